What follows belongs to an exercise in optimizing a design on an open flow for a short achievable clock period, few clock cycles per item and low power; a production flow would make more cautious choices.
Where RTL was checked, it was by simulation tests only, not by an equivalence proof against the original.
Order is by start time. A run may have started before the one above it ended, and the first run may already hold edits.
The series may have gaps, and a smaller design here may also do less where the tests do not look.
Only the layout flow was run in runs 3 to 12, 18, 20, 21 and 23; the RTL was not checked for function there.
No activity file was given, so power comes from the tool's default toggle rates.

$ cat flow/config.mk
export PLATFORM = sky130hd
export DESIGN_NAME = PID_controller
export DESIGN_NICKNAME = PID_controller
export VERILOG_FILES = /design/flow/design.v
export SDC_FILE = /design/flow/constraint.sdc
export NUM_CORES = 4
export LEC_CHECK = 0
export CAP_MARGIN = 20
export CORE_MARGIN = 2
export CORE_UTILIZATION = 40
export SLEW_MARGIN = 20
$ cat flow/constraint.sdc
create_clock -name core_clock -period 7.5 [get_ports {clk}]
set_input_delay 1.5000 -clock core_clock [delete_from_list [all_inputs] [get_ports {clk}]]
set_output_delay 1.5000 -clock core_clock [all_outputs]
set_load 0.01 [all_outputs]
$ cat flow/design.v
`timescale 1ns / 1ps
module PID_controller #(
    parameter W = 16,
    parameter signed MAX_VAL = 32767, 
    parameter signed MIN_VAL = -32768
)(
    input logic clk,
    input logic reset_n,
    input  logic signed [W-1:0] s_axi_tdata,
    input  logic s_axi_tvalid,
    output logic s_axi_tready,
    input  logic signed [W-1:0] Kp, Ki, Kd,
    input  logic signed [W-1:0] setpoint,
    output logic [W-1:0] m_axi_tdata,
    output logic m_axi_tvalid,
    input  logic m_axi_tready
);
    logic signed [W:0] err_s1, prev_err_s1, diff_s1;
    logic valid_s1;
    logic signed [(2*W)+1:0] p_term_s2, i_term_s2, d_term_s2;
    logic valid_s2;
    logic signed [(2*W)+1:0] acc_s3; 
    logic valid_s3;
    assign s_axi_tready = m_axi_tready;
    always_ff @(posedge clk or negedge reset_n) begin
        if (!reset_n) begin
            err_s1      <= 0;
            prev_err_s1 <= 0;
            diff_s1     <= 0;
            valid_s1    <= 0;
        end else if (s_axi_tready) begin
            valid_s1 <= s_axi_tvalid;
            if (s_axi_tvalid) begin
                prev_err_s1 <= err_s1;
                err_s1 <= setpoint - $signed(s_axi_tdata);
                diff_s1 <= prev_err_s1 - err_s1;
            end
        end
    end
    always_ff @(posedge clk or negedge reset_n) begin
        if (!reset_n) begin
            p_term_s2 <= 0;
            i_term_s2 <= 0;
            d_term_s2 <= 0;
            valid_s2  <= 0;
        end else if (s_axi_tready) begin
            valid_s2  <= valid_s1;
            p_term_s2 <= err_s1 * Kp;
            i_term_s2 <= err_s1 * Ki;
            d_term_s2 <= diff_s1 * Kd;
        end
    end
    logic signed [(2*W)+1:0] full_sum;
    logic saturated;
    assign full_sum  = p_term_s2 + acc_s3 + d_term_s2;
    assign saturated = (full_sum >= MAX_VAL) || (full_sum <= MIN_VAL);
    always_ff @(posedge clk or negedge reset_n) begin
        if (!reset_n) begin
            acc_s3 <= 0;
            m_axi_tdata <= 0;
            valid_s3 <= 0;
        end else if (s_axi_tready) begin
            valid_s3 <= valid_s2;
            if (valid_s2) begin
                if (!saturated) begin
                    acc_s3 <= acc_s3 + i_term_s2;
                end
                if (full_sum > MAX_VAL)
                    m_axi_tdata <= MAX_VAL[W-1:0];
                else if (full_sum < MIN_VAL)
                    m_axi_tdata <= MIN_VAL[W-1:0];
                else
                    m_axi_tdata <= full_sum[W-1:0];
            end
        end
    end
    assign m_axi_tvalid = valid_s3;
endmodule
$ cat flow/run.sh
#!/bin/bash
# synth_recipe.tcl (not shown) runs the flow's synth.tcl, then flattens the netlist and writes it again
# the make line also repeats each setting of config.mk as NAME=value (left out here)
make -C /OpenROAD-flow-scripts/flow DESIGN_CONFIG=/design/flow/config.mk WORK_HOME=/design/flow/orfs CLKGATE_MAP_FILE= SYNTH_SCRIPT=/design/flow/synth_recipe.tcl finish
==> results of run 1 <==
==> worst max path at each step <==
stage,end
3_3_place_gp,d_term_s2[29]
4_1_cts,d_term_s2[32]
5_1_grt,d_term_s2[31]
6_report,p_term_s2[29]
3_5_place_dp,d_term_s2[29]
2_1_floorplan,d_term_s2[29]
==> worst min-delay path: stages, from the launching register on <==
cell     delay (ns)
dfrtp_1        0.34
nand2_1        0.05
o21ai_0        0.06
==> cell type report <==
type	instances	area, um2
Clock buffer	34	752.0
Timing Repair Buffer	537	4643
Inverter	1003	3765
Multi-Input combinational cell	3369	35020
Clock inverter	13	162.7
Fill cell	10393	57890
Sequential cell	203	5080
Tap cell	1476	1847
==> cell usage in the layout, fill, tap and decap left out, types with 15 or more instances in the layout <==
cell,n
ha_1,343
a211oi_1,16
mux2_4,28
buf_4,399
o211ai_1,18
o21ai_0,118
nor2_1,174
fa_1,850
clkdlybuf4s50_1,78
xnor2_1,136
dfrtp_1,203
a21oi_1,145
nand2b_1,29
nand3_1,30
nand2_1,528
o21a_1,18
and2_1,388
o31ai_1,15
fa_2,15
nor2b_1,19
inv_1,999
mux2_2,83
a21boi_0,19
a31oi_1,21
nand4_1,20
xor2_1,39
nor3_1,26
a21o_1,75
and3_1,20
buf_12,23
clkbuf_16,28
o21bai_1,20
==> registers in the layout (all words and copies together) (netlist names) <==
register,count
acc_s3,34
d_term_s2,33
diff_s1,17
err_s1,17
i_term_s2,33
m_axi_tdata,16
p_term_s2,33
prev_err_s1,17
valid_s1,1
valid_s2,1
valid_s3,1
==> stage by stage <==
| step | cell area, um2 | setup TNS, ns | hold WS [ns] | cells | util |
|---|---|---|---|---|---|
| global route | 51270 | -0.01593 | 0.5092 | 6635 | 0.4697 |
| global placement | 49730 | -19.21 | 0.4656 | 6570 | 0.4556 |
| floorplan | 44190 | -0.004984 | 0.4538 | 4747 | - |
| CTS | 50690 | 0 | 0.4875 | 6615 | 0.4644 |
| finish | 51270 | 0 | 0.4826 | 6635 | 0.4697 |
| detailed placement | 49730 | -20.36 | 0.4748 | 6570 | 0.4556 |
==> kinds of logic after synthesis <==
logic type               count (synthesis)  synth area share
multiplexers                           116           0.03181
AO/OA/AOI/OAI                          565           0.08166
AND/OR/NAND/NOR                       1297            0.1440
XOR/XNOR                               176           0.03490
adder cells (fa/ha/maj)               1215            0.4911
buffers and inverters                 1175            0.1015
flip-flops                             203            0.1150
==> layer usage <==
layer,wire (um),share of wire
met5,14,0.00012
met4,2473,0.022
met3,4175,0.037
met2,55070,0.49
met1,50980,0.45
==> repair_timing <==
action	in CTS	in global routing
pin swaps	16	72
resized for setup	26	96
setup endpoints to repair	16	29
hold buffers	0	0
cloned	0	1
buffers inserted	0	20
==> flow_metrics.tcl, run 1 <==
set metrics [dict create \
    clock_latency_ns 0.57 \
    gp_congestion 0.8846 \
    dieArea_um2 113100 \
    syn-cell-area_um2 44170 \
    layout_min_cycle_time_ns 7.329 \
    viasPerCell 4.940 \
    slew_violations 0 \
    path_common_cell "fa_1" \
    groute.layer.met1.usage 0.2926 \
    timing.max_cap.violations 0 \
    dp_hpwl_um 95710 \
    worstMarginPinSlew_ns 0.9386 \
    ys_warn_count 1 \
    antenna_found_initial 1 \
    core_um2 109200 \
    endpoint_kind "flop" \
    fmax_ghz 0.1364 \
    layout_setup_ws_ns 0.1707 \
    max_stage_delay_ns 0.58 \
    r2r-start "err_s1[12]" \
    cp_slowest_cell "fa_1" \
    synth_top_area_cell "fa_1" \
    drive_gt1_frac 0.1322 \
    grt_remaining_overflow 0 \
    ys_seq_elements 203 \
    yosys-top-cells-count "inv_1, fa_1, nand2_1, and2_1, ha_1" \
    critical_path_class "input port to flop" \
    firstDrtPassIters 5 \
    crit_required_ns 7.94 \
    grtUsageMet3 0.01684 \
    cts_tree "done" \
    r2r_slack_ns 0.68 \
    die_w_um 336.3 \
    die_h_um 336.3 \
    critPathLaunchType "input port" \
    ys_types 75 \
    critPathArrivalTime_ns 7.77 \
    wl_per_cell_um 16.99 \
    async_flop_share 1.000 \
    clock_sinks 203 \
    synth_top_area_share 0.3920 \
    grt-busiest-layer "met2" \
    grt_max_degree 113 \
    setup_viol 0 \
    clock-skew-final_ns 0.01942 \
    num_rows 121 \
    use_met2 0.3644 \
    cts_root_buffer "clkbuf_16" \
    reg2regPathDepth 24 \
    cp.buffers_inverters 8 \
    grt_pass1_wl_um 190700 \
    finalNetCount 6439 \
    postRouteAntennaNets 0 \
    cts-htree-levels 1 \
    ctsLongestPathBuffers 3 \
    outcome "no timing/DRC/antenna violations" \
    crit_cells 25 \
    drc 0 \
    syn_area_per_cell_um2 9.306 \
    hold_viol_final 0 \
    min_period_over_period 0.9772 \
    hold_start "prev_err_s1[15]" \
    pre_cts_ws_ns -0.8471 \
    worstPathMaxFanout 6 \
    netlist_top_cells_area "fa_1, dfrtp_1, ha_1, inv_1, and2_1" \
    critPathTopFamily "adder cells" \
    dr.first_iter.drc_count 1665 \
    grtUsageTotal 0.2115 \
    syn_to_final_growth_pct 16.07 \
    ys_seq_area_frac 0.1150 \
    wl_um 112700 \
    slew_headroom 0.3743 \
    antenna_cells 0 \
    r2r_end "i_term_s2[30]" \
    cts.reportedPaths.clkPinSlew_ns 0.06 \
    holdPathEnd "prev_err_s1[15]" \
    postSynthCellCount 4747 \
    pin_count 102 \
    synth_edf_count 0 \
    hp-class "flop to flop" \
    startpoint "Kp[1]" \
    portBuffers 101 \
    grt_pass1_vias 35478 \
    synth_most_common_cell "inv_1" \
    num_vias 32779 \
    cts_made_buffers 26 \
    initial_utilization 0.4047 \
    holdPathStages 2 \
    synth_flop_cell "dfrtp_1" \
]
Testbench counts, summed over its fixed seeds: cycles 2,424, items 2,400.
Power of run 1 is left out: the tool's default activity adds up to more than one toggle a clock period on the data nets, which glitch-free logic cannot reach.
--- run 2: outline of the changes from run 1 ---
flow/design.v: 78 -> 1690 lines; modules unchanged: 0
  PID_controller: edited, 77 -> 1689 lines, shown in part
==> module PID_controller, changes in run 2, first 58 of 1740 lines <==
@@ -1,5 +1,5 @@
 module PID_controller #(
     parameter W = 16,
-    parameter signed MAX_VAL = 32767, 
+    parameter signed MAX_VAL = 32767,
     parameter signed MIN_VAL = -32768
 )(
@@ -15,63 +15,1675 @@
     input  logic m_axi_tready
 );
-    logic signed [W:0] err_s1, prev_err_s1, diff_s1;
-    logic valid_s1;
-    logic signed [(2*W)+1:0] p_term_s2, i_term_s2, d_term_s2;
-    logic valid_s2;
-    logic signed [(2*W)+1:0] acc_s3; 
-    logic valid_s3;
-    assign s_axi_tready = m_axi_tready;
-    always_ff @(posedge clk or negedge reset_n) begin
-        if (!reset_n) begin
-            err_s1      <= 0;
-            prev_err_s1 <= 0;
-            diff_s1     <= 0;
-            valid_s1    <= 0;
-        end else if (s_axi_tready) begin
-            valid_s1 <= s_axi_tvalid;
-            if (s_axi_tvalid) begin
-                prev_err_s1 <= err_s1;
-                err_s1 <= setpoint - $signed(s_axi_tdata);
-                diff_s1 <= prev_err_s1 - err_s1;
-            end
-        end
+  logic vA, vB, vo, vs;
+  logic [15:0] skid;
+  wire adv = ~vs;
+  wire take = s_axi_tvalid & adv;
+  assign s_axi_tready = adv;
+  logic [16:0] e1, e0, df;
+  logic [15:0] kp_r, ki_r, kd_r;
+  wire [16:0] e_new = {setpoint[15], setpoint} - {s_axi_tdata[15], s_axi_tdata};
+  always_ff @(posedge clk or negedge reset_n) begin
+    if (!reset_n) begin
+      e1 <= '0;
+      e0 <= '0;
+      vA <= 1'b0;
+    end else begin
+      if (adv) vA <= take;
+      if (take) begin
+        e1 <= e_new;
+        e0 <= e1;
+      end
     end
-    always_ff @(posedge clk or negedge reset_n) begin
-        if (!reset_n) begin
-            p_term_s2 <= 0;
-            i_term_s2 <= 0;
-            d_term_s2 <= 0;
-            valid_s2  <= 0;
-        end else if (s_axi_tready) begin
==> run 2 against run 1 <==
- first-iteration DRC count grew 140%
- non-clock buffer count shrank 327
- register-to-register slack gained 1.2 ns
- critical path depth shrank 10
- synthesized area shrank 2.1%
- flip-flop and latch count grew 158
- critical path type is now flop to flop
- critical endpoint is now acc[33]
- hold slack gained 0.0020 ns
- maximum frequency grew 29%
- cell area shrank 9.2%
- worst setup slack gained 1.7 ns
==> flow_metrics.tcl, run 2 <==
set metrics [dict create \
    grtUsageTotal 0.2417 \
    pre_cts_ws_ns 1.847 \
    endpoint_kind "flop" \
    rsz0062_at_grt "no" \
    cts_setup_buffers 0 \
    setup_viol 0 \
    ys_types 75 \
    postRouteAntennaNets 0 \
    slew_violations 0 \
    drc 0 \
    clock_sinks 361 \
    dieArea_um2 110800 \
    gp_congestion 0.9047 \
    die_w_um 332.9 \
    regArea_um2 10060 \
    wl_um 136000 \
    cts-htree-levels 2 \
    clock_latency_ns 0.63 \
    portBuffers 101 \
    cp.buffers_inverters 2 \
    antenna_found_initial 1 \
    critPathArrivalTime_ns 6.20 \
    path_cells "fa_1 -> fa_1 -> inv_1 -> fa_1 -> inv_1 -> ha_1 -> fa_1 -> nand4b_1 -> nor4_1 -> nor4_1 -> o2111a_1 -> nand2_2 -> o21ai_0 -> a311oi_1 -> xnor2_1" \
    num_vias 37144 \
    critPathTopFamily "adder cells" \
    cts_tree "done" \
    num_rows 120 \
    ys_warn_count 1 \
    worstMarginPinSlew_ns 1.128 \
    cts_root_buffer "clkbuf_16" \
    final_common_cell "inv_1" \
    layout_min_cycle_time_ns 5.663 \
    viasPerCell 5.787 \
    final_cell_mix "inv_1, o21ai_0, a21oi_1" \
    antenna_cells 0 \
    syn-cell-area_um2 43260 \
    min_period_over_period 0.7551 \
    ys_seq_area_frac 0.2316 \
    whs_ns 0.4846 \
    synth_edf_count 241 \
    slew_headroom 0.2450 \
    netlist_top_cells_area "fa_1, edfxtp_1, ha_1, o21ai_0, a21oi_1" \
    post_cts_resize_count 0 \
    drive_gt1_frac 0.05622 \
    layout_setup_ws_ns 1.837 \
    cts_made_buffers 47 \
    ys_seq_elements 361 \
    top_register "acc" \
    worstPathMaxFanout 42 \
    dr.first_iter.drc_count 3931 \
    dp_hpwl_um 98600 \
    postSynthCellCount 5218 \
    cts_hold_buffers 0 \
    grt_remaining_overflow 0 \
    grt_pass1_wl_um 209300 \
    timing.max_cap.violations 0 \
    fmax_ghz 0.1766 \
    max_stage_delay_ns 0.67 \
    grt_max_degree 81 \
    firstDrtPassIters 6 \
    grt_pass1_vias 34275 \
    crit_required_ns 8.04 \
    critPathLaunchType "flop" \
    synth_most_common_cell "inv_1" \
    ctsLongestPathBuffers 3 \
    hp-class "flop to flop" \
    finalNetCount 5692 \
    largest_reg_flops 34 \
    hold_viol_final 0 \
    fillers 10558 \
    path_common_cell "fa_1" \
    syn_to_final_growth_pct 7.607 \
    clock-skew-final_ns 0.02966 \
    wl_per_cell_um 21.19 \
    initial_utilization 0.4035 \
    pin_count 102 \
    synth_flop_cell "edfxtp_1" \
    synth_top_area_share 0.1911 \
    outcome "no timing/DRC/antenna violations" \
    critical_path_class "flop to flop" \
    async_flop_share 0.1994 \
    die_h_um 332.9 \
    setup_tns_ns 0 \
    core_um2 107200 \
    cts.reportedPaths.clkPinSlew_ns 0.06 \
    multi_input_area_um2 29250 \
    synth_top_area_cell "fa_1" \
    yosys-top-cells-count "inv_1, o21ai_0, a21oi_1, nor2_1, nand2_1" \
    syn_area_per_cell_um2 8.290 \
    cp_slowest_cell "nand2_2" \
]
[run 2: cell count changes after synthesis, sizes merged, moves of 249 or more]
cell / before / now
fa: 865 / 413
clkbuf: 154 / 403
a21oi: 158 / 471
nor2: 174 / 460
o21ai: 128 / 508
and2: 390 / 30
inv: 1003 / 544
[run 2: metrics by stage]
step,cells,utilization,instance area [um2]
3_5_place_dp,6331,0.4197,45000
4_1_cts,6419,0.4342,46540
6_report,6419,0.4342,46550
2_1_floorplan,5218,-,43260
3_3_place_gp,6331,0.4197,45000
5_1_grt,6419,0.4342,46550
[run 2: path summary, 6_finish.rpt]
check,slack [ns],depth (start not counted),endpoint,startpoint
max in group asynchronous,5.61,2,e1[13],reset_n
worst max register to register,1.84,15,acc[33],acc[12]
worst min register to register,0.48,2,e0[13],e0[13]
worst max-delay path,1.84,15,acc[33],acc[12]
worst min-delay path,0.48,2,e0[13],e0[13]
min in group asynchronous,0.74,1,vA,reset_n
[run 2: area by class of cell]
type                    count  area share
clock buffers              59     0.02715
clock inverters            29    0.006075
inverters                 561     0.04540
multi-input cells        3796      0.6283
flip-flops and latches    361      0.2161
well taps                1403     0.03771
repair buffers            210     0.03925
[run 2: cell families after synthesis]
| logic type | Yosys count | share of synthesized area |
|---|---|---|
| flops | 361 | 0.2316 |
| compound gates | 1653 | 0.2325 |
| xor+xnor | 179 | 0.03624 |
| fa+ha+maj | 767 | 0.2857 |
| buf+inv | 1061 | 0.09253 |
| simple gates | 1158 | 0.1115 |
| mux | 39 | 0.009979 |
[run 2: worst min-delay path, cell delays in order, from the launching register on]
cell	delay [ns]
dfrtp_1	0.34
nand2_1	0.05
o21ai_0	0.06
[run 2: layer usage]
layer	part of all wire	vias to the layer above	track usage
li1	-	17469	-
met1	0.44	18002	0.3477
met2	0.45	1494	0.3818
met3	0.080	179	0.03638
met4	0.022	0	0.05728
met5	0	-	0
Testbench counts for the RTL of run 2, summed over its fixed seeds: cycles 2,424, items 2,400.
Power of run 2 is left out for the same reason.
--- run 3: outline of the changes from run 2 ---
flow/design.v: 1690 -> 1512 lines; modules unchanged: 0
  PID_controller: edited, 1689 -> 1503 lines, shown in part
  pid_fa: new, 4 lines
  pid_ha: new, 4 lines
==> module PID_controller, changes in run 3, first 48 of 3036 lines <==
@@ -15,5 +15,5 @@
     input  logic m_axi_tready
 );
-  logic vA, vB, vo, vs;
+  logic vA, vB, vC, vo, vs;
   logic [15:0] skid;
   wire adv = ~vs;
@@ -21,5 +21,16 @@
   assign s_axi_tready = adv;
   logic [16:0] e1, e0, df;
-  logic [15:0] kp_r, ki_r, kd_r;
+  logic [7:0] kp_neg, kp_one, kp_two, ki_neg, ki_one, ki_two, kd_neg, kd_one, kd_two;
+  function automatic [23:0] booth_enc(input logic [15:0] k);
+    logic [16:0] kk;
+    logic [7:0] ng, on, tw;
+    kk = {k, 1'b0};
+    for (int j = 0; j < 8; j++) begin
+      ng[j] = kk[2*j+2];
+      on[j] = kk[2*j+1] ^ kk[2*j];
+      tw[j] = (kk[2*j+2] & ~kk[2*j+1] & ~kk[2*j]) | (~kk[2*j+2] & kk[2*j+1] & kk[2*j]);
+    end
+    booth_enc = {ng, on, tw};
+  endfunction
   wire [16:0] e_new = {setpoint[15], setpoint} - {s_axi_tdata[15], s_axi_tdata};
   always_ff @(posedge clk or negedge reset_n) begin
@@ -38,1324 +49,1252 @@
   always_ff @(posedge clk) begin
     if (take) df <= e0 - e1;
-    kp_r <= Kp;
-    ki_r <= Ki;
-    kd_r <= Kd;
+    {kp_neg, kp_one, kp_two} <= booth_enc(Kp);
+    {ki_neg, ki_one, ki_two} <= booth_enc(Ki);
+    {kd_neg, kd_one, kd_two} <= booth_enc(Kd);
   end
   logic [33:0] pS_d, pC_d, iS_d, iC_d, dS_d, dC_d;
   logic [33:0] pS, pC, iS, iC, dS, dC;
-  wire pneg1 = kp_r[1];
-  wire pone2 = kp_r[0];
-  wire ptwo3 = kp_r[1] & ~kp_r[0];
-  wire ppp4 = (pone2 & e1[0]) ^ pneg1;
-  wire ppp5 = ((pone2 & e1[1]) | (ptwo3 & e1[0])) ^ pneg1;
-  wire ppp6 = ((pone2 & e1[2]) | (ptwo3 & e1[1])) ^ pneg1;
-  wire ppp7 = ((pone2 & e1[3]) | (ptwo3 & e1[2])) ^ pneg1;
-  wire ppp8 = ((pone2 & e1[4]) | (ptwo3 & e1[3])) ^ pneg1;
-  wire ppp9 = ((pone2 & e1[5]) | (ptwo3 & e1[4])) ^ pneg1;
-  wire ppp10 = ((pone2 & e1[6]) | (ptwo3 & e1[5])) ^ pneg1;
-  wire ppp11 = ((pone2 & e1[7]) | (ptwo3 & e1[6])) ^ pneg1;
==> module pid_fa as of run 3 <==
module pid_fa (input logic a, b, c, output logic s, co);
  assign s = a ^ b ^ c;
  assign co = (a & b) | (a & c) | (b & c);
endmodule
==> module pid_ha as of run 3 <==
module pid_ha (input logic a, b, output logic s, co);
  assign s = a ^ b;
  assign co = a & b;
endmodule
--- a/flow/config.mk
+++ b/flow/config.mk
@@ -10,2 +10,4 @@
 export CORE_UTILIZATION = 40
 export SLEW_MARGIN = 20
+export SYNTH_HIERARCHICAL = 1
+export SYNTH_MINIMUM_KEEP_SIZE = 0
==> run 3 against run 2 <==
- still clean
- critical path depth decreased by 2
- non-clock buffer count down 63
- synthesized area shrank 10%
- register-to-register slack better by 1.5 ns
- clock skew decreased by 0.0055 ns
- first-iteration DRC count shrank 46%
- clock-buffer cell count grew 9
- die area is 10% lower
- worst setup slack better by 1.5 ns
- via count down 29%
- cell count decreased by 26%
==> flow_metrics.tcl, run 3 <==
set metrics [dict create \
    outcome "no timing/DRC/antenna violations" \
    critPathArrivalTime_ns 4.59 \
    async_flop_share 0.1597 \
    cp_slowest_cell "fa_1" \
    worstMarginPinSlew_ns 0.9480 \
    synth_flop_cell "edfxtp_1" \
    cts_hold_buffers 0 \
    cts_made_buffers 53 \
    max_stage_delay_ns 0.57 \
    num_rows 114 \
    syn_area_per_cell_um2 11.17 \
    ys_seq_area_frac 0.3256 \
    worstPathMaxFanout 4 \
    layout_min_cycle_time_ns 4.203 \
    rsz0062_at_grt "no" \
    grt_remaining_overflow 0 \
    antenna_found_initial 3 \
    dr.first_iter.drc_count 2112 \
    ys_seq_elements 457 \
    clock_sinks 457 \
    wl_per_cell_um 20.85 \
    hold_viol_final 0 \
    post_cts_resize_count 0 \
    critical_path_class "flop to flop" \
    cts_tree "done" \
    synth_top_area_cell "edfxtp_1" \
    clock-skew-final_ns 0.02414 \
    final_common_cell "xnor2_1" \
    drc 0 \
    whs_ns 0.4837 \
    netlist_top_cells_area "edfxtp_1, fa_1, xnor2_1, ha_1, a22oi_1" \
    yosys-top-cells-count "xnor2_1, fa_1, a22oi_1, edfxtp_1, ha_1" \
    clock_latency_ns 0.64 \
    setup_viol 0 \
    postSynthCellCount 3475 \
    multi_input_area_um2 24530 \
    core_um2 96420 \
    syn_to_final_growth_pct 10.30 \
    timing.max_cap.violations 0 \
    portBuffers 101 \
    num_vias 26272 \
    cts_root_buffer "clkbuf_16" \
    initial_utilization 0.4025 \
    viasPerCell 5.526 \
    setup_tns_ns 0 \
    grt_max_degree 65 \
    ctsLongestPathBuffers 3 \
    grtUsageTotal 0.2001 \
    cts-htree-levels 2 \
    die_h_um 315.5 \
    path_cells "fa_1 -> fa_1 -> ha_1 -> a21oi_1 -> nand2_1 -> o211ai_1 -> a31oi_1 -> o22a_1 -> a41o_1 -> a21oi_1 -> o21ai_0 -> a221o_1 -> xor2_1" \
    die_w_um 315.5 \
    pin_count 102 \
    crit_required_ns 7.89 \
    min_period_over_period 0.5603 \
    slew_violations 0 \
    critPathLaunchType "flop" \
    fmax_ghz 0.2379 \
    final_cell_mix "xnor2_1, fa_1, a22oi_1" \
    hp-class "flop to flop" \
    firstDrtPassIters 7 \
    syn-cell-area_um2 38810 \
    postRouteAntennaNets 0 \
    synth_edf_count 312 \
    synth_most_common_cell "xnor2_1" \
    ys_types 76 \
    wl_um 99110 \
    drive_gt1_frac 0.05608 \
    ys_warn_count 7 \
    regArea_um2 12650 \
    dieArea_um2 99530 \
    endpoint_kind "flop" \
    slew_headroom 0.3671 \
    cts.reportedPaths.clkPinSlew_ns 0.06 \
    synth_top_area_share 0.2414 \
    cts_setup_buffers 0 \
    fillers 9113 \
    gp_congestion 0.9329 \
    dp_hpwl_um 71470 \
    finalNetCount 4171 \
    grt_pass1_vias 26724 \
    grt_pass1_wl_um 154900 \
    largestRegisters "accq (34), ib (34), pd (34)" \
]
[run 3: cell families (layout without fill, tap and decap cells)]
group                      after synthesis  after routing  synth area share
buffers and inverters                  464            441           0.04494
DFF                                    457            457            0.3256
muxes                                   22             22          0.006319
AOI/OAI and AO/OA                      860            860            0.1506
and+or+nand+nor                        431            431           0.05474
xor gates and xnor gates               586            586            0.1324
adders and majority gates              654            654            0.2853
other                                    1             27        0.00009662
[run 3: cell type report]
cell class              count  share of cell area
inverters                 195             0.01730
repair buffers            147             0.03162
multi-input cells        2579              0.5730
flip-flops and latches    457              0.2954
diodes                      1          0.00005846
well taps                1276             0.03729
clock buffers              68             0.03645
clock inverters            31            0.008885
[run 3: worst paths after layout]
path | start | endpoint | slack, ns | depth (start not counted)
min in group asynchronous | reset_n | e0[15] | 0.73 | 1
hold / removal | vA | vA | 0.48 | 2
max in group asynchronous | reset_n | accq[28] | 5.57 | 2
hold reg to reg | vA | vA | 0.48 | 2
setup / recovery | pS[4] | pd[31] | 3.30 | 13
setup reg to reg | pS[4] | pd[31] | 3.30 | 13
[run 3: per-layer routing]
layer	part of all wire	GRT usage	wire length [um]	up-vias
met1	0.44	0.2762	44080	13133
met2	0.46	0.3209	45900	916
met3	0.069	0.03824	6847	135
li1	-	-	-	12088
met5	0	0	0	-
met4	0.023	0.05784	2284	0
[run 3: critical path, delay by kind of cell, from the launching register on]
| kind | cells | cell delay [ns] |
|---|---|---|
| adders and majority gates | 3 | 1.33 |
| AOI/OAI and AO/OA | 8 | 2.00 |
| DFF | 1 | 0.40 |
| and+or+nand+nor | 1 | 0.10 |
| xor gates and xnor gates | 1 | 0.15 |
[run 3: stage by stage]
step	std cells	utilization	instance area [um2]	setup WS, ns
after floorplan	3500	-	38910	1.687
after global placement	4654	0.4238	40860	2.807
after detailed placement	4654	0.4238	40870	2.813
after CTS	4753	0.4439	42810	3.336
after global routing	4754	0.4440	42810	3.058
final	4754	0.4440	42810	3.297
[run 3: Yosys stat by module, one instance, submodules excluded]
module          cells inside  flip-flops and latches  times used
pid_fa                     1                       0         372
pid_ha                     1                       0          72
PID_controller          3031                     457           1
Power of run 3 is left out for the same reason.
==> inputs of run 4 (changes only) <==
--- a/flow/config.mk
+++ b/flow/config.mk
@@ -6,7 +6,9 @@
 export NUM_CORES = 4
 export LEC_CHECK = 0
+export ABC_CLOCK_PERIOD_IN_PS = 3000
 export CAP_MARGIN = 20
 export CORE_MARGIN = 2
 export CORE_UTILIZATION = 40
+export SETUP_SLACK_MARGIN = 4.5
 export SLEW_MARGIN = 20
 export SYNTH_HIERARCHICAL = 1
==> run 4 against run 3 <==
- hold slack better by 0.0049 ns
- critical path depth is 1 higher
- clock skew grew 0.0030 ns
- global-route usage is 2.7 points higher
- utilization rose by 7.7 points
- worst setup slack improved by 0.43 ns
- non-clock buffer count up 338
- die area is the same
- flip-flop and latch count is the same
- critical endpoint is now pd[30]
==> flow_metrics.tcl, run 4 <==
set metrics [dict create \
    outcome "no timing/DRC/antenna violations" \
    layoutNonFillerInstCount 5100 \
    fmax_ghz 0.2654 \
    setup_tns_ns 0 \
    synth_flop_cell "edfxtp_1" \
    num_vias 28433 \
    firstDrtPassIters 6 \
    initial_utilization 0.4025 \
    final_cell_mix "xnor2_1, edfxtp_1, a22oi_1" \
    hold_start "vA" \
    die_w_um 315.5 \
    min_period_over_period 0.5024 \
    ys_warn_count 7 \
    synth_top_area_share 0.2414 \
    timing.max_cap.violations 0 \
    grt_max_degree 76 \
    crit_required_ns 7.90 \
    slew_headroom 0.3312 \
    critical_path_class "flop to flop" \
    r2r_end "pd[30]" \
    drc 0 \
    netlist_top_cells_area "edfxtp_1, fa_1, xnor2_1, ha_1, a22oi_1" \
    ys_types 76 \
    slew_violations 0 \
    grt_pass1_vias 28970 \
    ctsLongestPathBuffers 3 \
    async_flop_share 0.1597 \
    max_stage_delay_ns 0.59 \
    dp_cells 4669 \
    dieArea_um2 99530 \
    regArea_um2 12780 \
    cts_made_buffers 55 \
    pin_count 102 \
    holdPathStages 2 \
    largestRegisters "accq (34), ib (34), pd (34)" \
    clock-skew-final_ns 0.02711 \
    reg2regPathDepth 14 \
    final_common_cell "xnor2_1" \
    portBuffers 101 \
    ys_seq_elements 457 \
    synth_edf_count 312 \
    clock_latency_ns 0.65 \
    path_cells "fa_2 -> fa_1 -> ha_4 -> and3_4 -> a31oi_1 -> o21ai_1 -> a221o_1 -> a32o_2 -> o211ai_2 -> buf_4 -> a21oi_2 -> o21a_1 -> nor2_2 -> xnor2_1" \
    gp_congestion 0.9106 \
    syn_area_per_cell_um2 11.17 \
    endpoint_kind "flop" \
    wl_per_cell_um 22.46 \
    postSynthCellCount 3475 \
    syn_to_final_growth_pct 29.35 \
    synth_top_area_cell "edfxtp_1" \
    hold_viol_final 0 \
    core_um2 96420 \
    antenna_found_initial 2 \
    rsz0062_at_grt "yes" \
    hp-class "flop to flop" \
    finalNetCount 4515 \
    postRouteAntennaNets 0 \
    dr.first_iter.drc_count 2553 \
    ys_seq_area_frac 0.3256 \
    drive_gt1_frac 0.3210 \
    num_rows 114 \
    cts-htree-levels 2 \
    yosys-top-cells-count "xnor2_1, fa_1, a22oi_1, edfxtp_1, ha_1" \
    grtUsageTotal 0.2269 \
    multi_input_area_um2 27840 \
    cts_tree "done" \
    viasPerCell 5.575 \
    clock_sinks 457 \
    r2r-start "pS[13]" \
    cp_slowest_cell "fa_2" \
    cts.reportedPaths.clkPinSlew_ns 0.06 \
    worstMarginPinSlew_ns 1.003 \
    wl_um 114500 \
    grt_pass1_wl_um 173700 \
    critPathArrivalTime_ns 4.16 \
    fillers 8282 \
    critPathLaunchType "flop" \
    die_h_um 315.5 \
    worstPathMaxFanout 5 \
    setup_viol 0 \
    synth_most_common_cell "xnor2_1" \
    r2r_slack_ns 3.73 \
    syn-cell-area_um2 38810 \
    layout_min_cycle_time_ns 3.768 \
    cts_root_buffer "clkbuf_16" \
    holdPathEnd "vA" \
    grt_remaining_overflow 0 \
    cts_hold_buffers 0 \
    dp_hpwl_um 71810 \
]
run 4: stage by stage:
| step | util | setup slack [ns] | area, um2 | hold slack (ns) |
|---|---|---|---|---|
| floorplan | - | 3.628 | 40600 | 0.4064 |
| global placement | 0.4328 | 2.814 | 41740 | 0.4613 |
| detailed placement | 0.4329 | 2.764 | 41740 | 0.4667 |
| CTS | 0.5011 | 3.769 | 48320 | 0.4938 |
| global route | 0.5206 | 3.553 | 50200 | 0.5157 |
| finish | 0.5206 | 3.732 | 50200 | 0.4886 |
run 4: layout make-up:
cell class,instances,area share
tap,1276,0.03180
clock buffer,69,0.02991
timing repair buffer,485,0.1067
multi-input combinational,2580,0.5547
sequential,457,0.2545
clock inverter,34,0.006480
antenna,1,0.00004985
timing repair inverter,3,0.0005234
inverter,195,0.01535
run 4: critical path, delay by kind of cell (launching register included):
kind | cells | cell delay, ns
DFF | 1 | 0.40
xor gates and xnor gates | 1 | 0.07
buffers and inverters | 1 | 0.16
AOI/OAI and AO/OA | 7 | 1.30
adders and majority gates | 3 | 1.32
and+or+nand+nor | 2 | 0.29
run 4: cells by family after synthesis:
kind of cell             Yosys count  synth area share
XOR/XNOR                         586            0.1324
other                              1        0.00009662
multiplexers                      22          0.006319
buffers and inverters            464           0.04494
adder cells (fa/ha/maj)          654            0.2853
AND/OR/NAND/NOR                  431           0.05474
flip-flops                       457            0.3256
AO/OA/AOI/OAI                    860            0.1506
run 4: how the worst max path moves through the flow:
stage                start     end  slack [ns]  cells past startpoint
2_1_floorplan  setpoint[0]  e1[14]        3.63                     13
3_3_place_gp   setpoint[0]  e1[14]        2.81                     14
3_5_place_dp   setpoint[0]  e1[14]        2.76                     14
4_1_cts             pC[17]  pd[32]        3.77                     12
5_1_grt             pS[15]  pd[30]        3.55                     14
6_report            pS[13]  pd[30]        3.73                     14
run 4: routing by layer:
layer / share of wire / routed length (um) / GRT usage
met1: 0.42 / 47610 / 0.3042
met2: 0.47 / 53700 / 0.3678
met3: 0.077 / 8771 / 0.04139
met4: 0.038 / 4390 / 0.08337
met5: 0.00047 / 54 / 0
run 4: Yosys stat by module (local to each module, per instance):
module / copies in the design / flops+latches / cells inside / area, um2
PID_controller: 1 / 457 / 3031 / 30460
pid_ha: 72 / 0 / 1 / 12.51
pid_fa: 372 / 0 / 1 / 20.02
run 4: what timing repair did:
action / 4_1_cts / 5_1_grt
endpoints found under the hold margin: 0 / 0
endpoints found under the setup margin: 306 / 224
resized for setup: 627 / 294
cloned: 25 / 3
buffers inserted: 226 / 73
pin swaps: 315 / 257
Power of run 4 is left out for the same reason.
==> inputs of run 5 (changes only) <==
--- a/flow/config.mk
+++ b/flow/config.mk
@@ -10,4 +10,5 @@
 export CORE_MARGIN = 2
 export CORE_UTILIZATION = 40
+export CTS_BUF_LIST = sky130_fd_sc_hd__clkbuf_4 sky130_fd_sc_hd__clkbuf_8
 export SETUP_SLACK_MARGIN = 4.5
 export SLEW_MARGIN = 20
==> run 5 against run 4 <==
- maximum frequency decreased by 2.0%
- hold slack improved by 0.00055 ns
- largest cell class unchanged
- non-clock buffer count increased by 18
- routed wire length increased by 0.94%
- flip-flop and latch count unchanged
==> flow_metrics.tcl, run 5 <==
set metrics [dict create \
    ys_types 76 \
    slew_headroom 0.3431 \
    clock_latency_ns 0.73 \
    cts_hold_buffers 0 \
    dr.first_iter.drc_count 2550 \
    use_met2 0.3695 \
    slew_violations 0 \
    synth_xor_xnor_area_share 0.1324 \
    clock_sinks 457 \
    grt_pass1_vias 29184 \
    hold_start "e0[10]" \
    timing.max_cap.violations 0 \
    groute.layer.met1.usage 0.3022 \
    setup_viol 0 \
    holdPathStages 2 \
    layout_min_cycle_time_ns 3.846 \
    grt_max_degree 76 \
    gp_congestion 0.9106 \
    portBuffers 101 \
    cts.reportedPaths.clkPinSlew_ns 0.06 \
    grtUsageTotal 0.2292 \
    path_common_cell "a21oi_2" \
    setup_tns_ns 0 \
    synth_top_family_by_area "adder cells" \
    worstPathMaxFanout 4 \
    synth_compound_gate_area_share 0.1506 \
    critPathArrivalTime_ns 4.30 \
    yosys-top-cells-count "xnor2_1, fa_1, a22oi_1, edfxtp_1, ha_1" \
    whs_ns 0.4891 \
    hp-class "flop to flop" \
    critPathTopFamily "compound AO/OA/AOI/OAI gates" \
    final_util 0.5256 \
    critical_path_class "flop to flop" \
    postPlaceCellArea_um2 41740 \
    dp_hpwl_um 71810 \
    rsz0062_at_grt "yes" \
    cts-htree-levels 3 \
    die_w_um 315.5 \
    synth_top_area_share 0.2414 \
    worstMarginPinSlew_ns 0.9854 \
    ctsLongestPathBuffers 3 \
    syn_to_final_growth_pct 30.57 \
    max_stage_delay_ns 0.60 \
    netlist_top_cells_area "edfxtp_1, fa_1, xnor2_1, ha_1, a22oi_1" \
    ys_warn_count 7 \
    drc 0 \
    reg2regPathDepth 13 \
    grt-busiest-layer "met2" \
    syn_area_per_cell_um2 11.17 \
    async_flop_share 0.1597 \
    postSynthCellCount 3475 \
    startpoint "pS[13]" \
    drive_gt1_frac 0.3410 \
    critPathLaunchType "flop" \
    endpoint_kind "flop" \
    ys_seq_area_frac 0.3256 \
    num_rows 114 \
    crit_required_ns 7.96 \
    synth_fa_ha_area_frac 0.2853 \
    ys_seq_elements 457 \
    cts_made_buffers 84 \
    r2r-start "pS[13]" \
    pin_count 102 \
    wl_um 115600 \
    viasPerCell 5.557 \
    outcome "no timing/DRC/antenna violations" \
    crit_cells 13 \
    initial_utilization 0.4025 \
    synth_most_common_cell "xnor2_1" \
    synth_mux_area_frac 0.006319 \
    grt_remaining_overflow 0 \
    path_cells "fa_2 -> fa_1 -> ha_4 -> and3_4 -> a31oi_1 -> o21ai_1 -> a221o_1 -> a32o_2 -> o211ai_2 -> a21oi_2 -> a211o_1 -> a21oi_2 -> xnor2_1" \
    final_common_cell "xnor2_1" \
    synth_top_area_cell "edfxtp_1" \
    postRouteAntennaNets 0 \
    cp_slowest_cell "fa_2" \
    antenna_found_initial 4 \
    synth_edf_count 312 \
    cts_tree "done" \
    design_area_um2 50670 \
    yosys.area_share.simple 0.05474 \
    num_vias 28729 \
    die_h_um 315.5 \
    firstDrtPassIters 6 \
    core_um2 96420 \
    min_period_over_period 0.5128 \
    cp.buffers_inverters 0 \
    clock-skew-final_ns 0.04389 \
    fmax_ghz 0.2600 \
    synth_flop_cell "edfxtp_1" \
    grt_pass1_wl_um 175100 \
    dieArea_um2 99530 \
    wl_per_cell_um 22.36 \
    cts_root_buffer "clkbuf_8" \
    final_cell_mix "xnor2_1, edfxtp_1, buf_4" \
    syn-cell-area_um2 38810 \
    finalNetCount 4562 \
    hold_viol_final 0 \
    grtUsageMet3 0.05018 \
    largestRegisters "accq (34), ib (34), pd (34)" \
]
## run 5: cell counts after synthesis
No cell type changed its count.
## run 5: final timing paths
kind | to | slack (ns)
max | pd[32] | 3.65
min | e0[10] | 0.49
max reg2reg | pd[32] | 3.65
min reg2reg | e0[10] | 0.49
max in group asynchronous | vs | 5.49
min in group asynchronous | e0[8] | 0.67
## run 5: timing repair
item | CTS | global route
pin swaps | 362 | 307
resized for setup | 610 | 351
setup buffers | 225 | 91
endpoints found under the hold margin | 0 | 0
gates cloned | 26 | 3
endpoints found under the setup margin | 304 | 283
## run 5: per-layer routing
layer	vias to the layer above	share of wire
met5	-	0
li1	12933	-
met1	14345	0.41
met2	1151	0.47
met4	0	0.039
met3	300	0.080
## run 5: worst register-to-register path, delay by kind of cell, from the launching register on
kind | cells | cell delay [ns]
fa+ha+maj | 3 | 1.32
flops | 1 | 0.41
simple gates | 1 | 0.19
xor+xnor | 1 | 0.09
compound gates | 8 | 1.58
## run 5: Yosys stat by module (local to each module, per instance)
module | flip-flops and latches | area, um2
pid_ha | 0 | 12.51
pid_fa | 0 | 20.02
PID_controller | 457 | 30460
## run 5: cell families after synthesis
group	after synthesis
flip-flops	457
adder cells (fa/ha/maj)	654
multiplexers	22
other	1
AND/OR/NAND/NOR	431
XOR/XNOR	586
AO/OA/AOI/OAI	860
buffers and inverters	464
## run 5: metrics by stage
step | cells | setup WS, ns
after floorplan | 3500 | 3.628
after global placement | 4669 | 2.814
after detailed placement | 4669 | 2.764
after CTS | 5073 | 3.693
after global routing | 5170 | 3.489
final | 5170 | 3.654
## run 5: final cells by class
class / instances / area (um2)
antenna: 3 / 7.507
clock buffer: 107 / 1366
clock inverter: 46 / 481.7
fill: 8291 / 45750
inverter: 195 / 780.7
multi-input combinational: 2580 / 28000
sequential: 457 / 12780
tap: 1276 / 1597
timing repair buffer: 503 / 5635
timing repair inverter: 3 / 28.78
Power of run 5 is left out for the same reason.
==> run 6: too many edits to list; what changed since run 5 <==
flow/design.v: 1512 -> 1573 lines; modules unchanged: 2
  PID_controller: edited, 1503 -> 1564 lines, shown in part
==> module PID_controller, changes in run 6, first 44 of 2339 lines <==
@@ -15,5 +15,5 @@
     input  logic m_axi_tready
 );
-  logic vA, vB, vC, vo, vs;
+  logic vA, vB, vo, vs;
   logic [15:0] skid;
   wire adv = ~vs;
@@ -22,4 +22,5 @@
   logic [16:0] e1, e0, df;
   logic [7:0] kp_neg, kp_one, kp_two, ki_neg, ki_one, ki_two, kd_neg, kd_one, kd_two;
+  wire [16:0] e_new = {setpoint[15], setpoint} - {s_axi_tdata[15], s_axi_tdata};
   function automatic [23:0] booth_enc(input logic [15:0] k);
     logic [16:0] kk;
@@ -33,5 +34,4 @@
     booth_enc = {ng, on, tw};
   endfunction
-  wire [16:0] e_new = {setpoint[15], setpoint} - {s_axi_tdata[15], s_axi_tdata};
   always_ff @(posedge clk or negedge reset_n) begin
     if (!reset_n) begin
@@ -53,6 +53,6 @@
     {kd_neg, kd_one, kd_two} <= booth_enc(Kd);
   end
-  logic [33:0] pS_d, pC_d, iS_d, iC_d, dS_d, dC_d;
-  logic [33:0] pS, pC, iS, iC, dS, dC;
+  logic [33:0] pdS_d, pdC_d, iS_d, iC_d;
+  logic [33:0] pdS, pdC, iS, iC;
   wire ppp1 = (kp_one[0] & e1[0]) ^ kp_neg[0];
   wire ppp2 = ((kp_one[0] & e1[1]) | (kp_two[0] & e1[0])) ^ kp_neg[0];
@@ -215,1091 +215,1156 @@
   wire ppp159 = ((kp_one[7] & e1[16]) | (kp_two[7] & e1[16])) ^ kp_neg[7];
   wire pppn160 = ~ppp159;
-  wire hs161, hc162;
-  pid_ha u_hs161 (.a(ppp11), .b(ppp29), .s(hs161), .co(hc162));
-  wire hs163, hc164;
-  pid_ha u_hs163 (.a(ppp12), .b(ppp30), .s(hs163), .co(hc164));
-  wire fs165, fc166;
-  pid_fa u_fs165 (.a(ppp13), .b(ppp31), .c(ppp49), .s(fs165), .co(fc166));
-  wire hs167, hc168;
-  pid_ha u_hs167 (.a(ppp67), .b(ppp85), .s(hs167), .co(hc168));
-  wire fs169, fc170;
-  pid_fa u_fs169 (.a(ppp14), .b(ppp32), .c(ppp50), .s(fs169), .co(fc170));
-  wire hs171, hc172;
-  pid_ha u_hs171 (.a(ppp68), .b(ppp86), .s(hs171), .co(hc172));
-  wire fs173, fc174;
--- a/flow/config.mk
+++ b/flow/config.mk
@@ -6,10 +6,7 @@
 export NUM_CORES = 4
 export LEC_CHECK = 0
-export ABC_CLOCK_PERIOD_IN_PS = 3000
 export CAP_MARGIN = 20
 export CORE_MARGIN = 2
 export CORE_UTILIZATION = 40
-export CTS_BUF_LIST = sky130_fd_sc_hd__clkbuf_4 sky130_fd_sc_hd__clkbuf_8
-export SETUP_SLACK_MARGIN = 4.5
 export SLEW_MARGIN = 20
 export SYNTH_HIERARCHICAL = 1
==> run 6 against run 5 <==
- still clean on timing, DRC and antenna
- register-to-register slack worse by 1.1 ns
- critical path depth is 4 lower
- flip-flop and latch count decreased by 131
- die area fell by 15%
- utilization down 8.5 points
- cell count shrank 23%
- non-clock buffer count shrank 349
- clock skew decreased by 0.019 ns
- sequential share of layout area fell by 1.0 points
- cell area decreased by 29%
- critical path type unchanged
- critical endpoint is now pdC[14]
==> flow_metrics.tcl, run 6 <==
set metrics [dict create \
    outcome "no timing/DRC/antenna violations" \
    drive_gt1_frac 0.05988 \
    r2r-start "e1[8]" \
    regArea_um2 8716 \
    die_h_um 290.7 \
    firstDrtPassIters 7 \
    min_period_over_period 0.6615 \
    ys_seq_elements 326 \
    wl_per_cell_um 25.01 \
    holdPathStages 2 \
    multi_input_area_um2 22740 \
    critPathLaunchType "flop" \
    netlist_top_cells_area "fa_1, edfxtp_1, xnor2_1, a22oi_1, ha_1" \
    final_common_cell "xnor2_1" \
    worstPathMaxFanout 19 \
    final_cell_mix "xnor2_1, fa_1, a22oi_1" \
    pre_cts_ws_ns 2.390 \
    setup_viol 0 \
    hp-class "flop to flop" \
    cts_setup_buffers 0 \
    viasPerCell 5.885 \
    cts.reportedPaths.clkPinSlew_ns 0.06 \
    syn-cell-area_um2 32880 \
    endpoint_kind "flop" \
    r2r_end "pdC[14]" \
    antenna_cells 0 \
    rsz0062_at_grt "no" \
    timing.max_cap.violations 0 \
    grt_pass1_wl_um 153000 \
    critPathArrivalTime_ns 5.28 \
    largestRegisters "acc (34), pdC (34), pdS (34)" \
    grtUsageMet3 0.06325 \
    synth_top_area_share 0.2679 \
    r2r_slack_ns 2.54 \
    postSynthCellCount 2927 \
    grt_max_degree 82 \
    slew_violations 0 \
    dp_hpwl_um 70560 \
    yosys-top-cells-count "xnor2_1, fa_1, a22oi_1, clkbuf_1, edfxtp_1" \
    clock_sinks 326 \
    synth_edf_count 182 \
    cts_tree "done" \
    ys_types 76 \
    post_cts_resize_count 0 \
    holdPathEnd "vA" \
    clock_latency_ns 0.59 \
    design_area_um2 36010 \
    synth_most_common_cell "xnor2_1" \
    die_w_um 290.7 \
    worstMarginPinSlew_ns 1.193 \
    core_um2 81720 \
    drc 0 \
    cts_hold_buffers 0 \
    hold_viol_final 0 \
    reg2regPathDepth 9 \
    antenna_found_initial 2 \
    crit_required_ns 7.81 \
    num_vias 23399 \
    num_rows 105 \
    async_flop_share 0.2209 \
    use_met2 0.3617 \
    grt-busiest-layer "met2" \
    wl_um 99450 \
    postRouteAntennaNets 0 \
    dieArea_um2 84500 \
    pin_count 102 \
    ctsLongestPathBuffers 3 \
    cts_made_buffers 41 \
    layout_setup_ws_ns 2.539 \
    portBuffers 101 \
    critical_path_class "flop to flop" \
    postPlaceCellArea_um2 34680 \
    grt_pass1_vias 25036 \
    ys_seq_area_frac 0.2649 \
    cts_root_buffer "clkbuf_16" \
    fillers 7595 \
    whs_ns 0.4762 \
    finalNetCount 3566 \
    synth_top_area_cell "fa_1" \
    gp_congestion 0.8856 \
    grtUsageTotal 0.2352 \
    hold_start "vA" \
    synth_flop_cell "edfxtp_1" \
    dr.first_iter.drc_count 2543 \
    ys_warn_count 7 \
    clock-skew-final_ns 0.02473 \
    slew_headroom 0.2033 \
    grt_remaining_overflow 0 \
    initial_utilization 0.4023 \
    layout_min_cycle_time_ns 4.961 \
    syn_area_per_cell_um2 11.23 \
    syn_to_final_growth_pct 9.538 \
    groute.layer.met1.usage 0.3132 \
    cts-htree-levels 2 \
    setup_tns_ns 0 \
    fmax_ghz 0.2016 \
]
==> run 6: changes by cell type after synthesis, sizes merged, moves of 13 or more <==
cell / before / now
clkbuf: 232 / 219
a21oi: 121 / 48
ha: 269 / 169
mux2: 20 / 34
nand2: 143 / 110
o21ai: 153 / 112
edfxtp: 312 / 182
fa: 385 / 440
xor2: 79 / 58
a21o: 69 / 29
a31oi: 21 / 8
nor2: 90 / 50
xnor2: 507 / 488
inv: 194 / 131
==> run 6: per-layer routing <==
metal,vias to the layer above,wire length [um]
met4,4,4460
met1,11724,41150
met2,1342,43770
li1,10046,-
met3,283,10060
met5,-,18
==> run 6: how the worst max path moves through the flow <==
stage | slack [ns] | endpoint | start | depth (start not counted)
2_1_floorplan | 2.23 | skid[0] | vs | 3
3_3_place_gp | 2.53 | m_axi_tdata[14] | acc[4] | 11
3_5_place_dp | 2.39 | m_axi_tdata[9] | acc[4] | 11
4_1_cts | 2.34 | m_axi_tdata[9] | acc[4] | 11
5_1_grt | 2.39 | m_axi_tdata[9] | acc[4] | 11
6_report | 2.54 | pdC[14] | e1[8] | 9
==> run 6: through the flow <==
step / utilization / cells
2_1_floorplan: - / 2943
3_3_place_gp: 0.4244 / 3900
3_5_place_dp: 0.4244 / 3900
4_1_cts: 0.4404 / 3976
5_1_grt: 0.4407 / 3976
6_report: 0.4407 / 3976
==> run 6: cells by family (layout without fill, tap and decap cells) <==
family                     Yosys count  in the layout  share of synthesized area
AOI/OAI and AO/OA                  685            685                     0.1473
adders and majority gates          609            609                     0.3323
buffers and inverters              398            361                    0.04617
and+or+nand+nor                    327            327                    0.05085
DFF                                326            326                     0.2649
other                                1             17                  0.0001141
muxes                               35             35                    0.01298
xor gates and xnor gates           546            546                     0.1455
==> run 6: cell type report <==
type | instances | area share
clock buffers | 61 | 0.03172
clock inverters | 15 | 0.004586
inverters | 131 | 0.01379
multi-input cells | 2219 | 0.6314
flip-flops and latches | 326 | 0.2420
well taps | 1070 | 0.03718
repair buffers | 154 | 0.03926
==> run 6: critical path, stage by stage (launching register included) <==
cell     delay (ns)
dfrtp_1        0.90
buf_4          0.41
a22oi_1        0.16
xnor2_1        0.28
fa_1           0.49
fa_1           0.48
fa_1           0.53
fa_1           0.47
fa_1           0.56
fa_1           0.41
==> run 6: Yosys stat by module, one instance, submodules excluded <==
module          flip-flops and latches  times used
PID_controller                     326           1
pid_ha                               0          53
pid_fa                               0         427
Power of run 6 is left out for the same reason.
--- run 7: outline of the changes from run 6 ---
flow/design.v: 1573 -> 1583 lines; modules unchanged: 2
  PID_controller: edited, 1564 -> 1574 lines, shown in part
==> module PID_controller as of run 7, first 57 of 1574 lines <==
module PID_controller #(
    parameter W = 16,
    parameter signed MAX_VAL = 32767,
    parameter signed MIN_VAL = -32768
)(
    input logic clk,
    input logic reset_n,
    input  logic signed [W-1:0] s_axi_tdata,
    input  logic s_axi_tvalid,
    output logic s_axi_tready,
    input  logic signed [W-1:0] Kp, Ki, Kd,
    input  logic signed [W-1:0] setpoint,
    output logic [W-1:0] m_axi_tdata,
    output logic m_axi_tvalid,
    input  logic m_axi_tready
);
  logic vA, vB, vC, vo, vs;
  logic [15:0] skid;
  wire adv = ~vs;
  wire take = s_axi_tvalid & adv;
  assign s_axi_tready = adv;
  logic [16:0] e1, e0, df;
  logic [7:0] kp_neg, kp_one, kp_two, ki_neg, ki_one, ki_two, kd_neg, kd_one, kd_two;
  wire [16:0] e_new = {setpoint[15], setpoint} - {s_axi_tdata[15], s_axi_tdata};
  function automatic [23:0] booth_enc(input logic [15:0] k);
    logic [16:0] kk;
    logic [7:0] ng, on, tw;
    kk = {k, 1'b0};
    for (int j = 0; j < 8; j++) begin
      ng[j] = kk[2*j+2];
      on[j] = kk[2*j+1] ^ kk[2*j];
      tw[j] = (kk[2*j+2] & ~kk[2*j+1] & ~kk[2*j]) | (~kk[2*j+2] & kk[2*j+1] & kk[2*j]);
    end
    booth_enc = {ng, on, tw};
  endfunction
  always_ff @(posedge clk or negedge reset_n) begin
    if (!reset_n) begin
      e1 <= '0;
      e0 <= '0;
      vA <= 1'b0;
    end else begin
      if (adv) vA <= take;
      if (take) begin
        e1 <= e_new;
        e0 <= e1;
      end
    end
  end
  always_ff @(posedge clk) begin
    if (take) df <= e0 - e1;
    {kp_neg, kp_one, kp_two} <= booth_enc(Kp);
    {ki_neg, ki_one, ki_two} <= booth_enc(Ki);
    {kd_neg, kd_one, kd_two} <= booth_enc(Kd);
  end
  logic [33:0] pS_d, pC_d, iS_d, iC_d, dS_d, dC_d;
  logic [33:0] pS, pC, iS, iC, dS, dC;
  wire ppp1 = (kp_one[0] & e1[0]) ^ kp_neg[0];
==> run 7 against run 6 <==
- routed wire length shrank 1.0%
- critical path depth rose by 2
- cell count increased by 16%
- worst setup slack gained 0.18 ns
- non-clock buffer count shrank 10
- still clean on timing, DRC and antenna
- first-iteration DRC count shrank 8.0%
- register-to-register slack improved by 0.18 ns
- largest cell class unchanged
- cell area is 20% higher
- die area increased by 19%
==> flow_metrics.tcl, run 7 <==
set metrics [dict create \
    num_vias 25518 \
    die_h_um 316.8 \
    viasPerCell 5.513 \
    syn_area_per_cell_um2 11.70 \
    fmax_ghz 0.2091 \
    initial_utilization 0.4041 \
    ys_seq_area_frac 0.3490 \
    yosys.area_share.simple 0.05451 \
    grt_remaining_overflow 0 \
    grt_pass1_vias 25652 \
    synth_top_area_share 0.2655 \
    cts_made_buffers 59 \
    post_cts_resize_count 0 \
    critPathLaunchType "flop" \
    cts_setup_buffers 0 \
    portBuffers 101 \
    wl_um 98420 \
    drive_gt1_frac 0.05040 \
    dp_hpwl_um 72250 \
    synth_xor_xnor_area_share 0.1267 \
    worstPathMaxFanout 12 \
    max_stage_delay_ns 0.86 \
    dieArea_um2 100400 \
    async_flop_share 0.1487 \
    ys_seq_elements 491 \
    cp_slowest_cell "a21oi_2" \
    path_cells "fa_1 -> ha_1 -> a211oi_1 -> nor3_1 -> o211ai_2 -> a31oi_1 -> xor2_1 -> or4_1 -> a41o_1 -> a21oi_2 -> mux2_2" \
    netlist_top_cells_area "edfxtp_1, fa_1, xnor2_1, a22oi_1, ha_1" \
    critical_path_class "flop to flop" \
    antenna_found_initial 2 \
    slew_violations 0 \
    cts_root_buffer "clkbuf_16" \
    core_um2 96850 \
    whs_ns 0.4484 \
    firstDrtPassIters 6 \
    dr.first_iter.drc_count 2339 \
    slew_headroom 0.2645 \
    reg2regPathDepth 11 \
    cts-htree-levels 2 \
    cts_tree "done" \
    critPathArrivalTime_ns 5.31 \
    holdPathStages 0 \
    die_w_um 316.8 \
    pin_count 102 \
    worstMarginPinSlew_ns 1.103 \
    final_util 0.4458 \
    endpoint_kind "flop" \
    min_period_over_period 0.6377 \
    postRouteAntennaNets 0 \
    postSynthCellCount 3345 \
    wl_per_cell_um 21.26 \
    yosys-top-cells-count "xnor2_1, fa_1, a22oi_1, edfxtp_1, clkbuf_1" \
    synth_fa_ha_area_frac 0.2848 \
    grt_max_degree 131 \
    rsz0062_at_grt "no" \
    syn-cell-area_um2 39130 \
    hold_viol_final 0 \
    clock-skew-final_ns 0.02903 \
    final_cell_mix "xnor2_1, fa_1, a22oi_1" \
    drc 0 \
    synth_edf_count 346 \
    synth_top_area_cell "edfxtp_1" \
    num_rows 114 \
    dp_cells 4516 \
    grtUsageTotal 0.1995 \
    synth_flop_cell "edfxtp_1" \
    ctsLongestPathBuffers 3 \
    setup_viol 0 \
    fillers 8869 \
    clock_latency_ns 0.66 \
    synth_mux_area_frac 0.003677 \
    synth_most_common_cell "xnor2_1" \
    clock_sinks 491 \
    ys_types 76 \
    timing.max_cap.violations 0 \
    cts.reportedPaths.clkPinSlew_ns 0.06 \
    antenna_cells 0 \
    ys_warn_count 7 \
    cts_hold_buffers 0 \
    synth_top_family_by_area "adder cells" \
    syn_to_final_growth_pct 10.33 \
    hp-class "flop to flop" \
    grt_pass1_wl_um 154100 \
    outcome "no timing/DRC/antenna violations" \
    crit_required_ns 8.03 \
    layoutNonFillerInstCount 4629 \
    final_common_cell "xnor2_1" \
    gp_congestion 0.9105 \
    layout_min_cycle_time_ns 4.783 \
    setup_tns_ns 0 \
    synth_compound_gate_area_share 0.1400 \
    finalNetCount 4026 \
]
-- run 7: layout make-up --
class / count / area [um2] / area share
clock buffer: 80 / 1680 / 0.03892
timing repair buffer: 144 / 1376 / 0.03188
sequential: 491 / 13660 / 0.3165
inverter: 146 / 551.8 / 0.01278
tap: 1276 / 1597 / 0.03698
multi-input combinational: 2460 / 23980 / 0.5555
clock inverter: 32 / 322.8 / 0.007477
-- run 7: cells by family (layout without fill, tap and decap cells) --
kind of cell	after synthesis	count (layout)
compound gates	797	797
fa+ha+maj	640	640
xor+xnor	566	566
flops	491	491
buf+inv	419	402
simple gates	418	418
mux	13	13
other cells	1	26
-- run 7: path summary, 6_finish.rpt --
kind / startpoint / to / slack (ns)
max: acc[1] / acc[1] / 2.72
min: dC[0] / pdy[0] / 0.45
max reg2reg: acc[1] / acc[1] / 2.72
min reg2reg: dC[0] / pdy[0] / 0.45
max in group asynchronous: reset_n / e1[7] / 5.53
min in group asynchronous: reset_n / acc[12] / 0.73
-- run 7: per-stage QoR --
stage	setup slack, ns	instance area [um2]
finish	2.717	43180
global route	2.418	43180
CTS	2.638	43140
detailed placement	2.634	41130
global placement	2.729	41130
floorplan	1.265	39230
-- run 7: Yosys stat by module, one instance, submodules excluded --
module | copies in the design | cell area [um2]
pid_ha | 73 | 12.51
PID_controller | 1 | 30110
pid_fa | 405 | 20.02
-- run 7: critical path: cells and delay by family (launching register included) --
kind / cells / cell delay (ns)
flops: 1 / 0.44
xor+xnor: 1 / 0.23
fa+ha+maj: 2 / 0.87
compound gates: 5 / 1.59
simple gates: 2 / 1.11
mux: 1 / 0.42
-- run 7: per-layer routing --
layer,track usage,share of wire,up-vias
li1,-,-,11689
met1,0.2832,0.44,12700
met5,0,0.00012,-
met4,0.06657,0.035,2
met3,0.03417,0.072,165
met2,0.3100,0.45,962
Power of run 7 is not shown: the default activity estimate is doubtful for this run.
==> inputs of run 8 (changes only) <==
--- a/flow/design.v
+++ b/flow/design.v
@@ -16,9 +16,9 @@
     input  logic m_axi_tready
 );
-  logic vA, vB, vC, vo, vs;
+  logic vA, vB, vC, vo, vs, rdy;
   logic [15:0] skid;
   wire adv = ~vs;
   wire take = s_axi_tvalid & adv;
-  assign s_axi_tready = adv;
+  assign s_axi_tready = rdy;       
   logic [16:0] e1, e0, df;
   logic [7:0] kp_neg, kp_one, kp_two, ki_neg, ki_one, ki_two, kd_neg, kd_one, kd_two;
@@ -1549,16 +1549,16 @@
   end
   wire pop = vo & m_axi_tready;
+  wire vs_next = vs ? ~pop : (fire & vo & ~pop);
   always_ff @(posedge clk or negedge reset_n) begin
     if (!reset_n) begin
       vo <= 1'b0;
       vs <= 1'b0;
+      rdy <= 1'b1;
     end else begin
-      if (vs) begin
-        if (pop) vs <= 1'b0;
-      end else if (fire) begin
-        if (!pop && vo) vs <= 1'b1;
-        vo <= 1'b1;
-      end else if (pop) begin
-        vo <= 1'b0;
+      vs <= vs_next;
+      rdy <= ~vs_next;
+      if (!vs) begin
+        if (fire) vo <= 1'b1;
+        else if (pop) vo <= 1'b0;
       end
     end
--- a/flow/config.mk
+++ b/flow/config.mk
@@ -9,4 +9,5 @@
 export CORE_MARGIN = 2
 export CORE_UTILIZATION = 40
+export SETUP_SLACK_MARGIN = 3.6
 export SLEW_MARGIN = 20
 export SYNTH_HIERARCHICAL = 1
==> run 8 against run 7 <==
- still clean
- register-to-register slack improved by 0.62 ns
- clock skew decreased by 0.0065 ns
- synthesized area decreased by 0.14%
- flip-flop and latch count increased by 1
- routed wire length decreased by 1.1%
- die area decreased by 0.14%
- first-iteration DRC count decreased by 10%
- worst setup slack improved by 0.62 ns
- critical path depth increased by 3
==> flow_metrics.tcl, run 8 <==
set metrics [dict create \
    ys_seq_area_frac 0.3502 \
    gp_congestion 0.8178 \
    groute.layer.met1.usage 0.2792 \
    cts-htree-levels 2 \
    synth_most_common_cell "xnor2_1" \
    reg2regPathDepth 14 \
    antenna_cells 0 \
    clock_latency_ns 0.63 \
    hold_viol_final 0 \
    use_met2 0.3184 \
    cts.reportedPaths.clkPinSlew_ns 0.06 \
    cts_root_buffer "clkbuf_16" \
    ys_warn_count 7 \
    async_flop_share 0.1504 \
    syn_to_final_growth_pct 13.19 \
    critPathLaunchType "flop" \
    postSynthCellCount 3301 \
    hp-class "flop to flop" \
    crit_required_ns 8.00 \
    pin_count 102 \
    worstPathMaxFanout 6 \
    synth_edf_count 346 \
    synth_top_area_cell "edfxtp_1" \
    grt_pass1_vias 26264 \
    ys_seq_elements 492 \
    drc 0 \
    dp_cells 4479 \
    netlist_top_cells_area "edfxtp_1, fa_1, xnor2_1, a22oi_1, ha_1" \
    clock-skew-final_ns 0.02250 \
    min_period_over_period 0.5548 \
    ys_types 79 \
    viasPerCell 5.452 \
    synth_flop_cell "edfxtp_1" \
    postRouteAntennaNets 0 \
    cts_tree "done" \
    worstMarginPinSlew_ns 1.166 \
    setup_viol 0 \
    num_vias 25257 \
    wl_um 97380 \
    die_w_um 316.6 \
    timing.max_cap.violations 0 \
    rsz0062_at_grt "yes" \
    core_um2 96710 \
    holdPathStages 0 \
    portBuffers 101 \
    layoutNonFillerInstCount 4633 \
    yosys-top-cells-count "xnor2_1, fa_1, a22oi_1, edfxtp_1, clkbuf_1" \
    dr.first_iter.drc_count 2104 \
    endpoint_kind "flop" \
    dieArea_um2 100200 \
    grt-busiest-layer "met2" \
    firstDrtPassIters 8 \
    final_cell_mix "xnor2_1, fa_1, a22oi_1" \
    ctsLongestPathBuffers 3 \
    critical_path_class "flop to flop" \
    critPathArrivalTime_ns 4.66 \
    grt_remaining_overflow 0 \
    num_rows 114 \
    setup_tns_ns 0 \
    outcome "no timing/DRC/antenna violations" \
    fmax_ghz 0.2403 \
    layout_min_cycle_time_ns 4.161 \
    wl_per_cell_um 21.02 \
    grt_max_degree 155 \
    die_h_um 316.6 \
    initial_utilization 0.4041 \
    fillers 8867 \
    grtUsageTotal 0.1969 \
    final_common_cell "xnor2_1" \
    slew_headroom 0.2217 \
    cts_hold_buffers 0 \
    clock_sinks 492 \
    drive_gt1_frac 0.09711 \
    syn_area_per_cell_um2 11.84 \
    dp_hpwl_um 68480 \
    grtUsageMet3 0.02910 \
    cts_made_buffers 58 \
    finalNetCount 4031 \
    synth_top_area_share 0.2659 \
    antenna_found_initial 1 \
    grt_pass1_wl_um 153400 \
    slew_violations 0 \
    syn-cell-area_um2 39080 \
]
==> run 8: worst max-delay path, stage by stage, from the launching register on <==
cell	delay, ns
edfxtp_1	0.39
fa_1	0.59
ha_4	0.24
a2111oi_4	0.37
o21ai_2	0.15
o2111a_2	0.32
o211ai_2	0.14
nand3b_1	0.10
buf_6	0.14
or4_4	0.54
a221oi_4	0.28
buf_12	0.17
buf_12	0.12
clkbuf_16	0.16
mux2_4	0.30
==> run 8: metrics by stage <==
step                      cell area (um2)    util  hold WS (ns)  worst slack, ns
after detailed placement            41110  0.4251        0.4045            2.754
after global routing                44230  0.4574        0.4398            3.236
after floorplan                     39190       -        0.4003            3.610
after global placement              41110  0.4251        0.4043            2.723
after CTS                           43720  0.4521        0.4186            3.415
final                               44230  0.4574        0.4186            3.339
==> run 8: layer usage <==
metal | vias up | share of wire
met5 | - | 0
met4 | 0 | 0.021
met3 | 145 | 0.060
met2 | 820 | 0.47
met1 | 12674 | 0.45
li1 | 11618 | -
==> run 8: logic make-up (layout without fill, tap and decap cells) <==
group,Yosys count,count (layout),synth area share
xor+xnor,574,574,0.1286
simple gates,384,385,0.04850
compound gates,749,749,0.1325
flops,492,492,0.3502
other cells,1,26,0.00009596
fa+ha+maj,640,640,0.2852
buf+inv,411,441,0.04040
mux,50,50,0.01450
==> run 8: worst paths after layout <==
| kind | end | slack, ns | from |
|---|---|---|---|
| worst max-delay path | acc[5] | 3.34 | pdy[4] |
| worst min-delay path | pdy[0] | 0.42 | dC[0] |
| worst max register to register | acc[5] | 3.34 | pdy[4] |
| worst min register to register | pdy[0] | 0.42 | dC[0] |
| max in group asynchronous | acc[1] | 5.56 | reset_n |
| min in group asynchronous | vA | 0.87 | reset_n |
==> run 8: cell type report <==
cell class                      count  area (um2)  share of cell area
Multi-Input combinational cell   2424       24510              0.5541
Sequential cell                   492       13720              0.3101
Timing Repair Buffer              184        1872             0.04232
Clock buffer                       74        1598             0.03612
Tap cell                         1276        1597             0.03609
Inverter                          147       559.3             0.01264
Clock inverter                     36       381.6            0.008627
==> run 8: modules after synthesis, one instance, submodules excluded <==
module,flip-flops and latches,cells
PID_controller,492,2823
pid_fa,0,1
pid_ha,0,1
==> run 8: what timing repair did <==
action | in CTS | in global routing
gates cloned | 5 | 2
gates resized for setup | 60 | 95
pin swaps | 13 | 32
endpoints found under the setup margin | 78 | 94
buffers inserted | 23 | 14
Power of run 8 is not shown: the default activity estimate is doubtful for this run.
==> inputs of run 9 (changes only) <==
--- a/flow/config.mk
+++ b/flow/config.mk
@@ -6,4 +6,5 @@
 export NUM_CORES = 4
 export LEC_CHECK = 0
+export ABC_CLOCK_PERIOD_IN_PS = 4000
 export CAP_MARGIN = 20
 export CORE_MARGIN = 2
==> run 9 against run 8 <==
- still clean
- flip-flop and latch count unchanged
- routed wire length did not move
- cell area unchanged
- cell count stayed put
- first-iteration DRC count is the same
- clock skew unchanged
- critical path depth did not move
- maximum frequency unchanged
- utilization is the same
- critical endpoint unchanged
- largest cell class unchanged
==> flow_metrics.tcl, run 9 <==
set metrics [dict create \
    outcome "no timing/DRC/antenna violations" \
    cts_root_buffer "clkbuf_16" \
    setup_viol 0 \
    postRouteAntennaNets 0 \
    syn_to_final_growth_pct 13.19 \
    cts-htree-levels 2 \
    wl_um 97380 \
    ys_seq_area_frac 0.3502 \
    worstMarginPinSlew_ns 1.166 \
    cp_slowest_cell "fa_1" \
    synth_edf_count 346 \
    crit_required_ns 8.00 \
    dp_hpwl_um 68480 \
    drc 0 \
    path_cells "fa_1 -> ha_4 -> a2111oi_4 -> o21ai_2 -> o2111a_2 -> o211ai_2 -> nand3b_1 -> buf_6 -> or4_4 -> a221oi_4 -> buf_12 -> buf_12 -> clkbuf_16 -> mux2_4" \
    setup_tns_ns 0 \
    syn_area_per_cell_um2 11.84 \
    final_cell_mix "xnor2_1, fa_1, a22oi_1" \
    worstPathMaxFanout 6 \
    whs_ns 0.4186 \
    synth_most_common_cell "xnor2_1" \
    drive_gt1_frac 0.09711 \
    pin_count 102 \
    clock_sinks 492 \
    critical_path_class "flop to flop" \
    grt_pass1_vias 26264 \
    clock-skew-final_ns 0.02250 \
    timing.max_cap.violations 0 \
    grt_remaining_overflow 0 \
    num_vias 25257 \
    rsz0062_at_grt "yes" \
    cts_tree "done" \
    fmax_ghz 0.2403 \
    synth_top_area_share 0.2659 \
    core_um2 96710 \
    yosys-top-cells-count "xnor2_1, fa_1, a22oi_1, edfxtp_1, clkbuf_1" \
    r2r_end "acc[5]" \
    hold_viol_final 0 \
    synth_flop_cell "edfxtp_1" \
    worstSetupEndpoint "acc[5]" \
    max_stage_delay_ns 0.59 \
    ctsLongestPathBuffers 3 \
    critPathArrivalTime_ns 4.66 \
    async_flop_share 0.1504 \
    startpoint "pdy[4]" \
    clock_latency_ns 0.63 \
    initial_utilization 0.4041 \
    ys_warn_count 7 \
    postPlaceCellArea_um2 41110 \
    portBuffers 101 \
    min_period_over_period 0.5548 \
    slew_headroom 0.2217 \
    r2r-start "pdy[4]" \
    slew_violations 0 \
    wl_per_cell_um 21.02 \
    design_area_um2 44230 \
    hp-class "flop to flop" \
    cts_made_buffers 58 \
    syn-cell-area_um2 39080 \
    cts.reportedPaths.clkPinSlew_ns 0.06 \
    critPathLaunchType "flop" \
    r2r_slack_ns 3.34 \
    antenna_cells 0 \
    cts_hold_buffers 0 \
    ys_seq_elements 492 \
    synth_top_area_cell "edfxtp_1" \
    dieArea_um2 100200 \
    die_h_um 316.6 \
    pre_cts_ws_ns 2.754 \
    die_w_um 316.6 \
    layout_min_cycle_time_ns 4.161 \
    path_common_cell "buf_12" \
    dr.first_iter.drc_count 2104 \
    ys_types 79 \
    layout_setup_ws_ns 3.339 \
    netlist_top_cells_area "edfxtp_1, fa_1, xnor2_1, a22oi_1, ha_1" \
    finalNetCount 4031 \
    final_common_cell "xnor2_1" \
    reg2regPathDepth 14 \
    firstDrtPassIters 8 \
    endpoint_kind "flop" \
    grt_max_degree 155 \
    antenna_found_initial 1 \
    gp_congestion 0.8178 \
    grt_pass1_wl_um 153400 \
    postSynthCellCount 3301 \
    num_rows 114 \
    viasPerCell 5.452 \
    grtUsageTotal 0.1969 \
]
[run 9: what timing repair did]
action	in CTS	in global routing
endpoints found under the setup margin	78	94
buffers inserted	23	14
pin swaps	13	32
cloned	5	2
gates resized for setup	60	95
endpoints found under the hold margin	0	0
[run 9: layout make-up]
class                           instances  area [um2]
Fill cell                            8867       52470
Timing Repair Buffer                  184        1872
Tap cell                             1276        1597
Clock inverter                         36       381.6
Sequential cell                       492       13720
Inverter                              147       559.3
Multi-Input combinational cell       2424       24510
Clock buffer                           74        1598
[run 9: modules after synthesis (local to each module, per instance)]
| module | cells | area [um2] | flops+latches |
|---|---|---|---|
| pid_ha | 1 | 12.51 | 0 |
| PID_controller | 2823 | 30060 | 492 |
| pid_fa | 1 | 20.02 | 0 |
[run 9: per-layer routing]
| metal | part of all wire | up-vias | global-route usage |
|---|---|---|---|
| li1 | - | 11618 | - |
| met1 | 0.45 | 12674 | 0.2792 |
| met2 | 0.47 | 820 | 0.3184 |
| met3 | 0.060 | 145 | 0.02910 |
| met4 | 0.021 | 0 | 0.04760 |
| met5 | 0 | - | 0 |
[run 9: logic make-up after synthesis]
| group | Yosys count | share of synthesized area |
|---|---|---|
| buffers and inverters | 411 | 0.04040 |
| adders and majority gates | 640 | 0.2852 |
| muxes | 50 | 0.01450 |
| DFF | 492 | 0.3502 |
| other | 1 | 0.00009596 |
| AOI/OAI and AO/OA | 749 | 0.1325 |
| xor gates and xnor gates | 574 | 0.1286 |
| and+or+nand+nor | 384 | 0.04850 |
[run 9: worst min path at each step]
stage | startpoint | to | slack (ns) | cells after the start
after CTS | dC[0] | pdy[0] | 0.42 | 0
after global placement | dC[0] | pdy[0] | 0.40 | 0
after global routing | dC[0] | pdy[0] | 0.44 | 0
final | dC[0] | pdy[0] | 0.42 | 0
after floorplan | dC[0] | pdy[0] | 0.40 | 0
after detailed placement | dC[0] | pdy[0] | 0.40 | 0
[run 9: critical path, delay by kind of cell (launching register included)]
kind | cells | cell delay (ns)
adder cells (fa/ha/maj) | 2 | 0.83
flip-flops | 1 | 0.39
buffers and inverters | 4 | 0.59
AND/OR/NAND/NOR | 2 | 0.64
AO/OA/AOI/OAI | 5 | 1.26
multiplexers | 1 | 0.30
[run 9: metrics by stage]
stage,utilization,std cells
2_1_floorplan,-,3326
3_3_place_gp,0.4251,4479
3_5_place_dp,0.4251,4479
4_1_cts,0.4521,4617
5_1_grt,0.4574,4633
6_report,0.4574,4633
Power of run 9 is not shown: the default activity estimate is doubtful for this run.
==> inputs of run 10 (changes only) <==
--- a/flow/design.v
+++ b/flow/design.v
@@ -1528,14 +1528,19 @@
   wire [16:0] lo_sum = {1'b0, ux[15:0]} + {1'b0, uy[15:0]};
   wire [15:0] s_lo = lo_sum[15:0];                                    
-  wire c15 = lo_sum[15] ^ ux[15] ^ uy[15];                            
-  wire [33:15] hx = ux[33:15] ^ uy[33:15];
-  wire [33:15] ho = ux[33:15] | uy[33:15];
-  wire [33:15] ha = ux[33:15] & uy[33:15];
-  wire s_hi_zero = (&(hx[33:16] ~^ ho[32:15])) & (hx[15] ~^ c15);
-  wire s_hi_ones = (&(hx[33:16] ^ ha[32:15])) & (hx[15] ^ c15);
-  wire s_lo_zero = ~|lo_sum[14:0];
-  wire s_lo_ones = &lo_sum[14:0];
-  wire not_sat = (s_hi_zero & ~s_lo_ones) | (s_hi_ones & ~s_lo_zero);
-  wire in_range = s_hi_zero | s_hi_ones;
+  wire [15:0] lo15 = {1'b0, ux[14:0]} + {1'b0, uy[14:0]};
+  wire c15 = lo15[15];                                                
+  wire [33:0] hx = ux ^ uy;
+  wire [33:0] ho = ux | uy;
+  wire [33:0] ha = ux & uy;
+  wire hi_zero_r = &(hx[33:16] ~^ ho[32:15]);        
+  wire hi_ones_r = &(hx[33:16] ^ ha[32:15]);         
+  wire z0 = hi_zero_r & ~hx[15], z1 = hi_zero_r & hx[15];             
+  wire o0 = hi_ones_r & hx[15],  o1 = hi_ones_r & ~hx[15];            
+  wire s_lo_zero = ~hx[0] & (&(hx[14:1] ~^ ho[13:0]));                
+  wire s_lo_ones = hx[0] & (&(hx[14:1] ^ ha[13:0]));                  
+  wire ns0 = (z0 & ~s_lo_ones) | (o0 & ~s_lo_zero);
+  wire ns1 = (z1 & ~s_lo_ones) | (o1 & ~s_lo_zero);
+  wire not_sat = c15 ? ns1 : ns0;
+  wire in_range = c15 ? (z1 | o1) : (z0 | o0);
   wire [18:0] hi_sum = {1'b0, ux[32:15]} + {1'b0, uy[32:15]};
   wire c33 = hi_sum[18] | ((&hx[32:15]) & c15);
--- a/flow/config.mk
+++ b/flow/config.mk
@@ -6,9 +6,8 @@
 export NUM_CORES = 4
 export LEC_CHECK = 0
-export ABC_CLOCK_PERIOD_IN_PS = 4000
 export CAP_MARGIN = 20
 export CORE_MARGIN = 2
 export CORE_UTILIZATION = 40
-export SETUP_SLACK_MARGIN = 3.6
+export SETUP_SLACK_MARGIN = 3.7
 export SLEW_MARGIN = 20
 export SYNTH_HIERARCHICAL = 1
==> run 10 against run 9 <==
- global-route usage grew 0.074 points
- still clean on timing, DRC and antenna
- clock skew is 0.012 ns higher
- critical path depth grew 1
- cell area hardly changed
- die area grew 1.2%
- non-clock buffer count shrank 12
==> flow_metrics.tcl, run 10 <==
set metrics [dict create \
    p_leak_nw 16.36 \
    final_common_cell "xnor2_1" \
    design_area_um2 44190 \
    syn_area_per_cell_um2 11.76 \
    ys_warn_count 7 \
    dp_cells 4548 \
    cts.reportedPaths.clkPinSlew_ns 0.06 \
    die_h_um 318.5 \
    dieArea_um2 101500 \
    wl_per_cell_um 21.39 \
    crit_cells 15 \
    synth_flop_cell "edfxtp_1" \
    yosys-top-cells-count "xnor2_1, fa_1, a22oi_1, edfxtp_1, ha_1" \
    viasPerCell 5.439 \
    firstDrtPassIters 6 \
    synth_top_area_share 0.2626 \
    cellPowerDensity_nw_per_um2 201.1 \
    worstMarginPinSlew_ns 0.9606 \
    pre_cts_ws_ns 2.839 \
    holdPathStages 0 \
    postPlaceCellArea_um2 41580 \
    dp_hpwl_um 72070 \
    critPathLaunchType "flop" \
    ys_types 79 \
    max_stage_delay_ns 0.64 \
    timing.max_cap.violations 0 \
    critPathArrivalTime_ns 4.23 \
    pin_count 102 \
    cp_slowest_cell "fa_2" \
    ys_seq_area_frac 0.3458 \
    finalNetCount 4105 \
    final_cell_mix "xnor2_1, fa_1, a22oi_1" \
    grtUsageTotal 0.1976 \
    min_period_over_period 0.5141 \
    die_w_um 318.5 \
    ys_seq_elements 492 \
    synth_top_area_cell "edfxtp_1" \
    grt_pass1_wl_um 156400 \
    setup_tns_ns 0 \
    dr.first_iter.drc_count 2219 \
    syn-cell-area_um2 39570 \
    worstPathMaxFanout 6 \
    num_vias 25483 \
    antenna_found_initial 3 \
    critical_path_class "flop to flop" \
    ctsLongestPathBuffers 3 \
    cts_hold_buffers 0 \
    layoutNonFillerInstCount 4685 \
    whs_ns 0.4213 \
    wl_um 100200 \
    reg2regPathDepth 15 \
    async_flop_share 0.1504 \
    clock-skew-final_ns 0.03411 \
    hp-class "flop to flop" \
    synth_edf_count 346 \
    ir_worst_vdd_mv 0.1704 \
    syn_to_final_growth_pct 11.67 \
    clock_latency_ns 0.65 \
    crit_required_ns 7.87 \
    cp.buffers_inverters 3 \
    hold_viol_final 0 \
    fmax_ghz 0.2594 \
    outcome "no timing/DRC/antenna violations" \
    cts_made_buffers 56 \
    grt_remaining_overflow 0 \
    synth_most_common_cell "xnor2_1" \
    slew_headroom 0.3596 \
    layout_min_cycle_time_ns 3.855 \
    initial_utilization 0.4027 \
    drc 0 \
    drive_gt1_frac 0.08802 \
    gp_congestion 0.8806 \
    postSynthCellCount 3364 \
    netlist_top_cells_area "edfxtp_1, fa_1, xnor2_1, ha_1, a22oi_1" \
    slew_violations 0 \
    grt_pass1_vias 25947 \
    cts_tree "done" \
    setup_viol 0 \
    cts_root_buffer "clkbuf_16" \
    critPathTopFamily "simple AND/OR/NAND/NOR gates" \
    path_cells "fa_2 -> inv_2 -> ha_4 -> xor2_2 -> nand2_1 -> or3b_1 -> or4_4 -> a211oi_4 -> o21bai_4 -> a221oi_4 -> nand2_4 -> buf_12 -> buf_12 -> nand2_4 -> mux2_4" \
    cts-htree-levels 2 \
    grt_max_degree 114 \
    endpoint_kind "flop" \
    layout_setup_ws_ns 3.645 \
    rsz0062_at_grt "yes" \
    portBuffers 101 \
    postRouteAntennaNets 0 \
    num_rows 115 \
    clock_sinks 492 \
    core_um2 98280 \
]
## run 10: final cells by class
class | count | area, um2
fillers | 9052 | 54080
multi-input cells | 2454 | 24680
flip-flops and latches | 492 | 13750
well taps | 1287 | 1610
repair buffers | 172 | 1605
clock buffers | 68 | 1468
inverters | 178 | 679.4
clock inverters | 33 | 392.9
diodes | 1 | 2.502
## run 10: cell families after synthesis
family / count (synthesis) / synth area share
compound gates: 752 / 0.1304
xor+xnor: 590 / 0.1311
mux: 25 / 0.007841
other cells: 1 / 0.00009476
simple gates: 393 / 0.04951
buf+inv: 444 / 0.04259
fa+ha+maj: 667 / 0.2927
flops: 492 / 0.3458
## run 10: power by group
part	switching (mW)	internal [mW]	leakage, nW	total (mW)
logic	1.40	1.29	10.8	2.69
clock network	1.14	1.69	0.912	2.83
registers	0.159	3.22	4.63	3.37
## run 10: worst paths after layout
| path | end | slack, ns | start |
|---|---|---|---|
| min reg2reg | pdy[0] | 0.42 | dC[0] |
| max reg2reg | m_axi_tdata[11] | 3.64 | pdx[16] |
| min | pdy[0] | 0.42 | dC[0] |
| min in group asynchronous | e1[8] | 0.85 | reset_n |
| max in group asynchronous | acc[5] | 5.57 | reset_n |
| max | m_axi_tdata[11] | 3.64 | pdx[16] |
## run 10: stage by stage
stage | power [mW] | utilization
after floorplan | 5.116 | -
after global routing | 9.415 | 0.4496
final | 8.889 | 0.4497
after global placement | 6.082 | 0.4230
after detailed placement | 6.128 | 0.4231
after CTS | 8.990 | 0.4439
## run 10: per-module statistics from Yosys, one instance, submodules excluded
module | copies in the design | cells | cell area (um2) | flops+latches
pid_ha | 73 | 1 | 12.51 | 0
pid_fa | 405 | 1 | 20.02 | 0
PID_controller | 1 | 2886 | 30550 | 492
## run 10: routing by layer
| metal | wire [um] | GRT usage | vias up |
|---|---|---|---|
| met3 | 6380 | 0.03084 | 164 |
| met2 | 45600 | 0.3094 | 869 |
| met1 | 44680 | 0.2791 | 12764 |
| met5 | 27 | 0 | - |
| met4 | 3503 | 0.06888 | 4 |
| li1 | - | - | 11682 |
## run 10: worst reg2reg max path: cells and delay by family, from the launching register on
family / cells / cell delay (ns)
simple gates: 5 / 1.12
flops: 1 / 0.40
xor+xnor: 1 / 0.15
fa+ha+maj: 2 / 0.92
mux: 1 / 0.25
compound gates: 3 / 0.49
buf+inv: 3 / 0.28
## run 10: repair_timing
action | in CTS | in global routing
endpoints found under the setup margin | 106 | 106
gates cloned | 1 | 0
pin swaps | 14 | 37
setup buffers | 8 | 26
gates resized for setup | 33 | 89
--- run 11: outline of the changes from run 10 ---
flow/design.v: 1588 -> 1659 lines; modules unchanged: 2
  PID_controller: edited, 1579 -> 1650 lines, shown in part
==> module PID_controller as of run 11, first 58 of 1650 lines <==
module PID_controller #(
    parameter W = 16,
    parameter signed MAX_VAL = 32767,
    parameter signed MIN_VAL = -32768
)(
    input logic clk,
    input logic reset_n,
    input  logic signed [W-1:0] s_axi_tdata,
    input  logic s_axi_tvalid,
    output logic s_axi_tready,
    input  logic signed [W-1:0] Kp, Ki, Kd,
    input  logic signed [W-1:0] setpoint,
    output logic [W-1:0] m_axi_tdata,
    output logic m_axi_tvalid,
    input  logic m_axi_tready
);
  logic vA, vB, vC, vo, vs, rdy;
  logic [15:0] skid;
  wire adv = ~vs;
  wire take = s_axi_tvalid & adv;
  assign s_axi_tready = rdy;       
  logic [16:0] e1, e0, df;
  logic [7:0] kp_neg, kp_one, kp_two, ki_neg, ki_one, ki_two, kd_neg, kd_one, kd_two;
  wire [16:0] e_new = {setpoint[15], setpoint} - {s_axi_tdata[15], s_axi_tdata};
  function automatic [23:0] booth_enc(input logic [15:0] k);
    logic [16:0] kk;
    logic [7:0] ng, on, tw;
    kk = {k, 1'b0};
    for (int j = 0; j < 8; j++) begin
      ng[j] = kk[2*j+2];
      on[j] = kk[2*j+1] ^ kk[2*j];
      tw[j] = (kk[2*j+2] & ~kk[2*j+1] & ~kk[2*j]) | (~kk[2*j+2] & kk[2*j+1] & kk[2*j]);
    end
    booth_enc = {ng, on, tw};
  endfunction
  always_ff @(posedge clk or negedge reset_n) begin
    if (!reset_n) begin
      e1 <= '0;
      e0 <= '0;
      vA <= 1'b0;
    end else begin
      if (adv) vA <= take;
      if (take) begin
        e1 <= e_new;
        e0 <= e1;
      end
    end
  end
  always_ff @(posedge clk) begin
    if (take) df <= e0 - e1;
    {kp_neg, kp_one, kp_two} <= booth_enc(Kp);
    {ki_neg, ki_one, ki_two} <= booth_enc(Ki);
    {kd_neg, kd_one, kd_two} <= booth_enc(Kd);
  end
  logic [33:0] pS_d, pC_d, dS_d, dC_d;
  logic [33:0] pS, pC, dS, dC;
  logic [16:0] e1b;
  wire ppp1 = (kp_one[0] & e1[0]) ^ kp_neg[0];
==> run 11 against run 10 <==
- cell area decreased by 3.3%
- synthesized cell count decreased by 4.8%
- worst setup slack got worse by 0.046 ns
- routed wire length decreased by 2.9%
- clock skew decreased by 0.016 ns
- non-clock buffer count decreased by 23
- flip-flop and latch count decreased by 17
- clock power increased by 6%
- clock-buffer cell count decreased by 3
- die area decreased by 3.5%
==> flow_metrics.tcl, run 11 <==
set metrics [dict create \
    clock_sinks 475 \
    worstPathMaxFanout 8 \
    pre_cts_ws_ns 2.629 \
    largestRegisters "acc (34), pdx (34), pdy (34)" \
    ys_warn_count 7 \
    antenna_found_initial 2 \
    final_cell_mix "xnor2_1, fa_1, a22oi_1" \
    die_w_um 312.9 \
    critPathArrivalTime_ns 4.42 \
    critical_path_class "flop to flop" \
    clock_latency_ns 0.64 \
    num_rows 113 \
    rsz0062_at_grt "yes" \
    setup_viol 0 \
    syn-cell-area_um2 38180 \
    hold_viol_final 0 \
    setup_tns_ns 0 \
    num_vias 24610 \
    slew_violations 0 \
    path_cells "fa_1 -> ha_2 -> inv_2 -> fa_1 -> or4b_4 -> nor4b_4 -> nand4_1 -> nor3_4 -> buf_6 -> nand3_4 -> mux2_8 -> mux2_4" \
    grtUsageTotal 0.2003 \
    yosys-top-cells-count "xnor2_1, fa_1, a22oi_1, edfxtp_1, clkbuf_1" \
    slew_headroom 0.4090 \
    syn_to_final_growth_pct 11.98 \
    postSynthCellCount 3201 \
    min_period_over_period 0.5201 \
    hp-class "flop to flop" \
    grt_remaining_overflow 0 \
    cts_made_buffers 55 \
    cts_tree "done" \
    synth_top_area_cell "edfxtp_1" \
    viasPerCell 5.486 \
    core_um2 94730 \
    initial_utilization 0.4030 \
    cts-htree-levels 2 \
    dp_hpwl_um 69610 \
    cts.reportedPaths.clkPinSlew_ns 0.06 \
    timing.max_cap.violations 0 \
    portBuffers 101 \
    firstDrtPassIters 5 \
    cp_slowest_cell "fa_1" \
    dp_cells 4353 \
    synth_edf_count 329 \
    fmax_ghz 0.2563 \
    layoutNonFillerInstCount 4486 \
    pin_count 102 \
    path_common_cell "fa_1" \
    gp_congestion 0.8489 \
    critPathLaunchType "flop" \
    synth_flop_cell "edfxtp_1" \
    die_h_um 312.9 \
    syn_area_per_cell_um2 11.93 \
    drive_gt1_frac 0.08010 \
    synth_top_area_share 0.2588 \
    grt_pass1_wl_um 152500 \
    finalNetCount 3926 \
    drc 0 \
    wl_um 97270 \
    netlist_top_cells_area "edfxtp_1, fa_1, xnor2_1, a22oi_1, ha_1" \
    antenna_cells 0 \
    grt_pass1_vias 25317 \
    dr.first_iter.drc_count 2206 \
    ir_worst_vdd_mv 0.1710 \
    cts_hold_buffers 0 \
    ys_types 68 \
    r2r_slack_ns 3.60 \
    worstMarginPinSlew_ns 0.8865 \
    cellPowerDensity_nw_per_um2 228.0 \
    layout_setup_ws_ns 3.599 \
    synth_most_common_cell "xnor2_1" \
    max_stage_delay_ns 0.57 \
    cts_root_buffer "clkbuf_16" \
    design_area_um2 42750 \
    crit_required_ns 8.02 \
    ys_seq_elements 475 \
    final_common_cell "xnor2_1" \
    p_leak_nw 15.79 \
    dieArea_um2 97930 \
    wl_per_cell_um 21.68 \
    ys_seq_area_frac 0.3451 \
    postPlaceCellArea_um2 40080 \
    outcome "no timing/DRC/antenna violations" \
    layout_min_cycle_time_ns 3.901 \
    ctsLongestPathBuffers 3 \
    clock-skew-final_ns 0.01818 \
    async_flop_share 0.1558 \
    endpoint_kind "flop" \
    grt_max_degree 108 \
    postRouteAntennaNets 0 \
]
[run 11: changes by cell type after synthesis, moves of 15 or more]
cell	change
a21o_1	-24
nor2_1	+17
inv_1	-15
o21ai_0	+17
a21oi_1	-21
fa_1	+31
edfxtp_1	-17
nand2_1	-25
xnor2_1	-17
ha_1	-30
buf_1	+15
[run 11: power breakdown]
group	switching, mW	internal [mW]
logic	1.82	1.59
registers	0.153	3.18
clock network	1.13	1.87
total	3.11	6.64
[run 11: layout make-up]
type	count	area (um2)
timing repair inverter	1	7.507
fill	8741	51980
timing repair buffer	149	1428
clock buffer	65	1455
sequential	475	13230
clock inverter	39	578.1
multi-input combinational	2328	23840
inverter	164	635.6
tap	1265	1583
[run 11: metrics by stage]
step           hold slack, ns  utilization  power (mW)
2_1_floorplan          0.4003            -       5.452
5_1_grt                0.4602       0.4513       10.36
4_1_cts                0.4465       0.4482       9.869
3_5_place_dp           0.4321       0.4231       6.837
6_report               0.4394       0.4513       9.746
3_3_place_gp           0.4203       0.4231       6.776
[run 11: logic make-up (layout without fill, tap and decap cells)]
logic type,after synthesis,in the layout,synth area share
other cells,1,27,0.00009823
xor+xnor,562,562,0.1289
compound gates,696,696,0.1240
flops,475,475,0.3451
simple gates,352,356,0.04536
mux,12,19,0.003474
fa+ha+maj,668,668,0.3098
buf+inv,435,418,0.04323
[run 11: what timing repair did]
action	4_1_cts	5_1_grt
setup buffers	8	8
resized for setup	66	73
gates cloned	9	4
endpoints found under the hold margin	0	0
pin swaps	25	19
endpoints found under the setup margin	77	141
[run 11: critical path, delay by kind of cell, from the launching register on]
kind | cells | cell delay (ns)
multiplexers | 2 | 0.73
AND/OR/NAND/NOR | 5 | 1.26
adder cells (fa/ha/maj) | 3 | 1.20
buffers and inverters | 2 | 0.19
flip-flops | 1 | 0.40
[run 11: worst paths after layout]
kind / endpoint / cells after the start / start
max: acc[24] / 12 / acc[17]
min: pdy[0] / 0 / dC[0]
max reg2reg: acc[24] / 12 / acc[17]
min reg2reg: pdy[0] / 0 / dC[0]
max in group asynchronous: acc[5] / 2 / reset_n
min in group asynchronous: e0[12] / 1 / reset_n
[run 11: layer usage]
metal | vias to the layer above | part of all wire | GRT usage
li1 | 11030 | - | -
met1 | 12583 | 0.44 | 0.2799
met2 | 846 | 0.48 | 0.3309
met3 | 151 | 0.056 | 0.02124
met4 | 0 | 0.028 | 0.05872
met5 | - | 0 | 0
[run 11: per-module statistics from Yosys, one instance, submodules excluded]
module          cell area (um2)  flip-flops and latches
pid_ha                    12.51                       0
PID_controller            28500                     475
pid_fa                    20.02                       0
==> inputs of run 12 (changes only) <==
--- a/flow/design.v
+++ b/flow/design.v
@@ -1625,5 +1625,5 @@
   end
   wire pop = vo & m_axi_tready;
-  wire vs_next = vs ? ~pop : (fire & vo & ~pop);
+  wire vs_next = vo & ~pop & (vs | fire);
   always_ff @(posedge clk or negedge reset_n) begin
     if (!reset_n) begin
==> run 12 against run 11 <==
- still clean on timing, DRC and antenna
- cell count fell by 1.4%
- synthesized area barely moved
- worst setup slack got worse by 0.022 ns
- clock-buffer cell count rose by 11
- via count fell by 2.7%
- critical path depth rose by 5
- flip-flop and latch count did not move
- global-route usage fell by 0.57 points
- sequential share of layout area rose by 0.14 points
- register-to-register slack got worse by 0.02 ns
- largest cell class unchanged
- highest routed layer unchanged
==> flow_metrics.tcl, run 12 <==
set metrics [dict create \
    die_h_um 312.8 \
    rsz0062_at_grt "yes" \
    multi_input_area_um2 23730 \
    critPathLaunchType "flop" \
    synth_top_area_cell "edfxtp_1" \
    dp_hpwl_um 67790 \
    cts_hold_buffers 0 \
    crit_required_ns 8.00 \
    yosys-top-cells-count "xnor2_1, fa_1, a22oi_1, edfxtp_1, clkbuf_1" \
    ctsLongestPathBuffers 3 \
    fillers 8698 \
    postSynthCellCount 3125 \
    clock-skew-final_ns 0.02316 \
    num_vias 23951 \
    syn-cell-area_um2 38140 \
    critical_path_class "flop to flop" \
    syn_area_per_cell_um2 12.21 \
    gp_congestion 0.9155 \
    ys_seq_area_frac 0.3454 \
    clock_sinks 475 \
    grt_pass1_vias 24819 \
    synth_edf_count 329 \
    cts-htree-levels 2 \
    timing.max_cap.violations 0 \
    holdPathStages 0 \
    r2r-start "pdx[1]" \
    setup_tns_ns 0 \
    ys_seq_elements 475 \
    worstMarginPinSlew_ns 1.099 \
    critPathArrivalTime_ns 4.43 \
    regArea_um2 13230 \
    num_rows 113 \
    core_um2 94730 \
    cts.reportedPaths.clkPinSlew_ns 0.06 \
    ys_types 73 \
    setup_viol 0 \
    endpoint_kind "flop" \
    cts_tree "done" \
    hold_viol_final 0 \
    synth_top_area_share 0.2590 \
    holdPathEnd "pdy[0]" \
    drc 0 \
    postRouteAntennaNets 0 \
    ys_warn_count 7 \
    r2r_end "acc[31]" \
    synth_most_common_cell "xnor2_1" \
    outcome "no timing/DRC/antenna violations" \
    synth_flop_cell "edfxtp_1" \
    finalNetCount 3862 \
    netlist_top_cells_area "edfxtp_1, fa_1, xnor2_1, a22oi_1, ha_1" \
    portBuffers 101 \
    viasPerCell 5.418 \
    hp-class "flop to flop" \
    firstDrtPassIters 6 \
    min_period_over_period 0.5231 \
    layout_min_cycle_time_ns 3.923 \
    die_w_um 312.8 \
    pin_count 102 \
    hold_start "dC[0]" \
    final_common_cell "xnor2_1" \
    cts_made_buffers 56 \
    drive_gt1_frac 0.09316 \
    slew_violations 0 \
    grtUsageTotal 0.1947 \
    fmax_ghz 0.2549 \
    wl_um 94350 \
    reg2regPathDepth 17 \
    slew_headroom 0.2628 \
    wl_per_cell_um 21.34 \
    grt_max_degree 190 \
    grt_pass1_wl_um 148100 \
    grt_remaining_overflow 0 \
    dr.first_iter.drc_count 2001 \
    final_cell_mix "xnor2_1, fa_1, a22oi_1" \
    cts_root_buffer "clkbuf_16" \
    clock_latency_ns 0.63 \
    antenna_cells 0 \
    r2r_slack_ns 3.58 \
    syn_to_final_growth_pct 11.59 \
    async_flop_share 0.1558 \
    dieArea_um2 97850 \
    initial_utilization 0.4027 \
    antenna_found_initial 0 \
    worstPathMaxFanout 8 \
    largestRegisters "acc (34), pdx (34), pdy (34)" \
]
[run 12: cell types whose count changed after synthesis, moves of 10 or more]
cell | previous run | this run
mux2_2 | 9 | 51
o21ai_0 | 158 | 119
nand2_1 | 140 | 104
a21oi_1 | 54 | 40
clkbuf_1 | 223 | 212
a221o_1 | 11 | 1
[run 12: layout make-up]
| cell class | instances | area share |
|---|---|---|
| repair buffers | 161 | 0.03721 |
| clock buffers | 76 | 0.03610 |
| inverters | 166 | 0.01482 |
| multi-input cells | 2250 | 0.5575 |
| well taps | 1265 | 0.03719 |
| flip-flops and latches | 475 | 0.3108 |
| clock inverters | 28 | 0.006320 |
[run 12: worst max-delay path by stage]
stage | from | endpoint | slack (ns)
after global routing | acc[30] | acc[19] | 3.45
after global placement | s_axi_tdata[1] | e1[15] | 2.96
after detailed placement | setpoint[0] | e1[14] | 2.94
after CTS | acc[7] | acc[33] | 3.67
after floorplan | vs | m_axi_tdata[0] | 3.76
final | pdx[1] | acc[31] | 3.58
[run 12: per-module statistics from Yosys (local to each module, per instance)]
module,cells inside,copies in the design,cell area [um2],flops+latches
PID_controller,2613,1,28460,475
pid_ha,1,76,12.51,0
pid_fa,1,436,20.02,0
[run 12: through the flow]
step | hold slack (ns) | worst slack [ns] | util | instances | area [um2]
global placement | 0.4090 | 2.956 | 0.4231 | 4283 | 40080
CTS | 0.4262 | 3.671 | 0.4457 | 4411 | 42220
detailed placement | 0.4119 | 2.941 | 0.4231 | 4283 | 40080
global route | 0.4319 | 3.451 | 0.4493 | 4421 | 42560
floorplan | 0.4003 | 3.756 | - | 3151 | 38250
finish | 0.4227 | 3.577 | 0.4493 | 4421 | 42560
[run 12: per-layer routing]
| layer | up-vias | wire (um) | part of all wire | global-route usage |
|---|---|---|---|---|
| met2 | 753 | 45480 | 0.48 | 0.3208 |
| met4 | 0 | 2549 | 0.027 | 0.05698 |
| met1 | 12280 | 41110 | 0.44 | 0.2715 |
| met3 | 140 | 5205 | 0.055 | 0.02236 |
| met5 | - | 0 | 0 | 0 |
| li1 | 10778 | - | - | - |
[run 12: worst max-delay path: stages (launching register included)]
cell and delay, ns:
edfxtp_1 0.39, fa_1 0.61, ha_2 0.19, inv_2 0.04, fa_2 0.38, a21oi_2 0.18
o211ai_2 0.12, a21oi_2 0.25, o31ai_2 0.12, a221oi_4 0.31, buf_4 0.18, a211oi_2 0.05
a31oi_4 0.19, buf_6 0.13, nor2_4 0.03, buf_12 0.16, clkbuf_16 0.17, mux2_4 0.30
[run 12: kinds of logic (layout without fill, tap and decap cells)]
kind of cell               count (synthesis)  after routing  share of synthesized area
other                                      1             27                 0.00009831
AOI/OAI and AO/OA                        644            644                     0.1186
buffers and inverters                    427            431                    0.04235
muxes                                     56             56                    0.01663
xor gates and xnor gates                 559            559                     0.1284
DFF                                      475            475                     0.3454
adders and majority gates                668            668                     0.3100
and+or+nand+nor                          295            296                    0.03854
[run 12: timing repair]
action / 4_1_cts / 5_1_grt
setup buffers: 22 / 8
pin swaps: 11 / 18
gates cloned: 2 / 2
gates resized for setup: 36 / 74
setup endpoints to repair: 89 / 115
Power of run 12 is not shown: default switching activity piles up to over one toggle a cycle in this logic, so the estimate is an artifact.
## Run 13: large edit since run 12, in outline
flow/design.v: 1659 -> 1588 lines; modules unchanged: 2
  PID_controller: edited, 1650 -> 1579 lines, shown in part
==> module PID_controller as of run 13, first 57 of 1579 lines <==
module PID_controller #(
    parameter W = 16,
    parameter signed MAX_VAL = 32767,
    parameter signed MIN_VAL = -32768
)(
    input logic clk,
    input logic reset_n,
    input  logic signed [W-1:0] s_axi_tdata,
    input  logic s_axi_tvalid,
    output logic s_axi_tready,
    input  logic signed [W-1:0] Kp, Ki, Kd,
    input  logic signed [W-1:0] setpoint,
    output logic [W-1:0] m_axi_tdata,
    output logic m_axi_tvalid,
    input  logic m_axi_tready
);
  logic vA, vB, vC, vo, vs, rdy;
  logic [15:0] skid;
  wire adv = ~vs;
  wire take = s_axi_tvalid & adv;
  assign s_axi_tready = rdy;       
  logic [16:0] e1, e0, df;
  logic [7:0] kp_neg, kp_one, kp_two, ki_neg, ki_one, ki_two, kd_neg, kd_one, kd_two;
  wire [16:0] e_new = {setpoint[15], setpoint} - {s_axi_tdata[15], s_axi_tdata};
  function automatic [23:0] booth_enc(input logic [15:0] k);
    logic [16:0] kk;
    logic [7:0] ng, on, tw;
    kk = {k, 1'b0};
    for (int j = 0; j < 8; j++) begin
      ng[j] = kk[2*j+2];
      on[j] = kk[2*j+1] ^ kk[2*j];
      tw[j] = (kk[2*j+2] & ~kk[2*j+1] & ~kk[2*j]) | (~kk[2*j+2] & kk[2*j+1] & kk[2*j]);
    end
    booth_enc = {ng, on, tw};
  endfunction
  always_ff @(posedge clk or negedge reset_n) begin
    if (!reset_n) begin
      e1 <= '0;
      e0 <= '0;
      vA <= 1'b0;
    end else begin
      if (adv) vA <= take;
      if (take) begin
        e1 <= e_new;
        e0 <= e1;
      end
    end
  end
  always_ff @(posedge clk) begin
    if (take) df <= e0 - e1;
    {kp_neg, kp_one, kp_two} <= booth_enc(Kp);
    {ki_neg, ki_one, ki_two} <= booth_enc(Ki);
    {kd_neg, kd_one, kd_two} <= booth_enc(Kd);
  end
  logic [33:0] pS_d, pC_d, iS_d, iC_d, dS_d, dC_d;
  logic [33:0] pS, pC, iS, iC, dS, dC;
  wire ppp1 = (kp_one[0] & e1[0]) ^ kp_neg[0];
==> run 13 against run 12 <==
- still clean
- sequential share of layout area shrank 0.094 points
- utilization is 0.19 points higher
- flip-flop and latch count is 17 higher
- register-to-register slack better by 0.14 ns
- clock skew increased by 0.013 ns
- via count up 7.5%
- clock-buffer cell count fell by 7
- worst setup slack better by 0.11 ns
- highest routed layer is now met5
==> flow_metrics.tcl, run 13 <==
set metrics [dict create \
    critPathLaunchType "input port" \
    ys_types 75 \
    timing.max_cap.violations 0 \
    grt_pass1_vias 26045 \
    pin_count 102 \
    ys_seq_elements 492 \
    multi_input_area_um2 24640 \
    grtUsageTotal 0.1975 \
    postRouteAntennaNets 0 \
    num_vias 25742 \
    cts_hold_buffers 0 \
    worstMarginPinSlew_ns 1.066 \
    rsz0062_at_grt "yes" \
    gp_congestion 0.8951 \
    design_area_um2 44290 \
    synth_top_area_share 0.2629 \
    clock-skew-final_ns 0.03580 \
    fmax_ghz 0.2622 \
    crit_required_ns 8.02 \
    cp.buffers_inverters 2 \
    synth_fa_ha_area_frac 0.2931 \
    grt_pass1_wl_um 156500 \
    cts_tree "done" \
    synth_top_area_cell "edfxtp_1" \
    final_util 0.4513 \
    wl_per_cell_um 21.32 \
    min_period_over_period 0.5085 \
    synth_xor_xnor_area_share 0.1310 \
    finalNetCount 4127 \
    cp_slowest_cell "clkdlybuf4s50_1" \
    synth_top_family_by_area "adder cells" \
    clock_sinks 492 \
    regArea_um2 13720 \
    cts.reportedPaths.clkPinSlew_ns 0.06 \
    setup_tns_ns 0 \
    ys_seq_area_frac 0.3463 \
    setup_viol 0 \
    hp-class "flop to flop" \
    clock_latency_ns 0.67 \
    initial_utilization 0.4027 \
    layout_min_cycle_time_ns 3.813 \
    grt_max_degree 124 \
    die_h_um 318.3 \
    endpoint_kind "flop" \
    slew_headroom 0.2882 \
    worstPathMaxFanout 2 \
    r2r-start "acc[7]" \
    antenna_found_initial 6 \
    dp_hpwl_um 72790 \
    yosys-top-cells-count "xnor2_1, fa_1, a22oi_1, edfxtp_1, ha_1" \
    cts_made_buffers 57 \
    synth_edf_count 346 \
    syn_area_per_cell_um2 11.70 \
    startpoint "setpoint[0]" \
    critical_path_class "input port to flop" \
    hold_start "dC[0]" \
    grt_remaining_overflow 0 \
    drive_gt1_frac 0.08528 \
    postPlaceCellArea_um2 41590 \
    postSynthCellCount 3378 \
    outcome "no timing/DRC/antenna violations" \
    r2r_slack_ns 3.72 \
    ctsLongestPathBuffers 3 \
    synth_flop_cell "edfxtp_1" \
    final_cell_mix "xnor2_1, fa_1, a22oi_1" \
    die_w_um 318.3 \
    dieArea_um2 101300 \
    core_um2 98130 \
    firstDrtPassIters 6 \
    syn-cell-area_um2 39510 \
    cts_root_buffer "clkbuf_16" \
    cts-htree-levels 2 \
    dr.first_iter.drc_count 2396 \
    wl_um 100500 \
    final_common_cell "xnor2_1" \
    synth_mux_area_frac 0.004718 \
    path_cells "clkdlybuf4s50_1 -> inv_1 -> ha_1 -> fa_1 -> nor2b_2 -> o21ai_1 -> a21boi_1 -> o21ai_1 -> a211o_1 -> o311a_1 -> a21oi_2 -> a21oi_1 -> xnor2_1 -> o21ai_1" \
    critPathArrivalTime_ns 4.33 \
    num_rows 115 \
    synth_most_common_cell "xnor2_1" \
    viasPerCell 5.463 \
    portBuffers 101 \
    async_flop_share 0.1504 \
    hold_viol_final 0 \
    netlist_top_cells_area "edfxtp_1, fa_1, xnor2_1, ha_1, a22oi_1" \
    path_common_cell "o21ai_1" \
    critPathTopFamily "compound AO/OA/AOI/OAI gates" \
    ys_warn_count 7 \
    syn_to_final_growth_pct 12.07 \
    synth_compound_gate_area_share 0.1312 \
    yosys.area_share.simple 0.05228 \
    slew_violations 0 \
    max_stage_delay_ns 0.46 \
    drc 0 \
    fillers 9028 \
]
[run 13: changes by cell type after synthesis, moves of 23 or more]
cell / previous run / this run
ha_1: 206 / 236
nand2_1: 104 / 164
clkbuf_1: 212 / 235
fa_1: 462 / 431
mux2_2: 51 / 14
o21ai_0: 119 / 150
a21oi_1: 40 / 68
[run 13: repair_timing]
action                                  in CTS  in global routing
setup buffers                               13                 21
hold endpoints to repair                     0                  0
endpoints found under the setup margin     111                110
cloned                                       1                  1
resized for setup                           17                 88
pin swaps                                   12                 17
[run 13: worst reg2reg max path, cell delays in order, from the launching register on]
cell and delay, ns:
dfrtp_1 0.43, fa_1 0.58, ha_2 0.17, inv_2 0.03, fa_2 0.33, nand3b_1 0.17, a21boi_2 0.19, a311oi_4 0.08
nor4_2 0.30, o211ai_1 0.12, a211o_1 0.31, a31o_4 0.29, nand3_4 0.16, o21ai_2 0.09, mux2_2 0.26
[run 13: routing by layer]
metal,up-vias,part of all wire,GRT usage
li1,11765,-,-
met1,12911,0.45,0.2830
met2,911,0.46,0.3124
met3,149,0.063,0.02697
met4,6,0.024,0.05814
met5,-,0.00040,0
[run 13: final timing paths]
| check | endpoint | depth (start not counted) |
|---|---|---|
| worst max-delay path | e1[14] | 14 |
| worst min-delay path | pdy[0] | 0 |
| worst max register to register | m_axi_tdata[4] | 14 |
| worst min register to register | pdy[0] | 0 |
| max in group asynchronous | acc[1] | 2 |
| min in group asynchronous | e1[16] | 1 |
[run 13: per-stage QoR]
step / cells / hold slack, ns / setup WS, ns
6_report: 4712 / 0.4146 / 3.687
5_1_grt: 4711 / 0.4340 / 3.556
4_1_cts: 4689 / 0.4139 / 3.701
3_5_place_dp: 4568 / 0.4045 / 2.493
3_3_place_gp: 4566 / 0.4127 / 2.655
2_1_floorplan: 3403 / 0.4003 / 3.707
[run 13: area by class of cell]
class	instances	area share
Sequential cell	492	0.3099
Clock inverter	38	0.009832
Multi-Input combinational cell	2477	0.5564
Tap cell	1287	0.03636
Clock buffer	69	0.03532
Antenna cell	1	0.00005651
Inverter	171	0.01466
Timing Repair Buffer	177	0.03752
[run 13: Yosys stat by module, one instance, submodules excluded]
module | times used | area (um2)
pid_fa | 405 | 20.02
pid_ha | 73 | 12.51
PID_controller | 1 | 30490
[run 13: logic make-up after synthesis]
logic type / after synthesis
other: 1
AO/OA/AOI/OAI: 757
adder cells (fa/ha/maj): 667
XOR/XNOR: 591
AND/OR/NAND/NOR: 419
buffers and inverters: 435
multiplexers: 16
flip-flops: 492
Testbench counts for the RTL of run 13, summed over its fixed seeds: cycles 2,432, items 2,400.
Power of run 13 is not shown: the default activity estimate is doubtful for this run.
==> inputs of run 14 (changes only) <==
--- a/flow/config.mk
+++ b/flow/config.mk
@@ -9,4 +9,6 @@
 export CORE_MARGIN = 2
 export CORE_UTILIZATION = 40
+export CTS_CLUSTER_DIAMETER = 80
+export CTS_CLUSTER_SIZE = 30
 export SETUP_SLACK_MARGIN = 3.7
 export SLEW_MARGIN = 20
==> run 14 against run 13 <==
- worst setup slack improved by 0.032 ns
- clock skew rose by 0.0032 ns
- cell area is 0.98% lower
- via count decreased by 0.19%
- hold slack improved by 0.0099 ns
- critical endpoint is now e1[15]
- first-iteration DRC count up 1.2%
- clock-buffer cell count down 29
- maximum frequency grew 0.86%
==> flow_metrics.tcl, run 14 <==
set metrics [dict create \
    cts-htree-levels 2 \
    async_flop_share 0.1504 \
    r2r-start "acc[25]" \
    postRouteAntennaNets 0 \
    outcome "no timing/DRC/antenna violations" \
    die_h_um 318.3 \
    layout_min_cycle_time_ns 3.781 \
    regArea_um2 13720 \
    setup_viol 0 \
    fillers 9043 \
    initial_utilization 0.4027 \
    final_cell_mix "xnor2_1, fa_1, a22oi_1" \
    path_cells "clkdlybuf4s50_1 -> inv_1 -> ha_4 -> o21a_1 -> o21ai_2 -> a31oi_2 -> o41ai_2 -> o21ai_2 -> or4_4 -> a31oi_4 -> xor2_1 -> o21ai_1" \
    slew_headroom 0.2829 \
    yosys-top-cells-count "xnor2_1, fa_1, a22oi_1, edfxtp_1, ha_1" \
    crit_required_ns 7.96 \
    firstDrtPassIters 8 \
    clock_sinks 492 \
    drc 0 \
    finalNetCount 4118 \
    fmax_ghz 0.2645 \
    dr.first_iter.drc_count 2425 \
    num_rows 115 \
    critPathLaunchType "input port" \
    grt_remaining_overflow 0 \
    cts_tree "done" \
    ys_types 75 \
    critPathArrivalTime_ns 4.24 \
    slew_violations 0 \
    ys_seq_elements 492 \
    netlist_top_cells_area "edfxtp_1, fa_1, xnor2_1, ha_1, a22oi_1" \
    worstPathMaxFanout 3 \
    ctsLongestPathBuffers 3 \
    max_stage_delay_ns 0.56 \
    worstMarginPinSlew_ns 1.074 \
    holdPathStages 0 \
    synth_top_area_cell "edfxtp_1" \
    critical_path_class "input port to flop" \
    ys_warn_count 7 \
    wl_um 100200 \
    portBuffers 101 \
    reg2regPathDepth 13 \
    holdPathEnd "pdy[0]" \
    critPathTopFamily "compound AO/OA/AOI/OAI gates" \
    hp-class "flop to flop" \
    cts_root_buffer "clkbuf_16" \
    synth_edf_count 346 \
    hold_start "dC[0]" \
    postSynthCellCount 3378 \
    wl_per_cell_um 21.40 \
    rsz0062_at_grt "yes" \
    grt_pass1_wl_um 156000 \
    final_common_cell "xnor2_1" \
    ys_seq_area_frac 0.3463 \
    cp_slowest_cell "or4_4" \
    grt_pass1_vias 25897 \
    grtUsageTotal 0.1963 \
    cp.buffers_inverters 2 \
    dieArea_um2 101300 \
    hold_viol_final 0 \
    synth_top_area_share 0.2629 \
    pin_count 102 \
    viasPerCell 5.486 \
    antenna_found_initial 6 \
    synth_flop_cell "edfxtp_1" \
    path_common_cell "o21ai_2" \
    core_um2 98130 \
    grt_max_degree 124 \
    dp_hpwl_um 72790 \
    r2r_slack_ns 3.73 \
    die_w_um 318.3 \
    endpoint_kind "flop" \
    setup_tns_ns 0 \
    synth_most_common_cell "xnor2_1" \
    syn-cell-area_um2 39510 \
    syn_to_final_growth_pct 10.97 \
    clock_latency_ns 0.62 \
    timing.max_cap.violations 0 \
    min_period_over_period 0.5041 \
    syn_area_per_cell_um2 11.70 \
    num_vias 25693 \
    drive_gt1_frac 0.07776 \
    multi_input_area_um2 24730 \
    r2r_end "m_axi_tdata[9]" \
    clock-skew-final_ns 0.03903 \
    gp_congestion 0.8951 \
    cts.reportedPaths.clkPinSlew_ns 0.08 \
    cts_made_buffers 36 \
]
-- run 14: cell counts after synthesis --
Identical to the previous run, type by type.
-- run 14: how the worst max path moves through the flow --
stage | endpoint | cells after the start | from
2_1_floorplan | m_axi_tdata[15] | 11 | acc[3]
3_3_place_gp | m_axi_tdata[1] | 11 | acc[3]
3_5_place_dp | m_axi_tdata[3] | 11 | acc[3]
4_1_cts | iC[24] | 8 | e1[16]
5_1_grt | m_axi_tdata[15] | 11 | pdx[3]
6_report | e1[15] | 12 | s_axi_tdata[2]
-- run 14: cells by family (layout without fill, tap and decap cells) --
group | Yosys count | in the layout | synth area share
and+or+nand+nor | 419 | 420 | 0.05228
xor gates and xnor gates | 591 | 591 | 0.1310
other | 1 | 27 | 0.00009490
DFF | 492 | 492 | 0.3463
buffers and inverters | 435 | 426 | 0.04135
AOI/OAI and AO/OA | 757 | 757 | 0.1312
muxes | 16 | 16 | 0.004718
adders and majority gates | 667 | 667 | 0.2931
-- run 14: timing repair --
action | CTS | global route
setup endpoints to repair | 109 | 106
hold buffers | 0 | 0
pin swaps | 13 | 22
buffers inserted | 33 | 12
gates resized for setup | 28 | 90
gates cloned | 1 | 2
-- run 14: per-layer routing --
metal | track usage | vias up | wire, um
li1 | - | 11717 | -
met1 | 0.2848 | 12927 | 45390
met2 | 0.3126 | 903 | 46450
met3 | 0.02487 | 142 | 6027
met4 | 0.04739 | 4 | 2329
met5 | 0 | - | 27
-- run 14: area by class of cell --
class,count,share of cell area
Antenna cell,1,0.00005707
Clock buffer,40,0.02137
Clock inverter,26,0.009616
Inverter,171,0.01481
Multi-Input combinational cell,2477,0.5639
Sequential cell,492,0.3129
Tap cell,1287,0.03672
Timing Repair Buffer,189,0.04060
-- run 14: metrics by stage --
step                      setup WS [ns]  hold slack [ns]  instances  instance area, um2    util
after floorplan                   3.707           0.4003       3403               39620       -
after CTS                         3.702           0.4250       4668               43360  0.4418
after detailed placement          2.493           0.4045       4568               41590  0.4239
final                             3.719           0.4245       4683               43850  0.4468
after global placement            2.655           0.4127       4566               41550  0.4234
after global routing              3.568           0.4447       4682               43850  0.4468
-- run 14: Yosys stat by module (local to each module, per instance) --
module          flip-flops and latches  area [um2]  times used  cells inside
PID_controller                     492       30490           1          2900
pid_ha                               0       12.51          73             1
pid_fa                               0       20.02         405             1
Power of run 14 is not shown: the default activity estimate is doubtful for this run.
==> inputs of run 15 (changes only) <==
--- a/flow/config.mk
+++ b/flow/config.mk
@@ -9,6 +9,7 @@
 export CORE_MARGIN = 2
 export CORE_UTILIZATION = 40
-export CTS_CLUSTER_DIAMETER = 80
-export CTS_CLUSTER_SIZE = 30
+export CTS_CLUSTER_DIAMETER = 60
+export CTS_CLUSTER_SIZE = 20
+export PLACE_DENSITY = 0.75
 export SETUP_SLACK_MARGIN = 3.7
 export SLEW_MARGIN = 20
==> run 15 against run 14 <==
- worst setup slack worse by 0.11 ns
- critical path depth rose by 1
- cell count up 0.19%
- routed wire length is 3.3% lower
- non-clock buffer count down 2
- still clean
==> flow_metrics.tcl, run 15 <==
set metrics [dict create \
    postSynthCellCount 3378 \
    worstPathMaxFanout 7 \
    critPathLaunchType "flop" \
    num_vias 26385 \
    r2r-start "acc[3]" \
    setup_viol 0 \
    yosys-top-cells-count "xnor2_1, fa_1, a22oi_1, edfxtp_1, ha_1" \
    grt_pass1_wl_um 153600 \
    clock-skew-final_ns 0.03868 \
    antenna_cells 0 \
    die_h_um 318.3 \
    wl_um 96960 \
    grt_remaining_overflow 0 \
    synth_most_common_cell "xnor2_1" \
    drive_gt1_frac 0.08722 \
    slew_headroom 0.2834 \
    pin_count 102 \
    startpoint "acc[3]" \
    die_w_um 318.3 \
    worstMarginPinSlew_ns 1.075 \
    cts_hold_buffers 0 \
    crit_required_ns 7.85 \
    ctsLongestPathBuffers 3 \
    fillers 8765 \
    clock_sinks 492 \
    syn-cell-area_um2 39510 \
    layout_setup_ws_ns 3.606 \
    grt_max_degree 148 \
    drc 0 \
    pre_cts_ws_ns 2.684 \
    postRouteAntennaNets 0 \
    cts_root_buffer "clkbuf_16" \
    outcome "no timing/DRC/antenna violations" \
    hp-class "flop to flop" \
    cts-htree-levels 2 \
    grtUsageTotal 0.1902 \
    fmax_ghz 0.2568 \
    dieArea_um2 101300 \
    critical_path_class "flop to flop" \
    endpoint_kind "flop" \
    rsz0062_at_grt "yes" \
    ys_seq_area_frac 0.3463 \
    whs_ns 0.4439 \
    synth_edf_count 346 \
    critPathArrivalTime_ns 4.25 \
    timing.max_cap.violations 0 \
    cts_made_buffers 42 \
    cts.reportedPaths.clkPinSlew_ns 0.09 \
    clock_latency_ns 0.63 \
    hold_start "dC[0]" \
    viasPerCell 5.623 \
    netlist_top_cells_area "edfxtp_1, fa_1, xnor2_1, ha_1, a22oi_1" \
    antenna_found_initial 1 \
    slew_violations 0 \
    reg2regPathDepth 13 \
    core_um2 98130 \
    final_cell_mix "xnor2_1, fa_1, a22oi_1" \
    holdPathStages 0 \
    layout_min_cycle_time_ns 3.894 \
    ys_seq_elements 492 \
    ys_types 75 \
    min_period_over_period 0.5192 \
    ys_warn_count 7 \
    setup_tns_ns 0 \
    synth_top_area_cell "edfxtp_1" \
    firstDrtPassIters 8 \
    syn_area_per_cell_um2 11.70 \
    dr.first_iter.drc_count 2867 \
    finalNetCount 4122 \
    num_rows 115 \
    async_flop_share 0.1504 \
    hold_viol_final 0 \
    portBuffers 101 \
    wl_per_cell_um 20.66 \
    syn_to_final_growth_pct 11.41 \
    synth_flop_cell "edfxtp_1" \
    final_common_cell "xnor2_1" \
    cts_tree "done" \
    gp_congestion 0.8721 \
    synth_top_area_share 0.2629 \
    initial_utilization 0.4027 \
    dp_hpwl_um 68670 \
    grt_pass1_vias 27681 \
]
[run 15: worst max-delay path, stage by stage (launching register included)]
cell and delay, ns:
dfrtp_1 0.41, fa_1 0.53, ha_2 0.21, fa_2 0.35, nand4b_1 0.34, a311oi_4 0.39
o21ai_2 0.14, xor2_4 0.19, mux2i_4 0.22, buf_6 0.14, buf_4 0.13, nand3_4 0.16
o21ai_1 0.12, mux2_2 0.27
[run 15: layout make-up]
cell class	count	area (um2)	area share
multi-input combinational	2477	24760	0.5625
sequential	492	13730	0.3118
timing repair buffer	187	1808	0.04107
tap	1287	1610	0.03658
clock buffer	48	1084	0.02461
inverter	171	651.9	0.01481
clock inverter	30	379.1	0.008612
[run 15: worst paths after layout]
check	endpoint	slack, ns
worst max-delay path	m_axi_tdata[8]	3.61
worst min-delay path	pdy[0]	0.44
worst max register to register	m_axi_tdata[8]	3.61
worst min register to register	pdy[0]	0.44
max in group asynchronous	acc[13]	5.57
min in group asynchronous	e1[14]	0.83
[run 15: kinds of logic after synthesis]
group	after synthesis	synth area share
AO/OA/AOI/OAI	757	0.1312
adder cells (fa/ha/maj)	667	0.2931
XOR/XNOR	591	0.1310
flip-flops	492	0.3463
buffers and inverters	435	0.04135
AND/OR/NAND/NOR	419	0.05228
multiplexers	16	0.004718
other	1	0.00009490
[run 15: routing by layer]
layer	track usage	vias to the layer above	wire, um
li1	-	11758	-
met1	0.2491	13277	39500
met2	0.3166	1124	46400
met3	0.02951	226	7126
met4	0.07509	0	3931
met5	0	-	0
[run 15: Yosys stat by module (local to each module, per instance)]
module	area [um2]	cells	flip-flops and latches	times used
pid_fa	20.02	1	0	405
PID_controller	30490	2900	492	1
pid_ha	12.51	1	0	73
[run 15: repair_timing]
item                                   CTS  global route
endpoints found under the hold margin    0             0
gates resized for setup                 49            92
setup endpoints to repair               69            79
cloned                                   2             2
pin swaps                               21            23
buffers inserted                        29            18
[run 15: stage by stage]
stage               utilization  instances  cell area, um2
global route             0.4486       4692           44020
detailed placement       0.4231       4562           41520
finish                   0.4486       4692           44020
global placement         0.4231       4562           41520
floorplan                     -       3403           39620
CTS                      0.4428       4671           43450
Power of run 15 is not shown: the default activity estimate is doubtful for this run.
==> inputs of run 16 (changes only) <==
--- a/flow/config.mk
+++ b/flow/config.mk
@@ -11,6 +11,5 @@
 export CTS_CLUSTER_DIAMETER = 60
 export CTS_CLUSTER_SIZE = 20
-export PLACE_DENSITY = 0.75
-export SETUP_SLACK_MARGIN = 3.7
+export SETUP_SLACK_MARGIN = 4.0
 export SLEW_MARGIN = 20
 export SYNTH_HIERARCHICAL = 1
==> run 16 against run 15 <==
- die area unchanged
- critical path depth is 1 higher
- global-route usage increased by 1.3 points
- register-to-register slack gained 0.09 ns
==> flow_metrics.tcl, run 16 <==
set metrics [dict create \
    synth_top_family_by_area "adder cells" \
    cts-htree-levels 2 \
    ys_seq_elements 492 \
    hold_viol_final 0 \
    wl_um 103500 \
    grt_remaining_overflow 0 \
    path_cells "fa_1 -> ha_2 -> fa_2 -> nand4b_1 -> a311oi_2 -> o21ai_2 -> xor2_4 -> buf_4 -> buf_6 -> nor3b_4 -> o21ai_4 -> buf_8 -> inv_4 -> mux2_4" \
    rsz0062_at_grt "yes" \
    viasPerCell 5.464 \
    grt_pass1_wl_um 160000 \
    critPathTopFamily "adder cells" \
    critical_path_class "flop to flop" \
    synth_fa_ha_area_frac 0.2931 \
    dp_hpwl_um 72050 \
    firstDrtPassIters 7 \
    critPathArrivalTime_ns 4.32 \
    endpoint_kind "flop" \
    netlist_top_cells_area "edfxtp_1, fa_1, xnor2_1, ha_1, a22oi_1" \
    core_um2 98130 \
    cts_hold_buffers 0 \
    startpoint "pdy[3]" \
    layout_min_cycle_time_ns 3.805 \
    ys_seq_area_frac 0.3463 \
    worstMarginPinSlew_ns 0.9299 \
    syn_to_final_growth_pct 14.24 \
    finalNetCount 4175 \
    outcome "no timing/DRC/antenna violations" \
    cts_tree "done" \
    synth_edf_count 346 \
    grt_pass1_vias 26205 \
    portBuffers 101 \
    clock_latency_ns 0.65 \
    async_flop_share 0.1504 \
    synth_xor_xnor_area_share 0.1310 \
    slew_headroom 0.3800 \
    die_w_um 318.3 \
    clock-skew-final_ns 0.03237 \
    initial_utilization 0.4027 \
    final_cell_mix "xnor2_1, fa_1, a22oi_1" \
    min_period_over_period 0.5073 \
    synth_most_common_cell "xnor2_1" \
    crit_required_ns 8.02 \
    fmax_ghz 0.2628 \
    synth_mux_area_frac 0.004718 \
    setup_tns_ns 0 \
    cts.reportedPaths.clkPinSlew_ns 0.07 \
    ys_warn_count 7 \
    dr.first_iter.drc_count 2207 \
    postSynthCellCount 3378 \
    num_rows 115 \
    yosys-top-cells-count "xnor2_1, fa_1, a22oi_1, edfxtp_1, ha_1" \
    clock_sinks 492 \
    cts_root_buffer "clkbuf_16" \
    grt_max_degree 111 \
    setup_viol 0 \
    timing.max_cap.violations 0 \
    hp-class "flop to flop" \
    ctsLongestPathBuffers 3 \
    gp_congestion 0.8894 \
    final_common_cell "xnor2_1" \
    syn-cell-area_um2 39510 \
    wl_per_cell_um 21.77 \
    postRouteAntennaNets 0 \
    max_stage_delay_ns 0.53 \
    hold_start "dC[0]" \
    antenna_found_initial 1 \
    yosys.area_share.simple 0.05228 \
    synth_top_area_cell "edfxtp_1" \
    dieArea_um2 101300 \
    synth_flop_cell "edfxtp_1" \
    cp.buffers_inverters 4 \
    synth_top_area_share 0.2629 \
    cp_slowest_cell "fa_1" \
    grtUsageTotal 0.2034 \
    critPathLaunchType "flop" \
    r2r-start "pdy[3]" \
    num_vias 25966 \
    synth_compound_gate_area_share 0.1312 \
    die_h_um 318.3 \
    drive_gt1_frac 0.1175 \
    cts_made_buffers 49 \
    syn_area_per_cell_um2 11.70 \
    ys_types 75 \
    slew_violations 0 \
    pin_count 102 \
    worstPathMaxFanout 4 \
    drc 0 \
]
==> run 16: cell counts after synthesis <==
Identical to the previous run, type by type.
==> run 16: area by class of cell <==
| type | count | area (um2) |
|---|---|---|
| timing repair buffer | 234 | 2579 |
| sequential | 492 | 13820 |
| inverter | 171 | 671.9 |
| antenna | 1 | 2.502 |
| fill | 8960 | 52990 |
| clock inverter | 39 | 464.2 |
| clock buffer | 52 | 1237 |
| tap | 1287 | 1610 |
| multi-input combinational | 2476 | 24760 |
==> run 16: logic make-up after synthesis <==
| group | count (synthesis) |
|---|---|
| AO/OA/AOI/OAI | 757 |
| adder cells (fa/ha/maj) | 667 |
| XOR/XNOR | 591 |
| flip-flops | 492 |
| buffers and inverters | 435 |
| AND/OR/NAND/NOR | 419 |
| multiplexers | 16 |
| other | 1 |
==> run 16: stage by stage <==
stage | hold slack [ns] | util | area [um2] | cells | worst slack, ns
global placement | 0.4072 | 0.4245 | 41660 | 4568 | 2.870
detailed placement | 0.4137 | 0.4245 | 41660 | 4568 | 2.844
global route | 0.4378 | 0.4600 | 45140 | 4751 | 3.593
finish | 0.4255 | 0.4600 | 45140 | 4752 | 3.695
floorplan | 0.4003 | - | 39730 | 3403 | 3.818
CTS | 0.4299 | 0.4547 | 44620 | 4726 | 3.610
==> run 16: worst paths after layout <==
| path | to | slack [ns] | depth (start not counted) |
|---|---|---|---|
| min in group asynchronous | e1[14] | 0.81 | 1 |
| max in group asynchronous | acc[11] | 5.60 | 2 |
| max reg2reg | acc[32] | 3.69 | 14 |
| max | acc[32] | 3.69 | 14 |
| min | pdy[0] | 0.43 | 0 |
| min reg2reg | pdy[0] | 0.43 | 0 |
==> run 16: per-module statistics from Yosys (local to each module, per instance) <==
module | times used | flops+latches | cell area [um2]
pid_ha | 73 | 0 | 12.51
pid_fa | 405 | 0 | 20.02
PID_controller | 1 | 492 | 30490
==> run 16: routing by layer <==
metal	track usage	wire length, um	vias to the layer above
met4	0.06182	3547	0
met1	0.2930	46110	12963
met5	0	0	-
met2	0.3165	46770	958
li1	-	-	11882
met3	0.03110	7030	163
==> run 16: what timing repair did <==
item,in CTS,in global routing
gates resized for setup,180,74
gates cloned,7,0
endpoints found under the setup margin,160,209
setup buffers,60,25
pin swaps,49,29
Power of run 16 is not shown: the default activity estimate is doubtful for this run.
==> inputs of run 17 (changes only) <==
--- a/flow/config.mk
+++ b/flow/config.mk
@@ -8,8 +8,9 @@
 export CAP_MARGIN = 20
 export CORE_MARGIN = 2
-export CORE_UTILIZATION = 40
-export CTS_CLUSTER_DIAMETER = 60
-export CTS_CLUSTER_SIZE = 20
-export SETUP_SLACK_MARGIN = 4.0
+export CORE_UTILIZATION = 65
+export CTS_CLUSTER_DIAMETER = 70
+export CTS_CLUSTER_SIZE = 25
+export PLACE_DENSITY = 0.85
+export SETUP_SLACK_MARGIN = 3.7
 export SLEW_MARGIN = 20
 export SYNTH_HIERARCHICAL = 1
==> run 17 against run 16 <==
- largest cell class unchanged
- clock-buffer cell count is 13 lower
- critical path type unchanged
- die area is 38% lower
- critical endpoint is now m_axi_tdata[15]
- critical path depth down 2
- non-clock buffer count down 70
- maximum frequency decreased by 0.95%
- highest routed layer is now met5
==> flow_metrics.tcl, run 17 <==
set metrics [dict create \
    clock-skew-final_ns 0.03287 \
    synth_top_area_cell "edfxtp_1" \
    grt_pass1_vias 28287 \
    layout_min_cycle_time_ns 3.842 \
    hold_viol_final 0 \
    dieArea_um2 62780 \
    synth_compound_gate_area_share 0.1312 \
    async_flop_share 0.1504 \
    num_vias 27219 \
    initial_utilization 0.6559 \
    timing.max_cap.violations 0 \
    die_h_um 250.6 \
    synth_most_common_cell "xnor2_1" \
    slew_headroom 0.2415 \
    endpoint_kind "flop" \
    grtUsageTotal 0.3234 \
    fmax_ghz 0.2603 \
    finalNetCount 4093 \
    critPathTopFamily "adder cells" \
    core_um2 60250 \
    critPathLaunchType "flop" \
    critical_path_class "flop to flop" \
    final_cell_mix "xnor2_1, fa_1, a22oi_1" \
    cp_slowest_cell "fa_1" \
    antenna_found_initial 1 \
    critPathArrivalTime_ns 4.20 \
    rsz0062_at_grt "yes" \
    synth_flop_cell "edfxtp_1" \
    portBuffers 101 \
    cts.reportedPaths.clkPinSlew_ns 0.10 \
    r2r_slack_ns 3.66 \
    synth_top_family_by_area "adder cells" \
    wl_um 100600 \
    worstMarginPinSlew_ns 1.138 \
    min_period_over_period 0.5122 \
    grt_remaining_overflow 0 \
    die_w_um 250.6 \
    postRouteAntennaNets 0 \
    ctsLongestPathBuffers 3 \
    syn_area_per_cell_um2 11.70 \
    dp_hpwl_um 73240 \
    hp-class "flop to flop" \
    worstPathMaxFanout 9 \
    cts-htree-levels 2 \
    dr.first_iter.drc_count 3219 \
    grt_max_degree 154 \
    antenna_cells 0 \
    synth_top_area_share 0.2629 \
    ys_types 75 \
    max_stage_delay_ns 0.57 \
    crit_required_ns 7.86 \
    ys_seq_area_frac 0.3463 \
    synth_fa_ha_area_frac 0.2931 \
    cts_root_buffer "clkbuf_16" \
    slew_violations 0 \
    final_common_cell "xnor2_1" \
    syn-cell-area_um2 39510 \
    ys_warn_count 7 \
    drc 0 \
    syn_to_final_growth_pct 8.217 \
    ys_seq_elements 492 \
    pre_cts_ws_ns 2.668 \
    clock_sinks 492 \
    clock_latency_ns 0.60 \
    synth_xor_xnor_area_share 0.1310 \
    gp_congestion 0.9466 \
    viasPerCell 6.556 \
    postSynthCellCount 3378 \
    setup_viol 0 \
    num_rows 90 \
    synth_edf_count 346 \
    synth_mux_area_frac 0.004718 \
    cts_tree "done" \
    path_cells "fa_1 -> inv_1 -> ha_1 -> nand3_1 -> nand4b_1 -> a311oi_2 -> o21ai_2 -> xor2_4 -> mux2i_4 -> buf_6 -> nand4_1 -> o211a_1" \
    setup_tns_ns 0 \
    netlist_top_cells_area "edfxtp_1, fa_1, xnor2_1, ha_1, a22oi_1" \
    drive_gt1_frac 0.07211 \
    outcome "no timing/DRC/antenna violations" \
    pin_count 102 \
    wl_per_cell_um 24.24 \
    grt_pass1_wl_um 157400 \
    cts_hold_buffers 0 \
    cp.buffers_inverters 2 \
    whs_ns 0.4432 \
    layout_setup_ws_ns 3.658 \
    firstDrtPassIters 6 \
    yosys.area_share.simple 0.05228 \
    cts_made_buffers 36 \
    yosys-top-cells-count "xnor2_1, fa_1, a22oi_1, edfxtp_1, ha_1" \
]
==> run 17: cell counts after synthesis <==
No cell type changed its count.
==> run 17: metal layers <==
metal | wire (um) | global-route usage | up-vias
li1 | - | - | 11679
met1 | 38620 | 0.4318 | 13571
met2 | 47660 | 0.5232 | 1681
met3 | 9962 | 0.06131 | 286
met4 | 4381 | 0.1365 | 2
met5 | 13 | 0 | -
==> run 17: area by class of cell <==
| cell class | instances | area, um2 |
|---|---|---|
| timing repair buffer | 164 | 1553 |
| inverter | 171 | 653.1 |
| sequential | 492 | 13740 |
| clock inverter | 27 | 344.1 |
| tap | 782 | 978.4 |
| fill | 4039 | 17480 |
| clock buffer | 39 | 933.4 |
| multi-input combinational | 2477 | 24560 |
==> run 17: kinds of logic after synthesis <==
kind of cell,Yosys count
AO/OA/AOI/OAI,757
XOR/XNOR,591
adder cells (fa/ha/maj),667
buffers and inverters,435
flip-flops,492
multiplexers,16
other,1
AND/OR/NAND/NOR,419
==> run 17: Yosys stat by module, one instance, submodules excluded <==
module          flip-flops and latches  cells inside
pid_fa                               0             1
pid_ha                               0             1
PID_controller                     492          2900
==> run 17: repair_timing <==
item,4_1_cts,5_1_grt
gates cloned,2,0
resized for setup,31,67
hold endpoints to repair,0,0
endpoints found under the setup margin,95,112
pin swaps,9,25
setup buffers,15,12
==> run 17: final timing paths <==
kind	from	endpoint	cells after the start
min in group asynchronous	reset_n	e1[15]	1
min reg2reg	dC[0]	pdy[0]	0
max reg2reg	acc[2]	m_axi_tdata[15]	12
min	dC[0]	pdy[0]	0
max in group asynchronous	reset_n	acc[1]	2
max	acc[2]	m_axi_tdata[15]	12
==> run 17: metrics by stage <==
stage,util,cell area (um2),instances
5_1_grt,0.7098,42760,4152
6_report,0.7098,42760,4152
3_5_place_dp,0.6786,40880,4056
2_1_floorplan,-,39620,3403
3_3_place_gp,0.6784,40870,4055
4_1_cts,0.7039,42410,4139
Power of run 17 is not shown: the default activity estimate is doubtful for this run.
==> inputs of run 18 (changes only) <==
--- a/flow/design.v
+++ b/flow/design.v
@@ -256,12 +256,12 @@
   wire fs199, fc200;
   pid_fa u_fs199 (.a(ppp73), .b(ppp91), .c(ppp109), .s(fs199), .co(fc200));
-  wire fs201, fc202;
-  pid_fa u_fs201 (.a(ppp127), .b(ppp145), .c(1'b1), .s(fs201), .co(fc202));
+  wire fs201 = ~(ppp127 ^ ppp145);
+  wire fc202 = ppp127 | ppp145;
   wire fs203, fc204;
   pid_fa u_fs203 (.a(ppp38), .b(ppp56), .c(ppp74), .s(fs203), .co(fc204));
   wire fs205, fc206;
   pid_fa u_fs205 (.a(ppp92), .b(ppp110), .c(ppp128), .s(fs205), .co(fc206));
-  wire hs207, hc208;
-  pid_ha u_hs207 (.a(ppp146), .b(1'b1), .s(hs207), .co(hc208));
+  wire hs207 = ~ppp146;
+  wire hc208 = ppp146;
   wire fs209, fc210;
   pid_fa u_fs209 (.a(pppn40), .b(ppp57), .c(ppp75), .s(fs209), .co(fc210));
@@ -334,6 +334,6 @@
   wire fs277, fc278;
   pid_fa u_fs277 (.a(fc210), .b(fc212), .c(fs213), .s(fs277), .co(fc278));
-  wire fs279, fc280;
-  pid_fa u_fs279 (.a(hs215), .b(ppp148), .c(1'b1), .s(fs279), .co(fc280));
+  wire fs279 = ~(hs215 ^ ppp148);
+  wire fc280 = hs215 | ppp148;
   wire fs281, fc282;
   pid_fa u_fs281 (.a(fc214), .b(hc216), .c(fs217), .s(fs281), .co(fc282));
@@ -342,6 +342,6 @@
   wire fs285, fc286;
   pid_fa u_fs285 (.a(fc218), .b(hs219), .c(ppp114), .s(fs285), .co(fc286));
-  wire fs287, fc288;
-  pid_fa u_fs287 (.a(ppp132), .b(ppp150), .c(1'b1), .s(fs287), .co(fc288));
+  wire fs287 = ~(ppp132 ^ ppp150);
+  wire fc288 = ppp132 | ppp150;
   wire fs289, fc290;
   pid_fa u_fs289 (.a(hc220), .b(pppn80), .c(ppp97), .s(fs289), .co(fc290));
@@ -350,6 +350,6 @@
   wire fs293, fc294;
   pid_fa u_fs293 (.a(ppp98), .b(ppp116), .c(ppp134), .s(fs293), .co(fc294));
-  wire hs295, hc296;
-  pid_ha u_hs295 (.a(ppp152), .b(1'b1), .s(hs295), .co(hc296));
+  wire hs295 = ~ppp152;
+  wire hc296 = ppp152;
   wire fs297, fc298;
   pid_fa u_fs297 (.a(pppn100), .b(ppp117), .c(ppp135), .s(fs297), .co(fc298));
@@ -458,14 +458,14 @@
   wire fs401, fc402;
   pid_fa u_fs401 (.a(fc344), .b(fs345), .c(ppp153), .s(fs401), .co(fc402));
-  wire fs403, fc404;
-  pid_fa u_fs403 (.a(fc346), .b(fs347), .c(1'b1), .s(fs403), .co(fc404));
+  wire fs403 = ~(fc346 ^ fs347);
+  wire fc404 = fc346 | fs347;
   wire fs405, fc406;
   pid_fa u_fs405 (.a(fc348), .b(fs349), .c(ppp155), .s(fs405), .co(fc406));
-  wire fs407, fc408;
-  pid_fa u_fs407 (.a(fc350), .b(hs351), .c(1'b1), .s(fs407), .co(fc408));
+  wire fs407 = ~(fc350 ^ hs351);
+  wire fc408 = fc350 | hs351;
   wire fs409, fc410;
   pid_fa u_fs409 (.a(hc352), .b(pppn140), .c(ppp157), .s(fs409), .co(fc410));
-  wire hs411, hc412;
-  pid_ha u_hs411 (.a(ppp158), .b(1'b1), .s(hs411), .co(hc412));
+  wire hs411 = ~ppp158;
+  wire hc412 = ppp158;
   wire ipp413 = (ki_one[0] & e1[0]) ^ ki_neg[0];
   wire ipp414 = ((ki_one[0] & e1[1]) | (ki_two[0] & e1[0])) ^ ki_neg[0];
@@ -668,12 +668,12 @@
   wire fs611, fc612;
   pid_fa u_fs611 (.a(ipp485), .b(ipp503), .c(ipp521), .s(fs611), .co(fc612));
-  wire fs613, fc614;
-  pid_fa u_fs613 (.a(ipp539), .b(ipp557), .c(1'b1), .s(fs613), .co(fc614));
+  wire fs613 = ~(ipp539 ^ ipp557);
+  wire fc614 = ipp539 | ipp557;
   wire fs615, fc616;
   pid_fa u_fs615 (.a(ipp450), .b(ipp468), .c(ipp486), .s(fs615), .co(fc616));
   wire fs617, fc618;
   pid_fa u_fs617 (.a(ipp504), .b(ipp522), .c(ipp540), .s(fs617), .co(fc618));
-  wire hs619, hc620;
-  pid_ha u_hs619 (.a(ipp558), .b(1'b1), .s(hs619), .co(hc620));
+  wire hs619 = ~ipp558;
+  wire hc620 = ipp558;
   wire fs621, fc622;
   pid_fa u_fs621 (.a(ippn452), .b(ipp469), .c(ipp487), .s(fs621), .co(fc622));
@@ -746,6 +746,6 @@
   wire fs689, fc690;
   pid_fa u_fs689 (.a(fc622), .b(fc624), .c(fs625), .s(fs689), .co(fc690));
-  wire fs691, fc692;
-  pid_fa u_fs691 (.a(hs627), .b(ipp560), .c(1'b1), .s(fs691), .co(fc692));
+  wire fs691 = ~(hs627 ^ ipp560);
+  wire fc692 = hs627 | ipp560;
   wire fs693, fc694;
   pid_fa u_fs693 (.a(fc626), .b(hc628), .c(fs629), .s(fs693), .co(fc694));
@@ -754,6 +754,6 @@
   wire fs697, fc698;
   pid_fa u_fs697 (.a(fc630), .b(hs631), .c(ipp526), .s(fs697), .co(fc698));
-  wire fs699, fc700;
-  pid_fa u_fs699 (.a(ipp544), .b(ipp562), .c(1'b1), .s(fs699), .co(fc700));
+  wire fs699 = ~(ipp544 ^ ipp562);
+  wire fc700 = ipp544 | ipp562;
   wire fs701, fc702;
   pid_fa u_fs701 (.a(hc632), .b(ippn492), .c(ipp509), .s(fs701), .co(fc702));
@@ -762,6 +762,6 @@
   wire fs705, fc706;
   pid_fa u_fs705 (.a(ipp510), .b(ipp528), .c(ipp546), .s(fs705), .co(fc706));
-  wire hs707, hc708;
-  pid_ha u_hs707 (.a(ipp564), .b(1'b1), .s(hs707), .co(hc708));
+  wire hs707 = ~ipp564;
+  wire hc708 = ipp564;
   wire fs709, fc710;
   pid_fa u_fs709 (.a(ippn512), .b(ipp529), .c(ipp547), .s(fs709), .co(fc710));
@@ -870,14 +870,14 @@
   wire fs813, fc814;
   pid_fa u_fs813 (.a(fc756), .b(fs757), .c(ipp565), .s(fs813), .co(fc814));
-  wire fs815, fc816;
-  pid_fa u_fs815 (.a(fc758), .b(fs759), .c(1'b1), .s(fs815), .co(fc816));
+  wire fs815 = ~(fc758 ^ fs759);
+  wire fc816 = fc758 | fs759;
   wire fs817, fc818;
   pid_fa u_fs817 (.a(fc760), .b(fs761), .c(ipp567), .s(fs817), .co(fc818));
-  wire fs819, fc820;
-  pid_fa u_fs819 (.a(fc762), .b(hs763), .c(1'b1), .s(fs819), .co(fc820));
+  wire fs819 = ~(fc762 ^ hs763);
+  wire fc820 = fc762 | hs763;
   wire fs821, fc822;
   pid_fa u_fs821 (.a(hc764), .b(ippn552), .c(ipp569), .s(fs821), .co(fc822));
-  wire hs823, hc824;
-  pid_ha u_hs823 (.a(ipp570), .b(1'b1), .s(hs823), .co(hc824));
+  wire hs823 = ~ipp570;
+  wire hc824 = ipp570;
   wire dpp825 = (kd_one[0] & df[0]) ^ kd_neg[0];
   wire dpp826 = ((kd_one[0] & df[1]) | (kd_two[0] & df[0])) ^ kd_neg[0];
@@ -1080,12 +1080,12 @@
   wire fs1023, fc1024;
   pid_fa u_fs1023 (.a(dpp897), .b(dpp915), .c(dpp933), .s(fs1023), .co(fc1024));
-  wire fs1025, fc1026;
-  pid_fa u_fs1025 (.a(dpp951), .b(dpp969), .c(1'b1), .s(fs1025), .co(fc1026));
+  wire fs1025 = ~(dpp951 ^ dpp969);
+  wire fc1026 = dpp951 | dpp969;
   wire fs1027, fc1028;
   pid_fa u_fs1027 (.a(dpp862), .b(dpp880), .c(dpp898), .s(fs1027), .co(fc1028));
   wire fs1029, fc1030;
   pid_fa u_fs1029 (.a(dpp916), .b(dpp934), .c(dpp952), .s(fs1029), .co(fc1030));
-  wire hs1031, hc1032;
-  pid_ha u_hs1031 (.a(dpp970), .b(1'b1), .s(hs1031), .co(hc1032));
+  wire hs1031 = ~dpp970;
+  wire hc1032 = dpp970;
   wire fs1033, fc1034;
   pid_fa u_fs1033 (.a(dppn864), .b(dpp881), .c(dpp899), .s(fs1033), .co(fc1034));
@@ -1158,6 +1158,6 @@
   wire fs1101, fc1102;
   pid_fa u_fs1101 (.a(fc1034), .b(fc1036), .c(fs1037), .s(fs1101), .co(fc1102));
-  wire fs1103, fc1104;
-  pid_fa u_fs1103 (.a(hs1039), .b(dpp972), .c(1'b1), .s(fs1103), .co(fc1104));
+  wire fs1103 = ~(hs1039 ^ dpp972);
+  wire fc1104 = hs1039 | dpp972;
   wire fs1105, fc1106;
   pid_fa u_fs1105 (.a(fc1038), .b(hc1040), .c(fs1041), .s(fs1105), .co(fc1106));
@@ -1166,6 +1166,6 @@
   wire fs1109, fc1110;
   pid_fa u_fs1109 (.a(fc1042), .b(hs1043), .c(dpp938), .s(fs1109), .co(fc1110));
-  wire fs1111, fc1112;
-  pid_fa u_fs1111 (.a(dpp956), .b(dpp974), .c(1'b1), .s(fs1111), .co(fc1112));
+  wire fs1111 = ~(dpp956 ^ dpp974);
+  wire fc1112 = dpp956 | dpp974;
   wire fs1113, fc1114;
   pid_fa u_fs1113 (.a(hc1044), .b(dppn904), .c(dpp921), .s(fs1113), .co(fc1114));
@@ -1174,6 +1174,6 @@
   wire fs1117, fc1118;
   pid_fa u_fs1117 (.a(dpp922), .b(dpp940), .c(dpp958), .s(fs1117), .co(fc1118));
-  wire hs1119, hc1120;
-  pid_ha u_hs1119 (.a(dpp976), .b(1'b1), .s(hs1119), .co(hc1120));
+  wire hs1119 = ~dpp976;
+  wire hc1120 = dpp976;
   wire fs1121, fc1122;
   pid_fa u_fs1121 (.a(dppn924), .b(dpp941), .c(dpp959), .s(fs1121), .co(fc1122));
@@ -1282,14 +1282,14 @@
   wire fs1225, fc1226;
   pid_fa u_fs1225 (.a(fc1168), .b(fs1169), .c(dpp977), .s(fs1225), .co(fc1226));
-  wire fs1227, fc1228;
-  pid_fa u_fs1227 (.a(fc1170), .b(fs1171), .c(1'b1), .s(fs1227), .co(fc1228));
+  wire fs1227 = ~(fc1170 ^ fs1171);
+  wire fc1228 = fc1170 | fs1171;
   wire fs1229, fc1230;
   pid_fa u_fs1229 (.a(fc1172), .b(fs1173), .c(dpp979), .s(fs1229), .co(fc1230));
-  wire fs1231, fc1232;
-  pid_fa u_fs1231 (.a(fc1174), .b(hs1175), .c(1'b1), .s(fs1231), .co(fc1232));
+  wire fs1231 = ~(fc1174 ^ hs1175);
+  wire fc1232 = fc1174 | hs1175;
   wire fs1233, fc1234;
   pid_fa u_fs1233 (.a(hc1176), .b(dppn964), .c(dpp981), .s(fs1233), .co(fc1234));
-  wire hs1235, hc1236;
-  pid_ha u_hs1235 (.a(dpp982), .b(1'b1), .s(hs1235), .co(hc1236));
+  wire hs1235 = ~dpp982;
+  wire hc1236 = dpp982;
   assign pS_d = {1'b1, hc412, fc410, fc408, fc406, fc404, fc402, fc400, fc398, fc396, fc394, fc392, fc390, fc388, fc386, fc384, fc382, fc380, fc378, fc376, fc374, fc372, fc370, fc368, fc366, fc364, fc362, fc360, fc358, hc356, hc354, hs353, ppp2, ppp1};
   assign pC_d = {1'b0, pppn160, hs411, fs409, fs407, fs405, fs403, fs401, fs399, fs397, fs395, fs393, fs391, fs389, fs387, fs385, fs383, fs381, fs379, fs377, fs375, fs373, fs371, fs369, fs367, fs365, fs363, fs361, fs359, fs357, hs355, kp_neg[1], 1'b0, kp_neg[0]};
--- a/flow/config.mk
+++ b/flow/config.mk
@@ -8,8 +8,7 @@
 export CAP_MARGIN = 20
 export CORE_MARGIN = 2
-export CORE_UTILIZATION = 65
+export CORE_UTILIZATION = 40
 export CTS_CLUSTER_DIAMETER = 70
 export CTS_CLUSTER_SIZE = 25
-export PLACE_DENSITY = 0.85
 export SETUP_SLACK_MARGIN = 3.7
 export SLEW_MARGIN = 20
==> run 18 against run 17 <==
- still clean
- synthesized area down 0.47%
- synthesized cell count about the same
- first-iteration DRC count down 33%
- utilization down 26 points
- non-clock buffer count up 9
- sequential share of layout area down 1.0 points
- cell area up 2.8%
- flip-flop and latch count down 3
- critical path depth up 1
==> flow_metrics.tcl, run 18 <==
set metrics [dict create \
    outcome "no timing/DRC/antenna violations" \
    synth_top_family_by_area "adder cells" \
    clock_sinks 489 \
    dr.first_iter.drc_count 2163 \
    ys_seq_elements 489 \
    synth_most_common_cell "xnor2_1" \
    ys_types 82 \
    firstDrtPassIters 5 \
    synth_xor_xnor_area_share 0.1329 \
    clock_latency_ns 0.65 \
    setup_viol 0 \
    endpoint_kind "flop" \
    antenna_found_initial 0 \
    die_h_um 317.6 \
    syn_to_final_growth_pct 11.73 \
    fmax_ghz 0.2477 \
    gp_congestion 0.8575 \
    whs_ns 0.4380 \
    fillers 8972 \
    cts_made_buffers 43 \
    yosys-top-cells-count "xnor2_1, fa_1, a22oi_1, edfxtp_1, ha_1" \
    viasPerCell 5.514 \
    cts-htree-levels 2 \
    grt_remaining_overflow 0 \
    initial_utilization 0.4014 \
    antenna_cells 0 \
    async_flop_share 0.1513 \
    hp-class "flop to flop" \
    wl_per_cell_um 22.30 \
    netlist_top_cells_area "edfxtp_1, fa_1, xnor2_1, ha_1, a22oi_1" \
    postSynthCellCount 3379 \
    synth_fa_ha_area_frac 0.2887 \
    layoutNonFillerInstCount 4657 \
    final_cell_mix "xnor2_1, fa_1, a22oi_1" \
    final_common_cell "xnor2_1" \
    cts.reportedPaths.clkPinSlew_ns 0.08 \
    setup_tns_ns 0 \
    cts_tree "done" \
    synth_top_area_share 0.2619 \
    rsz0062_at_grt "yes" \
    critPathLaunchType "flop" \
    clock-skew-final_ns 0.04098 \
    layout_min_cycle_time_ns 4.037 \
    dp_cells 4540 \
    synth_flop_cell "edfxtp_1" \
    design_area_um2 43940 \
    syn_area_per_cell_um2 11.64 \
    finalNetCount 4077 \
    postRouteAntennaNets 0 \
    core_um2 97990 \
    dp_hpwl_um 72960 \
    ys_seq_area_frac 0.3456 \
    dieArea_um2 100900 \
    grt_pass1_wl_um 161400 \
    postPlaceCellArea_um2 41270 \
    wl_um 103800 \
    yosys.area_share.simple 0.04584 \
    grt_pass1_vias 26758 \
    synth_mux_area_frac 0.007953 \
    pin_count 102 \
    worstPathMaxFanout 7 \
    slew_violations 0 \
    min_period_over_period 0.5382 \
    drc 0 \
    slew_headroom 0.3629 \
    synth_compound_gate_area_share 0.1315 \
    crit_required_ns 8.02 \
    grt_max_degree 120 \
    timing.max_cap.violations 0 \
    hold_viol_final 0 \
    critPathArrivalTime_ns 4.55 \
    cts_root_buffer "clkbuf_16" \
    drive_gt1_frac 0.09080 \
    cts_hold_buffers 0 \
    num_rows 115 \
    critical_path_class "flop to flop" \
    die_w_um 317.6 \
    ctsLongestPathBuffers 3 \
    worstMarginPinSlew_ns 0.9557 \
    synth_edf_count 343 \
    portBuffers 101 \
    syn-cell-area_um2 39330 \
    grtUsageTotal 0.2053 \
    ys_warn_count 7 \
    synth_top_area_cell "edfxtp_1" \
    num_vias 25680 \
]
run 18: changes by cell type in the layout (fill, tap and decap cells not counted), moves of 13 or more:
cell / change
nand2_1: -30
xnor2_1: -25
fa_1: -18
xor2_1: +26
o21ai_0: -33
o21ai_1: +17
dfxtp_2: -14
conb_1: -24
inv_1: +55
dfxtp_1: +13
a21o_1: +14
nor3_1: -13
nand2_2: +15
run 18: through the flow:
stage / setup WS (ns) / utilization
2_1_floorplan: 3.803 / -
3_3_place_gp: 2.953 / 0.4211
3_5_place_dp: 2.910 / 0.4211
4_1_cts: 3.550 / 0.4427
5_1_grt: 3.351 / 0.4485
6_report: 3.463 / 0.4485
run 18: layer usage:
| layer | GRT usage | routed length [um] |
|---|---|---|
| met1 | 0.2883 | 46400 |
| met2 | 0.3278 | 47980 |
| met3 | 0.02789 | 6265 |
| met4 | 0.06963 | 3204 |
| met5 | 0 | 0 |
run 18: final timing paths:
check                           startpoint  depth (start not counted)  slack (ns)       to
worst max-delay path               pdx[17]                         13        3.46  acc[13]
worst min-delay path                 dC[0]                          0        0.44   pdy[0]
worst max register to register     pdx[17]                         13        3.46  acc[13]
worst min register to register       dC[0]                          0        0.44   pdy[0]
max in group asynchronous          reset_n                          2        5.57   acc[1]
min in group asynchronous          reset_n                          1        0.67    e1[8]
run 18: timing repair:
action / 4_1_cts / 5_1_grt
endpoints found under the setup margin: 95 / 110
gates resized for setup: 71 / 104
pin swaps: 16 / 29
setup buffers: 17 / 13
gates cloned: 6 / 1
run 18: critical path: stages, from the launching register on:
cell      delay (ns)
edfxtp_1        0.42
fa_1            0.58
ha_2            0.19
inv_2           0.04
fa_1            0.48
nor2_2          0.15
nand3_2         0.10
nor4b_4         0.33
nand3_1         0.11
or4_4           0.56
mux2i_4         0.19
nand3_4         0.21
buf_12          0.26
mux2_4          0.29
run 18: final cells by class:
class                           instances  area, um2  area share
Multi-Input combinational cell       2402      24410      0.5554
Sequential cell                       489      13660      0.3109
Timing Repair Buffer                  173       1758     0.04000
Tap cell                             1287       1610     0.03664
Clock buffer                           45       1105     0.02514
Inverter                              226      857.1     0.01950
Clock inverter                         35      543.0     0.01236
run 18: modules after synthesis (local to each module, per instance):
module          cells  copies in the design  cell area (um2)
PID_controller   2925                     1            30720
pid_ha              1                    64            12.51
pid_fa              1                   390            20.02
run 18: cells by family after synthesis:
family | Yosys count
AO/OA/AOI/OAI | 751
adder cells (fa/ha/maj) | 658
XOR/XNOR | 595
buffers and inverters | 492
flip-flops | 489
AND/OR/NAND/NOR | 367
multiplexers | 26
other | 1
Power of run 18 is not shown: the default activity estimate is doubtful for this run.
==> inputs of run 19 (changes only) <==
==> flow/design.v: back to that of run 13 <==
==> run 19 against run 18 <==
- hold slack got worse by 0.013 ns
- die area is 0.46% higher
- via count about the same
- synthesized cell count is essentially flat
- first-iteration DRC count rose by 17%
- worst setup slack better by 0.21 ns
- sequential share of layout area increased by 0.056 points
- clock-buffer cell count decreased by 3
- flip-flop and latch count up 3
- routed wire length is 2.7% lower
- non-clock buffer count grew 23
- register-to-register slack gained 0.21 ns
- critical path type unchanged
- critical endpoint is now m_axi_tdata[0]
- largest cell class unchanged
==> flow_metrics.tcl, run 19 <==
set metrics [dict create \
    outcome "no timing/DRC/antenna violations" \
    antenna_found_initial 6 \
    drc 0 \
    pin_count 102 \
    worstPathMaxFanout 8 \
    final_cell_mix "xnor2_1, fa_1, a22oi_1" \
    synth_most_common_cell "xnor2_1" \
    cts_made_buffers 39 \
    drive_gt1_frac 0.08424 \
    postSynthCellCount 3378 \
    syn_area_per_cell_um2 11.70 \
    postRouteAntennaNets 0 \
    ys_types 75 \
    synth_top_family_by_area "adder cells" \
    netlist_top_cells_area "edfxtp_1, fa_1, xnor2_1, ha_1, a22oi_1" \
    setup_viol 0 \
    hold_viol_final 0 \
    slew_violations 0 \
    fmax_ghz 0.2612 \
    die_h_um 318.3 \
    layout_min_cycle_time_ns 3.829 \
    dp_hpwl_um 72790 \
    rsz0062_at_grt "yes" \
    clock-skew-final_ns 0.04278 \
    wl_per_cell_um 21.51 \
    wl_um 101000 \
    synth_compound_gate_area_share 0.1312 \
    endpoint_kind "flop" \
    core_um2 98130 \
    synth_top_area_share 0.2629 \
    grtUsageTotal 0.1962 \
    holdPathStages 0 \
    dieArea_um2 101300 \
    final_common_cell "xnor2_1" \
    portBuffers 101 \
    ys_warn_count 7 \
    grt_remaining_overflow 0 \
    gp_congestion 0.8951 \
    initial_utilization 0.4027 \
    die_w_um 318.3 \
    num_vias 25670 \
    ys_seq_area_frac 0.3463 \
    syn-cell-area_um2 39510 \
    cts.reportedPaths.clkPinSlew_ns 0.08 \
    critPathArrivalTime_ns 4.29 \
    path_cells "fa_1 -> ha_2 -> fa_2 -> nand4b_1 -> a311oi_4 -> o21ai_2 -> xor2_4 -> mux2i_4 -> buf_4 -> nand3_4 -> o21ai_1 -> mux2_2" \
    viasPerCell 5.468 \
    fillers 9033 \
    yosys.area_share.simple 0.05228 \
    synth_top_area_cell "edfxtp_1" \
    min_period_over_period 0.5105 \
    synth_edf_count 346 \
    clock_sinks 492 \
    finalNetCount 4128 \
    num_rows 115 \
    synth_fa_ha_area_frac 0.2931 \
    async_flop_share 0.1504 \
    cts-htree-levels 2 \
    grt_pass1_wl_um 155900 \
    max_stage_delay_ns 0.51 \
    reg2regPathDepth 12 \
    yosys-top-cells-count "xnor2_1, fa_1, a22oi_1, edfxtp_1, ha_1" \
    syn_to_final_growth_pct 11.51 \
    firstDrtPassIters 6 \
    ctsLongestPathBuffers 3 \
    slew_headroom 0.2916 \
    timing.max_cap.violations 0 \
    grt_pass1_vias 25861 \
    hp-class "flop to flop" \
    critPathLaunchType "flop" \
    synth_xor_xnor_area_share 0.1310 \
    synth_mux_area_frac 0.004718 \
    cts_root_buffer "clkbuf_16" \
    ys_seq_elements 492 \
    worstMarginPinSlew_ns 1.061 \
    cp_slowest_cell "fa_1" \
    grt_max_degree 124 \
    clock_latency_ns 0.62 \
    setup_tns_ns 0 \
    crit_required_ns 7.97 \
    cts_tree "done" \
    dr.first_iter.drc_count 2525 \
    critical_path_class "flop to flop" \
    synth_flop_cell "edfxtp_1" \
]
==> run 19: cell count changes in the layout (fill, tap and decap cells not counted), sizes merged, moves of 13 or more <==
cell   previous run  this run
inv             243       188
xnor2           490       512
fa              416       431
conb              2        26
a21o             48        34
nor3             12        25
buf              72        93
xor2            105        79
==> run 19: through the flow <==
stage / hold WS, ns / util / instances / instance area (um2) / worst slack [ns]
finish: 0.4246 / 0.4490 / 4695 / 44060 / 3.671
global route: 0.4447 / 0.4490 / 4694 / 44060 / 3.532
CTS: 0.4250 / 0.4426 / 4673 / 43440 / 3.702
detailed placement: 0.4045 / 0.4239 / 4568 / 41590 / 2.493
global placement: 0.4127 / 0.4234 / 4566 / 41550 / 2.655
floorplan: 0.4003 / - / 3403 / 39620 / 3.707
==> run 19: final cells by class <==
class | instances | area, um2 | share of cell area
Tap cell | 1287 | 1610 | 0.03655
Clock buffer | 42 | 1008 | 0.02289
Clock inverter | 29 | 462.9 | 0.01051
Inverter | 171 | 656.9 | 0.01491
Sequential cell | 492 | 13720 | 0.3115
Antenna cell | 1 | 2.502 | 0.00005679
Multi-Input combinational cell | 2477 | 24710 | 0.5608
Timing Repair Buffer | 196 | 1888 | 0.04285
==> run 19: critical path, delay by kind of cell, from the launching register on <==
kind / cells / cell delay [ns]
compound gates: 3 / 0.78
buf+inv: 1 / 0.19
mux: 2 / 0.53
xor+xnor: 1 / 0.26
simple gates: 2 / 0.46
fa+ha+maj: 3 / 1.06
flops: 1 / 0.41
==> run 19: cells by family after synthesis <==
kind of cell             Yosys count
flip-flops                       492
AND/OR/NAND/NOR                  419
AO/OA/AOI/OAI                    757
other                              1
XOR/XNOR                         591
multiplexers                      16
adder cells (fa/ha/maj)          667
buffers and inverters            435
==> run 19: modules after synthesis (local to each module, per instance) <==
| module | cells | flip-flops and latches | area [um2] | copies in the design |
|---|---|---|---|---|
| PID_controller | 2900 | 492 | 30490 | 1 |
| pid_fa | 1 | 0 | 20.02 | 405 |
| pid_ha | 1 | 0 | 12.51 | 73 |
==> run 19: path summary, 6_finish.rpt <==
path	from	end	slack, ns
setup reg to reg	acc[3]	m_axi_tdata[0]	3.67
hold / removal	dC[0]	pdy[0]	0.42
max in group asynchronous	reset_n	acc[1]	5.56
setup / recovery	acc[3]	m_axi_tdata[0]	3.67
hold reg to reg	dC[0]	pdy[0]	0.42
min in group asynchronous	reset_n	e1[6]	0.87
==> run 19: metal layers <==
| layer | share of wire | GRT usage | up-vias |
|---|---|---|---|
| met1 | 0.45 | 0.2844 | 12894 |
| met3 | 0.061 | 0.02538 | 145 |
| met4 | 0.024 | 0.04803 | 4 |
| li1 | - | - | 11739 |
| met5 | 0.00027 | 0 | - |
| met2 | 0.46 | 0.3121 | 888 |
==> run 19: repair_timing <==
item                                    in CTS  in global routing
endpoints found under the setup margin     113                110
gates cloned                                 1                  4
pin swaps                                   13                 35
hold buffers                                 0                  0
buffers inserted                            33                 17
resized for setup                           19                123
Testbench counts for the RTL of run 19, summed over its fixed seeds: cycles 2,432, items 2,400.
Power of run 19 is not shown: the default activity estimate is doubtful for this run.
--- run 20: outline of the changes from run 19 ---
flow/design.v: 1588 -> 1675 lines; modules unchanged: 2
  PID_controller: edited, 1579 -> 1666 lines, shown in part
==> module PID_controller, changes in run 20, first 29 of 2499 lines <==
@@ -22,4 +22,5 @@
   logic [16:0] e1, e0, df;
   logic [7:0] kp_neg, kp_one, kp_two, ki_neg, ki_one, ki_two, kd_neg, kd_one, kd_two;
+  logic [7:0] kp_negb, kp_oneb, kp_twob, ki_negb, ki_oneb, ki_twob, kd_negb, kd_oneb, kd_twob;
   wire [16:0] e_new = {setpoint[15], setpoint} - {s_axi_tdata[15], s_axi_tdata};
   function automatic [23:0] booth_enc(input logic [15:0] k);
@@ -52,1249 +53,1324 @@
     {ki_neg, ki_one, ki_two} <= booth_enc(Ki);
     {kd_neg, kd_one, kd_two} <= booth_enc(Kd);
+    {kp_negb, kp_oneb, kp_twob} <= ~booth_enc(Kp);
+    {ki_negb, ki_oneb, ki_twob} <= ~booth_enc(Ki);
+    {kd_negb, kd_oneb, kd_twob} <= ~booth_enc(Kd);
   end
   logic [33:0] pS_d, pC_d, iS_d, iC_d, dS_d, dC_d;
   logic [33:0] pS, pC, iS, iC, dS, dC;
-  wire ppp1 = (kp_one[0] & e1[0]) ^ kp_neg[0];
-  wire ppp2 = ((kp_one[0] & e1[1]) | (kp_two[0] & e1[0])) ^ kp_neg[0];
-  wire ppp3 = ((kp_one[0] & e1[2]) | (kp_two[0] & e1[1])) ^ kp_neg[0];
-  wire ppp4 = ((kp_one[0] & e1[3]) | (kp_two[0] & e1[2])) ^ kp_neg[0];
-  wire ppp5 = ((kp_one[0] & e1[4]) | (kp_two[0] & e1[3])) ^ kp_neg[0];
-  wire ppp6 = ((kp_one[0] & e1[5]) | (kp_two[0] & e1[4])) ^ kp_neg[0];
-  wire ppp7 = ((kp_one[0] & e1[6]) | (kp_two[0] & e1[5])) ^ kp_neg[0];
-  wire ppp8 = ((kp_one[0] & e1[7]) | (kp_two[0] & e1[6])) ^ kp_neg[0];
-  wire ppp9 = ((kp_one[0] & e1[8]) | (kp_two[0] & e1[7])) ^ kp_neg[0];
-  wire ppp10 = ((kp_one[0] & e1[9]) | (kp_two[0] & e1[8])) ^ kp_neg[0];
-  wire ppp11 = ((kp_one[0] & e1[10]) | (kp_two[0] & e1[9])) ^ kp_neg[0];
-  wire ppp12 = ((kp_one[0] & e1[11]) | (kp_two[0] & e1[10])) ^ kp_neg[0];
-  wire ppp13 = ((kp_one[0] & e1[12]) | (kp_two[0] & e1[11])) ^ kp_neg[0];
-  wire ppp14 = ((kp_one[0] & e1[13]) | (kp_two[0] & e1[12])) ^ kp_neg[0];
==> run 20 against run 19 <==
- still clean on timing, DRC and antenna
- critical path depth grew 2
- flip-flop and latch count increased by 58
- routed wire length is 2.9% lower
- synthesized cell count up 3.8%
- utilization is 0.39 points lower
- non-clock buffer count decreased by 41
- first-iteration DRC count is 21% lower
- cell area increased by 2.5%
- hold slack gained 0.064 ns
- sequential share of layout area rose by 1.4 points
- cell count is 4.0% higher
==> flow_metrics.tcl, run 20 <==
set metrics [dict create \
    largestRegisters "acc (34), ib (34)" \
    grt_remaining_overflow 0 \
    fillers 9321 \
    rsz0062_at_grt "yes" \
    ys_warn_count 7 \
    antenna_found_initial 1 \
    max_stage_delay_ns 0.57 \
    hold_viol_final 0 \
    cts_root_buffer "clkbuf_16" \
    critPathArrivalTime_ns 4.36 \
    min_period_over_period 0.5104 \
    setup_viol 0 \
    syn_area_per_cell_um2 11.63 \
    ys_seq_area_frac 0.3605 \
    syn_to_final_growth_pct 10.71 \
    core_um2 101400 \
    worstPathMaxFanout 15 \
    endpoint_kind "flop" \
    synth_edf_count 332 \
    timing.max_cap.violations 0 \
    synth_most_common_cell "xnor2_1" \
    num_vias 25827 \
    outcome "no timing/DRC/antenna violations" \
    firstDrtPassIters 6 \
    num_rows 117 \
    finalNetCount 4251 \
    hp-class "flop to flop" \
    yosys-top-cells-count "xnor2_1, fa_1, edfxtp_1, ha_1, inv_1" \
    grt_pass1_wl_um 154300 \
    ys_types 74 \
    netlist_top_cells_area "edfxtp_1, fa_1, xnor2_1, ha_1, dfxtp_1" \
    die_w_um 323.3 \
    drc 0 \
    die_h_um 323.3 \
    ys_seq_elements 550 \
    clock_latency_ns 0.62 \
    final_util 0.4451 \
    pin_count 102 \
    viasPerCell 5.290 \
    setup_tns_ns 0 \
    postRouteAntennaNets 0 \
    critical_path_class "flop to flop" \
    slew_headroom 0.2603 \
    cts_hold_buffers 0 \
    grt_pass1_vias 26454 \
    cp_slowest_cell "fa_1" \
    cts.reportedPaths.clkPinSlew_ns 0.09 \
    path_cells "ha_2 -> fa_1 -> ha_2 -> inv_2 -> fa_2 -> nor2_2 -> nand3_1 -> nor4b_2 -> nand3_2 -> a311o_1 -> a21o_4 -> buf_12 -> nor3b_4 -> xor2_1" \
    dieArea_um2 104500 \
    clock_sinks 550 \
    pre_cts_ws_ns 2.473 \
    async_flop_share 0.1345 \
    grtUsageTotal 0.1894 \
    final_common_cell "xnor2_1" \
    synth_flop_cell "edfxtp_1" \
    cts-htree-levels 2 \
    critPathLaunchType "flop" \
    dp_hpwl_um 74700 \
    dp_cells 4771 \
    portBuffers 101 \
    crit_required_ns 8.03 \
    synth_top_area_share 0.2444 \
    slew_violations 0 \
    clock-skew-final_ns 0.02740 \
    initial_utilization 0.4021 \
    worstMarginPinSlew_ns 1.110 \
    gp_congestion 0.8776 \
    synth_top_area_cell "edfxtp_1" \
    fmax_ghz 0.2612 \
    wl_um 98130 \
    cts_tree "done" \
    grt_max_degree 166 \
    wl_per_cell_um 20.10 \
    layoutNonFillerInstCount 4882 \
    ctsLongestPathBuffers 3 \
    path_common_cell "ha_2" \
    postSynthCellCount 3508 \
    cts_made_buffers 41 \
    syn-cell-area_um2 40790 \
    layout_setup_ws_ns 3.672 \
    final_cell_mix "xnor2_1, fa_1, edfxtp_1" \
    dr.first_iter.drc_count 1992 \
    drive_gt1_frac 0.07344 \
    layout_min_cycle_time_ns 3.828 \
]
run 20: changes by cell type after synthesis, sizes merged, moves of 32 or more:
cell	change
a21oi	+32
a22oi	-168
o22ai	+171
o21ai	-50
inv	+86
ha	+34
dfxtp	+72
clkbuf	-32
run 20: final timing paths:
path / start / endpoint / slack [ns] / cells past startpoint
worst max-delay path: acc[16] / acc[33] / 3.67 / 14
worst min-delay path: vA / vA / 0.49 / 2
worst max register to register: acc[16] / acc[33] / 3.67 / 14
worst min register to register: vA / vA / 0.49 / 2
max in group asynchronous: reset_n / acc[1] / 5.53 / 2
min in group asynchronous: reset_n / e1[11] / 0.85 / 1
run 20: cells by family after synthesis:
group | Yosys count | share of synthesized area
AOI/OAI and AO/OA | 760 | 0.1228
xor gates and xnor gates | 607 | 0.1305
adders and majority gates | 687 | 0.2875
buffers and inverters | 515 | 0.04942
DFF | 550 | 0.3605
muxes | 28 | 0.007792
other | 1 | 0.00009194
and+or+nand+nor | 360 | 0.04132
run 20: modules after synthesis, one instance, submodules excluded:
module,copies in the design,cells inside
PID_controller,1,3026
pid_fa,390,1
pid_ha,92,1
run 20: repair_timing:
| item | 4_1_cts | 5_1_grt |
|---|---|---|
| buffers inserted | 14 | 15 |
| endpoints found under the setup margin | 135 | 83 |
| resized for setup | 33 | 91 |
| cloned | 2 | 3 |
| pin swaps | 15 | 25 |
run 20: layer usage:
layer,vias to the layer above,part of all wire,track usage
li1,12052,-,-
met1,13000,0.45,0.2660
met2,667,0.47,0.3094
met3,108,0.053,0.02736
met4,0,0.023,0.04424
met5,-,0,0
run 20: through the flow:
step,instance area [um2],hold WS (ns)
6_report,45160,0.4890
5_1_grt,45160,0.5147
4_1_cts,44630,0.4918
3_5_place_dp,42780,0.4742
3_3_place_gp,42780,0.4594
2_1_floorplan,40910,0.4064
run 20: cell type report:
type	instances	area, um2	area share
Antenna cell	1	2.502	0.00005542
Clock buffer	46	1109	0.02455
Clock inverter	30	419.2	0.009282
Inverter	264	1013	0.02244
Multi-Input combinational cell	2468	24620	0.5453
Sequential cell	550	14720	0.3259
Tap cell	1368	1712	0.03791
Timing Repair Buffer	155	1563	0.03461
run 20: worst max-delay path, delay by kind of cell, from the launching register on:
| family | cells | cell delay (ns) |
|---|---|---|
| adders and majority gates | 4 | 1.41 |
| xor gates and xnor gates | 1 | 0.15 |
| and+or+nand+nor | 5 | 0.91 |
| buffers and inverters | 2 | 0.21 |
| AOI/OAI and AO/OA | 2 | 0.61 |
| DFF | 1 | 0.44 |
Power of run 20 is not shown: the default activity estimate is doubtful for this run.
==> inputs of run 21 (changes only) <==
--- a/flow/config.mk
+++ b/flow/config.mk
@@ -11,5 +11,5 @@
 export CTS_CLUSTER_DIAMETER = 70
 export CTS_CLUSTER_SIZE = 25
-export SETUP_SLACK_MARGIN = 3.7
+export SETUP_SLACK_MARGIN = 4.1
 export SLEW_MARGIN = 20
 export SYNTH_HIERARCHICAL = 1
==> run 21 against run 20 <==
- synthesized cell count unchanged
- worst setup slack got worse by 0.0028 ns
- clock-buffer cell count decreased by 2
- via count is 3.7% higher
- critical endpoint is now acc[31]
==> flow_metrics.tcl, run 21 <==
set metrics [dict create \
    outcome "no timing/DRC/antenna violations" \
    crit_required_ns 8.05 \
    grt-busiest-layer "met2" \
    min_period_over_period 0.5108 \
    antenna_found_initial 2 \
    synth_edf_count 332 \
    cts.reportedPaths.clkPinSlew_ns 0.09 \
    wl_per_cell_um 21.29 \
    cts_made_buffers 42 \
    worstMarginPinSlew_ns 1.037 \
    synth_compound_gate_area_share 0.1228 \
    synth_xor_xnor_area_share 0.1305 \
    synth_top_area_cell "edfxtp_1" \
    hp-class "flop to flop" \
    critPathLaunchType "flop" \
    hold_viol_final 0 \
    initial_utilization 0.4021 \
    use_met2 0.3237 \
    multi_input_area_um2 25690 \
    layout_min_cycle_time_ns 3.831 \
    ys_warn_count 7 \
    ctsLongestPathBuffers 3 \
    rsz0062_at_grt "yes" \
    setup_viol 0 \
    synth_fa_ha_area_frac 0.2875 \
    firstDrtPassIters 6 \
    path_cells "ha_1 -> fa_1 -> ha_2 -> inv_2 -> fa_2 -> nor2_1 -> nand3_1 -> nor4b_2 -> nand3_2 -> a311o_1 -> a21o_4 -> buf_6 -> buf_16 -> nor3b_2 -> a21o_1" \
    final_common_cell "xnor2_1" \
    pin_count 102 \
    syn-cell-area_um2 40790 \
    postSynthCellCount 3508 \
    cp_slowest_cell "fa_1" \
    grt_remaining_overflow 0 \
    die_h_um 323.3 \
    num_rows 117 \
    slew_violations 0 \
    netlist_top_cells_area "edfxtp_1, fa_1, xnor2_1, ha_1, dfxtp_1" \
    finalNetCount 4365 \
    grtUsageTotal 0.1998 \
    worstPathMaxFanout 7 \
    synth_top_family_by_area "adder cells" \
    max_stage_delay_ns 0.54 \
    synth_flop_cell "edfxtp_1" \
    synth_mux_area_frac 0.007792 \
    syn_area_per_cell_um2 11.63 \
    postRouteAntennaNets 0 \
    grtUsageMet3 0.03325 \
    viasPerCell 5.361 \
    num_vias 26782 \
    yosys.area_share.simple 0.04132 \
    syn_to_final_growth_pct 16.99 \
    synth_top_area_share 0.2444 \
    cts_tree "done" \
    regArea_um2 14750 \
    clock_latency_ns 0.61 \
    ys_seq_area_frac 0.3605 \
    grt_pass1_vias 27134 \
    timing.max_cap.violations 0 \
    yosys-top-cells-count "xnor2_1, fa_1, edfxtp_1, ha_1, inv_1" \
    cts_root_buffer "clkbuf_16" \
    cts-htree-levels 2 \
    critPathArrivalTime_ns 4.38 \
    dr.first_iter.drc_count 2246 \
    grt_pass1_wl_um 160800 \
    grt_max_degree 199 \
    cp.buffers_inverters 3 \
    critical_path_class "flop to flop" \
    final_cell_mix "xnor2_1, fa_1, edfxtp_1" \
    endpoint_kind "flop" \
    clock-skew-final_ns 0.03163 \
    dieArea_um2 104500 \
    core_um2 101400 \
    slew_headroom 0.3089 \
    wl_um 106400 \
    largestRegisters "acc (34), ib (34)" \
    async_flop_share 0.1345 \
    critPathTopFamily "adder cells" \
    die_w_um 323.3 \
    drc 0 \
    synth_most_common_cell "xnor2_1" \
    drive_gt1_frac 0.1591 \
    cts_hold_buffers 0 \
    portBuffers 101 \
    ys_types 74 \
    fillers 9105 \
    gp_congestion 0.8428 \
    ys_seq_elements 550 \
    dp_hpwl_um 74660 \
    fmax_ghz 0.2610 \
    groute.layer.met1.usage 0.2768 \
    clock_sinks 550 \
    setup_tns_ns 0 \
]
-- run 21: cell count changes in the layout (fill, tap and decap cells not counted), moves of 21 or more --
cell     before  now
o21ai_0      81   60
buf_12        4   30
fa_1        412  361
fa_2          5   56
buf_4        43  103
o22ai_1     171  150
-- run 21: kinds of logic after synthesis --
group / count (synthesis)
AND/OR/NAND/NOR: 360
buffers and inverters: 515
adder cells (fa/ha/maj): 687
XOR/XNOR: 607
AO/OA/AOI/OAI: 760
flip-flops: 550
other: 1
multiplexers: 28
-- run 21: layout make-up --
| class | instances | area share |
|---|---|---|
| multi-input combinational | 2470 | 0.5384 |
| antenna | 1 | 0.00005244 |
| clock buffer | 44 | 0.02263 |
| sequential | 550 | 0.3091 |
| timing repair inverter | 3 | 0.0004720 |
| timing repair buffer | 263 | 0.06173 |
| inverter | 264 | 0.02234 |
| tap | 1368 | 0.03587 |
| clock inverter | 33 | 0.009440 |
-- run 21: worst paths after layout --
kind / endpoint / slack (ns) / cells past startpoint / from
max: acc[31] / 3.67 / 15 / acc[17]
min: e0[12] / 0.49 / 2 / e0[12]
max reg2reg: acc[31] / 3.67 / 15 / acc[17]
min reg2reg: e0[12] / 0.49 / 2 / e0[12]
max in group asynchronous: acc[21] / 5.58 / 2 / reset_n
min in group asynchronous: e1[13] / 0.84 / 1 / reset_n
-- run 21: stage by stage --
stage                     instances  hold slack (ns)    util  cell area, um2  setup WS (ns)
after floorplan                3533           0.4064       -           41000          3.813
after global placement         4769           0.4603  0.4223           42840          3.001
after detailed placement       4769           0.4727  0.4223           42840          2.953
after CTS                      4939           0.4897  0.4559           46250          3.715
after global routing           4995           0.5032  0.4703           47710          3.571
final                          4996           0.4855  0.4703           47720          3.669
-- run 21: worst register-to-register path: stages, from the launching register on --
cell and delay, ns:
dfrtp_1 0.41, ha_1 0.33, fa_1 0.54, ha_2 0.19
inv_2 0.04, fa_2 0.43, nor2_1 0.11, nand3_1 0.10
nor4b_2 0.25, nand3_2 0.20, a311o_1 0.34, a21o_4 0.29
buf_6 0.15, buf_16 0.14, nor3b_2 0.16, a21o_1 0.10
-- run 21: routing by layer --
metal  up-vias  wire length [um]
li1      12280                 -
met1     13337             45540
met2       986             50370
met3       177              7292
met4         2              3144
met5         -                13
-- run 21: timing repair --
action / CTS / global route
endpoints found under the setup margin: 179 / 156
setup buffers: 83 / 46
gates resized for setup: 235 / 202
gates cloned: 10 / 9
pin swaps: 67 / 86
-- run 21: modules after synthesis, one instance, submodules excluded --
module | cells | times used | flip-flops and latches | cell area, um2
PID_controller | 3026 | 1 | 550 | 31830
pid_fa | 1 | 390 | 0 | 20.02
pid_ha | 1 | 92 | 0 | 12.51
Power of run 21 is not shown: the default activity estimate is doubtful for this run.
==> inputs of run 22 (changes only) <==
==> flow/design.v: back to that of run 13 <==
--- a/flow/config.mk
+++ b/flow/config.mk
@@ -8,8 +8,9 @@
 export CAP_MARGIN = 20
 export CORE_MARGIN = 2
-export CORE_UTILIZATION = 40
+export CORE_UTILIZATION = 55
 export CTS_CLUSTER_DIAMETER = 70
 export CTS_CLUSTER_SIZE = 25
-export SETUP_SLACK_MARGIN = 4.1
+export PLACE_DENSITY = 0.75
+export SETUP_SLACK_MARGIN = 3.7
 export SLEW_MARGIN = 20
 export SYNTH_HIERARCHICAL = 1
==> run 22 against run 21 <==
- largest cell class unchanged
- worst setup slack gained 0.021 ns
- clock-buffer cell count shrank 5
- non-clock buffer count shrank 86
- still clean on timing, DRC and antenna
- clock skew shrank 0.0039 ns
- critical path type unchanged
==> flow_metrics.tcl, run 22 <==
set metrics [dict create \
    pin_count 102 \
    fmax_ghz 0.2625 \
    cts_made_buffers 36 \
    ys_warn_count 7 \
    synth_top_area_share 0.2629 \
    postSynthCellCount 3378 \
    ys_seq_area_frac 0.3463 \
    grt_pass1_wl_um 152000 \
    timing.max_cap.violations 0 \
    regArea_um2 13740 \
    outcome "no timing/DRC/antenna violations" \
    synth_flop_cell "edfxtp_1" \
    drive_gt1_frac 0.07126 \
    core_um2 71360 \
    top_layer_used "met5" \
    route.met3.wl_um 8723 \
    antenna_cells 0 \
    initial_utilization 0.5537 \
    setup_tns_ns 0 \
    clock_sinks 492 \
    r2r-start "acc[11]" \
    ys_seq_elements 492 \
    portBuffers 101 \
    syn-cell-area_um2 39510 \
    grtUsageTotal 0.2614 \
    cts.reportedPaths.clkPinSlew_ns 0.09 \
    grt_remaining_overflow 0 \
    grt_max_degree 122 \
    cts_root_buffer "clkbuf_16" \
    syn_to_final_growth_pct 9.034 \
    wl_um 96000 \
    slew_violations 0 \
    fillers 5668 \
    hp-class "flop to flop" \
    startpoint "acc[11]" \
    synth_most_common_cell "xnor2_1" \
    wl_per_cell_um 22.16 \
    hold_viol_final 0 \
    drc 0 \
    netlist_top_cells_area "edfxtp_1, fa_1, xnor2_1, ha_1, a22oi_1" \
    critical_path_class "flop to flop" \
    ctsLongestPathBuffers 3 \
    num_vias 26490 \
    syn_area_per_cell_um2 11.70 \
    final_cell_mix "xnor2_1, fa_1, a22oi_1" \
    viasPerCell 6.115 \
    slew_headroom 0.3922 \
    cts-htree-levels 2 \
    ys_types 75 \
    m1WireLength_um 39430 \
    final_util 0.6037 \
    endpoint_kind "flop" \
    cts_tree "done" \
    clock-skew-final_ns 0.02776 \
    critPathLaunchType "flop" \
    die_h_um 272.0 \
    dieArea_um2 74000 \
    grt_pass1_vias 27113 \
    multi_input_area_um2 24510 \
    clock_latency_ns 0.58 \
    antenna_found_initial 2 \
    yosys-top-cells-count "xnor2_1, fa_1, a22oi_1, edfxtp_1, ha_1" \
    gp_congestion 0.9038 \
    critPathArrivalTime_ns 4.13 \
    crit_required_ns 7.82 \
    worstMarginPinSlew_ns 0.9117 \
    synth_top_area_cell "edfxtp_1" \
    final_common_cell "xnor2_1" \
    met2_wirelength_um 44780 \
    postRouteAntennaNets 0 \
    min_period_over_period 0.5080 \
    layout_min_cycle_time_ns 3.810 \
    dr.first_iter.drc_count 2718 \
    die_w_um 272.0 \
    firstDrtPassIters 6 \
    hold_start "dC[0]" \
    worstPathMaxFanout 8 \
    dp_hpwl_um 69410 \
    async_flop_share 0.1504 \
    finalNetCount 4106 \
    rsz0062_at_grt "yes" \
    num_rows 98 \
    setup_viol 0 \
    synth_edf_count 346 \
]
-- run 22: changes by cell type after synthesis, sizes merged, moves of 16 or more --
cell    before  now
a21oi      100   68
a22oi      216  384
buf         48   29
clkbuf     203  235
dfxtp      144   72
ha         270  236
inv        256  170
nand2b       9   33
nand3b       2   25
o21a        28   12
o21ai      115  165
o22ai      171    0
xnor2      528  512
-- run 22: cell type report --
class / count / area share
Clock buffer: 39 / 0.02190
Clock inverter: 26 / 0.008828
Sequential cell: 492 / 0.3189
Tap cell: 950 / 0.02759
Multi-Input combinational cell: 2477 / 0.5689
Timing Repair Buffer: 177 / 0.03880
Inverter: 171 / 0.01507
-- run 22: critical path, cell delays in order (launching register included) --
cell and delay (ns):
dfrtp_1 0.47, fa_1 0.58, inv_1 0.08, ha_1 0.42, nand3_1 0.13, nor2_1 0.19, a311oi_4 0.15, nor4_2 0.29
o211ai_1 0.12, a211o_1 0.36, a31o_4 0.28, nand3_4 0.13, o21ai_1 0.11, mux2_2 0.27
-- run 22: path summary, 6_finish.rpt --
kind	end	slack, ns	depth (start not counted)
min	pdy[0]	0.45	0
max	m_axi_tdata[7]	3.69	13
max reg2reg	m_axi_tdata[7]	3.69	13
min in group asynchronous	e1[14]	0.91	1
min reg2reg	pdy[0]	0.45	0
max in group asynchronous	acc[1]	5.49	2
-- run 22: cell families after synthesis --
logic type	synth area share
compound gates	0.1312
xor+xnor	0.1310
fa+ha+maj	0.2931
buf+inv	0.04135
flops	0.3463
mux	0.004718
other cells	0.00009490
simple gates	0.05228
-- run 22: what timing repair did --
item | in CTS | in global routing
gates cloned | 1 | 1
hold buffers | 0 | 0
resized for setup | 25 | 65
setup buffers | 19 | 12
setup endpoints to repair | 85 | 78
pin swaps | 9 | 26
-- run 22: layer usage --
layer	vias to the layer above	track usage
met1	13237	0.3648
met3	211	0.04734
met5	-	0
met2	1332	0.4167
met4	4	0.08459
li1	11706	-
-- run 22: per-module statistics from Yosys, one instance, submodules excluded --
module	area, um2	cells inside	times used	flip-flops and latches
PID_controller	30490	2900	1	492
pid_ha	12.51	1	73	0
pid_fa	20.02	1	405	0
-- run 22: per-stage QoR --
step                      cells  instance area [um2]  hold slack, ns  worst slack (ns)
after global routing       4332                43080          0.4587             3.512
final                      4332                43080          0.4476             3.690
after CTS                  4318                42730          0.4450             3.705
after floorplan            3403                39620          0.4003             3.707
after global placement     4232                41150          0.4092             2.769
after detailed placement   4233                41160          0.4230             2.735
Testbench counts for the RTL of run 22, summed over its fixed seeds: cycles 2,432, items 2,400.
Power of run 22 is not shown: the default activity estimate is doubtful for this run.
==> inputs of run 23 (changes only) <==
--- a/flow/design.v
+++ b/flow/design.v
@@ -1309,5 +1309,5 @@
     else if (adv) vB <= vA;
   end
-  logic [33:0] pdx_d, pdy_d, pdx, pdy, ib;
+  logic [33:0] pdx_d, pdy_d, pd, ib;
   wire hs100001, hc100002;
   pid_ha u_hs100001 (.a(pS[0]), .b(pC[0]), .s(hs100001), .co(hc100002));
@@ -1446,5 +1446,5 @@
   always_ff @(posedge clk) begin
     if (adv) begin
-      pdx <= pdx_d; pdy <= pdy_d;
+      pd <= pdx_d + pdy_d;
       ib <= iS + iC;
     end
@@ -1455,75 +1455,6 @@
   end
   logic [33:0] acc;
-  logic [33:0] ux, uy;      
-  wire hs200001, hc200002;
-  pid_ha u_hs200001 (.a(acc[0]), .b(pdx[0]), .s(hs200001), .co(hc200002));
-  wire fs200003, fc200004;
-  pid_fa u_fs200003 (.a(acc[1]), .b(pdx[1]), .c(pdy[1]), .s(fs200003), .co(fc200004));
-  wire fs200005, fc200006;
-  pid_fa u_fs200005 (.a(acc[2]), .b(pdx[2]), .c(pdy[2]), .s(fs200005), .co(fc200006));
-  wire fs200007, fc200008;
-  pid_fa u_fs200007 (.a(acc[3]), .b(pdx[3]), .c(pdy[3]), .s(fs200007), .co(fc200008));
-  wire fs200009, fc200010;
-  pid_fa u_fs200009 (.a(acc[4]), .b(pdx[4]), .c(pdy[4]), .s(fs200009), .co(fc200010));
-  wire fs200011, fc200012;
-  pid_fa u_fs200011 (.a(acc[5]), .b(pdx[5]), .c(pdy[5]), .s(fs200011), .co(fc200012));
-  wire fs200013, fc200014;
-  pid_fa u_fs200013 (.a(acc[6]), .b(pdx[6]), .c(pdy[6]), .s(fs200013), .co(fc200014));
-  wire fs200015, fc200016;
-  pid_fa u_fs200015 (.a(acc[7]), .b(pdx[7]), .c(pdy[7]), .s(fs200015), .co(fc200016));
-  wire fs200017, fc200018;
-  pid_fa u_fs200017 (.a(acc[8]), .b(pdx[8]), .c(pdy[8]), .s(fs200017), .co(fc200018));
-  wire fs200019, fc200020;
-  pid_fa u_fs200019 (.a(acc[9]), .b(pdx[9]), .c(pdy[9]), .s(fs200019), .co(fc200020));
-  wire fs200021, fc200022;
-  pid_fa u_fs200021 (.a(acc[10]), .b(pdx[10]), .c(pdy[10]), .s(fs200021), .co(fc200022));
-  wire fs200023, fc200024;
-  pid_fa u_fs200023 (.a(acc[11]), .b(pdx[11]), .c(pdy[11]), .s(fs200023), .co(fc200024));
-  wire fs200025, fc200026;
-  pid_fa u_fs200025 (.a(acc[12]), .b(pdx[12]), .c(pdy[12]), .s(fs200025), .co(fc200026));
-  wire fs200027, fc200028;
-  pid_fa u_fs200027 (.a(acc[13]), .b(pdx[13]), .c(pdy[13]), .s(fs200027), .co(fc200028));
-  wire fs200029, fc200030;
-  pid_fa u_fs200029 (.a(acc[14]), .b(pdx[14]), .c(pdy[14]), .s(fs200029), .co(fc200030));
-  wire fs200031, fc200032;
-  pid_fa u_fs200031 (.a(acc[15]), .b(pdx[15]), .c(pdy[15]), .s(fs200031), .co(fc200032));
-  wire fs200033, fc200034;
-  pid_fa u_fs200033 (.a(acc[16]), .b(pdx[16]), .c(pdy[16]), .s(fs200033), .co(fc200034));
-  wire fs200035, fc200036;
-  pid_fa u_fs200035 (.a(acc[17]), .b(pdx[17]), .c(pdy[17]), .s(fs200035), .co(fc200036));
-  wire fs200037, fc200038;
-  pid_fa u_fs200037 (.a(acc[18]), .b(pdx[18]), .c(pdy[18]), .s(fs200037), .co(fc200038));
-  wire fs200039, fc200040;
-  pid_fa u_fs200039 (.a(acc[19]), .b(pdx[19]), .c(pdy[19]), .s(fs200039), .co(fc200040));
-  wire fs200041, fc200042;
-  pid_fa u_fs200041 (.a(acc[20]), .b(pdx[20]), .c(pdy[20]), .s(fs200041), .co(fc200042));
-  wire fs200043, fc200044;
-  pid_fa u_fs200043 (.a(acc[21]), .b(pdx[21]), .c(pdy[21]), .s(fs200043), .co(fc200044));
-  wire fs200045, fc200046;
-  pid_fa u_fs200045 (.a(acc[22]), .b(pdx[22]), .c(pdy[22]), .s(fs200045), .co(fc200046));
-  wire fs200047, fc200048;
-  pid_fa u_fs200047 (.a(acc[23]), .b(pdx[23]), .c(pdy[23]), .s(fs200047), .co(fc200048));
-  wire fs200049, fc200050;
-  pid_fa u_fs200049 (.a(acc[24]), .b(pdx[24]), .c(pdy[24]), .s(fs200049), .co(fc200050));
-  wire fs200051, fc200052;
-  pid_fa u_fs200051 (.a(acc[25]), .b(pdx[25]), .c(pdy[25]), .s(fs200051), .co(fc200052));
-  wire fs200053, fc200054;
-  pid_fa u_fs200053 (.a(acc[26]), .b(pdx[26]), .c(pdy[26]), .s(fs200053), .co(fc200054));
-  wire fs200055, fc200056;
-  pid_fa u_fs200055 (.a(acc[27]), .b(pdx[27]), .c(pdy[27]), .s(fs200055), .co(fc200056));
-  wire fs200057, fc200058;
-  pid_fa u_fs200057 (.a(acc[28]), .b(pdx[28]), .c(pdy[28]), .s(fs200057), .co(fc200058));
-  wire fs200059, fc200060;
-  pid_fa u_fs200059 (.a(acc[29]), .b(pdx[29]), .c(pdy[29]), .s(fs200059), .co(fc200060));
-  wire fs200061, fc200062;
-  pid_fa u_fs200061 (.a(acc[30]), .b(pdx[30]), .c(pdy[30]), .s(fs200061), .co(fc200062));
-  wire fs200063, fc200064;
-  pid_fa u_fs200063 (.a(acc[31]), .b(pdx[31]), .c(pdy[31]), .s(fs200063), .co(fc200064));
-  wire fs200065, fc200066;
-  pid_fa u_fs200065 (.a(acc[32]), .b(pdx[32]), .c(pdy[32]), .s(fs200065), .co(fc200066));
-  wire fs200067, fc200068;
-  pid_fa u_fs200067 (.a(acc[33]), .b(pdx[33]), .c(pdy[33]), .s(fs200067), .co(fc200068));
-  assign ux = {fc200066, fc200064, fc200062, fc200060, fc200058, fc200056, fc200054, fc200052, fc200050, fc200048, fc200046, fc200044, fc200042, fc200040, fc200038, fc200036, fc200034, fc200032, fc200030, fc200028, fc200026, fc200024, fc200022, fc200020, fc200018, fc200016, fc200014, fc200012, fc200010, fc200008, fc200006, fc200004, hc200002, hs200001};
-  assign uy = {fs200067, fs200065, fs200063, fs200061, fs200059, fs200057, fs200055, fs200053, fs200051, fs200049, fs200047, fs200045, fs200043, fs200041, fs200039, fs200037, fs200035, fs200033, fs200031, fs200029, fs200027, fs200025, fs200023, fs200021, fs200019, fs200017, fs200015, fs200013, fs200011, fs200009, fs200007, fs200005, fs200003, pdy[0]};
+  wire [33:0] ux = acc;      
+  wire [33:0] uy = pd;
   wire [16:0] lo_sum = {1'b0, ux[15:0]} + {1'b0, uy[15:0]};
   wire [15:0] s_lo = lo_sum[15:0];                                    
--- a/flow/config.mk
+++ b/flow/config.mk
@@ -12,5 +12,5 @@
 export CTS_CLUSTER_SIZE = 25
 export PLACE_DENSITY = 0.75
-export SETUP_SLACK_MARGIN = 3.7
+export SETUP_SLACK_MARGIN = 4.0
 export SLEW_MARGIN = 20
 export SYNTH_HIERARCHICAL = 1
==> run 23 against run 22 <==
- hold slack improved by 0.051 ns
- still clean
- cell area increased by 3.2%
- clock skew increased by 0.015 ns
- highest routed layer is now met4
- largest cell class unchanged
- global-route usage increased by 0.41 points
- synthesized cell count increased by 6.9%
- flip-flop and latch count decreased by 34
- routed wire length increased by 4.3%
- synthesized area increased by 0.92%
==> flow_metrics.tcl, run 23 <==
set metrics [dict create \
    outcome "no timing/DRC/antenna violations" \
    portBuffers 101 \
    wl_per_cell_um 21.74 \
    cts_made_buffers 34 \
    antenna_found_initial 1 \
    cts-htree-levels 2 \
    initial_utilization 0.5569 \
    syn_to_final_growth_pct 11.53 \
    grtUsageTotal 0.2655 \
    critPathLaunchType "flop" \
    ctsLongestPathBuffers 3 \
    dieArea_um2 74670 \
    synth_flop_cell "edfxtp_1" \
    cts_hold_buffers 0 \
    clock_sinks 458 \
    synth_most_common_cell "xnor2_1" \
    clock_latency_ns 0.60 \
    synth_top_area_cell "edfxtp_1" \
    wl_um 100200 \
    drive_gt1_frac 0.1069 \
    syn_area_per_cell_um2 11.04 \
    setup_tns_ns 0 \
    viasPerCell 6.149 \
    timing.max_cap.violations 0 \
    num_rows 98 \
    postRouteAntennaNets 0 \
    cts_tree "done" \
    final_common_cell "xnor2_1" \
    netlist_top_cells_area "edfxtp_1, fa_1, xnor2_1, ha_1, a22oi_1" \
    cts_root_buffer "clkbuf_16" \
    syn-cell-area_um2 39880 \
    synth_edf_count 312 \
    critPathArrivalTime_ns 4.19 \
    grt_pass1_wl_um 157500 \
    gp_congestion 0.8979 \
    yosys-top-cells-count "xnor2_1, fa_1, a22oi_1, edfxtp_1, ha_1" \
    die_h_um 273.3 \
    hold_viol_final 0 \
    final_cell_mix "xnor2_1, fa_1, a22oi_1" \
    ys_warn_count 7 \
    dp_hpwl_um 68800 \
    die_w_um 273.3 \
    endpoint_kind "flop" \
    worstMarginPinSlew_ns 1.010 \
    core_um2 71610 \
    grt_pass1_vias 28633 \
    ys_seq_area_frac 0.3176 \
    postSynthCellCount 3612 \
    rsz0062_at_grt "yes" \
    largestRegisters "acc (34), ib (34), pd (34)" \
    min_period_over_period 0.5128 \
    firstDrtPassIters 10 \
    num_vias 28329 \
    cts.reportedPaths.clkPinSlew_ns 0.10 \
    drc 0 \
    antenna_cells 0 \
    slew_headroom 0.3267 \
    crit_required_ns 7.84 \
    setup_viol 0 \
    postPlaceCellArea_um2 41440 \
    design_area_um2 44470 \
    fmax_ghz 0.2600 \
    clock-skew-final_ns 0.04243 \
    hp-class "flop to flop" \
    ys_types 87 \
    async_flop_share 0.1616 \
    pin_count 102 \
    worstPathMaxFanout 6 \
    slew_violations 0 \
    layout_min_cycle_time_ns 3.846 \
    dr.first_iter.drc_count 3053 \
    grt_max_degree 79 \
    critical_path_class "flop to flop" \
    finalNetCount 4382 \
    synth_top_area_share 0.2350 \
    grt_remaining_overflow 0 \
    ys_seq_elements 458 \
]
[run 23: cell types whose count changed in the layout (fill, tap and decap cells not counted), moves of 29 or more]
| cell | change |
|---|---|
| buf_4 | +34 |
| dfxtp_1 | -29 |
| nor2_1 | +38 |
| fa_1 | -34 |
| edfxtp_1 | -34 |
| nand2_1 | +43 |
[run 23: path summary, 6_finish.rpt]
| path | slack, ns | cells past startpoint | to | from |
|---|---|---|---|---|
| setup / recovery | 3.65 | 15 | pd[29] | pC[12] |
| hold / removal | 0.50 | 2 | e0[6] | e0[6] |
| setup reg to reg | 3.65 | 15 | pd[29] | pC[12] |
| hold reg to reg | 0.50 | 2 | e0[6] | e0[6] |
| max in group asynchronous | 5.51 | 2 | e1[8] | reset_n |
| min in group asynchronous | 0.80 | 1 | acc[7] | reset_n |
[run 23: per-module statistics from Yosys (local to each module, per instance)]
| module | cell area (um2) | cells | times used |
|---|---|---|---|
| PID_controller | 31530 | 3168 | 1 |
| pid_fa | 20.02 | 1 | 372 |
| pid_ha | 12.51 | 1 | 72 |
[run 23: final cells by class]
cell class / instances / area, um2
Timing Repair Buffer: 234 / 2406
Timing Repair inverter: 1 / 5.005
Sequential cell: 458 / 12810
Fill cell: 5632 / 27130
Clock buffer: 36 / 858.3
Inverter: 181 / 695.7
Multi-Input combinational cell: 2721 / 26160
Clock inverter: 26 / 352.8
Tap cell: 950 / 1189
[run 23: logic make-up after synthesis]
| family | Yosys count | synth area share |
|---|---|---|
| xor gates and xnor gates | 607 | 0.1335 |
| muxes | 19 | 0.005271 |
| adders and majority gates | 667 | 0.2844 |
| other | 1 | 0.00009404 |
| AOI/OAI and AO/OA | 850 | 0.1483 |
| buffers and inverters | 458 | 0.04355 |
| and+or+nand+nor | 552 | 0.06727 |
| DFF | 458 | 0.3176 |
[run 23: per-layer routing]
layer  GRT usage  vias to the layer above  wire (um)
met3     0.05202                      215       8914
met1      0.3638                    14058      40850
met2      0.4237                     1391      46760
met4     0.09074                        0       3643
li1            -                    12665          -
met5           0                        -          0
[run 23: what timing repair did]
| action | in CTS | in global routing |
|---|---|---|
| endpoints found under the setup margin | 129 | 135 |
| buffers inserted | 47 | 50 |
| gates cloned | 0 | 2 |
| resized for setup | 102 | 124 |
| pin swaps | 52 | 62 |
| hold endpoints to repair | 0 | 0 |
[run 23: worst max-delay path, cell delays in order (launching register included)]
cell and delay, ns:
edfxtp_1 0.43, fa_1 0.59, fa_1 0.46, ha_4 0.35, o21ai_4 0.08, a211o_1 0.35
nor2_2 0.14, a211oi_2 0.07, o31ai_4 0.09, buf_6 0.17, nand2_4 0.05, a31o_4 0.26
o31ai_4 0.20, nand2_1 0.12, buf_4 0.15, xnor2_1 0.11
[run 23: metrics by stage]
step / setup WS [ns] / hold WS [ns] / instances / utilization
6_report: 3.654 / 0.4985 / 4607 / 0.6211
5_1_grt: 3.563 / 0.5215 / 4607 / 0.6211
4_1_cts: 3.679 / 0.4940 / 4555 / 0.6071
3_5_place_dp: 3.307 / 0.4746 / 4446 / 0.5787
3_3_place_gp: 3.297 / 0.4631 / 4446 / 0.5787
2_1_floorplan: 3.848 / 0.4064 / 3637 / -
Power of run 23 is left out: the tool's default activity adds up to more than one toggle a clock period on the data nets, which glitch-free logic cannot reach.
## Run 24: large edit since run 23, in outline
flow/design.v: 1519 -> 1606 lines; modules unchanged: 2
  PID_controller: edited, 1510 -> 1597 lines, shown in part
==> module PID_controller, changes in run 24, first 29 of 2385 lines <==
@@ -22,4 +22,5 @@
   logic [16:0] e1, e0, df;
   logic [7:0] kp_neg, kp_one, kp_two, ki_neg, ki_one, ki_two, kd_neg, kd_one, kd_two;
+  logic [7:0] kp_negb, kp_oneb, kp_twob, ki_negb, ki_oneb, ki_twob, kd_negb, kd_oneb, kd_twob;
   wire [16:0] e_new = {setpoint[15], setpoint} - {s_axi_tdata[15], s_axi_tdata};
   function automatic [23:0] booth_enc(input logic [15:0] k);
@@ -52,1249 +53,1324 @@
     {ki_neg, ki_one, ki_two} <= booth_enc(Ki);
     {kd_neg, kd_one, kd_two} <= booth_enc(Kd);
+    {kp_negb, kp_oneb, kp_twob} <= ~booth_enc(Kp);
+    {ki_negb, ki_oneb, ki_twob} <= ~booth_enc(Ki);
+    {kd_negb, kd_oneb, kd_twob} <= ~booth_enc(Kd);
   end
   logic [33:0] pS_d, pC_d, iS_d, iC_d, dS_d, dC_d;
   logic [33:0] pS, pC, iS, iC, dS, dC;
-  wire ppp1 = (kp_one[0] & e1[0]) ^ kp_neg[0];
-  wire ppp2 = ((kp_one[0] & e1[1]) | (kp_two[0] & e1[0])) ^ kp_neg[0];
-  wire ppp3 = ((kp_one[0] & e1[2]) | (kp_two[0] & e1[1])) ^ kp_neg[0];
-  wire ppp4 = ((kp_one[0] & e1[3]) | (kp_two[0] & e1[2])) ^ kp_neg[0];
-  wire ppp5 = ((kp_one[0] & e1[4]) | (kp_two[0] & e1[3])) ^ kp_neg[0];
-  wire ppp6 = ((kp_one[0] & e1[5]) | (kp_two[0] & e1[4])) ^ kp_neg[0];
-  wire ppp7 = ((kp_one[0] & e1[6]) | (kp_two[0] & e1[5])) ^ kp_neg[0];
-  wire ppp8 = ((kp_one[0] & e1[7]) | (kp_two[0] & e1[6])) ^ kp_neg[0];
-  wire ppp9 = ((kp_one[0] & e1[8]) | (kp_two[0] & e1[7])) ^ kp_neg[0];
-  wire ppp10 = ((kp_one[0] & e1[9]) | (kp_two[0] & e1[8])) ^ kp_neg[0];
-  wire ppp11 = ((kp_one[0] & e1[10]) | (kp_two[0] & e1[9])) ^ kp_neg[0];
-  wire ppp12 = ((kp_one[0] & e1[11]) | (kp_two[0] & e1[10])) ^ kp_neg[0];
-  wire ppp13 = ((kp_one[0] & e1[12]) | (kp_two[0] & e1[11])) ^ kp_neg[0];
-  wire ppp14 = ((kp_one[0] & e1[13]) | (kp_two[0] & e1[12])) ^ kp_neg[0];
--- a/flow/config.mk
+++ b/flow/config.mk
@@ -12,5 +12,5 @@
 export CTS_CLUSTER_SIZE = 25
 export PLACE_DENSITY = 0.75
-export SETUP_SLACK_MARGIN = 4.0
+export SETUP_SLACK_MARGIN = 4.3
 export SLEW_MARGIN = 20
 export SYNTH_HIERARCHICAL = 1
==> run 24 against run 23 <==
- still clean on timing, DRC and antenna
- cell area rose by 16%
- worst setup slack better by 0.44 ns
- flip-flop and latch count up 175
- clock skew shrank 0.012 ns
- maximum frequency grew 13%
- synthesized area is 12% higher
- global-route usage is 0.71 points lower
- largest cell class unchanged
==> flow_metrics.tcl, run 24 <==
set metrics [dict create \
    fmax_ghz 0.2938 \
    gp_congestion 0.9198 \
    endpoint_kind "flop" \
    synth_flop_cell "edfxtp_1" \
    dieArea_um2 83260 \
    final_common_cell "xnor2_1" \
    layout_min_cycle_time_ns 3.404 \
    grt_remaining_overflow 0 \
    critPathLaunchType "flop" \
    dr.first_iter.drc_count 3081 \
    drc 0 \
    synth_most_common_cell "xnor2_1" \
    synth_top_area_cell "edfxtp_1" \
    outcome "no timing/DRC/antenna violations" \
    final_cell_mix "xnor2_1, edfxtp_1, fa_1" \
    core_um2 80290 \
    drive_gt1_frac 0.1858 \
    grt_pass1_vias 29857 \
    cts.reportedPaths.clkPinSlew_ns 0.09 \
    worstMarginPinSlew_ns 0.9388 \
    timing.max_cap.violations 0 \
    firstDrtPassIters 8 \
    ys_seq_elements 633 \
    whs_ns 0.4141 \
    cts-htree-levels 2 \
    pin_count 102 \
    ys_types 90 \
    min_period_over_period 0.4538 \
    slew_headroom 0.3742 \
    antenna_cells 0 \
    viasPerCell 6.036 \
    ys_seq_area_frac 0.3861 \
    setup_tns_ns 0 \
    hp-class "flop to flop" \
    netlist_top_cells_area "edfxtp_1, fa_1, xnor2_1, ha_1, dfxtp_1" \
    top_layer_used "met4" \
    dp_hpwl_um 76160 \
    grt_max_degree 94 \
    slew_violations 0 \
    syn_area_per_cell_um2 11.60 \
    num_vias 30308 \
    syn-cell-area_um2 44530 \
    synth_top_area_share 0.2792 \
    met2_wirelength_um 52930 \
    antenna_found_initial 1 \
    critPathArrivalTime_ns 3.76 \
    die_w_um 288.6 \
    cts_made_buffers 41 \
    clock_sinks 633 \
    wl_per_cell_um 22.36 \
    cts_root_buffer "clkbuf_16" \
    grtUsageTotal 0.2584 \
    crit_required_ns 7.85 \
    async_flop_share 0.1185 \
    num_rows 104 \
    ctsLongestPathBuffers 3 \
    m1WireLength_um 44010 \
    worstPathMaxFanout 3 \
    wl_um 112300 \
    portBuffers 101 \
    die_h_um 288.6 \
    critical_path_class "flop to flop" \
    synth_edf_count 414 \
    syn_to_final_growth_pct 15.65 \
    finalNetCount 4681 \
    postRouteAntennaNets 0 \
    initial_utilization 0.5547 \
    postSynthCellCount 3838 \
    hold_viol_final 0 \
    fillers 5775 \
    holdPathStages 0 \
    reg2regPathDepth 8 \
    yosys-top-cells-count "xnor2_1, edfxtp_1, fa_1, ha_1, inv_1" \
    cts_tree "done" \
    rsz0062_at_grt "yes" \
    grt_pass1_wl_um 167200 \
    ys_warn_count 7 \
    setup_viol 0 \
    clock-skew-final_ns 0.03021 \
    clock_latency_ns 0.61 \
    route.met3.wl_um 10500 \
]
## run 24: final timing paths
kind | startpoint | end | slack [ns]
worst max-delay path | df[9] | dC[14] | 4.10
worst min-delay path | ibc[30] | ib[30] | 0.41
worst max register to register | df[9] | dC[14] | 4.10
worst min register to register | ibc[30] | ib[30] | 0.41
max in group asynchronous | reset_n | e1[3] | 5.52
min in group asynchronous | reset_n | acc[1] | 0.85
## run 24: final cells by class
type                    instances  area, um2  area share
multi-input cells            2705      27370      0.5315
flip-flops and latches        633      17260      0.3352
repair buffers                277       2972     0.05770
well taps                    1060       1326     0.02575
clock buffers                  46       1109     0.02152
inverters                     266       1097     0.02130
clock inverters                28      315.3    0.006122
repair inverters                6      47.55   0.0009231
## run 24: what timing repair did
action,CTS,global route
setup buffers,96,43
endpoints found under the setup margin,274,172
hold buffers,0,0
pin swaps,112,148
gates cloned,14,9
resized for setup,305,252
## run 24: routing by layer
| metal | vias to the layer above | track usage |
|---|---|---|
| li1 | 13563 | - |
| met1 | 14928 | 0.3520 |
| met2 | 1489 | 0.4202 |
| met3 | 328 | 0.04534 |
| met4 | 0 | 0.08886 |
| met5 | - | 0 |
## run 24: kinds of logic (layout without fill, tap and decap cells)
logic type / after synthesis / in the layout / synth area share
XOR/XNOR: 615 / 615 / 0.1210
multiplexers: 14 / 14 / 0.004214
AND/OR/NAND/NOR: 524 / 524 / 0.05535
flip-flops: 633 / 633 / 0.3861
buffers and inverters: 528 / 623 / 0.04678
adder cells (fa/ha/maj): 667 / 667 / 0.2547
other: 1 / 26 / 0.00008421
AO/OA/AOI/OAI: 856 / 859 / 0.1319
## run 24: through the flow
stage | instances | worst slack [ns] | area (um2) | util
floorplan | 3863 | 4.170 | 44750 | -
global placement | 4784 | 3.347 | 46130 | 0.5746
detailed placement | 4785 | 3.248 | 46140 | 0.5747
CTS | 4969 | 4.187 | 49860 | 0.6210
global route | 5021 | 4.075 | 51500 | 0.6415
finish | 5021 | 4.096 | 51500 | 0.6415
## run 24: Yosys stat by module (local to each module, per instance)
module | area (um2) | times used
PID_controller | 36190 | 1
pid_fa | 20.02 | 372
pid_ha | 12.51 | 72
## run 24: worst max-delay path, cell delays in order, from the launching register on
cell      delay (ns)
edfxtp_1        0.56
inv_4           0.15
buf_6           0.13
o22ai_4         0.07
xnor2_2         0.17
fa_2            0.62
fa_2            0.47
fa_2            0.58
fa_1            0.41
Testbench counts for the RTL of run 24, summed over its fixed seeds: cycles 2,440, items 2,400.
Power of run 24 is not shown: the default activity estimate is doubtful for this run.
==> inputs of run 25 (changes only) <==
--- a/flow/config.mk
+++ b/flow/config.mk
@@ -12,5 +12,5 @@
 export CTS_CLUSTER_SIZE = 25
 export PLACE_DENSITY = 0.75
-export SETUP_SLACK_MARGIN = 4.3
+export SETUP_SLACK_MARGIN = 4.0
 export SLEW_MARGIN = 20
 export SYNTH_HIERARCHICAL = 1
==> run 25 against run 24 <==
- cell area decreased by 6.1%
- largest cell class unchanged
- maximum frequency decreased by 0.49%
- critical path depth increased by 2
- first-iteration DRC count decreased by 21%
- clock-buffer cell count unchanged
- clock skew increased by 0.014 ns
- hold slack improved by 0.0086 ns
- synthesized area unchanged
- worst setup slack got worse by 0.017 ns
- critical endpoint is now m_axi_tdata[15]
==> flow_metrics.tcl, run 25 <==
set metrics [dict create \
    regArea_um2 17200 \
    drive_gt1_frac 0.06304 \
    finalNetCount 4555 \
    postRouteAntennaNets 0 \
    antenna_found_initial 0 \
    min_period_over_period 0.4561 \
    num_vias 28563 \
    dp_hpwl_um 73850 \
    grt_remaining_overflow 0 \
    die_h_um 288.6 \
    clock_sinks 633 \
    path_cells "ha_1 -> fa_1 -> nand4b_1 -> a41oi_2 -> o211ai_2 -> a21boi_0 -> o31ai_2 -> mux2i_1 -> a211o_4 -> a31o_2" \
    fmax_ghz 0.2924 \
    ys_seq_area_frac 0.3861 \
    endpoint_kind "flop" \
    cts_tree "done" \
    rsz0062_at_grt "yes" \
    worstMarginPinSlew_ns 0.9182 \
    clock_latency_ns 0.63 \
    netlist_top_cells_area "edfxtp_1, fa_1, xnor2_1, ha_1, dfxtp_1" \
    yosys-top-cells-count "xnor2_1, edfxtp_1, fa_1, ha_1, inv_1" \
    clock-skew-final_ns 0.04389 \
    dr.first_iter.drc_count 2444 \
    grt_pass1_vias 28247 \
    cp.buffers_inverters 0 \
    hold_viol_final 0 \
    cts-htree-levels 2 \
    synth_top_area_share 0.2792 \
    critPathArrivalTime_ns 3.77 \
    max_stage_delay_ns 0.46 \
    wl_per_cell_um 19.96 \
    multi_input_area_um2 25560 \
    ys_types 90 \
    core_um2 80290 \
    critPathLaunchType "flop" \
    synth_flop_cell "edfxtp_1" \
    initial_utilization 0.5547 \
    syn_to_final_growth_pct 8.541 \
    synth_edf_count 414 \
    viasPerCell 5.829 \
    layout_setup_ws_ns 4.080 \
    postSynthCellCount 3838 \
    dieArea_um2 83260 \
    ys_warn_count 7 \
    worstPathMaxFanout 8 \
    ys_seq_elements 633 \
    cts_root_buffer "clkbuf_16" \
    synth_top_area_cell "edfxtp_1" \
    slew_violations 0 \
    layout_min_cycle_time_ns 3.420 \
    pre_cts_ws_ns 3.306 \
    drc 0 \
    hp-class "flop to flop" \
    portBuffers 101 \
    pin_count 102 \
    timing.max_cap.violations 0 \
    die_w_um 288.6 \
    synth_most_common_cell "xnor2_1" \
    syn-cell-area_um2 44530 \
    slew_headroom 0.3879 \
    num_rows 104 \
    async_flop_share 0.1185 \
    final_cell_mix "xnor2_1, edfxtp_1, fa_1" \
    cts_made_buffers 43 \
    cts.reportedPaths.clkPinSlew_ns 0.10 \
    outcome "no timing/DRC/antenna violations" \
    final_common_cell "xnor2_1" \
    gp_congestion 0.9132 \
    fillers 6289 \
    ctsLongestPathBuffers 3 \
    grtUsageTotal 0.2360 \
    cp_slowest_cell "a211o_4" \
    critical_path_class "flop to flop" \
    syn_area_per_cell_um2 11.60 \
    wl_um 97780 \
    setup_tns_ns 0 \
    grt_max_degree 220 \
    grt_pass1_wl_um 154900 \
    crit_required_ns 7.85 \
    cts_hold_buffers 0 \
    setup_viol 0 \
    firstDrtPassIters 6 \
    critPathTopFamily "compound AO/OA/AOI/OAI gates" \
]
## run 25: cell counts after synthesis
Identical to the previous run, type by type.
## run 25: worst paths after layout
kind	slack, ns	cells past startpoint	startpoint	endpoint
hold / removal	0.42	0	ibc[21]	ib[21]
setup reg to reg	4.08	10	pd[3]	m_axi_tdata[15]
setup / recovery	4.08	10	pd[3]	m_axi_tdata[15]
max in group asynchronous	5.45	2	reset_n	e1[3]
min in group asynchronous	0.76	1	reset_n	acc[0]
hold reg to reg	0.42	0	ibc[21]	ib[21]
## run 25: final cells by class
type / instances / share of cell area
diodes: 1 / 0.00005177
inverters: 266 / 0.02159
clock inverters: 34 / 0.01072
clock buffers: 46 / 0.02337
multi-input cells: 2704 / 0.5289
well taps: 1060 / 0.02744
flip-flops and latches: 633 / 0.3559
repair buffers: 156 / 0.03205
## run 25: per-layer routing
metal,share of wire,up-vias,wire (um),global-route usage
li1,-,13308,-,-
met1,0.44,14056,42620,0.3365
met2,0.47,1026,45790,0.3789
met3,0.072,173,7018,0.03657
met4,0.024,0,2347,0.06256
met5,0,-,0,0
## run 25: per-module statistics from Yosys (local to each module, per instance)
module / flops+latches / times used / cells inside
PID_controller: 633 / 1 / 3394
pid_fa: 0 / 372 / 1
pid_ha: 0 / 72 / 1
## run 25: worst register-to-register path, cell delays in order, from the launching register on
cell and delay (ns):
edfxtp_1 0.45, ha_1 0.24, fa_1 0.42, nand4b_1 0.24, a41oi_2 0.31, o211ai_2 0.13, a21boi_0 0.29, o31ai_2 0.11
mux2i_1 0.22, a211o_4 0.46, a31o_2 0.29
## run 25: logic make-up (layout without fill, tap and decap cells)
group,Yosys count,count (layout),share of synthesized area
DFF,633,633,0.3861
buffers and inverters,528,502,0.04678
muxes,14,14,0.004214
xor gates and xnor gates,615,615,0.1210
and+or+nand+nor,524,524,0.05535
other,1,27,0.00008421
AOI/OAI and AO/OA,856,858,0.1319
adders and majority gates,667,667,0.2547
## run 25: stage by stage
step	std cells	hold WS (ns)	area, um2	util
CTS	4867	0.4241	47800	0.5953
global route	4899	0.4350	48340	0.6020
global placement	4782	0.4013	46060	0.5737
finish	4900	0.4227	48340	0.6021
floorplan	3863	0.4003	44640	-
detailed placement	4782	0.4045	46060	0.5737
## run 25: timing repair
action,in CTS,in global routing
buffers inserted,4,30
setup endpoints to repair,106,99
pin swaps,1,9
gates resized for setup,12,60
gates cloned,1,1
Power of run 25 is not shown: the default activity estimate is doubtful for this run.
==> inputs of run 26 (changes only) <==
--- a/flow/config.mk
+++ b/flow/config.mk
@@ -10,5 +10,5 @@
 export CORE_UTILIZATION = 55
 export CTS_CLUSTER_DIAMETER = 70
-export CTS_CLUSTER_SIZE = 25
+export CTS_CLUSTER_SIZE = 30
 export PLACE_DENSITY = 0.75
 export SETUP_SLACK_MARGIN = 4.0
==> run 26 against run 25 <==
- largest cell class unchanged
- critical endpoint is now e1[10]
- global-route usage about the same
- cell area down 0.25%
- non-clock buffer count down 7
- routed wire length about the same
- synthesized area unchanged
- still clean on timing, DRC and antenna
- via count up 0.11%
- cell count down 0.18%
- first-iteration DRC count up 3.8%
- worst setup slack worse by 0.018 ns
- clock-buffer cell count down 3
- sequential share of layout area up 0.090 points
==> flow_metrics.tcl, run 26 <==
set metrics [dict create \
    grtUsageTotal 0.2358 \
    cts_root_buffer "clkbuf_16" \
    clock-skew-final_ns 0.03226 \
    critPathArrivalTime_ns 3.95 \
    synth_mux_area_frac 0.004214 \
    syn-cell-area_um2 44530 \
    firstDrtPassIters 6 \
    wl_per_cell_um 19.98 \
    wl_um 97730 \
    pre_cts_ws_ns 3.306 \
    die_h_um 288.6 \
    yosys-top-cells-count "xnor2_1, edfxtp_1, fa_1, ha_1, inv_1" \
    yosys.area_share.simple 0.05535 \
    critPathLaunchType "input port" \
    syn_to_final_growth_pct 8.268 \
    path_cells "clkdlybuf4s50_1 -> inv_1 -> ha_1 -> fa_2 -> nor2b_2 -> o21ai_2 -> a21boi_2 -> o21ai_2 -> a21boi_2 -> o21ai_1 -> a21oi_2 -> nor3_1 -> o31ai_1" \
    slew_headroom 0.3754 \
    synth_top_area_share 0.2792 \
    reg2regPathDepth 10 \
    fillers 6316 \
    cts_tree "done" \
    dr.first_iter.drc_count 2537 \
    initial_utilization 0.5547 \
    synth_fa_ha_area_frac 0.2547 \
    synth_xor_xnor_area_share 0.1210 \
    crit_cells 13 \
    postRouteAntennaNets 0 \
    setup_viol 0 \
    drc 0 \
    syn_area_per_cell_um2 11.60 \
    drive_gt1_frac 0.06057 \
    slew_violations 0 \
    core_um2 80290 \
    clock_sinks 633 \
    synth_top_family_by_area "adder cells" \
    dieArea_um2 83260 \
    setup_tns_ns 0 \
    cts.reportedPaths.clkPinSlew_ns 0.11 \
    final_cell_mix "xnor2_1, edfxtp_1, fa_1" \
    critPathTopFamily "compound AO/OA/AOI/OAI gates" \
    num_vias 28593 \
    postSynthCellCount 3838 \
    grt_remaining_overflow 0 \
    hp-class "flop to flop" \
    synth_top_area_cell "edfxtp_1" \
    num_rows 104 \
    portBuffers 101 \
    holdPathStages 0 \
    die_w_um 288.6 \
    outcome "no timing/DRC/antenna violations" \
    pin_count 102 \
    final_util 0.6005 \
    antenna_found_initial 0 \
    rsz0062_at_grt "yes" \
    worstMarginPinSlew_ns 0.9369 \
    grt_max_degree 220 \
    async_flop_share 0.1185 \
    ys_seq_elements 633 \
    viasPerCell 5.846 \
    ys_types 90 \
    cts-htree-levels 2 \
    worstPathMaxFanout 4 \
    ys_seq_area_frac 0.3861 \
    finalNetCount 4547 \
    synth_compound_gate_area_share 0.1319 \
    max_stage_delay_ns 0.45 \
    netlist_top_cells_area "edfxtp_1, fa_1, xnor2_1, ha_1, dfxtp_1" \
    critical_path_class "input port to flop" \
    cp_slowest_cell "clkdlybuf4s50_1" \
    ys_warn_count 7 \
    synth_most_common_cell "xnor2_1" \
    layout_setup_ws_ns 4.062 \
    cts_made_buffers 42 \
    timing.max_cap.violations 0 \
    cp.buffers_inverters 2 \
    clock_latency_ns 0.62 \
    hold_viol_final 0 \
    endpoint_kind "flop" \
    grt_pass1_vias 28272 \
    synth_flop_cell "edfxtp_1" \
    min_period_over_period 0.4584 \
    ctsLongestPathBuffers 3 \
    dp_hpwl_um 73850 \
    crit_required_ns 8.01 \
    gp_congestion 0.9132 \
    fmax_ghz 0.2909 \
    synth_edf_count 414 \
    layout_min_cycle_time_ns 3.438 \
    final_common_cell "xnor2_1" \
    grt_pass1_wl_um 154800 \
]
[run 26: cell counts after synthesis]
Identical to the previous run, type by type.
[run 26: Yosys stat by module (local to each module, per instance)]
module | times used | flops+latches | cell area [um2]
pid_fa | 372 | 0 | 20.02
PID_controller | 1 | 633 | 36190
pid_ha | 72 | 0 | 12.51
[run 26: timing repair]
item | CTS | global route
resized for setup | 11 | 60
setup endpoints to repair | 101 | 93
setup buffers | 6 | 21
pin swaps | 1 | 13
hold buffers | 0 | 0
cloned | 1 | 1
[run 26: kinds of logic (layout without fill, tap and decap cells)]
kind of cell,count (synthesis),in the layout
fa+ha+maj,667,667
compound gates,856,858
xor+xnor,615,615
other cells,1,27
simple gates,524,524
flops,633,633
mux,14,14
buf+inv,528,493
[run 26: final timing paths]
check / slack (ns) / startpoint / endpoint
max reg2reg: 4.09 / pd[3] / m_axi_tdata[15]
min: 0.42 / ibc[15] / ib[15]
max: 4.06 / setpoint[0] / e1[10]
min reg2reg: 0.42 / ibc[15] / ib[15]
min in group asynchronous: 0.74 / reset_n / acc[0]
max in group asynchronous: 5.42 / reset_n / e1[3]
[run 26: routing by layer]
layer,GRT usage,part of all wire
met1,0.3369,0.44
met2,0.3776,0.47
met3,0.03720,0.074
met4,0.06192,0.025
met5,0,0
[run 26: cell type report]
| cell class | instances | area [um2] | share of cell area |
|---|---|---|---|
| diodes | 1 | 2.502 | 0.00005190 |
| clock buffers | 43 | 1076 | 0.02232 |
| multi-input cells | 2704 | 25580 | 0.5305 |
| flip-flops and latches | 633 | 17200 | 0.3568 |
| repair buffers | 149 | 1475 | 0.03059 |
| clock inverters | 35 | 510.5 | 0.01059 |
| well taps | 1060 | 1326 | 0.02751 |
| inverters | 266 | 1044 | 0.02164 |
[run 26: metrics by stage]
stage,std cells,hold slack [ns],area [um2]
final,4891,0.4213,48220
after global routing,4890,0.4331,48210
after CTS,4867,0.4255,47730
after detailed placement,4782,0.4045,46060
after global placement,4782,0.4013,46060
after floorplan,3863,0.4003,44640
[run 26: worst register-to-register path: cells and delay by family, from the launching register on]
family                     cells  cell delay [ns]
AOI/OAI and AO/OA              6             1.59
adders and majority gates      2             0.66
DFF                            1             0.45
and+or+nand+nor                1             0.24
muxes                          1             0.22
Power of run 26 is not shown: the default activity estimate is doubtful for this run.

-- re-timing with driven ports --
In the flow no input, the clock included, has a driving cell. The finished layouts below were timed again as built, in two steps.
Step 1 assumes that a clkbuf_16 drives the clock port and a buf_2 every other input.
Step 2 adds t to the input delays and takes it off the output delays; t is the mean of the earliest and latest rising clock arrival at the registers after step 1. Input paths then give back, and output paths get back, about the clock's delay inside the block.
Three values: no drivers, after step 1, after step 2; two values: the first two.
run	t, ns	slack for setup (ns)	worst register clock-pin slew, ns	cell pins on the clock port's net
run 1	0.629	0.171 / 0.214 / -0.414	0.08 / 0.08	1
run 2	0.684	1.837 / 1.837 / 1.837	0.07 / 0.07	1
run 3	0.702	3.297 / 3.297 / 2.801	0.07 / 0.07	1
run 4	0.708	3.732 / 3.732 / 3.535	0.06 / 0.06	1
run 5	0.780	3.654 / 3.654 / 3.420	0.07 / 0.07	1
run 6	0.639	2.539 / 2.539 / 2.539	0.06 / 0.06	1
run 7	0.704	2.717 / 2.717 / 2.717	0.06 / 0.06	1
run 8	0.682	3.339 / 3.339 / 3.127	0.07 / 0.07	1
run 9	0.682	3.339 / 3.339 / 3.127	0.07 / 0.07	1
run 10	0.695	3.645 / 3.645 / 3.159	0.07 / 0.07	1
run 11	0.690	3.599 / 3.599 / 3.335	0.06 / 0.06	1
run 12	0.682	3.577 / 3.577 / 3.222	0.07 / 0.07	1
run 13	0.721	3.687 / 3.724 / 3.013	0.07 / 0.07	1
run 14	0.668	3.719 / 3.733 / 3.101	0.11 / 0.11	1
run 15	0.678	3.606 / 3.606 / 3.039	0.09 / 0.09	1
run 16	0.702	3.695 / 3.695 / 3.418	0.08 / 0.08	1
run 17	0.641	3.658 / 3.658 / 3.126	0.10 / 0.10	1
run 18	0.699	3.463 / 3.463 / 3.286	0.10 / 0.10	1
run 19	0.672	3.671 / 3.671 / 3.099	0.10 / 0.10	1
run 20	0.665	3.672 / 3.672 / 3.182	0.10 / 0.10	1
run 21	0.663	3.669 / 3.669 / 3.557	0.09 / 0.09	1
run 22	0.639	3.690 / 3.690 / 3.182	0.09 / 0.09	1
run 23	0.640	3.654 / 3.654 / 3.511	0.10 / 0.10	1
run 24	0.665	4.096 / 4.096 / 3.740	0.10 / 0.10	1
run 25	0.668	4.080 / 4.080 / 3.462	0.10 / 0.10	1
run 26	0.669	4.062 / 4.088 / 3.435	0.11 / 0.11	1
Met with ideal ports but missed after step 2: setup timing in run 1. For run 13, which loses most, drivers alone change the setup slack by +0.037 ns; drivers and shift together by -0.674 ns.
